This design comes from an exercise in tuning for a short achievable clock period and few clock cycles on the open sky130 flow, not from production work. At most, simulation tests tie the RTL to the original design; equivalence was not proved. Runs are listed by start time; runs that overlapped did not see each other's results, and the first one shown may already differ from the original design. Some runs may be left out. An edit can pass the tests and still lose a function that they never use. Function not checked in runs 6 to 12, 14, 15 and 17: the RTL went through the layout flow alone. Power is estimated from default activity; no workload was simulated.

[design/flow/run.sh]
#!/bin/bash
# synth_recipe.tcl (not shown) runs the flow's synth.tcl, then flattens the netlist and writes it again
# the make line also repeats each setting of config.mk as NAME=value (left out here)
make -C /OpenROAD-flow-scripts/flow DESIGN_CONFIG=/design/flow/config.mk WORK_HOME=/design/flow/orfs CLKGATE_MAP_FILE= SYNTH_SCRIPT=/design/flow/synth_recipe.tcl finish
[design/flow/config.mk]
export PLATFORM = sky130hd
export DESIGN_NAME = theProcessor
export DESIGN_NICKNAME = theProcessor
export VERILOG_FILES = /design/flow/design.v
export SDC_FILE = /design/flow/constraint.sdc
export NUM_CORES = 4
export LEC_CHECK = 0
export CAP_MARGIN = 20
export CORE_MARGIN = 2
export CORE_UTILIZATION = 40
export SETUP_SLACK_MARGIN = 0.3
export SLEW_MARGIN = 20
[design/flow/constraint.sdc]
create_clock -name core_clock -period 9.0 [get_ports {clk}]
set_input_delay 1.8000 -clock core_clock [delete_from_list [all_inputs] [get_ports {clk}]]
set_output_delay 1.8000 -clock core_clock [all_outputs]
set_load 0.01 [all_outputs]
[design/flow/design.v]
`timescale 1ns / 1ps
module ALU( 
    input [31:0] input1,
    input [31:0] input2,
    input [3:0] ALUCtrl,
    output [31:0] ALU_result,
	 output zero
    );
	assign ALU_result = (ALUCtrl == 4'b0000) ? input1 & input2 :
							  (ALUCtrl == 4'b0001) ? input1 | input2 :
							  (ALUCtrl == 4'b0010) ? input1 + input2 :
							  (ALUCtrl == 4'b0110) ? input1 - input2 : 
							  (ALUCtrl == 4'b0111) ? {31'b0, ($signed(input1) < $signed(input2))} : 32'b0;
	assign zero = ALU_result == 0;
endmodule
`timescale 1ns / 1ps
module ALU_control(
    input [5:0] funct,
    input [1:0] ALUOp,
    output reg [3:0] ALUCtrl
    );
	always @(*) begin
		ALUCtrl = 4'b1111;
		begin
			if(ALUOp == 2'b00) begin
				ALUCtrl = 4'b0010;  
			end
			else if(ALUOp == 2'b01) begin
				ALUCtrl = 4'b0110;
			end
			else if(ALUOp == 2'b10) begin
				case (funct)
					6'b100000: ALUCtrl = 4'b0010;
					6'b100010: ALUCtrl = 4'b0110;
					6'b100100: ALUCtrl = 4'b0000;
					6'b100101: ALUCtrl = 4'b0001;
					6'b101010: ALUCtrl = 4'b0111;
				endcase
			end
		end
	end
endmodule
`timescale 1ns / 1ps
module Control(
    input [5:0] opCode,
    output RegDst,
    output ALUSrc,
    output MemtoReg,
    output RegWrite,
    output MemRead,
    output MemWrite,
    output Branch,
    output [1:0] ALUOp
    );
	assign RegDst = (opCode == 6'b00_0000) ? 1 :
						 (opCode == 6'b10_0011) ? 0 :
						 (opCode == 6'b10_1011) ? 0 :  
						 (opCode == 6'b00_0100) ? 0 : 0;  
	assign ALUSrc = (opCode == 6'b00_0000) ? 0 :
						 (opCode == 6'b10_0011) ? 1 :
						 (opCode == 6'b10_1011) ? 1 : 
						 (opCode == 6'b00_0100) ? 0 : 0; 
	assign MemtoReg = (opCode == 6'b00_0000) ? 0 :
						 (opCode == 6'b10_0011) ? 1 :
						 (opCode == 6'b10_1011) ? 0 :  
						 (opCode == 6'b00_0100) ? 0 : 0;  
	assign RegWrite = (opCode == 6'b00_0000) ? 1 :
						 (opCode == 6'b10_0011) ? 1 :
						 (opCode == 6'b10_1011) ? 0 : 
						 (opCode == 6'b00_0100) ? 0 : 0;
	assign MemRead = (opCode == 6'b00_0000) ? 0 :
						 (opCode == 6'b10_0011) ? 1 :
						 (opCode == 6'b10_1011) ? 0 :
						 (opCode == 6'b00_0100) ? 0 : 0; 
	assign MemWrite = (opCode == 6'b00_0000) ? 0 :
						 (opCode == 6'b10_0011) ? 0 :
						 (opCode == 6'b10_1011) ? 1 : 
						 (opCode == 6'b00_0100) ? 0 : 0; 
	assign Branch = (opCode == 6'b00_0000) ? 0 :
						 (opCode == 6'b10_0011) ? 0 :
						 (opCode == 6'b10_1011) ? 0 : 
						 (opCode == 6'b00_0100) ? 1 : 0; 
	assign ALUOp = (opCode == 6'b00_0000) ? 2'b10 :
						 (opCode == 6'b10_0011) ? 2'b00 :
						 (opCode == 6'b10_1011) ? 2'b00 : 
						 (opCode == 6'b00_0100) ? 2'b01 : 2'b00; 
endmodule
`timescale 1ns / 1ps
module Mux32(
    input [31:0] input_l,
    input [31:0] input_h,
    input sel,
    output [31:0] mux_output
    );
	assign mux_output = (sel == 1'b1) ? input_h : input_l;
endmodule
`timescale 1ns / 1ps
module Mux5(
    input [4:0] input_l,
    input [4:0] input_h,
    input sel,
    output [4:0] mux_output
    );
	assign mux_output = (sel == 1'b1) ? input_h : input_l;
endmodule
`timescale 1ns / 1ps
module PC(
    input clk,
    input rst,
    input [31:0] pc_next,
    output reg [31:0] pc_now
    );
always @(posedge clk or posedge rst) begin
	if(rst == 1'b1) begin
		pc_now <= 32'b0;
	end
	else begin
		pc_now <= pc_next;
	end
end
endmodule
`timescale 1ns / 1ps
module Registers(
	 input clk,
    input [4:0] read_reg1,
    input [4:0] read_reg2,
    input [4:0] write_reg,
    input [31:0] write_data,
    input RegWrite,
    output [31:0] read_data1,
    output [31:0] read_data2
    );
	 reg [31:0] reg_mem[1:31];  
	 assign read_data1 = (read_reg1 == 5'b00000) ? 32'd0 : reg_mem[read_reg1];
	 assign read_data2 = (read_reg2 == 5'b00000) ? 32'd0 : reg_mem[read_reg2];
	 always @(posedge clk) begin
		if(RegWrite == 1'b1 && write_reg != 5'b00000) begin
			reg_mem[write_reg] <= write_data;
		end
	 end
endmodule
`timescale 1ns / 1ps
module Shift_left_2(
    input [31:0] sl_input,
    output [31:0] sl_output
    );
	assign sl_output = {sl_input[29:0] , 2'b0};
endmodule
`timescale 1ns / 1ps
module Sign_extend(
    input [15:0] inst,
    output [31:0] extended_inst
    );
	assign extended_inst = {{16{inst[15]}}, inst};
endmodule
`timescale 1ns / 1ps
module add4_32(
    input [31:0] add_input,
    output [31:0] add_output
    );
	assign add_output = add_input + 32'd4;
endmodule
`timescale 1ns / 1ps
module theProcessor(clk, 
                    rst, 
                    imem_addr, 
                    imem_rdata, 
                    dmem_addr, 
                    dmem_wdata, 
                    dmem_we, 
                    dmem_rdata);
    input clk;
    input rst;
   output [31:0] imem_addr;
    input [31:0] imem_rdata;
   output [31:0] dmem_addr;
   output [31:0] dmem_wdata;
   output dmem_we;
    input [31:0] dmem_rdata;
   wire [1:0] ALUOp;
   wire ALUSrc;
   wire [31:0] ALU_result;
   wire Branch;
   wire [3:0] ctrl_add;
   wire [31:0] extended_inst;
   wire MemRead;
   wire MemtoReg;
   wire MemWrite;
   wire [31:0] pc_next;
   wire [31:0] pc_now;
   wire [31:0] Read_memory;
   wire [31:0] Read_reg1;
   wire [31:0] Read_reg2;
   wire RegDst;
   wire RegWrite;
   wire [31:0] write_data;
   wire [4:0] write_reg;
   wire [31:0] XLXN_63;
   wire [31:0] XLXN_66;
   wire [3:0] XLXN_101;
   wire [31:0] XLXN_132;
   wire XLXN_137;
   wire XLXN_139;
   wire [31:0] XLXN_144;
   wire [31:0] inst_DUMMY;
   assign ctrl_add = 4'b0010;
   assign XLXN_139 = XLXN_137 & Branch;
   assign imem_addr = pc_now;
   assign inst_DUMMY = imem_rdata;
   assign dmem_addr = XLXN_66;
   assign dmem_wdata = Read_reg2;
   assign dmem_we = MemWrite;
   assign Read_memory = dmem_rdata;
   PC  XLXI_1 (.clk(clk), 
              .pc_next(pc_next[31:0]), 
              .rst(rst), 
              .pc_now(pc_now[31:0]));
   Sign_extend  XLXI_10 (.inst(inst_DUMMY[15:0]), 
                        .extended_inst(extended_inst[31:0]));
   ALU  XLXI_12 (.ALUCtrl(XLXN_101[3:0]), 
                .input1(Read_reg1[31:0]), 
                .input2(XLXN_63[31:0]), 
                .ALU_result(XLXN_66[31:0]), 
                .zero(XLXN_137));
   Control  XLXI_15 (.opCode(inst_DUMMY[31:26]), 
                    .ALUOp(ALUOp[1:0]), 
                    .ALUSrc(ALUSrc), 
                    .Branch(Branch), 
                    .MemRead(MemRead), 
                    .MemtoReg(MemtoReg), 
                    .MemWrite(MemWrite), 
                    .RegDst(RegDst), 
                    .RegWrite(RegWrite));
   Mux5  XLXI_16 (.input_h(inst_DUMMY[15:11]), 
                 .input_l(inst_DUMMY[20:16]), 
                 .sel(RegDst), 
                 .mux_output(write_reg[4:0]));
   Mux32  XLXI_20 (.input_h(extended_inst[31:0]), 
                  .input_l(Read_reg2[31:0]), 
                  .sel(ALUSrc), 
                  .mux_output(XLXN_63[31:0]));
   Mux32  XLXI_22 (.input_h(Read_memory[31:0]), 
                  .input_l(XLXN_66[31:0]), 
                  .sel(MemtoReg), 
                  .mux_output(write_data[31:0]));
   ALU_control  XLXI_23 (.ALUOp(ALUOp[1:0]), 
                        .funct(inst_DUMMY[5:0]), 
                        .ALUCtrl(XLXN_101[3:0]));
   add4_32  XLXI_24 (.add_input(pc_now[31:0]), 
                    .add_output(XLXN_132[31:0]));
   ALU  XLXI_26 (.ALUCtrl(ctrl_add[3:0]), 
                .input1(XLXN_132[31:0]), 
                .input2(XLXN_144[31:0]), 
                .ALU_result(ALU_result[31:0]), 
                .zero());
   Mux32  XLXI_33 (.input_h(ALU_result[31:0]), 
                  .input_l(XLXN_132[31:0]), 
                  .sel(XLXN_139), 
                  .mux_output(pc_next[31:0]));
   Shift_left_2  XLXI_35 (.sl_input(extended_inst[31:0]), 
                         .sl_output(XLXN_144[31:0]));
   Registers  XLXI_38 (.clk(clk), 
                      .read_reg1(inst_DUMMY[25:21]), 
                      .read_reg2(inst_DUMMY[20:16]), 
                      .RegWrite(RegWrite), 
                      .write_data(write_data[31:0]), 
                      .write_reg(write_reg[4:0]), 
                      .read_data1(Read_reg1[31:0]), 
                      .read_data2(Read_reg2[31:0]));
endmodule
==> summary.txt, run 1 <==
Floorplanning
  • Initial Util: between 40% and 50%
  • Die Ht: 377 µm
  • # rows: 136
  • I/O pin total: approximately 160
  • Die area: between 100,000 and 150,000 µm²
  • Core ar.: 138,000 µm²
  • Die width: approximately 380 µm

Synth
  • EDFF count, synth: 992
  • Area share of the largest cell type after synthesis: between 50% and 60%
  • Xor-xnor portion of the synthesized cell area: less than 1%
  • Synth area leader: edfxtp_1
  • Mapped Avg Cell Area: 14.0 µm²
  • #FFs+latches synth: 1,022
  • Ys Warns: 3
  • Synth top area cells: edfxtp_1 54%, mux4_2 14%, mux2i_1 5.6%
  • Post-synth top flop: edfxtp_1
  • Synth top cells by count: 992 x edfxtp_1, 338 x mux4_2, 313 x mux2i_1
  • Post-synthesis mux area share: roughly 22%
  • Post-Synth Simple-Gate Area: under 10%
  • Seq/Total Area, Yosys: 54.9%
  • Distinct cells, synth: between 80 and 90
  • Post-Synth Adder-Cell Area: between 2 and 3%
  • Post-Synthesis Cells: 3,985
  • Largest family of logic cells by synthesized area: multiplexers
  • Synth Area in Compound Gates: a little over a tenth
  • Async set-reset flop share out of synthesis: under 10%
  • Most common cell in the netlist: edfxtp_1
  • Synthesized area: 55,700 µm²

Global routing
  • Number of global-route vias before repair: 39,688
  • Largest net degree at the start of global routing: 65
  • Antenna violations before repair: 4
  • Global-route wire length before repair: 284 mm
  • Grt ovf: 0
  • Gr usage total: about 28%

Finish
  • FILL cells: 11,769
  • Synth-to-layout area growth: 19.8%
  • Util after Layout: 48.4%
  • Share of post-route cells with drive strength above 1: between 20 and 30%
  • Final nets: approximately 4,600
  • Post-Layout Cell Count: roughly 6,300
  • Area of the multi-input gates: 24,300 µm²
  • FF/Latch Area: slightly above 30,000 µm²

Clock tree
  • Worst-case clock buffer depth: 3
  • TritonCTS clock tree: done
  • Post-CTS Hold Buffers: 0
  • CTS Root Cell: clkbuf_16
  • Total CTS buffers: 104
  • Skew-Pair Late Insertion Delay: about 0.75 ns
  • H-tree Lvls: 3
  • Worst-path clk slew: 0.05 ns
  • CTS Sinks: between 1,000 and 1,500

Drt
  • Post-route ant nets: 0
  • M1 WL: 78.3 mm
  • DR top layer: met4
  • Vias per inst: between 6 and 7
  • DRT iter0 DRCs: approximately 5,000
  • Routed len/inst: around 32 µm
  • Routed met2 length: roughly 96 mm
  • WL final: between 200 and 250 mm
  • Initial DRT Pass Iterations: 5
  • DR vias: between 40,000 and 50,000
  • Met3 WL: approximately 18 mm
  • DRC viols: 0

Timing
  • Final Setup Violations: 0
  • Max Clk Rate: approximately 110 MHz
  • Unrepaired setup endpoints after global routing: true
  • Hold WS: between 0.6 and 0.7 ns
  • Slew Viols, Final: 0
  • Final Hold Vio Count: 0
  • Worst-Margin Slew: roughly 1.2 ns
  • Slack of the critical path: approximately 0.24 ns
  • Post-layout min period: a little under 9 ns
  • Final worst-path cycle share: about 97%
  • Slew Limit Headroom: approximately 21%
  • Clock skew: approximately 0.065 ns

Setup path
  • R2r setup slk: approximately 2.1 ns
  • R2r endpoint: XLXI_1.pc_now[16]
  • CP arrival: just under 7 ns
  • R2R depth: 23
  • Most frequent CP cell: buf_4
  • Crit-path max FO: 60
  • Crit. End Element: output pin
  • Cell Chain, Critical Path: buf_8, buf_12, buf_6, mux4_2, mux2_2, a221oi_1, nor3_1, a21oi_2, ha_1, buf_4, nor4_2, buf_4, and2_1, nand2_1, o22ai_2, o21ba_2, mux2i_1, a31oi_2, clkdlybuf4s50_1
  • Max stage delay cell, worst path: clkdlybuf4s50_1
  • FF-to-FF Start: XLXI_38.reg_mem[31][1]
  • Critical path required time: around 7 ns
  • Kind of critical path: primary input to output pin
  • CP max stage delay: 0.60 ns
  • Critical path launch point type: primary input

Run status
  • Run status: timing/DRC/antenna clean

Placement
  • Port Buffers: 160
  • Post-DP HPWL: roughly 130 mm
  • DP Worst Slack: -0.198 ns
  • Final estimated routing congestion in global placement: about 1
  • Cell count after placement: between 6,000 and 7,000

Power
  • PwrDens: between 200 and 250 nW/µm²
  • Peak supply drop: 0.159 mV
  • Lkg Pwr: between 20 and 25 nW

Worst hold path
  • Hold depth: 2
  • Min-Delay Endpoint: XLXI_1.pc_now[31]
  • Hold WC Path Type: flop to flop
  • Hold path start: XLXI_1.pc_now[31]

Job
  • Max-cap viol count: 0
[metrics by stage]
step           area, µm²  power, mW  TNS (ns)
5_1_grt            66700       13.8         0
4_1_cts            66200       13.3         0
2_1_floorplan      55700       7.43         0
6_report           66700       13.4         0
3_5_place_dp       62600       8.94    -0.268
3_3_place_gp       62500       8.91    -0.157
[registers in the layout (all words and copies together), names as in the netlist]
name / flops
XLXI_38.reg_mem: 992
XLXI_1.pc_now: 30
[cell type report]
type                       count  share of cell area (%)
clock buffer                 128                    4.10
clock inverter                62                    1.03
tap                         1794                    3.37
multi-input combinational   2542                    36.4
inverter                     132                   0.743
timing repair buffer         616                    8.55
antenna                        2                 0.00750
sequential                  1022                    45.8
[routing by layer]
| metal | vias to the layer above | track usage [%] |
|---|---|---|
| li1 | 16956 | - |
| met1 | 20765 | 36.6 |
| met2 | 2166 | 45.7 |
| met3 | 406 | 4.70 |
| met4 | 0 | 11.2 |
| met5 | - | 0 |
[how the worst max path moves through the flow]
stage | start | cells after the start | end
5_1_grt | imem_rdata[17] | 20 | dmem_addr[31]
3_3_place_gp | imem_rdata[19] | 17 | dmem_addr[31]
6_report | imem_rdata[17] | 19 | dmem_addr[31]
3_5_place_dp | imem_rdata[16] | 18 | dmem_addr[31]
4_1_cts | imem_rdata[16] | 20 | dmem_addr[31]
2_1_floorplan | imem_rdata[16] | 18 | dmem_addr[30]
[cells by family (layout without fill, tap and decap cells)]
kind of cell / after synthesis / after routing
flip-flops: 1022 / 1022
AND/OR/NAND/NOR: 669 / 669
AO/OA/AOI/OAI: 912 / 912
multiplexers: 768 / 768
buffers and inverters: 422 / 938
other: 1 / 4
XOR/XNOR: 62 / 62
adder cells (fa/ha/maj): 129 / 129
[layout by cell type, fill, tap and decap left out, types with 20 or more instances in the layout]
| cell | instances |
|---|---|
| clkbuf_1 | 22 |
| nand2_1 | 152 |
| mux2i_1 | 308 |
| o221ai_1 | 96 |
| nor2b_1 | 28 |
| a21o_1 | 24 |
| ha_1 | 121 |
| nor2_1 | 177 |
| inv_1 | 130 |
| a221oi_1 | 50 |
| o22ai_1 | 70 |
| nand3_1 | 36 |
| xnor2_1 | 45 |
| clkbuf_16 | 108 |
| a211oi_1 | 42 |
| dfrtp_1 | 30 |
| buf_4 | 404 |
| nor2_4 | 30 |
| edfxtp_1 | 992 |
| mux4_2 | 338 |
| a21oi_1 | 228 |
| buf_12 | 40 |
| clkdlybuf4s50_1 | 145 |
| clkinv_2 | 23 |
| o21ai_0 | 193 |
| nor3_2 | 20 |
| nor3_1 | 51 |
| nor3b_1 | 33 |
| mux2_2 | 108 |
[power by group]
| group | leakage, nW | internal, mW | switching [mW] | total, mW |
|---|---|---|---|---|
| Combinational | 12.6 | 1.18 | 2.01 | 3.19 |
| Clock | 1.67 | 2.49 | 1.91 | 4.40 |
| Sequential | 9.30 | 5.79 | 0.00202 | 5.79 |
[worst max-delay path, delay by kind of cell]
kind | cells | cell delay, ns
adder cells (fa/ha/maj) | 1 | 0.37
multiplexers | 3 | 0.72
buffers and inverters | 6 | 1.86
AO/OA/AOI/OAI | 5 | 1.38
AND/OR/NAND/NOR | 4 | 0.76
[timing repair]
| item | 4_1_cts | 5_1_grt |
|---|---|---|
| buffers inserted | 4 | 8 |
| setup endpoints to repair | 13 | 19 |
| hold endpoints to repair | 0 | 0 |
| resized for setup | 32 | 75 |
| gates cloned | 1 | 2 |
| pin swaps | 1 | 9 |
Testbench counts, summed over its fixed seeds: cycles 13,740.
==> run 2: changes to the inputs <==
--- a/design/flow/design.v
+++ b/design/flow/design.v
@@ -162,11 +162,11 @@
 endmodule
 `timescale 1ns / 1ps
-module theProcessor(clk, 
-                    rst, 
-                    imem_addr, 
-                    imem_rdata, 
-                    dmem_addr, 
-                    dmem_wdata, 
-                    dmem_we, 
+module theProcessor(clk,
+                    rst,
+                    imem_addr,
+                    imem_rdata,
+                    dmem_addr,
+                    dmem_wdata,
+                    dmem_we,
                     dmem_rdata);
     input clk;
@@ -178,93 +178,144 @@
    output dmem_we;
     input [31:0] dmem_rdata;
-   wire [1:0] ALUOp;
-   wire ALUSrc;
-   wire [31:0] ALU_result;
-   wire Branch;
-   wire [3:0] ctrl_add;
-   wire [31:0] extended_inst;
-   wire MemRead;
-   wire MemtoReg;
-   wire MemWrite;
-   wire [31:0] pc_next;
-   wire [31:0] pc_now;
-   wire [31:0] Read_memory;
-   wire [31:0] Read_reg1;
-   wire [31:0] Read_reg2;
-   wire RegDst;
-   wire RegWrite;
-   wire [31:0] write_data;
-   wire [4:0] write_reg;
-   wire [31:0] XLXN_63;
-   wire [31:0] XLXN_66;
-   wire [3:0] XLXN_101;
-   wire [31:0] XLXN_132;
-   wire XLXN_137;
-   wire XLXN_139;
-   wire [31:0] XLXN_144;
-   wire [31:0] inst_DUMMY;
-   assign ctrl_add = 4'b0010;
-   assign XLXN_139 = XLXN_137 & Branch;
-   assign imem_addr = pc_now;
-   assign inst_DUMMY = imem_rdata;
-   assign dmem_addr = XLXN_66;
-   assign dmem_wdata = Read_reg2;
-   assign dmem_we = MemWrite;
-   assign Read_memory = dmem_rdata;
-   PC  XLXI_1 (.clk(clk), 
-              .pc_next(pc_next[31:0]), 
-              .rst(rst), 
-              .pc_now(pc_now[31:0]));
-   Sign_extend  XLXI_10 (.inst(inst_DUMMY[15:0]), 
-                        .extended_inst(extended_inst[31:0]));
-   ALU  XLXI_12 (.ALUCtrl(XLXN_101[3:0]), 
-                .input1(Read_reg1[31:0]), 
-                .input2(XLXN_63[31:0]), 
-                .ALU_result(XLXN_66[31:0]), 
-                .zero(XLXN_137));
-   Control  XLXI_15 (.opCode(inst_DUMMY[31:26]), 
-                    .ALUOp(ALUOp[1:0]), 
-                    .ALUSrc(ALUSrc), 
-                    .Branch(Branch), 
-                    .MemRead(MemRead), 
-                    .MemtoReg(MemtoReg), 
-                    .MemWrite(MemWrite), 
-                    .RegDst(RegDst), 
-                    .RegWrite(RegWrite));
-   Mux5  XLXI_16 (.input_h(inst_DUMMY[15:11]), 
-                 .input_l(inst_DUMMY[20:16]), 
-                 .sel(RegDst), 
-                 .mux_output(write_reg[4:0]));
-   Mux32  XLXI_20 (.input_h(extended_inst[31:0]), 
-                  .input_l(Read_reg2[31:0]), 
-                  .sel(ALUSrc), 
-                  .mux_output(XLXN_63[31:0]));
-   Mux32  XLXI_22 (.input_h(Read_memory[31:0]), 
-                  .input_l(XLXN_66[31:0]), 
-                  .sel(MemtoReg), 
-                  .mux_output(write_data[31:0]));
-   ALU_control  XLXI_23 (.ALUOp(ALUOp[1:0]), 
-                        .funct(inst_DUMMY[5:0]), 
-                        .ALUCtrl(XLXN_101[3:0]));
-   add4_32  XLXI_24 (.add_input(pc_now[31:0]), 
-                    .add_output(XLXN_132[31:0]));
-   ALU  XLXI_26 (.ALUCtrl(ctrl_add[3:0]), 
-                .input1(XLXN_132[31:0]), 
-                .input2(XLXN_144[31:0]), 
-                .ALU_result(ALU_result[31:0]), 
-                .zero());
-   Mux32  XLXI_33 (.input_h(ALU_result[31:0]), 
-                  .input_l(XLXN_132[31:0]), 
-                  .sel(XLXN_139), 
-                  .mux_output(pc_next[31:0]));
-   Shift_left_2  XLXI_35 (.sl_input(extended_inst[31:0]), 
-                         .sl_output(XLXN_144[31:0]));
-   Registers  XLXI_38 (.clk(clk), 
-                      .read_reg1(inst_DUMMY[25:21]), 
-                      .read_reg2(inst_DUMMY[20:16]), 
-                      .RegWrite(RegWrite), 
-                      .write_data(write_data[31:0]), 
-                      .write_reg(write_reg[4:0]), 
-                      .read_data1(Read_reg1[31:0]), 
-                      .read_data2(Read_reg2[31:0]));
-endmodule
+   reg  [31:0] pc;
+   reg         id_valid;
+   reg  [31:0] id_ir;
+   reg  [31:0] id_pc4;
+   reg         ex_we;         
+   reg         ex_lw;
+   reg         ex_sw;
+   reg         ex_br;         
+   reg  [4:0]  ex_dst;
+   reg  [31:0] ex_a;
+   reg  [31:0] ex_b;
+   reg  [31:0] ex_imm;
+   reg  [31:0] ex_target;
+   reg  [1:0]  ex_op;         
+   reg         ex_or;
+   reg         ex_useimm;
+   reg         ex_fa_mem, ex_fa_wb;
+   reg         ex_fb_mem, ex_fb_wb;
+   reg         ex_fs_mem, ex_fs_ld, ex_fs_wb;
+   reg         mem_we;
+   reg         mem_lw;
+   reg         mem_sw;
+   reg  [4:0]  mem_dst;
+   reg  [31:0] mem_res;
+   reg  [31:0] mem_wdata;
+   reg         wb_we;
+   reg  [4:0]  wb_dst;
+   reg  [31:0] wb_val;
+   reg  [31:0] rf [1:31];
+   wire [5:0]  op  = id_ir[31:26];
+   wire [4:0]  rs  = id_ir[25:21];
+   wire [4:0]  rt  = id_ir[20:16];
+   wire [4:0]  rd  = id_ir[15:11];
+   wire [5:0]  fn  = id_ir[5:0];
+   wire [31:0] sext = {{16{id_ir[15]}}, id_ir[15:0]};
+   wire is_r   = ~op[5] & ~op[2];
+   wire is_beq = ~op[5] &  op[2];
+   wire is_lw  =  op[5] & ~op[3];
+   wire is_sw  =  op[5] &  op[3];
+   wire imm_nz   = |id_ir[15:0];
+   wire br_same  = (rs == rt);
+   wire br_uncond = is_beq & br_same;
+   wire br_cond   = is_beq & ~br_same;
+   wire [4:0] dst = is_r ? rd : rt;
+   wire       we  = (is_r | is_lw) & (dst != 5'd0);
+   wire use_rs = ~br_uncond;
+   wire use_rt = is_r | br_cond;
+   wire load_use = id_valid & ex_lw &
+                   ((use_rs & (ex_dst == rs)) | (use_rt & (ex_dst == rt)));
+   wire [31:0] id_target = id_pc4 + {sext[29:0], 2'b00};
+   wire id_redirect = id_valid & br_uncond & imm_nz;
+   wire [31:0] rf_rs = (rs == 5'd0) ? 32'd0 : rf[rs];
+   wire [31:0] rf_rt = (rt == 5'd0) ? 32'd0 : rf[rt];
+   wire [31:0] rs_val = (wb_we & (wb_dst == rs)) ? wb_val : rf_rs;
+   wire [31:0] rt_val = (wb_we & (wb_dst == rt)) ? wb_val : rf_rt;
+   wire fa_mem = ex_we & (ex_dst == rs);
+   wire fa_wb  = mem_we & (mem_dst == rs) & ~fa_mem;
+   wire fr_mem = ex_we & (ex_dst == rt);
+   wire fr_wb  = mem_we & (mem_dst == rt) & ~fr_mem;
+   wire [31:0] a = ex_fa_mem ? mem_res : ex_fa_wb ? wb_val : ex_a;
+   wire [31:0] b = ex_fb_mem ? mem_res : ex_fb_wb ? wb_val :
+                   ex_useimm ? ex_imm : ex_b;
+   wire [31:0] sdata = ex_fs_ld ? dmem_rdata : ex_fs_mem ? mem_res :
+                       ex_fs_wb ? wb_val : ex_b;
+   wire        sub  = (ex_op == 2'd1) | (ex_op == 2'd3);
+   wire [31:0] sum  = a + (sub ? ~b : b) + {31'd0, sub};
+   wire        lt   = (a[31] ^ b[31]) ? a[31] : sum[31];
+   wire [31:0] lg   = ex_or ? (a | b) : (a & b);
+   wire [31:0] res  = (ex_op == 2'd2) ? lg :
+                      (ex_op == 2'd3) ? {31'd0, lt} : sum;
+   wire ex_eq = (a == b);
+   wire ex_mispredict = ex_br & ex_eq;
+   wire stall = load_use & ~ex_mispredict;
+   wire [31:0] pc4 = pc + 32'd4;
+   assign imem_addr  = pc;
+   assign dmem_addr  = mem_res;
+   assign dmem_wdata = mem_wdata;
+   assign dmem_we    = mem_sw;
+   wire id_kill = ex_mispredict | load_use;    
+   always @(posedge clk or posedge rst) begin
+      if (rst) begin
+         pc       <= 32'd0;
+         id_valid <= 1'b0;
+         ex_we    <= 1'b0;
+         ex_lw    <= 1'b0;
+         ex_sw    <= 1'b0;
+         ex_br    <= 1'b0;
+         mem_we   <= 1'b0;
+         mem_lw   <= 1'b0;
+         mem_sw   <= 1'b0;
+         wb_we    <= 1'b0;
+      end else begin
+         if (ex_mispredict) begin
+            pc       <= ex_target;
+            id_valid <= 1'b0;
+         end else if (load_use) begin
+         end else if (id_redirect) begin
+            pc       <= id_target;
+            id_valid <= 1'b0;
+         end else begin
+            pc       <= pc4;
+            id_valid <= 1'b1;
+         end
+         ex_we <= id_valid & ~id_kill & we;
+         ex_lw <= id_valid & ~id_kill & is_lw;
+         ex_sw <= id_valid & ~id_kill & is_sw;
+         ex_br <= id_valid & ~id_kill & br_cond & imm_nz;
+         mem_we <= ex_we;
+         mem_lw <= ex_lw;
+         mem_sw <= ex_sw;
+         wb_we  <= mem_we;
+      end
+   end
+   always @(posedge clk) begin
+      if (~ex_mispredict & ~load_use) begin
+         id_ir  <= imem_rdata;
+         id_pc4 <= pc4;
+      end
+      ex_dst    <= dst;
+      ex_a      <= rs_val;
+      ex_b      <= rt_val;
+      ex_imm    <= sext;
+      ex_target <= id_target;
+      ex_op     <= is_r ? (fn[3] ? 2'd3 : fn[2] ? 2'd2 : fn[1] ? 2'd1 : 2'd0) :
+                   is_beq ? 2'd1 : 2'd0;
+      ex_or     <= fn[0];
+      ex_useimm <= is_lw | is_sw;
+      ex_fa_mem <= fa_mem;
+      ex_fa_wb  <= fa_wb;
+      ex_fb_mem <= fr_mem & ~(is_lw | is_sw);
+      ex_fb_wb  <= fr_wb & ~(is_lw | is_sw);
+      ex_fs_ld  <= ex_lw & ex_we & (ex_dst == rt);
+      ex_fs_mem <= fr_mem;
+      ex_fs_wb  <= fr_wb;
+      mem_dst   <= ex_dst;
+      mem_res   <= res;
+      mem_wdata <= sdata;
+      wb_dst    <= mem_dst;
+      wb_val    <= mem_lw ? dmem_rdata : mem_res;
+      if (wb_we) rf[wb_dst] <= wb_val;
+   end
+endmodule
==> run 2 against run 1 <==
  * Still clean
  * Sequential share of layout area increased by 5.7 points
  * Clock skew is 0.037 ns lower
  * Synthesized area up 15%
  * Sequential power rose by 45%
  * Core utilization fell by 2.7 points
  * Critical path type is now flop to flop
  * Critical endpoint is now ex_lw
  * Largest cell class unchanged
==> summary.txt, run 2 <==
Drt
  • Post-route ant nets: 0 (unchanged)
  • DR top layer: met4 (unchanged)
  • Initial DRT Pass Iterations: 6 (was 5)
  • Met3 WL: 13.3 mm (was 18.4 mm)
  • DRT iter0 DRCs: 4,309 (was 5,035)
  • Routed met2 length: 88.4 mm (was 95.9 mm)
  • WL final: 187 mm (was 201 mm)
  • Routed len/inst: 28.8 µm (was 31.9 µm)
  • DRC viols: 0 (unchanged)
  • Vias per inst: 6.02 (was 6.40)
  • M1 WL: 79.4 mm (was 78.3 mm)
  • DR vias: 39,107 (was 40,293)

Finish
  • Synth-to-layout area growth: 13.6% (was 19.8%)
  • Util after Layout: 45.6% (was 48.4%)
  • Share of post-route cells with drive strength above 1: 22.3% (was 27.6%)
  • Register name with the most flops: rf (was XLXI_38.reg_mem)
  • Commonest non-fill, non-tap cell in the layout: edfxtp_1 (unchanged)
  • Commonest cells after routing, fill and taps aside: 1,053 x edfxtp_1, 559 x mux4_2, 252 x a21oi_1, 247 x mux2i_1, 243 x nand2_1 (was 992 x edfxtp_1, 404 x buf_4, 338 x mux4_2, 308 x mux2i_1, 228 x a21oi_1)
  • Final nets: 4,494 (was 4,613)
  • FILL cells: 13,855 (was 11,769)
  • Ant diodes: 0 (was 2)
  • Max reg flops: 992 (unchanged)

Timing
  • Final Setup Violations: 0 (unchanged)
  • Post-layout min period: 5.51 ns (was 8.76 ns)
  • Max Clk Rate: 181 MHz (was 114 MHz)
  • Slew Limit Headroom: 34.1% (was 20.8%)
  • Clock skew: 0.0281 ns (was 0.0652 ns)
  • Slack of the critical path: 3.49 ns (was 0.238 ns)
  • Worst-Margin Slew: 0.988 ns (was 1.19 ns)
  • Slew Viols, Final: 0 (unchanged)
  • Unrepaired setup endpoints after global routing: false (was true)
  • Final Hold Vio Count: 0 (unchanged)
  • Final worst-path cycle share: 61.3% (was 97.4%)
  • Sum Neg Setup Slack: 0 ns (unchanged)

Worst hold path
  • Hold WC Path Type: flop to flop (unchanged)
  • Min-Delay Endpoint: ex_target[0] (was XLXI_1.pc_now[31])
  • Hold depth: 0 (was 2)
  • Hold path start: id_pc4[0] (was XLXI_1.pc_now[31])

Floorplanning
  • Die area: 164,000 µm² (was 142,000 µm²)
  • Core ar.: 160,000 µm² (was 138,000 µm²)
  • Die width: 405 µm (was 377 µm)
  • # rows: 147 (was 136)
  • Die Ht: 405 µm (was 377 µm)
  • Initial Util: 40.2% (was 40.4%)
  • I/O pin total: 163 (unchanged)

Clock tree
  • PostCTS Resize Cnt: 0 (was 32)
  • Worst-path clk slew: 0.06 ns (was 0.05 ns)
  • Total CTS buffers: 143 (was 104)
  • Skew-Pair Late Insertion Delay: 0.78 ns (was 0.75 ns)
  • CTS Sinks: 1,337 (was 1,022)
  • H-tree Lvls: 4 (was 3)
  • Post-CTS Hold Buffers: 0 (unchanged)
  • # Post-CTS Setup Buffers: 0 (was 4)
  • Worst-case clock buffer depth: 3 (unchanged)
  • TritonCTS clock tree: done (unchanged)
  • CTS Root Cell: clkbuf_16 (unchanged)

Global routing
  • Global-route wire length before repair: 271 mm (was 284 mm)
  • Gr usage total: 22.7% (was 27.8%)
  • Grt ovf: 0 (unchanged)
  • Antenna violations before repair: 2 (was 4)
  • Largest net degree at the start of global routing: 133 (was 65)
  • Number of global-route vias before repair: 39,180 (was 39,688)

Synth
  • Synthesized area: 64,300 µm² (was 55,700 µm²)
  • Post-Synthesis Cells: 4,187 (was 3,985)
  • Post-synth top flop: edfxtp_1 (unchanged)
  • Seq/Total Area, Yosys: 58.3% (was 54.9%)
  • Area share of the largest cell type after synthesis: 49.2% (was 53.5%)
  • Most common cell in the netlist: edfxtp_1 (unchanged)
  • Synth top cells by count: 1,053 x edfxtp_1, 559 x mux4_2, 252 x a21oi_1 (was 992 x edfxtp_1, 338 x mux4_2, 313 x mux2i_1)
  • Distinct cells, synth: 73 (was 86)
  • Ys Warns: 1 (was 3)
  • Synth top area cells: edfxtp_1 49%, mux4_2 20%, dfxtp_1 7.6% (was edfxtp_1 54%, mux4_2 14%, mux2i_1 5.6%)
  • #FFs+latches synth: 1,337 (was 1,022)
  • Mapped Avg Cell Area: 15.4 µm² (was 14.0 µm²)
  • EDFF count, synth: 1,053 (was 992)
  • Async set-reset flop share out of synthesis: 3.07% (was 2.94%)
  • Synth area leader: edfxtp_1 (unchanged)

Setup path
  • Kind of critical path: flop to flop (was primary input to output pin)
  • R2r setup slk: 3.49 ns (was 2.09 ns)
  • Crit-path max FO: 36 (was 60)
  • FF-to-FF Start: ex_useimm (was XLXI_38.reg_mem[31][1])
  • R2r endpoint: ex_lw (was XLXI_1.pc_now[16])
  • CP arrival: 6.17 ns (was 6.96 ns)
  • R2R depth: 16 (was 23)
  • Crit. End Element: flop (was output pin)
  • Critical path launch point type: flop (was primary input)
  • Critical path required time: 9.65 ns (was 7.20 ns)

Power
  • Peak supply drop: 0.246 mV (was 0.159 mV)
  • Lkg Pwr: 24.8 nW (was 23.5 nW)
  • PwrDens: 250 nW/µm² (was 201 nW/µm²)

Placement
  • Final estimated routing congestion in global placement: 0.879 (was 0.975)
  • Port Buffers: 159 (was 160)
  • DP Worst Slack: 3.63 ns (was -0.198 ns)
  • Post-DP HPWL: 111 mm (was 130 mm)

Job
  • Max-cap viol count: 0 (unchanged)

Run status
  • Run status: timing/DRC/antenna clean (unchanged)
## run 2: cell count changes in the layout (fill, tap and decap cells not counted), moves of 48 or more
| cell | before | now |
|---|---|---|
| a221oi_1 | 50 | 2 |
| buf_4 | 404 | 99 |
| dfxtp_1 | 0 | 216 |
| edfxtp_1 | 992 | 1053 |
| mux2_2 | 108 | 38 |
| mux2i_1 | 308 | 247 |
| mux4_2 | 338 | 559 |
| nand2_1 | 152 | 243 |
| o221ai_1 | 96 | 2 |
| xnor2_1 | 45 | 105 |
## run 2: stage by stage
| step | hold slack [ns] | instances | area, µm² | power (mW) |
|---|---|---|---|---|
| floorplan | 0.331 | 4187 | 64300 | 10.9 |
| global placement | 0.338 | 6243 | 68500 | 12.6 |
| detailed placement | 0.357 | 6243 | 68500 | 12.6 |
| CTS | 0.380 | 6499 | 73000 | 18.3 |
| global route | 0.389 | 6499 | 73000 | 19.0 |
| finish | 0.378 | 6499 | 73000 | 18.3 |
## run 2: logic make-up after synthesis
| kind of cell | count (synthesis) | share of synthesized area [%] |
|---|---|---|
| AO/OA/AOI/OAI | 638 | 5.91 |
| XOR/XNOR | 146 | 1.99 |
| adder cells (fa/ha/maj) | 126 | 2.48 |
| buffers and inverters | 422 | 2.53 |
| flip-flops | 1337 | 58.3 |
| multiplexers | 844 | 24.1 |
| AND/OR/NAND/NOR | 674 | 4.65 |
## run 2: metal layers
layer	GRT usage, %	up-vias
li1	-	16721
met1	32.2	20494
met2	36.0	1615
met3	3.15	277
met4	7.99	0
met5	0	-
## run 2: cell type report
class	instances	area (µm²)	area share [%]
clock buffers	186	3930	5.38
well taps	2086	2610	3.57
flip-flops and latches	1337	37600	51.4
inverters	127	478	0.655
clock inverters	70	542	0.742
multi-input cells	2428	25400	34.8
repair buffers	265	2470	3.39
## run 2: where the power goes
group	total [mW]	switching (mW)	internal (mW)
sequential	8.41	0.598	7.82
clock	5.73	2.46	3.27
combinational	4.13	2.40	1.73
## run 2: worst max path at each step
stage,slack [ns],startpoint,endpoint
2_1_floorplan,4.14,ex_useimm,id_ir[0]
3_3_place_gp,3.65,ex_useimm,ex_br
3_5_place_dp,3.63,ex_useimm,ex_br
4_1_cts,3.62,ex_useimm,ex_lw
5_1_grt,3.17,ex_useimm,ex_sw
6_report,3.49,ex_useimm,ex_lw
## run 2: critical path, cell delays in order (launching register included)
cell and delay [ns]:
dfxtp_2 0.31, buf_4 0.46, nand2_1 0.72, a21oi_1 0.32, a21oi_1 0.06, nor2_1 0.11, a21oi_1 0.09, ha_1 0.41
nor4_1 0.68, nand4_1 0.23, or4_1 0.57, buf_4 0.26, nand2_1 0.15, inv_2 0.31, buf_4 0.40, nand2_1 0.16
nor3b_1 0.06
Testbench counts for the RTL of run 2, summed over its fixed seeds: cycles 15,763.
==> run 3: changes to the inputs <==
--- a/design/flow/design.v
+++ b/design/flow/design.v
@@ -186,4 +186,5 @@
    reg         ex_sw;
    reg         ex_br;         
+   reg         ex_k1;         
    reg  [4:0]  ex_dst;
    reg  [31:0] ex_a;
@@ -225,8 +226,8 @@
    wire use_rs = ~br_uncond;
    wire use_rt = is_r | br_cond;
-   wire load_use = id_valid & ex_lw &
+   wire id_live  = id_valid & ~ex_taken;
+   wire load_use = id_live & ex_lw &
                    ((use_rs & (ex_dst == rs)) | (use_rt & (ex_dst == rt)));
    wire [31:0] id_target = id_pc4 + {sext[29:0], 2'b00};
-   wire id_redirect = id_valid & br_uncond & imm_nz;
    wire [31:0] rf_rs = (rs == 5'd0) ? 32'd0 : rf[rs];
    wire [31:0] rf_rt = (rt == 5'd0) ? 32'd0 : rf[rt];
@@ -249,6 +250,17 @@
                       (ex_op == 2'd3) ? {31'd0, lt} : sum;
    wire ex_eq = (a == b);
-   wire ex_mispredict = ex_br & ex_eq;
-   wire stall = load_use & ~ex_mispredict;
+   wire ex_taken = ex_br & ex_eq;
+   wire ex_mispredict = ex_taken & ~(ex_k1 & id_valid);
+   wire [5:0]  f_op  = imem_rdata[31:26];
+   wire        f_uncond = ~f_op[5] & f_op[2] &
+                          (imem_rdata[25:21] == imem_rdata[20:16]) &
+                          (|imem_rdata[15:0]);
+   wire [16:0] f_lo  = {1'b0, pc4[17:2]} + {1'b0, imem_rdata[15:0]};
+   wire [13:0] pc_up = pc4[31:18];
+   wire [13:0] up_inc = pc_up + 14'd1;
+   wire [13:0] up_dec = pc_up - 14'd1;
+   wire [13:0] f_up  = (f_lo[16] == imem_rdata[15]) ? pc_up :
+                       f_lo[16] ? up_inc : up_dec;
+   wire [31:0] f_target = {f_up, f_lo[15:0], 2'b00};
    wire [31:0] pc4 = pc + 32'd4;
    assign imem_addr  = pc;
@@ -256,5 +268,5 @@
    assign dmem_wdata = mem_wdata;
    assign dmem_we    = mem_sw;
-   wire id_kill = ex_mispredict | load_use;    
+   wire id_kill = ex_taken | load_use;    
    always @(posedge clk or posedge rst) begin
       if (rst) begin
@@ -274,6 +286,6 @@
             id_valid <= 1'b0;
          end else if (load_use) begin
-         end else if (id_redirect) begin
-            pc       <= id_target;
+         end else if (f_uncond) begin
+            pc       <= f_target;
             id_valid <= 1'b0;
          end else begin
@@ -285,4 +297,5 @@
          ex_sw <= id_valid & ~id_kill & is_sw;
          ex_br <= id_valid & ~id_kill & br_cond & imm_nz;
+         ex_k1 <= id_ir[15:0] == 16'd1;
          mem_we <= ex_we;
          mem_lw <= ex_lw;
--- a/design/flow/config.mk
+++ b/design/flow/config.mk
@@ -6,7 +6,9 @@
 export NUM_CORES = 4
 export LEC_CHECK = 0
+export ABC_CLOCK_PERIOD_IN_PS = 2500
 export CAP_MARGIN = 20
 export CORE_MARGIN = 2
 export CORE_UTILIZATION = 40
-export SETUP_SLACK_MARGIN = 0.3
+export SETUP_SLACK_MARGIN = 5
 export SLEW_MARGIN = 20
+export TNS_END_PERCENT = 100
==> run 3 against run 2 <==
  * Still clean on timing, DRC and antenna
  * Via count increased by 5.2%
  * Sequential share of layout area fell by 2.5 points
  * Clock skew up 0.0031 ns
  * Clock-buffer cell count is 9 lower
  * Sequential power about the same
  * Synthesized cell count is 4.0% higher
  * Register-to-register slack improved by 0.65 ns
  * Non-clock buffer count is 127 higher
  * First-iteration DRC count rose by 6.2%
  * Core utilization increased by 1.6 points
  * Power grew 8.4%
  * Largest power group unchanged
  * Highest routed layer is now met5
==> summary.txt, run 3 <==
Global routing
  • Number of global-route vias before repair: 40,748 (was 39,180)
  • Antenna violations before repair: 5 (was 2)
  • Largest net degree at the start of global routing: 134 (was 133)
  • Global-route wire length before repair: 280 mm (was 271 mm)
  • Grt ovf: 0 (unchanged)
  • Gr usage total: 22.9% (was 22.7%)

Setup path
  • Most frequent CP cell: ha_4
  • Worst path bufs/invs: 4 (unchanged)
  • Crit-path max FO: 4 (was 36)
  • Cell Chain, Critical Path: buf_8, ha_4, inv_2, fa_2, nand2b_4, a211o_1, a311oi_2, or2_4, inv_8, ha_4, and3_4, o41ai_4, o211ai_2, o21bai_1, a2111o_1, a31oi_4, buf_6, a21oi_2, or3_1, nand3_2, xor2_1, o21ai_1 (was buf_4, nand2_1, a21oi_1, a21oi_1, nor2_1, a21oi_1, ha_1, nor4_1, nand4_1, or4_1, buf_4, nand2_1, inv_2, buf_4, nand2_1, nor3b_1)
  • Kind of critical path: primary input to flop (was flop to flop)
  • Cell family with most CP delay: compound AO/OA/AOI/OAI gates (was simple AND/OR/NAND/NOR gates)
  • CP arrival: 5.58 ns (was 6.17 ns)
  • Critical path launch point type: primary input (was flop)
  • Max stage delay cell, worst path: a2111o_1 (was nand2_1)
  • Worst Setup SP: imem_rdata[0] (was ex_useimm)
  • CP max stage delay: 0.41 ns (was 0.72 ns)
  • Crit. End Element: flop (unchanged)
  • Critical path required time: 9.63 ns (was 9.65 ns)
  • FF-to-FF Start: pc[9] (was ex_useimm)

Floorplanning
  • Die Ht: 409 µm (was 405 µm)
  • Core ar.: 163,000 µm² (was 160,000 µm²)
  • I/O pin total: 163 (unchanged)
  • Die width: 409 µm (was 405 µm)
  • # rows: 148 (was 147)
  • Initial Util: 40.3% (was 40.2%)
  • Die area: 167,000 µm² (was 164,000 µm²)

Clock tree
  • Worst-case clock buffer depth: 3 (unchanged)
  • Post-CTS Hold Buffers: 0 (unchanged)
  • CTS Sinks: 1,338 (was 1,337)
  • TritonCTS clock tree: done (unchanged)
  • Skew-Pair Late Insertion Delay: 0.76 ns (was 0.78 ns)
  • Worst-path clk slew: 0.06 ns (about the same)
  • CTS Root Cell: clkbuf_16 (unchanged)
  • H-tree Lvls: 4 (unchanged)
  • Total CTS buffers: 140 (was 143)

Synth
  • Synth top cells by count: 1,054 x edfxtp_1, 559 x mux4_2, 259 x a21oi_1 (was 1,053 x edfxtp_1, 559 x mux4_2, 252 x a21oi_1)
  • Most common cell in the netlist: edfxtp_1 (unchanged)
  • Ys Warns: 1 (unchanged)
  • Synth area leader: edfxtp_1 (unchanged)
  • #FFs+latches synth: 1,338 (was 1,337)
  • Post-Synth Adder-Cell Area: 2.92% (was 2.48%)
  • Synth Area in Compound Gates: 6.49% (was 5.91%)
  • Largest family of logic cells by synthesized area: multiplexers (unchanged)
  • Distinct cells, synth: 82 (was 73)
  • Area share of the largest cell type after synthesis: 48.3% (was 49.2%)
  • Synth top area cells: edfxtp_1 48%, mux4_2 19%, dfxtp_1 7.4% (was edfxtp_1 49%, mux4_2 20%, dfxtp_1 7.6%)
  • Seq/Total Area, Yosys: 57.3% (was 58.3%)
  • Post-synthesis mux area share: 23.5% (was 24.1%)
  • Synthesized area: 65,600 µm² (was 64,300 µm²)
  • Post-Synth Simple-Gate Area: 4.99% (was 4.65%)
  • Async set-reset flop share out of synthesis: 3.06% (was 3.07%)
  • EDFF count, synth: 1,054 (was 1,053)
  • Post-Synthesis Cells: 4,353 (was 4,187)
  • Post-synth top flop: edfxtp_1 (unchanged)
  • Xor-xnor portion of the synthesized cell area: 2.33% (was 1.99%)
  • Mapped Avg Cell Area: 15.1 µm² (was 15.4 µm²)

Finish
  • Design area: 76,900 µm² (was 73,000 µm²)
  • Ant diodes: 0 (unchanged)
  • Register name with the most flops: rf (unchanged)
  • FF/Latch Area: 37,600 µm² (about the same)
  • Commonest cells after routing, fill and taps aside: 1,054 x edfxtp_1, 559 x mux4_2, 242 x nand2_1, 240 x mux2i_1 (was 1,053 x edfxtp_1, 559 x mux4_2, 252 x a21oi_1, 247 x mux2i_1, 243 x nand2_1)
  • Share of post-route cells with drive strength above 1: 27.4% (was 22.3%)
  • Util after Layout: 47.2% (was 45.6%)
  • Max reg flops: 992 (unchanged)
  • Synth-to-layout area growth: 17.2% (was 13.6%)
  • Commonest non-fill, non-tap cell in the layout: edfxtp_1 (unchanged)
  • Area of the multi-input gates: 27,900 µm² (was 25,400 µm²)
  • FILL cells: 13,874 (was 13,855)
  • Final nets: 4,812 (was 4,494)

Timing
  • Sum Neg Setup Slack: 0 ns (unchanged)
  • Clock skew: 0.0312 ns (was 0.0281 ns)
  • Final worst-path cycle share: 55.0% (was 61.3%)
  • Unrepaired setup endpoints after global routing: true (was false)
  • Post-layout min period: 4.95 ns (was 5.51 ns)
  • Final Hold Vio Count: 0 (unchanged)
  • Worst-Margin Slew: 1.02 ns (was 0.988 ns)
  • Slew Viols, Final: 0 (unchanged)
  • Final Setup Violations: 0 (unchanged)
  • Slew Limit Headroom: 31.6% (was 34.1%)
  • Slack of the critical path: 4.05 ns (was 3.49 ns)
  • Max Clk Rate: 202 MHz (was 181 MHz)

Worst hold path
  • Hold WC Path Type: flop to flop (unchanged)
  • Hold path start: id_pc4[1] (was id_pc4[0])

Drt
  • DR vias: 41,147 (was 39,107)
  • WL final: 195 mm (was 187 mm)
  • Post-route ant nets: 0 (unchanged)
  • Initial DRT Pass Iterations: 6 (unchanged)
  • Routed len/inst: 28.3 µm (was 28.8 µm)
  • Vias per inst: 5.98 (was 6.02)
  • DRT iter0 DRCs: 4,575 (was 4,309)
  • DRC viols: 0 (unchanged)

Power
  • PwrDens: 258 nW/µm² (was 250 nW/µm²)
  • Lkg Pwr: 26.2 nW (was 24.8 nW)
  • Pwr Total: 19.8 mW (was 18.3 mW)
  • Peak supply drop: 0.197 mV (was 0.246 mV)

Placement
  • Post-DP HPWL: 111 mm (about the same)
  • Placed cell areas: 70,000 µm² (was 68,500 µm²)
  • Final estimated routing congestion in global placement: 0.870 (was 0.879)
  • DP Worst Slack: 2.19 ns (was 3.63 ns)
  • Port Buffers: 159 (unchanged)

Job
  • Max-cap viol count: 0 (unchanged)

Run status
  • Run status: timing/DRC/antenna clean (unchanged)
[run 3: cell types whose count changed in the layout (fill, tap and decap cells not counted), sizes merged, moves of 9 or more]
cell,delta
clkdlybuf4s50,-16
dlygate4sd2,+9
o21ai,+20
inv,+13
nor2,+11
nand2,+11
a21o,+14
buf,+123
xor2,+26
ha,+22
[run 3: worst paths after layout]
| check | endpoint | slack, ns | cells past startpoint |
|---|---|---|---|
| max | pc[29] | 4.05 | 22 |
| min | ex_target[1] | 0.34 | 0 |
| max reg2reg | pc[29] | 4.14 | 21 |
| min reg2reg | ex_target[1] | 0.34 | 0 |
| max in group asynchronous | pc[11] | 6.99 | 3 |
| min in group asynchronous | pc[5] | 1.53 | 3 |
[run 3: routing by layer]
layer	global-route usage, %	routed length, µm	vias to the layer above
met4	7.66	6470	4
met3	3.21	13700	273
met1	32.1	81400	21472
li1	-	-	17678
met5	0	22	-
met2	36.7	93200	1720
[run 3: metrics by stage]
| stage | std cells | hold WS, ns |
|---|---|---|
| after global routing | 6878 | 0.360 |
| final | 6878 | 0.344 |
| after global placement | 6496 | 0.333 |
| after detailed placement | 6496 | 0.331 |
| after floorplan | 4353 | 0.323 |
| after CTS | 6818 | 0.345 |
[run 3: power by group]
group / total [mW] / leakage [nW] / switching (mW) / internal (mW)
combinational: 5.85 / 12.0 / 3.24 / 2.60
clock: 5.52 / 2.08 / 2.44 / 3.08
sequential: 8.44 / 12.1 / 0.609 / 7.83
[run 3: layout make-up]
class,instances,area share [%]
Timing Repair inverter,1,0.0114
Sequential cell,1338,48.9
Timing Repair Buffer,392,4.99
Clock inverter,72,0.653
Multi-Input combinational cell,2588,36.2
Clock buffer,177,4.90
Inverter,135,0.703
Tap cell,2175,3.54
[run 3: kinds of logic after synthesis]
logic type	count (synthesis)
AO/OA/AOI/OAI	704
XOR/XNOR	173
adder cells (fa/ha/maj)	151
buffers and inverters	427
flip-flops	1338
multiplexers	838
AND/OR/NAND/NOR	722
[run 3: timing repair]
action                     4_1_cts  5_1_grt
gates cloned                     5        3
hold endpoints to repair         0        0
pin swaps                       64       74
setup buffers                   68       57
setup endpoints to repair      140       97
resized for setup              229      108
Testbench counts for the RTL of run 3, summed over its fixed seeds: cycles 14,362.
==> run 4: changes to the inputs <==
--- a/design/flow/config.mk
+++ b/design/flow/config.mk
@@ -6,5 +6,5 @@
 export NUM_CORES = 4
 export LEC_CHECK = 0
-export ABC_CLOCK_PERIOD_IN_PS = 2500
+export ABC_CLOCK_PERIOD_IN_PS = 1000
 export CAP_MARGIN = 20
 export CORE_MARGIN = 2
==> run 4 against run 3 <==
  * Clock power is essentially flat
  * Via count is the same
  * Die area is the same
  * Core utilization is the same
  * Fmax is the same
  * Combinational power is essentially flat
  * Global-route usage is the same
  * Critical path type unchanged
  * Critical endpoint unchanged
==> summary.txt, run 4 <==
Synth
  • Synth top cells by count: 1,054 x edfxtp_1, 559 x mux4_2, 259 x a21oi_1 (unchanged)
  • Post-synth top flop: edfxtp_1 (unchanged)
  • Synthesized area: 65,600 µm² (unchanged)
  • Ys Warns: 1 (unchanged)
  • EDFF count, synth: 1,054 (unchanged)
  • Mapped Avg Cell Area: 15.1 µm² (unchanged)
  • Async set-reset flop share out of synthesis: 3.06% (unchanged)
  • Distinct cells, synth: 82 (unchanged)
  • Area share of the largest cell type after synthesis: 48.3% (unchanged)
  • Most common cell in the netlist: edfxtp_1 (unchanged)
  • #FFs+latches synth: 1,338 (unchanged)
  • Synth area leader: edfxtp_1 (unchanged)
  • Seq/Total Area, Yosys: 57.3% (unchanged)
  • Post-Synthesis Cells: 4,353 (unchanged)
  • Synth top area cells: edfxtp_1 48%, mux4_2 19%, dfxtp_1 7.4% (unchanged)

Timing
  • Slew Limit Headroom: 31.6% (unchanged)
  • Final worst-path cycle share: 55.0% (unchanged)
  • Worst-Margin Slew: 1.02 ns (unchanged)
  • Final Setup Violations: 0 (unchanged)
  • Slack of the critical path: 4.05 ns (unchanged)
  • Final Hold Vio Count: 0 (unchanged)
  • Post-layout min period: 4.95 ns (unchanged)
  • Sum Neg Setup Slack: 0 ns (unchanged)
  • Slew Viols, Final: 0 (unchanged)
  • Unrepaired setup endpoints after global routing: true (unchanged)
  • Clock skew: 0.0312 ns (unchanged)
  • Max Clk Rate: 202 MHz (unchanged)

Clock tree
  • CTS Root Cell: clkbuf_16 (unchanged)
  • Total CTS buffers: 140 (unchanged)
  • Worst-path clk slew: 0.06 ns (about the same)
  • Skew-Pair Late Insertion Delay: 0.76 ns (about the same)
  • H-tree Lvls: 4 (unchanged)
  • Worst-case clock buffer depth: 3 (unchanged)
  • CTS Sinks: 1,338 (unchanged)
  • Post-CTS Hold Buffers: 0 (unchanged)
  • TritonCTS clock tree: done (unchanged)

Floorplanning
  • Die area: 167,000 µm² (unchanged)
  • Core ar.: 163,000 µm² (unchanged)
  • I/O pin total: 163 (unchanged)
  • # rows: 148 (unchanged)
  • Initial Util: 40.3% (unchanged)
  • Die Ht: 409 µm (unchanged)
  • Die width: 409 µm (unchanged)

Finish
  • Commonest non-fill, non-tap cell in the layout: edfxtp_1 (unchanged)
  • Post-Layout Cell Count: 6,878 (unchanged)
  • Max reg flops: 992 (unchanged)
  • Ant diodes: 0 (unchanged)
  • Register name with the most flops: rf (unchanged)
  • Final nets: 4,812 (unchanged)
  • Share of post-route cells with drive strength above 1: 27.4% (unchanged)
  • FF/Latch Area: 37,600 µm² (unchanged)
  • FILL cells: 13,874 (unchanged)
  • Area of the multi-input gates: 27,900 µm² (unchanged)
  • Synth-to-layout area growth: 17.2% (unchanged)
  • Commonest cells after routing, fill and taps aside: 1,054 x edfxtp_1, 559 x mux4_2, 242 x nand2_1, 240 x mux2i_1 (unchanged)

Setup path
  • Critical path launch point type: primary input (unchanged)
  • CP arrival: 5.58 ns (about the same)
  • Crit. End Element: flop (unchanged)
  • Kind of critical path: primary input to flop (unchanged)
  • Most frequent CP cell: ha_4 (unchanged)
  • Cell Chain, Critical Path: buf_8, ha_4, inv_2, fa_2, nand2b_4, a211o_1, a311oi_2, or2_4, inv_8, ha_4, and3_4, o41ai_4, o211ai_2, o21bai_1, a2111o_1, a31oi_4, buf_6, a21oi_2, or3_1, nand3_2, xor2_1, o21ai_1 (unchanged)
  • CP max stage delay: 0.41 ns (about the same)
  • Crit-path max FO: 4 (unchanged)
  • Worst Setup SP: imem_rdata[0] (unchanged)
  • Max stage delay cell, worst path: a2111o_1 (unchanged)
  • R2R depth: 21 (unchanged)
  • Critical path required time: 9.63 ns (about the same)
  • FF-to-FF Start: pc[9] (unchanged)

Placement
  • Cell count after placement: 6,496 (unchanged)
  • DP Worst Slack: 2.19 ns (unchanged)
  • Final estimated routing congestion in global placement: 0.870 (unchanged)
  • Port Buffers: 159 (unchanged)
  • Post-DP HPWL: 111 mm (unchanged)

Global routing
  • Global-route wire length before repair: 280 mm (unchanged)
  • Grt ovf: 0 (unchanged)
  • Largest net degree at the start of global routing: 134 (unchanged)
  • Antenna violations before repair: 5 (unchanged)
  • Number of global-route vias before repair: 40,748 (unchanged)
  • Gr usage total: 22.9% (unchanged)

Drt
  • DRT iter0 DRCs: 4,575 (unchanged)
  • Post-route ant nets: 0 (unchanged)
  • Routed len/inst: 28.3 µm (unchanged)
  • WL final: 195 mm (unchanged)
  • DRC viols: 0 (unchanged)
  • Vias per inst: 5.98 (unchanged)
  • Initial DRT Pass Iterations: 6 (unchanged)
  • DR vias: 41,147 (unchanged)

Power
  • Peak supply drop: 0.197 mV (unchanged)
  • Switching pwr: 6.29 mW (unchanged)
  • Clock power share: 27.9% (about the same)
  • Int Pwr: 13.5 mW (unchanged)
  • Flop pwr share: 42.6% (about the same)
  • PwrDens: 258 nW/µm² (unchanged)
  • Lkg Pwr: 26.2 nW (unchanged)
  • Switching Fraction: 31.8% (unchanged)
  • Comb pwr share: 29.5% (about the same)

Job
  • Max-cap viol count: 0 (unchanged)

Worst hold path
  • Hold depth: 0 (unchanged)
  • Hold WC Path Type: flop to flop (unchanged)
  • Hold path start: id_pc4[1] (unchanged)

Run status
  • Run status: timing/DRC/antenna clean (unchanged)
==> run 4: per-layer routing <==
metal | track usage, % | routed length, µm
met1 | 32.1 | 81400
met2 | 36.7 | 93200
met3 | 3.21 | 13700
met4 | 7.66 | 6470
met5 | 0 | 22
==> run 4: critical path, delay by kind of cell <==
family	cells	cell delay [ns]
compound gates	9	1.65
xor+xnor	1	0.16
buf+inv	4	0.29
fa+ha+maj	3	0.70
simple gates	5	0.96
==> run 4: worst paths after layout <==
check	endpoint	slack [ns]
max	pc[29]	4.05
max reg2reg	pc[29]	4.14
min	ex_target[1]	0.34
min reg2reg	ex_target[1]	0.34
max in group asynchronous	pc[11]	6.99
min in group asynchronous	pc[5]	1.53
==> run 4: what timing repair did <==
item	in CTS	in global routing
hold endpoints to repair	0	0
gates cloned	5	3
endpoints found under the setup margin	140	97
gates resized for setup	229	108
pin swaps	64	74
setup buffers	68	57
==> run 4: cell type report <==
class | instances | share of cell area (%)
clock buffers | 177 | 4.90
repair buffers | 392 | 4.99
repair inverters | 1 | 0.0114
well taps | 2175 | 3.54
multi-input cells | 2588 | 36.2
flip-flops and latches | 1338 | 48.9
clock inverters | 72 | 0.653
inverters | 135 | 0.703
==> run 4: power by group through the flow <==
stage | sequential (mW) | clock, mW | combinational [mW]
global placement | 8.53 | 0 | 4.87
floorplan | 8.62 | 0 | 2.97
CTS | 8.44 | 5.60 | 5.46
detailed placement | 8.53 | 0 | 4.92
global route | 8.51 | 5.84 | 6.29
finish | 8.44 | 5.52 | 5.85
==> run 4: logic make-up (layout without fill, tap and decap cells) <==
| kind of cell | Yosys count | count (layout) | share of synthesized area [%] |
|---|---|---|---|
| AOI/OAI and AO/OA | 704 | 704 | 6.49 |
| muxes | 838 | 838 | 23.5 |
| xor gates and xnor gates | 173 | 173 | 2.33 |
| adders and majority gates | 151 | 151 | 2.92 |
| DFF | 1338 | 1338 | 57.3 |
| and+or+nand+nor | 722 | 722 | 4.99 |
| buffers and inverters | 427 | 777 | 2.48 |
==> run 4: stage by stage <==
step / hold slack [ns] / utilization (%) / cell area (µm²) / power [mW]
6_report: 0.344 / 47.2 / 76900 / 19.8
5_1_grt: 0.360 / 47.2 / 76900 / 20.6
4_1_cts: 0.345 / 46.6 / 75900 / 19.5
3_5_place_dp: 0.331 / 43.0 / 70000 / 13.4
3_3_place_gp: 0.333 / 43.0 / 70000 / 13.4
2_1_floorplan: 0.323 / - / 65700 / 11.6
==> run 5: changes to the inputs <==
==> design/flow/flow/run.sh (new file) <==
#!/bin/bash
set -euo pipefail
bash standard.sh SETUP_SLACK_MARGIN=6 finish > standard_flow.log 2>&1
==> design/flow/standard.sh (new file) <==
#!/bin/bash
# synth_recipe.tcl (not shown) runs the flow's synth.tcl, then flattens the netlist and writes it again
# the make line also repeats each setting of config.mk as NAME=value (left out here)
make -C /OpenROAD-flow-scripts/flow DESIGN_CONFIG=/design/flow/config.mk WORK_HOME=/design/flow/orfs CLKGATE_MAP_FILE= SYNTH_SCRIPT=/design/flow/synth_recipe.tcl "${@:-finish}"
removed: design/flow/run.sh
==> run 5 against run 4 <==
  * Non-clock buffer count grew 162
  * Die area unchanged
  * Via count grew 3.5%
  * Cell count rose by 2.7%
  * Synthesized area is the same
  * Highest routed layer unchanged
==> summary.txt, run 5 <==
Setup path
  • Crit-path max FO: 5 (was 4)
  • Crit. End Element: flop (unchanged)
  • Most frequent CP cell: ha_4 (unchanged)
  • CP arrival: 5.72 ns (was 5.58 ns)
  • CP max stage delay: 0.42 ns (was 0.41 ns)
  • Kind of critical path: primary input to flop (unchanged)
  • Critical path launch point type: primary input (unchanged)
  • Max stage delay cell, worst path: a2111o_1 (unchanged)
  • Cell Chain, Critical Path: buf_8, ha_4, inv_2, fa_2, nand2b_4, a211o_1, a311oi_2, or2_4, inv_8, ha_4, and3_4, o41ai_4, o211ai_2, o21bai_1, a2111o_1, a31oi_4, buf_6, and2_4, nor3_4, o31ai_2, xor2_1, o21ai_1 (was buf_8, ha_4, inv_2, fa_2, nand2b_4, a211o_1, a311oi_2, or2_4, inv_8, ha_4, and3_4, o41ai_4, o211ai_2, o21bai_1, a2111o_1, a31oi_4, buf_6, a21oi_2, or3_1, nand3_2, xor2_1, o21ai_1)
  • Critical path required time: 9.67 ns (was 9.63 ns)

Synth
  • Synth top area cells: edfxtp_1 48%, mux4_2 19%, dfxtp_1 7.4% (unchanged)
  • Synth area leader: edfxtp_1 (unchanged)
  • Distinct cells, synth: 82 (unchanged)
  • Ys Warns: 1 (unchanged)
  • Area share of the largest cell type after synthesis: 48.3% (unchanged)
  • Seq/Total Area, Yosys: 57.3% (unchanged)
  • Synthesized area: 65,600 µm² (unchanged)
  • Most common cell in the netlist: edfxtp_1 (unchanged)
  • Mapped Avg Cell Area: 15.1 µm² (unchanged)
  • EDFF count, synth: 1,054 (unchanged)
  • Post-Synthesis Cells: 4,353 (unchanged)
  • Post-synth top flop: edfxtp_1 (unchanged)
  • Synth top cells by count: 1,054 x edfxtp_1, 559 x mux4_2, 259 x a21oi_1 (unchanged)
  • Async set-reset flop share out of synthesis: 3.06% (unchanged)
  • #FFs+latches synth: 1,338 (unchanged)

Timing
  • Slack of the critical path: 3.95 ns (was 4.05 ns)
  • Sum Neg Setup Slack: 0 ns (unchanged)
  • Clock skew: 0.0286 ns (was 0.0312 ns)
  • Post-layout min period: 5.05 ns (was 4.95 ns)
  • Slew Limit Headroom: 35.2% (was 31.6%)
  • Hold WS: 0.348 ns (was 0.344 ns)
  • Final Hold Vio Count: 0 (unchanged)
  • Unrepaired setup endpoints after global routing: true (unchanged)
  • Max Clk Rate: 198 MHz (was 202 MHz)
  • Slew Viols, Final: 0 (unchanged)
  • Final Setup Violations: 0 (unchanged)
  • Final worst-path cycle share: 56.1% (was 55.0%)
  • Worst-Margin Slew: 0.971 ns (was 1.02 ns)

Power
  • PwrDens: 258 nW/µm² (about the same)
  • Pwr Total: 20.6 mW (was 19.8 mW)
  • Peak supply drop: 0.245 mV (was 0.197 mV)
  • Lkg Pwr: 27.8 nW (was 26.2 nW)

Floorplanning
  • Die Ht: 409 µm (unchanged)
  • Core ar.: 163,000 µm² (unchanged)
  • # rows: 148 (unchanged)
  • Die width: 409 µm (unchanged)
  • Initial Util: 40.3% (unchanged)
  • Die area: 167,000 µm² (unchanged)
  • I/O pin total: 163 (unchanged)

Job
  • Max-cap viol count: 0 (unchanged)

Clock tree
  • Total CTS buffers: 140 (unchanged)
  • Post-CTS Hold Buffers: 0 (unchanged)
  • Skew-Pair Late Insertion Delay: 0.80 ns (was 0.76 ns)
  • Worst-case clock buffer depth: 3 (unchanged)
  • CTS Sinks: 1,338 (unchanged)
  • TritonCTS clock tree: done (unchanged)
  • CTS Root Cell: clkbuf_16 (unchanged)
  • H-tree Lvls: 4 (unchanged)
  • Worst-path clk slew: 0.06 ns (about the same)

Global routing
  • Largest net degree at the start of global routing: 65 (was 134)
  • Grt ovf: 0 (unchanged)
  • Global-route wire length before repair: 294 mm (was 280 mm)
  • Gr usage total: 24.2% (was 22.9%)
  • Number of global-route vias before repair: 42,541 (was 40,748)
  • Antenna violations before repair: 2 (was 5)

Finish
  • Register name with the most flops: rf (unchanged)
  • Share of post-route cells with drive strength above 1: 35.9% (was 27.4%)
  • Design area: 80,000 µm² (was 76,900 µm²)
  • Final nets: 4,990 (was 4,812)
  • Synth-to-layout area growth: 22.0% (was 17.2%)
  • Post-Layout Cell Count: 7,067 (was 6,878)
  • Max reg flops: 992 (unchanged)
  • Area of the multi-input gates: 28,600 µm² (was 27,900 µm²)
  • FILL cells: 13,472 (was 13,874)
  • Commonest cells after routing, fill and taps aside: 1,054 x edfxtp_1, 559 x mux4_2, 261 x buf_4, 224 x mux2i_1, 218 x nand2_1 (was 1,054 x edfxtp_1, 559 x mux4_2, 242 x nand2_1, 240 x mux2i_1)
  • Commonest non-fill, non-tap cell in the layout: edfxtp_1 (unchanged)
  • Util after Layout: 49.2% (was 47.2%)
  • FF/Latch Area: 37,800 µm² (was 37,600 µm²)

Drt
  • DRC viols: 0 (unchanged)
  • WL final: 206 mm (was 195 mm)
  • DR vias: 42,586 (was 41,147)
  • DRT iter0 DRCs: 4,885 (was 4,575)
  • Initial DRT Pass Iterations: 5 (was 6)
  • Vias per inst: 6.03 (was 5.98)
  • Post-route ant nets: 0 (unchanged)
  • Routed len/inst: 29.2 µm (was 28.3 µm)

Placement
  • DP Worst Slack: 2.10 ns (was 2.19 ns)
  • Port Buffers: 159 (unchanged)
  • Post-DP HPWL: 112 mm (was 111 mm)
  • Final estimated routing congestion in global placement: 0.890 (was 0.870)
  • Placed cell areas: 70,300 µm² (was 70,000 µm²)
  • Cell count after placement: 6,495 (was 6,496)

Worst hold path
  • Hold WC Path Type: flop to flop (unchanged)

Run status
  • Run status: timing/DRC/antenna clean (unchanged)
==> run 5: critical path, delay by kind of cell <==
family | cells | cell delay (ns)
AO/OA/AOI/OAI | 9 | 2.02
AND/OR/NAND/NOR | 5 | 0.74
adder cells (fa/ha/maj) | 3 | 0.70
buffers and inverters | 4 | 0.28
XOR/XNOR | 1 | 0.17
==> run 5: logic make-up after synthesis <==
| family | Yosys count | synth area share, % |
|---|---|---|
| simple gates | 722 | 4.99 |
| xor+xnor | 173 | 2.33 |
| buf+inv | 427 | 2.48 |
| flops | 1338 | 57.3 |
| mux | 838 | 23.5 |
| compound gates | 704 | 6.49 |
| fa+ha+maj | 151 | 2.92 |
==> run 5: cell type report <==
type,count,area share [%]
Clock inverter,74,0.819
Sequential cell,1338,47.2
Timing Repair Buffer,554,7.10
Inverter,135,0.680
Timing Repair inverter,14,0.314
Tap cell,2175,3.40
Multi-Input combinational cell,2591,35.8
Clock buffer,183,4.68
Antenna cell,3,0.00938
==> run 5: layer usage <==
layer  vias up  wire [µm]  part of all wire, %  global-route usage, %
met2      2012      98500                   48                   39.0
met4         2       7770                  3.8                   9.15
met5         -         20               0.0097                      0
li1      18027          -                    -                      -
met3       406      16500                  8.0                   3.77
met1     22139      83600                   41                   33.0
==> run 5: timing repair <==
item	4_1_cts	5_1_grt
pin swaps	96	119
cloned	27	6
endpoints found under the setup margin	352	320
gates resized for setup	884	196
buffers inserted	211	68
==> run 5: power by group <==
part	switching, mW	leakage (nW)	internal (mW)
logic	3.49	13.5	2.92
clock network	2.51	2.16	3.17
registers	0.660	12.1	7.89
==> run 5: worst paths after layout <==
kind | startpoint | endpoint | slack [ns] | cells past startpoint
worst max-delay path | imem_rdata[0] | pc[31] | 3.95 | 22
worst min-delay path | id_pc4[0] | ex_target[0] | 0.35 | 0
worst max register to register | pc[6] | pc[31] | 4.01 | 23
worst min register to register | id_pc4[0] | ex_target[0] | 0.35 | 0
max in group asynchronous | rst | mem_lw | 6.95 | 3
min in group asynchronous | rst | pc[4] | 1.55 | 3
==> run 6: changes to the inputs <==
--- a/design/flow/design.v
+++ b/design/flow/design.v
@@ -161,4 +161,32 @@
 	assign add_output = add_input + 32'd4;
 endmodule
+module ks_add #(parameter W = 32) (
+    input  [W-1:0] a,
+    input  [W-1:0] b,
+    input          cin,
+    output [W-1:0] s
+    );
+	localparam L = $clog2(W);
+	wire [W-1:0] g [0:L];
+	wire [W-1:0] p [0:L];
+	wire [W-1:0] x = a ^ b;
+	assign g[0] = (a & b) | {{(W-1){1'b0}}, x[0] & cin};
+	assign p[0] = x;
+	genvar k, i;
+	generate
+		for (k = 1; k <= L; k = k + 1) begin : lvl
+			for (i = 0; i < W; i = i + 1) begin : bit_
+				if (i >= (1 << (k-1))) begin : comb
+					assign g[k][i] = g[k-1][i] | (p[k-1][i] & g[k-1][i - (1 << (k-1))]);
+					assign p[k][i] = p[k-1][i] & p[k-1][i - (1 << (k-1))];
+				end else begin : pass
+					assign g[k][i] = g[k-1][i];
+					assign p[k][i] = p[k-1][i];
+				end
+			end
+		end
+	endgenerate
+	assign s = x ^ {g[L][W-2:0], cin};
+endmodule
 `timescale 1ns / 1ps
 module theProcessor(clk,
@@ -181,5 +209,5 @@
    reg         id_valid;
    reg  [31:0] id_ir;
-   reg  [31:0] id_pc4;
+   reg  [31:0] id_pc;
    reg         ex_we;         
    reg         ex_lw;
@@ -192,10 +220,12 @@
    reg  [31:0] ex_imm;
    reg  [31:0] ex_target;
-   reg  [1:0]  ex_op;         
+   reg         ex_sub;        
+   reg         ex_slt;
+   reg         ex_and;
    reg         ex_or;
-   reg         ex_useimm;
-   reg         ex_fa_mem, ex_fa_wb;
-   reg         ex_fb_mem, ex_fb_wb;
-   reg         ex_fs_mem, ex_fs_ld, ex_fs_wb;
+   reg         ex_add;        
+   reg         ex_a_id, ex_a_mem, ex_a_wb;
+   reg         ex_b_id, ex_b_mem, ex_b_wb, ex_b_imm;
+   reg         ex_s_id, ex_s_mem, ex_s_wb, ex_s_ld;
    reg         mem_we;
    reg         mem_lw;
@@ -208,4 +238,15 @@
    reg  [31:0] wb_val;
    reg  [31:0] rf [1:31];
+   wire [29:0] pc_w4;
+   assign pc_w4 = pc[31:2] + 30'd1;
+   wire [31:0] pc4 = {pc_w4, 2'b00};
+   wire [5:0]  f_op = imem_rdata[31:26];
+   wire        f_uncond = ~f_op[5] & f_op[2] &
+                          (imem_rdata[25:21] == imem_rdata[20:16]) &
+                          (|imem_rdata[15:0]);
+   wire [29:0] f_tw;
+   ks_add #(30) f_add (.a(pc[31:2]), .b({{14{imem_rdata[15]}}, imem_rdata[15:0]}),
+                       .cin(1'b1), .s(f_tw));
+   wire [31:0] f_target = {f_tw, 2'b00};
    wire [5:0]  op  = id_ir[31:26];
    wire [4:0]  rs  = id_ir[25:21];
@@ -218,55 +259,63 @@
    wire is_lw  =  op[5] & ~op[3];
    wire is_sw  =  op[5] &  op[3];
-   wire imm_nz   = |id_ir[15:0];
-   wire br_same  = (rs == rt);
-   wire br_uncond = is_beq & br_same;
-   wire br_cond   = is_beq & ~br_same;
+   wire is_mem = op[5];
+   wire imm_nz    = |id_ir[15:0];
+   wire br_cond   = is_beq & (rs != rt);
    wire [4:0] dst = is_r ? rd : rt;
    wire       we  = (is_r | is_lw) & (dst != 5'd0);
-   wire use_rs = ~br_uncond;
    wire use_rt = is_r | br_cond;
-   wire id_live  = id_valid & ~ex_taken;
-   wire load_use = id_live & ex_lw &
-                   ((use_rs & (ex_dst == rs)) | (use_rt & (ex_dst == rt)));
-   wire [31:0] id_target = id_pc4 + {sext[29:0], 2'b00};
+   wire [29:0] id_tw;
+   ks_add #(30) id_add (.a(id_pc[31:2]), .b(sext[29:0]), .cin(1'b1), .s(id_tw));
+   wire [31:0] id_target = {id_tw, 2'b00};
    wire [31:0] rf_rs = (rs == 5'd0) ? 32'd0 : rf[rs];
    wire [31:0] rf_rt = (rt == 5'd0) ? 32'd0 : rf[rt];
    wire [31:0] rs_val = (wb_we & (wb_dst == rs)) ? wb_val : rf_rs;
    wire [31:0] rt_val = (wb_we & (wb_dst == rt)) ? wb_val : rf_rt;
-   wire fa_mem = ex_we & (ex_dst == rs);
-   wire fa_wb  = mem_we & (mem_dst == rs) & ~fa_mem;
-   wire fr_mem = ex_we & (ex_dst == rt);
-   wire fr_wb  = mem_we & (mem_dst == rt) & ~fr_mem;
-   wire [31:0] a = ex_fa_mem ? mem_res : ex_fa_wb ? wb_val : ex_a;
-   wire [31:0] b = ex_fb_mem ? mem_res : ex_fb_wb ? wb_val :
-                   ex_useimm ? ex_imm : ex_b;
-   wire [31:0] sdata = ex_fs_ld ? dmem_rdata : ex_fs_mem ? mem_res :
-                       ex_fs_wb ? wb_val : ex_b;
-   wire        sub  = (ex_op == 2'd1) | (ex_op == 2'd3);
-   wire [31:0] sum  = a + (sub ? ~b : b) + {31'd0, sub};
-   wire        lt   = (a[31] ^ b[31]) ? a[31] : sum[31];
-   wire [31:0] lg   = ex_or ? (a | b) : (a & b);
-   wire [31:0] res  = (ex_op == 2'd2) ? lg :
-                      (ex_op == 2'd3) ? {31'd0, lt} : sum;
-   wire ex_eq = (a == b);
-   wire ex_taken = ex_br & ex_eq;
-   wire ex_mispredict = ex_taken & ~(ex_k1 & id_valid);
-   wire [5:0]  f_op  = imem_rdata[31:26];
-   wire        f_uncond = ~f_op[5] & f_op[2] &
-                          (imem_rdata[25:21] == imem_rdata[20:16]) &
-                          (|imem_rdata[15:0]);
-   wire [16:0] f_lo  = {1'b0, pc4[17:2]} + {1'b0, imem_rdata[15:0]};
-   wire [13:0] pc_up = pc4[31:18];
-   wire [13:0] up_inc = pc_up + 14'd1;
-   wire [13:0] up_dec = pc_up - 14'd1;
-   wire [13:0] f_up  = (f_lo[16] == imem_rdata[15]) ? pc_up :
-                       f_lo[16] ? up_inc : up_dec;
-   wire [31:0] f_target = {f_up, f_lo[15:0], 2'b00};
-   wire [31:0] pc4 = pc + 32'd4;
+   wire rs_ex  = ex_we & (ex_dst == rs);
+   wire rs_mem = mem_we & (mem_dst == rs);
+   wire rt_ex  = ex_we & (ex_dst == rt);
+   wire rt_mem = mem_we & (mem_dst == rt);
+   wire [31:0] a = ({32{ex_a_id}}  & ex_a) |
+                   ({32{ex_a_mem}} & mem_res) |
+                   ({32{ex_a_wb}}  & wb_val);
+   wire [31:0] b = ({32{ex_b_id}}  & ex_b) |
+                   ({32{ex_b_mem}} & mem_res) |
+                   ({32{ex_b_wb}}  & wb_val) |
+                   ({32{ex_b_imm}} & ex_imm);
+   wire [31:0] sdata = ({32{ex_s_id}}  & ex_b) |
+                       ({32{ex_s_mem}} & mem_res) |
+                       ({32{ex_s_wb}}  & wb_val) |
+                       ({32{ex_s_ld}}  & dmem_rdata);
+   wire [31:0] sum;
+   ks_add #(32) alu_add (.a(a), .b(b ^ {32{ex_sub}}), .cin(ex_sub), .s(sum));
+   wire        lt  = (a[31] ^ b[31]) ? a[31] : sum[31];
+   wire [31:0] res = ({32{ex_add}} & sum) |
+                     ({32{ex_and}} & (a & b)) |
+                     ({32{ex_or}}  & (a | b)) |
+                     {31'd0, ex_slt & lt};
+   wire eq_ii = (ex_a == ex_b);
+   wire eq_im = (ex_a == mem_res);
+   wire eq_iw = (ex_a == wb_val);
+   wire eq_mi = (mem_res == ex_b);
+   wire eq_mw = (mem_res == wb_val);
+   wire eq_wi = (wb_val == ex_b);
+   wire ex_eq = (ex_a_id  & ex_b_id  & eq_ii) |
+                (ex_a_id  & ex_b_mem & eq_im) |
+                (ex_a_id  & ex_b_wb  & eq_iw) |
+                (ex_a_mem & ex_b_id  & eq_mi) |
+                (ex_a_mem & ex_b_mem) |
+                (ex_a_mem & ex_b_wb  & eq_mw) |
+                (ex_a_wb  & ex_b_id  & eq_wi) |
+                (ex_a_wb  & ex_b_mem & eq_mw) |
+                (ex_a_wb  & ex_b_wb);
+   wire ex_taken    = ex_br & ex_eq;
+   wire ex_redirect = ex_taken & ~(ex_k1 & id_valid);
+   wire id_live  = id_valid & ~ex_taken;
+   wire load_use = id_live & ex_lw & (rs_ex | (use_rt & rt_ex));
+   wire id_go    = id_live & ~load_use;      
    assign imem_addr  = pc;
    assign dmem_addr  = mem_res;
    assign dmem_wdata = mem_wdata;
    assign dmem_we    = mem_sw;
-   wire id_kill = ex_taken | load_use;    
    always @(posedge clk or posedge rst) begin
       if (rst) begin
@@ -282,5 +331,5 @@
          wb_we    <= 1'b0;
       end else begin
-         if (ex_mispredict) begin
+         if (ex_redirect) begin
             pc       <= ex_target;
             id_valid <= 1'b0;
@@ -293,9 +342,8 @@
             id_valid <= 1'b1;
          end
-         ex_we <= id_valid & ~id_kill & we;
-         ex_lw <= id_valid & ~id_kill & is_lw;
-         ex_sw <= id_valid & ~id_kill & is_sw;
-         ex_br <= id_valid & ~id_kill & br_cond & imm_nz;
-         ex_k1 <= id_ir[15:0] == 16'd1;
+         ex_we <= id_go & we;
+         ex_lw <= id_go & is_lw;
+         ex_sw <= id_go & is_sw;
+         ex_br <= id_go & br_cond & imm_nz;
          mem_we <= ex_we;
          mem_lw <= ex_lw;
@@ -305,8 +353,9 @@
    end
    always @(posedge clk) begin
-      if (~ex_mispredict & ~load_use) begin
-         id_ir  <= imem_rdata;
-         id_pc4 <= pc4;
+      if (~load_use) begin
+         id_ir <= imem_rdata;
+         id_pc <= pc;
       end
+      ex_k1     <= id_ir[15:0] == 16'd1;
       ex_dst    <= dst;
       ex_a      <= rs_val;
@@ -314,15 +363,20 @@
       ex_imm    <= sext;
       ex_target <= id_target;
-      ex_op     <= is_r ? (fn[3] ? 2'd3 : fn[2] ? 2'd2 : fn[1] ? 2'd1 : 2'd0) :
-                   is_beq ? 2'd1 : 2'd0;
-      ex_or     <= fn[0];
-      ex_useimm <= is_lw | is_sw;
-      ex_fa_mem <= fa_mem;
-      ex_fa_wb  <= fa_wb;
-      ex_fb_mem <= fr_mem & ~(is_lw | is_sw);
-      ex_fb_wb  <= fr_wb & ~(is_lw | is_sw);
-      ex_fs_ld  <= ex_lw & ex_we & (ex_dst == rt);
-      ex_fs_mem <= fr_mem;
-      ex_fs_wb  <= fr_wb;
+      ex_sub    <= is_r & (fn[1] | fn[3]);
+      ex_slt    <= is_r & fn[3];
+      ex_and    <= is_r & ~fn[3] & fn[2] & ~fn[0];
+      ex_or     <= is_r & ~fn[3] & fn[2] & fn[0];
+      ex_add    <= is_mem | (is_r & ~fn[3] & ~fn[2]);
+      ex_a_mem  <= rs_ex;
+      ex_a_wb   <= ~rs_ex & rs_mem;
+      ex_a_id   <= ~rs_ex & ~rs_mem;
+      ex_b_imm  <= is_mem;
+      ex_b_mem  <= ~is_mem & rt_ex;
+      ex_b_wb   <= ~is_mem & ~rt_ex & rt_mem;
+      ex_b_id   <= ~is_mem & ~rt_ex & ~rt_mem;
+      ex_s_ld   <= rt_ex & ex_lw;
+      ex_s_mem  <= rt_ex & ~ex_lw;
+      ex_s_wb   <= ~rt_ex & rt_mem;
+      ex_s_id   <= ~rt_ex & ~rt_mem;
       mem_dst   <= ex_dst;
       mem_res   <= res;
==> run 6 against run 5 <==
  * Core utilization decreased by 0.33 points
  * Critical endpoint is now mem_res[31]
  * Fmax up 41%
  * Critical path depth fell by 9
  * Die area up 1.2%
  * Power rose by 1.9%
  * Worst hold slack better by 0.012 ns
  * Clock-buffer cell count grew 7
  * Critical path type is now flop to flop
  * Clock power up 2%
  * Register-to-register slack improved by 1.4 ns
  * Synthesized area increased by 1.3%
  * Global-route usage grew 2.1 points
  * Largest cell class unchanged
==> summary.txt, run 6 <==
Synth
  • Async set-reset flop share out of synthesis: 2.91% (was 3.06%)
  • Most common cell in the netlist: edfxtp_1 (unchanged)
  • Post-Synth Adder-Cell Area: 1.81% (was 2.92%)
  • Post-synthesis mux area share: 21.8% (was 23.5%)
  • Synth Area in Compound Gates: 7.38% (was 6.49%)
  • Synth top area cells: edfxtp_1 48%, mux4_2 19%, dfxtp_1 7.5% (was edfxtp_1 48%, mux4_2 19%, dfxtp_1 7.4%)
  • Post-Synthesis Cells: 4,485 (was 4,353)
  • Ys Warns: 3 (was 1)
  • Area share of the largest cell type after synthesis: 47.5% (was 48.3%)
  • Seq/Total Area, Yosys: 56.5% (was 57.3%)
  • #FFs+latches synth: 1,338 (unchanged)
  • Largest family of logic cells by synthesized area: multiplexers (unchanged)
  • Mapped Avg Cell Area: 14.8 µm² (was 15.1 µm²)
  • Synth top cells by count: 1,051 x edfxtp_1, 556 x mux4_2, 272 x clkbuf_1 (was 1,054 x edfxtp_1, 559 x mux4_2, 259 x a21oi_1)
  • Synth area leader: edfxtp_1 (unchanged)
  • Post-synth top flop: edfxtp_1 (unchanged)
  • Synthesized area: 66,400 µm² (was 65,600 µm²)
  • Distinct cells, synth: 81 (was 82)
  • EDFF count, synth: 1,051 (was 1,054)
  • Xor-xnor portion of the synthesized cell area: 4.52% (was 2.33%)
  • Post-Synth Simple-Gate Area: 5.46% (was 4.99%)

Finish
  • Final nets: 5,031 (was 4,990)
  • FILL cells: 13,779 (was 13,472)
  • Commonest cells after routing, fill and taps aside: 1,051 x edfxtp_1, 556 x mux4_2, 301 x buf_4, 260 x nand2_1, 172 x xnor2_1 (was 1,054 x edfxtp_1, 559 x mux4_2, 261 x buf_4, 224 x mux2i_1, 218 x nand2_1)
  • Area of the multi-input gates: 28,700 µm² (was 28,600 µm²)
  • Max reg flops: 992 (unchanged)
  • Commonest non-fill, non-tap cell in the layout: edfxtp_1 (unchanged)
  • FF/Latch Area: 37,800 µm² (about the same)
  • Synth-to-layout area growth: 21.4% (was 22.0%)
  • Register name with the most flops: rf (unchanged)
  • Util after Layout: 48.8% (was 49.2%)
  • Share of post-route cells with drive strength above 1: 35.3% (was 35.9%)

Drt
  • Post-route ant nets: 0 (unchanged)
  • DRC viols: 0 (unchanged)
  • WL final: 228 mm (was 206 mm)
  • DR vias: 45,039 (was 42,586)
  • DRT iter0 DRCs: 5,665 (was 4,885)
  • Routed len/inst: 31.8 µm (was 29.2 µm)
  • Vias per inst: 6.28 (was 6.03)
  • Initial DRT Pass Iterations: 21 (was 5)

Placement
  • Port Buffers: 157 (was 159)
  • Final estimated routing congestion in global placement: 0.964 (was 0.890)
  • Post-DP HPWL: 124 mm (was 112 mm)

Clock tree
  • Worst-case clock buffer depth: 3 (unchanged)
  • Total CTS buffers: 143 (was 140)
  • H-tree Lvls: 4 (unchanged)
  • CTS Root Cell: clkbuf_16 (unchanged)
  • TritonCTS clock tree: done (unchanged)
  • CTS Sinks: 1,338 (unchanged)
  • Worst-path clk slew: 0.06 ns (about the same)
  • Skew-Pair Late Insertion Delay: 0.79 ns (was 0.80 ns)
  • Post-CTS Hold Buffers: 0 (unchanged)

Worst hold path
  • Hold WC Path Type: flop to flop (unchanged)
  • Hold depth: 0 (unchanged)
  • Min-Delay Endpoint: wb_dst[3] (was ex_target[0])
  • Hold path start: mem_dst[3] (was id_pc4[0])

Timing
  • Sum Neg Setup Slack: 0 ns (unchanged)
  • Final Hold Vio Count: 0 (unchanged)
  • Slew Viols, Final: 0 (unchanged)
  • Final Setup Violations: 0 (unchanged)
  • Clock skew: 0.0362 ns (was 0.0286 ns)
  • Unrepaired setup endpoints after global routing: true (unchanged)
  • Max Clk Rate: 279 MHz (was 198 MHz)
  • Post-layout min period: 3.58 ns (was 5.05 ns)
  • Slew Limit Headroom: 35.7% (was 35.2%)
  • Final worst-path cycle share: 39.8% (was 56.1%)
  • Worst-Margin Slew: 0.964 ns (was 0.971 ns)

Setup path
  • FF-to-FF Start: ex_b[2] (was pc[6])
  • R2r endpoint: mem_res[31] (was pc[31])
  • Critical path launch point type: flop (was primary input)
  • CP max stage delay: 0.42 ns (about the same)
  • Cell Chain, Critical Path: a22oi_2, nand2_1, xor2_1, ha_1, and3_1, a32o_2, o31a_1, o31ai_4, a21oi_4, o2111a_2, o2111ai_4, and3_4, o31ai_2 (was buf_8, ha_4, inv_2, fa_2, nand2b_4, a211o_1, a311oi_2, or2_4, inv_8, ha_4, and3_4, o41ai_4, o211ai_2, o21bai_1, a2111o_1, a31oi_4, buf_6, and2_4, nor3_4, o31ai_2, xor2_1, o21ai_1)
  • Crit. End Element: flop (unchanged)
  • Crit-path max FO: 5 (unchanged)
  • R2R depth: 13 (was 23)
  • CP arrival: 4.23 ns (was 5.72 ns)
  • Max stage delay cell, worst path: dfxtp_2 (was a2111o_1)
  • Kind of critical path: flop to flop (was primary input to flop)
  • R2r setup slk: 5.42 ns (was 4.01 ns)
  • Critical path required time: 9.65 ns (was 9.67 ns)

Global routing
  • Grt ovf: 0 (unchanged)
  • Antenna violations before repair: 8 (was 2)
  • Number of global-route vias before repair: 44,409 (was 42,541)
  • Largest net degree at the start of global routing: 87 (was 65)
  • Global-route wire length before repair: 319 mm (was 294 mm)
  • Gr usage total: 26.3% (was 24.2%)

Floorplanning
  • Die area: 169,000 µm² (was 167,000 µm²)
  • Die Ht: 411 µm (was 409 µm)
  • Die width: 411 µm (was 409 µm)
  • # rows: 149 (was 148)
  • Initial Util: 40.2% (was 40.3%)
  • Core ar.: 165,000 µm² (was 163,000 µm²)
  • I/O pin total: 163 (unchanged)

Run status
  • Run status: timing/DRC/antenna clean (unchanged)

Power
  • PwrDens: 261 nW/µm² (was 258 nW/µm²)
  • Lkg Pwr: 27.9 nW (was 27.8 nW)
  • Peak supply drop: 0.183 mV (was 0.245 mV)

Job
  • Max-cap viol count: 0 (unchanged)
-- run 6: cell types whose count changed in the layout (fill, tap and decap cells not counted), moves of 40 or more --
cell	delta
a22oi_1	+113
xor2_1	+97
xnor2_1	+83
ha_1	-51
a21oi_1	-66
nor2_1	-57
nand2_1	+42
buf_4	+40
inv_1	-66
mux2i_1	-92
-- run 6: where the power goes --
part           leakage, nW  switching [mW]  internal [mW]  total (mW)
clock network         2.21            2.49           3.31        5.79
registers             12.2           0.792           7.80        8.59
logic                 13.5            3.66           2.99        6.65
total                 27.9            6.94           14.1        21.0
-- run 6: worst max-delay path by stage --
stage	from	to	slack (ns)	depth (start not counted)
final	ex_b[2]	mem_res[31]	5.42	13
after global routing	ex_b_wb	mem_res[30]	5.32	16
after CTS	ex_b_id	mem_res[31]	5.40	14
after detailed placement	imem_rdata[15]	pc[31]	3.60	9
after global placement	imem_rdata[15]	pc[31]	3.55	9
after floorplan	imem_rdata[0]	pc[30]	5.14	13
-- run 6: stage by stage --
stage               instance area (µm²)  worst slack (ns)  instances  hold WS (ns)  total power, mW
floorplan                         66800              5.14       4486         0.331             11.7
global placement                  70600              3.55       6551         0.379             13.5
detailed placement                70600              3.60       6551         0.384             13.6
CTS                               79300              5.40       7090         0.362             20.6
global route                      80600              5.32       7173         0.366             21.7
finish                            80600              5.42       7176         0.360             21.0
-- run 6: area by class of cell --
class	count	share of cell area, %
sequential	1338	47.0
multi-input combinational	2705	35.6
timing repair buffer	615	7.97
clock buffer	190	4.87
tap	2189	3.40
clock inverter	68	0.777
inverter	68	0.345
antenna	3	0.00932
-- run 6: cell families after synthesis --
logic type,Yosys count
other cells,1
compound gates,747
xor+xnor,343
mux,742
flops,1338
simple gates,777
buf+inv,443
fa+ha+maj,94
-- run 6: what timing repair did --
action                     CTS  global route
gates cloned                16             4
pin swaps                  127           128
hold endpoints to repair     0             0
buffers inserted           265            79
setup endpoints to repair  371           290
resized for setup          954           157
-- run 6: critical path: cells and delay by family (launching register included) --
family	cells	cell delay (ns)
xor+xnor	1	0.15
fa+ha+maj	1	0.34
flops	1	0.42
compound gates	8	1.97
simple gates	3	0.54
-- run 6: metal layers --
layer / global-route usage, % / wire [µm] / vias to the layer above
met5: 0 / 82 / -
met4: 12.7 / 12700 / 14
met3: 5.06 / 20900 / 587
met2: 42.2 / 108000 / 2526
met1: 34.3 / 86800 / 23305
li1: - / - / 18607
==> run 7: changes to the inputs <==
--- a/design/flow/design.v
+++ b/design/flow/design.v
@@ -214,5 +214,4 @@
    reg         ex_sw;
    reg         ex_br;         
-   reg         ex_k1;         
    reg  [4:0]  ex_dst;
    reg  [31:0] ex_a;
@@ -238,4 +237,9 @@
    reg  [31:0] wb_val;
    reg  [31:0] rf [1:31];
+   reg  [7:0]  fold_v;
+   reg  [31:5] fold_key [0:7];
+   reg  [31:2] fold_tgt [0:7];
+   reg  [31:0] last_pc;       
+   reg         last_seq;      
    wire [29:0] pc_w4;
    assign pc_w4 = pc[31:2] + 30'd1;
@@ -249,4 +253,8 @@
                        .cin(1'b1), .s(f_tw));
    wire [31:0] f_target = {f_tw, 2'b00};
+   wire [2:0]  fi = pc[4:2];
+   wire        fold_hit = fold_v[fi] & (fold_key[fi] == pc[31:5]);
+   wire [31:0] fold_target = {fold_tgt[fi], 2'b00};
+   wire [2:0]  wi = last_pc[4:2];
    wire [5:0]  op  = id_ir[31:26];
    wire [4:0]  rs  = id_ir[25:21];
@@ -310,5 +318,5 @@
                 (ex_a_wb  & ex_b_wb);
    wire ex_taken    = ex_br & ex_eq;
-   wire ex_redirect = ex_taken & ~(ex_k1 & id_valid);
+   wire ex_redirect = ex_taken;
    wire id_live  = id_valid & ~ex_taken;
    wire load_use = id_live & ex_lw & (rs_ex | (use_rt & rt_ex));
@@ -322,4 +330,6 @@
          pc       <= 32'd0;
          id_valid <= 1'b0;
+         fold_v   <= 8'd0;
+         last_seq <= 1'b0;
          ex_we    <= 1'b0;
          ex_lw    <= 1'b0;
@@ -334,12 +344,20 @@
             pc       <= ex_target;
             id_valid <= 1'b0;
+            last_seq <= 1'b0;
          end else if (load_use) begin
          end else if (f_uncond) begin
             pc       <= f_target;
             id_valid <= 1'b0;
+            last_seq <= 1'b0;
+         end else if (fold_hit) begin
+            pc       <= fold_target;
+            id_valid <= 1'b1;
+            last_seq <= 1'b0;
          end else begin
             pc       <= pc4;
             id_valid <= 1'b1;
+            last_seq <= 1'b1;
          end
+         if (f_uncond & last_seq) fold_v[wi] <= 1'b1;
          ex_we <= id_go & we;
          ex_lw <= id_go & is_lw;
@@ -356,6 +374,10 @@
          id_ir <= imem_rdata;
          id_pc <= pc;
+         last_pc <= pc;
+      end
+      if (f_uncond & last_seq) begin
+         fold_key[wi] <= last_pc[31:5];
+         fold_tgt[wi] <= f_target[31:2];
       end
-      ex_k1     <= id_ir[15:0] == 16'd1;
       ex_dst    <= dst;
       ex_a      <= rs_val;
==> run 7 against run 6 <==
  * Still clean
  * Die area increased by 27%
  * Largest power group unchanged
  * Power increased by 41%
  * Global-route usage increased by 0.53 points
==> summary.txt, run 7 <==
Floorplanning
  • Die Ht: 464 µm (was 411 µm)
  • Initial Util: 40.4% (was 40.2%)
  • Core ar.: 210,000 µm² (was 165,000 µm²)
  • Die width: 464 µm (was 411 µm)
  • I/O pin total: 163 (unchanged)
  • # rows: 168 (was 149)
  • Die area: 216,000 µm² (was 169,000 µm²)

Timing
  • Clock skew: 0.0773 ns (was 0.0362 ns)
  • Slack of the critical path: 5.18 ns (was 5.42 ns)
  • Slew Limit Headroom: 24.6% (was 35.7%)
  • Slew Viols, Final: 0 (unchanged)
  • Sum Neg Setup Slack: 0 ns (unchanged)
  • Unrepaired setup endpoints after global routing: true (unchanged)
  • Worst-Margin Slew: 1.13 ns (was 0.964 ns)
  • Post-layout min period: 3.82 ns (was 3.58 ns)
  • Max Clk Rate: 262 MHz (was 279 MHz)
  • Hold WS: 0.363 ns (was 0.360 ns)
  • Final Hold Vio Count: 0 (unchanged)
  • Final Setup Violations: 0 (unchanged)
  • Final worst-path cycle share: 42.5% (was 39.8%)

Power
  • Int Pwr: 19.6 mW (was 14.1 mW)
  • Switching Fraction: 33.9% (was 33.0%)
  • Peak supply drop: 0.239 mV (was 0.183 mV)
  • Flop pwr share: 39.8% (was 40.8%)
  • Lkg Pwr: 36.5 nW (was 27.9 nW)
  • Clock power share: 25.9% (was 27.5%)
  • Switching pwr: 10.1 mW (was 6.94 mW)
  • Comb pwr share: 34.3% (was 31.6%)
  • PwrDens: 279 nW/µm² (was 261 nW/µm²)

Clock tree
  • CTS Sinks: 1,802 (was 1,338)
  • CTS Root Cell: clkbuf_16 (unchanged)
  • Skew-Pair Late Insertion Delay: 0.86 ns (was 0.79 ns)
  • Total CTS buffers: 186 (was 143)
  • TritonCTS clock tree: done (unchanged)
  • Post-CTS Hold Buffers: 0 (unchanged)
  • Worst-case clock buffer depth: 3 (unchanged)
  • H-tree Lvls: 4 (unchanged)
  • Worst-path clk slew: 0.06 ns (about the same)

Setup path
  • Crit-path max FO: 8 (was 5)
  • Critical path required time: 9.59 ns (was 9.65 ns)
  • CP max stage delay: 0.38 ns (was 0.42 ns)
  • FF-to-FF Start: pc[2] (was ex_b[2])
  • Worst path bufs/invs: 4 (was 0)
  • Cell Chain, Critical Path: buf_12, inv_12, ha_4, inv_2, fa_2, a211oi_4, o211ai_1, a21oi_2, o31ai_4, a211oi_4, o31ai_4, a21oi_1, o21bai_1, xor2_2, buf_6 (was a22oi_2, nand2_1, xor2_1, ha_1, and3_1, a32o_2, o31a_1, o31ai_4, a21oi_4, o2111a_2, o2111ai_4, and3_4, o31ai_2)
  • Crit. End Element: flop (unchanged)
  • Cell family with most CP delay: compound AO/OA/AOI/OAI gates (unchanged)
  • R2R depth: 17 (was 13)
  • CP arrival: 4.41 ns (was 4.23 ns)
  • Max stage delay cell, worst path: fa_2 (was dfxtp_2)
  • R2r setup slk: 5.23 ns (was 5.42 ns)
  • Critical path launch point type: primary input (was flop)
  • Kind of critical path: primary input to flop (was flop to flop)
  • Cell count along the critical path: 15 (was 13)
  • R2r endpoint: fold_tgt[0][26] (was mem_res[31])

Finish
  • Commonest cells after routing, fill and taps aside: 1,507 x edfxtp_1, 650 x mux4_2, 336 x buf_4, 251 x nand2_1, 232 x clkbuf_16 (was 1,051 x edfxtp_1, 556 x mux4_2, 301 x buf_4, 260 x nand2_1, 172 x xnor2_1)
  • Final nets: 6,106 (was 5,031)
  • Max reg flops: 992 (unchanged)
  • Post-Layout Cell Count: 8,911 (was 7,176)
  • Commonest non-fill, non-tap cell in the layout: edfxtp_1 (unchanged)
  • Register name with the most flops: rf (unchanged)
  • Share of post-route cells with drive strength above 1: 38.1% (was 35.3%)
  • Synth-to-layout area growth: 25.7% (was 21.4%)
  • Util after Layout: 50.7% (was 48.8%)

Placement
  • Post-DP HPWL: 160 mm (was 124 mm)
  • DP Worst Slack: 2.99 ns (was 3.60 ns)
  • Final estimated routing congestion in global placement: 0.994 (was 0.964)
  • Port Buffers: 157 (unchanged)
  • Cell count after placement: 7,980 (was 6,551)

Global routing
  • Gr usage total: 26.8% (was 26.3%)
  • Global-route wire length before repair: 410 mm (was 319 mm)
  • Number of global-route vias before repair: 53,882 (was 44,409)
  • Largest net degree at the start of global routing: 61 (was 87)
  • Antenna violations before repair: 32 (was 8)
  • Grt ovf: 0 (unchanged)

Synth
  • Synthesized area: 84,700 µm² (was 66,400 µm²)
  • Most common cell in the netlist: edfxtp_1 (unchanged)
  • Async set-reset flop share out of synthesis: 2.66% (was 2.91%)
  • Distinct cells, synth: 81 (unchanged)
  • Post-synth top flop: edfxtp_1 (unchanged)
  • Post-Synthesis Cells: 5,327 (was 4,485)
  • Seq/Total Area, Yosys: 60.7% (was 56.5%)
  • Ys Warns: 3 (unchanged)
  • #FFs+latches synth: 1,802 (was 1,338)
  • Synth top area cells: edfxtp_1 53%, mux4_2 17%, dfxtp_1 5.8% (was edfxtp_1 48%, mux4_2 19%, dfxtp_1 7.5%)
  • Area share of the largest cell type after synthesis: 53.4% (was 47.5%)
  • Synth area leader: edfxtp_1 (unchanged)
  • Mapped Avg Cell Area: 15.9 µm² (was 14.8 µm²)
  • Synth top cells by count: 1,507 x edfxtp_1, 650 x mux4_2, 315 x clkbuf_1 (was 1,051 x edfxtp_1, 556 x mux4_2, 272 x clkbuf_1)
  • EDFF count, synth: 1,507 (was 1,051)

Worst hold path
  • Hold depth: 0 (unchanged)
  • Hold WC Path Type: flop to flop (unchanged)
  • Min-Delay Endpoint: mem_sw (was wb_dst[3])
  • Hold path start: ex_sw (was mem_dst[3])

Drt
  • DR vias: 56,644 (was 45,039)
  • WL final: 305 mm (was 228 mm)
  • Post-route ant nets: 0 (unchanged)
  • DRC viols: 0 (unchanged)
  • Initial DRT Pass Iterations: 6 (was 21)
  • Vias per inst: 6.36 (was 6.28)
  • Routed len/inst: 34.3 µm (was 31.8 µm)
  • DRT iter0 DRCs: 8,438 (was 5,665)

Run status
  • Run status: timing/DRC/antenna clean (unchanged)

Job
  • Max-cap viol count: 0 (unchanged)
[run 7: cell types whose count changed after synthesis, sizes merged, moves of 11 or more]
cell	delta
clkbuf	+43
nor4	+20
xor2	+78
mux2	+18
nor3	+11
mux4	+94
edfxtp	+456
nor2	+17
xnor2	-45
a211oi	+42
o21ai	-18
a21oi	-15
nand3	+11
mux2i	+85
[run 7: worst max path at each step]
stage,start,to
after floorplan,imem_rdata[16],fold_key[5][0]
after global placement,imem_rdata[16],fold_key[1][20]
after detailed placement,imem_rdata[16],fold_key[1][20]
after CTS,imem_rdata[0],fold_tgt[2][28]
after global routing,imem_rdata[0],fold_tgt[0][26]
final,imem_rdata[0],fold_tgt[0][26]
[run 7: power by group through the flow]
stage | clock network [mW] | registers [mW] | logic (mW)
after floorplan | 0 | 11.5 | 4.74
after global placement | 0 | 12.7 | 5.97
after detailed placement | 0 | 12.8 | 6.06
after CTS | 7.77 | 11.8 | 9.15
after global routing | 8.11 | 11.9 | 10.7
final | 7.71 | 11.8 | 10.2
[run 7: kinds of logic (layout without fill, tap and decap cells)]
kind of cell             count (synthesis)  after routing  synth area share (%)
adder cells (fa/ha/maj)                 98             98                  1.47
multiplexers                           939            939                  20.8
XOR/XNOR                               376            376                  3.89
AND/OR/NAND/NOR                        837            838                  4.72
other                                    1             10               0.00443
flip-flops                            1802           1802                  60.7
AO/OA/AOI/OAI                          785            785                  6.21
buffers and inverters                  489           1258                  2.27
[run 7: layout make-up]
| cell class | instances | area, µm² |
|---|---|---|
| Multi-Input combinational cell | 3038 | 34100 |
| Sequential cell | 1802 | 51800 |
| Inverter | 63 | 256 |
| Tap cell | 2805 | 3510 |
| Timing Repair Buffer | 851 | 10700 |
| Clock inverter | 108 | 1060 |
| Antenna cell | 8 | 20.0 |
| Clock buffer | 236 | 4990 |
| Fill cell | 16816 | 104000 |
[run 7: timing repair]
item,CTS,global route
endpoints found under the setup margin,1041,889
hold endpoints to repair,0,0
pin swaps,145,122
gates cloned,37,50
gates resized for setup,1232,240
setup buffers,358,134
[run 7: metrics by stage]
step / power (mW) / cell area, µm²
3_3_place_gp: 18.7 / 90200
3_5_place_dp: 18.9 / 90200
2_1_floorplan: 16.2 / 85800
6_report: 29.7 / 106000
5_1_grt: 30.6 / 106000
4_1_cts: 28.7 / 103000
[run 7: routing by layer]
metal	up-vias	global-route usage (%)	part of all wire (%)
met4	14	10.2	4.7
met5	-	0	0.029
met1	29654	37.3	38
met2	3618	39.5	44
li1	22645	-	-
met3	713	8.15	13
[run 7: worst reg2reg max path, delay by kind of cell (launching register included)]
kind	cells	cell delay, ns
buffers and inverters	6	0.69
xor gates and xnor gates	1	0.15
DFF	1	0.50
AOI/OAI and AO/OA	8	1.63
adders and majority gates	2	0.53
==> run 8: changes to the inputs <==
--- a/design/flow/design.v
+++ b/design/flow/design.v
@@ -207,4 +207,5 @@
     input [31:0] dmem_rdata;
    reg  [31:0] pc;
+   reg  [31:0] pc_o;          
    reg         id_valid;
    reg  [31:0] id_ir;
@@ -215,7 +216,8 @@
    reg         ex_br;         
    reg  [4:0]  ex_dst;
-   reg  [31:0] ex_a;
-   reg  [31:0] ex_b;
-   reg  [31:0] ex_imm;
+   reg  [31:0] ex_a;          
+   reg  [31:0] ex_b;          
+   reg  [31:0] ex_bx;         
+   reg  [31:0] ex_sd;         
    reg  [31:0] ex_target;
    reg         ex_sub;        
@@ -224,7 +226,8 @@
    reg         ex_or;
    reg         ex_add;        
-   reg         ex_a_id, ex_a_mem, ex_a_wb;
-   reg         ex_b_id, ex_b_mem, ex_b_wb, ex_b_imm;
-   reg         ex_s_id, ex_s_mem, ex_s_wb, ex_s_ld;
+   reg         ex_fa;         
+   reg         ex_fb;         
+   reg         ex_fs;         
+   reg         ex_fs_ld;      
    reg         mem_we;
    reg         mem_lw;
@@ -237,9 +240,10 @@
    reg  [31:0] wb_val;
    reg  [31:0] rf [1:31];
-   reg  [7:0]  fold_v;
-   reg  [31:5] fold_key [0:7];
-   reg  [31:2] fold_tgt [0:7];
-   reg  [31:0] last_pc;       
+   reg  [3:0]  fold_v;
+   reg  [31:4] fold_key [0:3];
+   reg  [31:2] fold_tgt [0:3];
    reg         last_seq;      
+   reg         fw_go;         
+   reg  [31:2] fw_at;
    wire [29:0] pc_w4;
    assign pc_w4 = pc[31:2] + 30'd1;
@@ -253,8 +257,7 @@
                        .cin(1'b1), .s(f_tw));
    wire [31:0] f_target = {f_tw, 2'b00};
-   wire [2:0]  fi = pc[4:2];
-   wire        fold_hit = fold_v[fi] & (fold_key[fi] == pc[31:5]);
+   wire [1:0]  fi = pc[3:2];
+   wire        fold_hit = fold_v[fi] & (fold_key[fi] == pc[31:4]);
    wire [31:0] fold_target = {fold_tgt[fi], 2'b00};
-   wire [2:0]  wi = last_pc[4:2];
    wire [5:0]  op  = id_ir[31:26];
    wire [4:0]  rs  = id_ir[25:21];
@@ -272,55 +275,54 @@
    wire [4:0] dst = is_r ? rd : rt;
    wire       we  = (is_r | is_lw) & (dst != 5'd0);
+   wire       sub = is_r & (fn[1] | fn[3]);
    wire use_rt = is_r | br_cond;
    wire [29:0] id_tw;
    ks_add #(30) id_add (.a(id_pc[31:2]), .b(sext[29:0]), .cin(1'b1), .s(id_tw));
    wire [31:0] id_target = {id_tw, 2'b00};
-   wire [31:0] rf_rs = (rs == 5'd0) ? 32'd0 : rf[rs];
-   wire [31:0] rf_rt = (rt == 5'd0) ? 32'd0 : rf[rt];
-   wire [31:0] rs_val = (wb_we & (wb_dst == rs)) ? wb_val : rf_rs;
-   wire [31:0] rt_val = (wb_we & (wb_dst == rt)) ? wb_val : rf_rt;
    wire rs_ex  = ex_we & (ex_dst == rs);
    wire rs_mem = mem_we & (mem_dst == rs);
+   wire rs_wb  = wb_we & (wb_dst == rs);
    wire rt_ex  = ex_we & (ex_dst == rt);
    wire rt_mem = mem_we & (mem_dst == rt);
-   wire [31:0] a = ({32{ex_a_id}}  & ex_a) |
-                   ({32{ex_a_mem}} & mem_res) |
-                   ({32{ex_a_wb}}  & wb_val);
-   wire [31:0] b = ({32{ex_b_id}}  & ex_b) |
-                   ({32{ex_b_mem}} & mem_res) |
-                   ({32{ex_b_wb}}  & wb_val) |
-                   ({32{ex_b_imm}} & ex_imm);
-   wire [31:0] sdata = ({32{ex_s_id}}  & ex_b) |
-                       ({32{ex_s_mem}} & mem_res) |
-                       ({32{ex_s_wb}}  & wb_val) |
-                       ({32{ex_s_ld}}  & dmem_rdata);
+   wire rt_wb  = wb_we & (wb_dst == rt);
+   wire [31:0] mem_val = mem_lw ? dmem_rdata : mem_res;
+   wire [31:0] rf_rs = (rs == 5'd0) ? 32'd0 : rf[rs];
+   wire [31:0] rf_rt = (rt == 5'd0) ? 32'd0 : rf[rt];
+   wire [31:0] rs_val = rs_mem ? mem_val : rs_wb ? wb_val : rf_rs;
+   wire [31:0] rt_val = rt_mem ? mem_val : rt_wb ? wb_val : rf_rt;
+   wire [31:0] b_val  = is_mem ? sext : rt_val;
+   wire [31:0] a  = ex_fa ? mem_res : ex_a;
+   wire [31:0] bo = ex_fb ? mem_res : ex_b;                    
+   wire [31:0] bx = ex_fb ? (mem_res ^ {32{ex_sub}}) : ex_bx;    
+   wire [31:0] sdata = ex_fs_ld ? dmem_rdata : ex_fs ? mem_res : ex_sd;
    wire [31:0] sum;
-   ks_add #(32) alu_add (.a(a), .b(b ^ {32{ex_sub}}), .cin(ex_sub), .s(sum));
-   wire        lt  = (a[31] ^ b[31]) ? a[31] : sum[31];
+   ks_add #(32) alu_add (.a(a), .b(bx), .cin(ex_sub), .s(sum));
+   wire        lt  = (a[31] ^ bo[31]) ? a[31] : sum[31];
    wire [31:0] res = ({32{ex_add}} & sum) |
-                     ({32{ex_and}} & (a & b)) |
-                     ({32{ex_or}}  & (a | b)) |
+                     ({32{ex_and}} & (a & bo)) |
+                     ({32{ex_or}}  & (a | bo)) |
                      {31'd0, ex_slt & lt};
    wire eq_ii = (ex_a == ex_b);
-   wire eq_im = (ex_a == mem_res);
-   wire eq_iw = (ex_a == wb_val);
    wire eq_mi = (mem_res == ex_b);
-   wire eq_mw = (mem_res == wb_val);
-   wire eq_wi = (wb_val == ex_b);
-   wire ex_eq = (ex_a_id  & ex_b_id  & eq_ii) |
-                (ex_a_id  & ex_b_mem & eq_im) |
-                (ex_a_id  & ex_b_wb  & eq_iw) |
-                (ex_a_mem & ex_b_id  & eq_mi) |
-                (ex_a_mem & ex_b_mem) |
-                (ex_a_mem & ex_b_wb  & eq_mw) |
-                (ex_a_wb  & ex_b_id  & eq_wi) |
-                (ex_a_wb  & ex_b_mem & eq_mw) |
-                (ex_a_wb  & ex_b_wb);
-   wire ex_taken    = ex_br & ex_eq;
-   wire ex_redirect = ex_taken;
-   wire id_live  = id_valid & ~ex_taken;
+   wire eq_im = (ex_a == mem_res);
+   wire ex_eq = (~ex_fa & ~ex_fb & eq_ii) |
+                ( ex_fa & ~ex_fb & eq_mi) |
+                (~ex_fa &  ex_fb & eq_im) |
+                ( ex_fa &  ex_fb);
+   wire ex_redirect = ex_br & ex_eq;
+   wire id_live  = id_valid & ~ex_redirect;
    wire load_use = id_live & ex_lw & (rs_ex | (use_rt & rt_ex));
    wire id_go    = id_live & ~load_use;      
-   assign imem_addr  = pc;
+   wire s_ex   = ex_redirect;
+   wire s_hold = ~ex_redirect & load_use;
+   wire s_f    = ~ex_redirect & ~load_use & f_uncond;
+   wire s_fold = ~ex_redirect & ~load_use & ~f_uncond & fold_hit;
+   wire s_seq  = ~ex_redirect & ~load_use & ~f_uncond & ~fold_hit;
+   wire [31:0] pc_o_next = ({32{s_ex}}   & ex_target) |
+                           ({32{s_hold}} & pc_o) |
+                           ({32{s_fold}} & fold_target) |
+                           ({32{s_seq}}  & pc4) |
+                           ({32{s_f}}    & f_target);
+   assign imem_addr  = pc_o;
    assign dmem_addr  = mem_res;
    assign dmem_wdata = mem_wdata;
@@ -329,7 +331,9 @@
       if (rst) begin
          pc       <= 32'd0;
+         pc_o     <= 32'd0;
          id_valid <= 1'b0;
-         fold_v   <= 8'd0;
+         fold_v   <= 4'd0;
          last_seq <= 1'b0;
+         fw_go    <= 1'b0;
          ex_we    <= 1'b0;
          ex_lw    <= 1'b0;
@@ -359,5 +363,7 @@
             last_seq <= 1'b1;
          end
-         if (f_uncond & last_seq) fold_v[wi] <= 1'b1;
+         pc_o  <= pc_o_next;
+         fw_go <= s_f & last_seq;
+         if (fw_go) fold_v[fw_at[3:2]] <= 1'b1;
          ex_we <= id_go & we;
          ex_lw <= id_go & is_lw;
@@ -372,38 +378,32 @@
    always @(posedge clk) begin
       if (~load_use) begin
-         id_ir <= imem_rdata;
-         id_pc <= pc;
-         last_pc <= pc;
+         id_ir   <= imem_rdata;
+         id_pc   <= pc;
       end
-      if (f_uncond & last_seq) begin
-         fold_key[wi] <= last_pc[31:5];
-         fold_tgt[wi] <= f_target[31:2];
+      fw_at <= id_pc[31:2];
+      if (fw_go) begin
+         fold_key[fw_at[3:2]] <= fw_at[31:4];
+         fold_tgt[fw_at[3:2]] <= pc[31:2];
       end
       ex_dst    <= dst;
       ex_a      <= rs_val;
-      ex_b      <= rt_val;
-      ex_imm    <= sext;
+      ex_b      <= b_val;
+      ex_bx     <= b_val ^ {32{sub}};
+      ex_sd     <= rt_val;
       ex_target <= id_target;
-      ex_sub    <= is_r & (fn[1] | fn[3]);
+      ex_sub    <= sub;
       ex_slt    <= is_r & fn[3];
       ex_and    <= is_r & ~fn[3] & fn[2] & ~fn[0];
       ex_or     <= is_r & ~fn[3] & fn[2] & fn[0];
       ex_add    <= is_mem | (is_r & ~fn[3] & ~fn[2]);
-      ex_a_mem  <= rs_ex;
-      ex_a_wb   <= ~rs_ex & rs_mem;
-      ex_a_id   <= ~rs_ex & ~rs_mem;
-      ex_b_imm  <= is_mem;
-      ex_b_mem  <= ~is_mem & rt_ex;
-      ex_b_wb   <= ~is_mem & ~rt_ex & rt_mem;
-      ex_b_id   <= ~is_mem & ~rt_ex & ~rt_mem;
-      ex_s_ld   <= rt_ex & ex_lw;
-      ex_s_mem  <= rt_ex & ~ex_lw;
-      ex_s_wb   <= ~rt_ex & rt_mem;
-      ex_s_id   <= ~rt_ex & ~rt_mem;
+      ex_fa     <= rs_ex;
+      ex_fb     <= rt_ex & ~is_mem;
+      ex_fs     <= rt_ex & ~ex_lw;
+      ex_fs_ld  <= rt_ex & ex_lw;
       mem_dst   <= ex_dst;
       mem_res   <= res;
       mem_wdata <= sdata;
       wb_dst    <= mem_dst;
-      wb_val    <= mem_lw ? dmem_rdata : mem_res;
+      wb_val    <= mem_val;
       if (wb_we) rf[wb_dst] <= wb_val;
    end
==> run 8 against run 7 <==
  * Power is 15% lower
  * Register-to-register slack better by 0.21 ns
  * Synthesized area is 7.4% lower
  * Via count is 10% lower
  * Global-route usage is 1.0 points lower
  * Final area is 8.8% lower
  * Cell count is 7.0% lower
  * Critical path type unchanged
  * Highest routed layer unchanged
==> summary.txt, run 8 <==
Timing
  • Unrepaired setup endpoints after global routing: true (unchanged)
  • Max Clk Rate: 266 MHz (was 262 MHz)
  • Slew Limit Headroom: 19.4% (was 24.6%)
  • Clock skew: 0.0568 ns (was 0.0773 ns)
  • Post-layout min period: 3.76 ns (was 3.82 ns)
  • Final Hold Vio Count: 0 (unchanged)
  • Slew Viols, Final: 0 (unchanged)
  • Final Setup Violations: 0 (unchanged)
  • Sum Neg Setup Slack: 0 ns (unchanged)
  • Worst-Margin Slew: 1.21 ns (was 1.13 ns)
  • Final worst-path cycle share: 41.8% (was 42.5%)

Drt
  • DRC viols: 0 (unchanged)
  • M1 WL: 105 mm (was 117 mm)
  • Initial DRT Pass Iterations: 6 (unchanged)
  • DRT iter0 DRCs: 5,905 (was 8,438)
  • WL final: 263 mm (was 305 mm)
  • Vias per inst: 6.12 (was 6.36)
  • DR vias: 50,773 (was 56,644)
  • Routed len/inst: 31.7 µm (was 34.3 µm)
  • Post-route ant nets: 0 (unchanged)
  • DR top layer: met5 (unchanged)
  • Routed met2 length: 122 mm (was 134 mm)
  • Met3 WL: 24.1 mm (was 39.4 mm)

Setup path
  • Crit-path max FO: 2 (was 8)
  • R2r setup slk: 5.44 ns (was 5.23 ns)
  • Critical path required time: 9.74 ns (was 9.59 ns)
  • CP arrival: 4.50 ns (was 4.41 ns)
  • Kind of critical path: primary input to flop (unchanged)
  • Cell Chain, Critical Path: buf_12, inv_12, ha_4, inv_2, fa_2, a211oi_2, o211ai_1, nand4_1, buf_6, buf_6, buf_6, a21oi_2, a21o_1, buf_4, a21oi_2, xor2_1, o221ai_1, a21o_1 (was buf_12, inv_12, ha_4, inv_2, fa_2, a211oi_4, o211ai_1, a21oi_2, o31ai_4, a211oi_4, o31ai_4, a21oi_1, o21bai_1, xor2_2, buf_6)
  • Max stage delay cell, worst path: fa_2 (unchanged)
  • FF-to-FF Start: ex_fa (was pc[2])
  • R2R depth: 15 (was 17)
  • Critical path launch point type: primary input (unchanged)
  • CP max stage delay: 0.36 ns (was 0.38 ns)
  • Most frequent CP cell: buf_6
  • R2r endpoint: mem_res[28] (was fold_tgt[0][26])
  • Crit. End Element: flop (unchanged)

Job
  • Max-cap viol count: 0 (unchanged)

Finish
  • Register name with the most flops: rf (unchanged)
  • Commonest cells after routing, fill and taps aside: 1,283 x edfxtp_1, 596 x mux4_2, 307 x buf_4, 213 x dfxtp_1, 209 x mux2i_1 (was 1,507 x edfxtp_1, 650 x mux4_2, 336 x buf_4, 251 x nand2_1, 232 x clkbuf_16)
  • Commonest non-fill, non-tap cell in the layout: edfxtp_1 (unchanged)
  • Final nets: 5,673 (was 6,106)
  • Share of post-route cells with drive strength above 1: 37.2% (was 38.1%)
  • Max reg flops: 992 (unchanged)
  • Design area: 97,100 µm² (was 106,000 µm²)
  • Synth-to-layout area growth: 23.7% (was 25.7%)

Placement
  • Post-DP HPWL: 150 mm (was 160 mm)
  • Placed cell areas: 83,600 µm² (was 90,200 µm²)
  • Final estimated routing congestion in global placement: 0.930 (was 0.994)
  • Port Buffers: 159 (was 157)

Clock tree
  • Total CTS buffers: 177 (was 186)
  • CTS Sinks: 1,678 (was 1,802)
  • Worst-case clock buffer depth: 3 (unchanged)
  • CTS Root Cell: clkbuf_16 (unchanged)
  • Worst-path clk slew: 0.06 ns (about the same)
  • H-tree Lvls: 4 (unchanged)
  • Skew-Pair Late Insertion Delay: 0.86 ns (about the same)
  • TritonCTS clock tree: done (unchanged)

Synth
  • Synth Area in Compound Gates: 6.82% (was 6.21%)
  • Ys Warns: 3 (unchanged)
  • Most common cell in the netlist: edfxtp_1 (unchanged)
  • Post-Synthesis Cells: 5,033 (was 5,327)
  • Post-Synth Simple-Gate Area: 4.42% (was 4.72%)
  • Synthesized area: 78,500 µm² (was 84,700 µm²)
  • Area share of the largest cell type after synthesis: 49.1% (was 53.4%)
  • Xor-xnor portion of the synthesized cell area: 3.53% (was 3.89%)
  • Largest family of logic cells by synthesized area: multiplexers (unchanged)
  • Post-Synth Adder-Cell Area: 1.55% (was 1.47%)
  • Synth area leader: edfxtp_1 (unchanged)
  • Mapped Avg Cell Area: 15.6 µm² (was 15.9 µm²)
  • Synth top cells by count: 1,283 x edfxtp_1, 596 x mux4_2, 318 x dfxtp_1 (was 1,507 x edfxtp_1, 650 x mux4_2, 315 x clkbuf_1)
  • Async set-reset flop share out of synthesis: 4.59% (was 2.66%)
  • Synth top area cells: edfxtp_1 49%, mux4_2 17%, dfxtp_1 8.1% (was edfxtp_1 53%, mux4_2 17%, dfxtp_1 5.8%)
  • #FFs+latches synth: 1,678 (was 1,802)
  • Post-synth top flop: edfxtp_1 (unchanged)
  • EDFF count, synth: 1,283 (was 1,507)
  • Post-synthesis mux area share: 21.7% (was 20.8%)
  • Distinct cells, synth: 82 (was 81)
  • Seq/Total Area, Yosys: 59.7% (was 60.7%)

Floorplanning
  • # rows: 162 (was 168)
  • Core ar.: 195,000 µm² (was 210,000 µm²)
  • Die Ht: 447 µm (was 464 µm)
  • Die area: 200,000 µm² (was 216,000 µm²)
  • I/O pin total: 163 (unchanged)
  • Die width: 447 µm (was 464 µm)
  • Initial Util: 40.3% (was 40.4%)

Power
  • PwrDens: 262 nW/µm² (was 279 nW/µm²)
  • Peak supply drop: 0.216 mV (was 0.239 mV)
  • Lkg Pwr: 33.5 nW (was 36.5 nW)

Worst hold path
  • Hold path start: ex_sw (unchanged)
  • Min-Delay Endpoint: mem_sw (unchanged)
  • Hold WC Path Type: flop to flop (unchanged)
  • Hold depth: 0 (unchanged)

Global routing
  • Gr usage total: 25.8% (was 26.8%)
  • Antenna violations before repair: 22 (was 32)
  • Global-route wire length before repair: 366 mm (was 410 mm)
  • Number of global-route vias before repair: 49,416 (was 53,882)
  • Largest net degree at the start of global routing: 65 (was 61)
  • Grt ovf: 0 (unchanged)

Run status
  • Run status: timing/DRC/antenna clean (unchanged)
## run 8: changes by cell type in the layout (fill, tap and decap cells not counted), sizes merged, moves of 52 or more
cell    delta
buf      -169
mux4      -54
a22oi    -121
a21oi     +95
dfxtp     +71
xor2     -112
edfxtp   -224
nand2     -79
xnor2     +52
## run 8: timing repair
item | in CTS | in global routing
gates resized for setup | 1169 | 216
hold endpoints to repair | 0 | 0
setup endpoints to repair | 398 | 379
hold buffers | 0 | 0
pin swaps | 123 | 117
setup buffers | 235 | 113
gates cloned | 38 | 13
## run 8: worst max-delay path, delay by kind of cell
kind | cells | cell delay [ns]
adders and majority gates | 2 | 0.49
xor gates and xnor gates | 1 | 0.15
AOI/OAI and AO/OA | 7 | 1.20
and+or+nand+nor | 1 | 0.18
buffers and inverters | 7 | 0.65
## run 8: power by group
group	internal, mW	switching, mW	total [mW]
clock	4.17	3.19	7.36
sequential	9.82	1.24	11.1
combinational	3.26	3.74	7.00
total	17.2	8.17	25.4
## run 8: area by class of cell
class / count / area, µm²
Multi-Input combinational cell: 2902 / 32900
Sequential cell: 1678 / 47100
Tap cell: 2624 / 3280
Clock inverter: 98 / 1080
Timing Repair Buffer: 658 / 7670
Antenna cell: 7 / 17.5
Fill cell: 16153 / 97900
Timing Repair inverter: 1 / 7.51
Clock buffer: 229 / 4740
Inverter: 94 / 377
## run 8: how the worst max path moves through the flow
stage,to,cells after the start,startpoint,slack (ns)
after CTS,pc[28],15,imem_rdata[0],5.27
after global routing,pc[20],18,imem_rdata[0],5.17
after detailed placement,pc_o[28],14,imem_rdata[0],3.50
final,pc_o[18],18,imem_rdata[0],5.24
after floorplan,pc[28],13,imem_rdata[0],4.84
after global placement,pc_o[28],14,imem_rdata[0],3.50
## run 8: routing by layer
layer | GRT usage, % | up-vias
met2 | 40.6 | 2693
met3 | 4.58 | 526
met4 | 10.2 | 6
met1 | 35.5 | 26482
met5 | 0 | -
li1 | - | 21066
## run 8: kinds of logic after synthesis
| family | count (synthesis) |
|---|---|
| DFF | 1678 |
| muxes | 942 |
| AOI/OAI and AO/OA | 818 |
| and+or+nand+nor | 724 |
| buffers and inverters | 460 |
| xor gates and xnor gates | 316 |
| adders and majority gates | 95 |
## run 8: per-stage QoR
step | instances | util [%] | setup WS, ns | total power [mW] | hold slack [ns]
after floorplan | 5033 | - | 4.84 | 14.4 | 0.331
after global placement | 7556 | 42.9 | 3.50 | 16.6 | 0.337
after detailed placement | 7558 | 42.9 | 3.50 | 16.7 | 0.340
after CTS | 8158 | 48.7 | 5.27 | 25.1 | 0.353
after global routing | 8290 | 49.8 | 5.17 | 26.3 | 0.377
final | 8291 | 49.8 | 5.24 | 25.4 | 0.349
==> run 9: changes to the inputs <==
--- a/design/flow/design.v
+++ b/design/flow/design.v
@@ -226,7 +226,10 @@
    reg         ex_or;
    reg         ex_add;        
-   reg         ex_fa;         
-   reg         ex_fb;         
-   reg         ex_fs;         
+   reg         ex_fa_s;       
+   reg         ex_fa_l;       
+   reg         ex_fb_s;       
+   reg         ex_fb_l;       
+   reg         ex_fs_s;       
+   reg         ex_fs_l;       
    reg         ex_fs_ld;      
    reg         mem_we;
@@ -234,5 +237,7 @@
    reg         mem_sw;
    reg  [4:0]  mem_dst;
-   reg  [31:0] mem_res;
+   reg         mem_issum;     
+   reg  [31:0] mem_sum;       
+   reg  [31:0] mem_lg;        
    reg  [31:0] mem_wdata;
    reg         wb_we;
@@ -253,8 +258,17 @@
                           (imem_rdata[25:21] == imem_rdata[20:16]) &
                           (|imem_rdata[15:0]);
-   wire [29:0] f_tw;
-   ks_add #(30) f_add (.a(pc[31:2]), .b({{14{imem_rdata[15]}}, imem_rdata[15:0]}),
-                       .cin(1'b1), .s(f_tw));
-   wire [31:0] f_target = {f_tw, 2'b00};
+   wire [16:0] f_lo;
+   ks_add #(17) f_add (.a({1'b0, pc[17:2]}), .b({1'b0, imem_rdata[15:0]}),
+                       .cin(1'b1), .s(f_lo));
+   wire [13:0] up = pc[31:18];
+   wire [13:0] up_p, up_m;
+   ks_add #(14) up_inc (.a(up), .b(14'd0), .cin(1'b1), .s(up_p));
+   ks_add #(14) up_dec (.a(up), .b(14'h3fff), .cin(1'b0), .s(up_m));
+   wire        c16 = f_lo[16];
+   wire        neg = imem_rdata[15];
+   wire [13:0] f_up = ({14{ c16 & ~neg}} & up_p) |
+                      ({14{~c16 &  neg}} & up_m) |
+                      ({14{c16 == neg}}  & up);
+   wire [31:0] f_target = {f_up, f_lo[15:0], 2'b00};
    wire [1:0]  fi = pc[3:2];
    wire        fold_hit = fold_v[fi] & (fold_key[fi] == pc[31:4]);
@@ -286,4 +300,5 @@
    wire rt_mem = mem_we & (mem_dst == rt);
    wire rt_wb  = wb_we & (wb_dst == rt);
+   wire [31:0] mem_res = mem_issum ? mem_sum : mem_lg;
    wire [31:0] mem_val = mem_lw ? dmem_rdata : mem_res;
    wire [31:0] rf_rs = (rs == 5'd0) ? 32'd0 : rf[rs];
@@ -292,22 +307,28 @@
    wire [31:0] rt_val = rt_mem ? mem_val : rt_wb ? wb_val : rf_rt;
    wire [31:0] b_val  = is_mem ? sext : rt_val;
-   wire [31:0] a  = ex_fa ? mem_res : ex_a;
-   wire [31:0] bo = ex_fb ? mem_res : ex_b;                    
-   wire [31:0] bx = ex_fb ? (mem_res ^ {32{ex_sub}}) : ex_bx;    
-   wire [31:0] sdata = ex_fs_ld ? dmem_rdata : ex_fs ? mem_res : ex_sd;
+   wire [31:0] a  = ({32{ex_fa_s}} & mem_sum) | ({32{ex_fa_l}} & mem_lg) |
+                    ({32{~ex_fa_s & ~ex_fa_l}} & ex_a);
+   wire [31:0] bo = ({32{ex_fb_s}} & mem_sum) | ({32{ex_fb_l}} & mem_lg) |
+                    ({32{~ex_fb_s & ~ex_fb_l}} & ex_b);                       
+   wire [31:0] bx = ({32{ex_fb_s}} & (mem_sum ^ {32{ex_sub}})) |
+                    ({32{ex_fb_l}} & (mem_lg ^ {32{ex_sub}})) |
+                    ({32{~ex_fb_s & ~ex_fb_l}} & ex_bx);                      
+   wire [31:0] sdata = ({32{ex_fs_ld}} & dmem_rdata) |
+                       ({32{ex_fs_s}} & mem_sum) | ({32{ex_fs_l}} & mem_lg) |
+                       ({32{~ex_fs_ld & ~ex_fs_s & ~ex_fs_l}} & ex_sd);
    wire [31:0] sum;
    ks_add #(32) alu_add (.a(a), .b(bx), .cin(ex_sub), .s(sum));
    wire        lt  = (a[31] ^ bo[31]) ? a[31] : sum[31];
-   wire [31:0] res = ({32{ex_add}} & sum) |
-                     ({32{ex_and}} & (a & bo)) |
+   wire [31:0] lg  = ({32{ex_and}} & (a & bo)) |
                      ({32{ex_or}}  & (a | bo)) |
                      {31'd0, ex_slt & lt};
-   wire eq_ii = (ex_a == ex_b);
-   wire eq_mi = (mem_res == ex_b);
-   wire eq_im = (ex_a == mem_res);
-   wire ex_eq = (~ex_fa & ~ex_fb & eq_ii) |
-                ( ex_fa & ~ex_fb & eq_mi) |
-                (~ex_fa &  ex_fb & eq_im) |
-                ( ex_fa &  ex_fb);
+   wire fa_id = ~ex_fa_s & ~ex_fa_l;
+   wire fb_id = ~ex_fb_s & ~ex_fb_l;
+   wire ex_eq = (fa_id & fb_id & (ex_a == ex_b)) |
+                (ex_fa_s & fb_id & (mem_sum == ex_b)) |
+                (ex_fa_l & fb_id & (mem_lg == ex_b)) |
+                (fa_id & ex_fb_s & (ex_a == mem_sum)) |
+                (fa_id & ex_fb_l & (ex_a == mem_lg)) |
+                (ex_fa_s & ex_fb_s) | (ex_fa_l & ex_fb_l);
    wire ex_redirect = ex_br & ex_eq;
    wire id_live  = id_valid & ~ex_redirect;
@@ -325,5 +346,5 @@
                            ({32{s_f}}    & f_target);
    assign imem_addr  = pc_o;
-   assign dmem_addr  = mem_res;
+   assign dmem_addr  = mem_sum;
    assign dmem_wdata = mem_wdata;
    assign dmem_we    = mem_sw;
@@ -397,10 +418,15 @@
       ex_or     <= is_r & ~fn[3] & fn[2] & fn[0];
       ex_add    <= is_mem | (is_r & ~fn[3] & ~fn[2]);
-      ex_fa     <= rs_ex;
-      ex_fb     <= rt_ex & ~is_mem;
-      ex_fs     <= rt_ex & ~ex_lw;
+      ex_fa_s   <= rs_ex & ex_add;
+      ex_fa_l   <= rs_ex & ~ex_add;
+      ex_fb_s   <= rt_ex & ~is_mem & ex_add;
+      ex_fb_l   <= rt_ex & ~is_mem & ~ex_add;
+      ex_fs_s   <= rt_ex & ~ex_lw & ex_add;
+      ex_fs_l   <= rt_ex & ~ex_lw & ~ex_add;
       ex_fs_ld  <= rt_ex & ex_lw;
       mem_dst   <= ex_dst;
-      mem_res   <= res;
+      mem_issum <= ex_add;
+      mem_sum   <= sum;
+      mem_lg    <= lg;
       mem_wdata <= sdata;
       wb_dst    <= mem_dst;
==> run 9 against run 8 <==
  * Via count up 7.6%
  * Final area grew 3.1%
  * Sequential power hardly changed
  * First-iteration DRC count grew 29%
  * Combinational power rose by 1%
  * Routed wire length increased by 9.0%
  * Critical endpoint is now pc[30]
==> summary.txt, run 9 <==
Timing
  • Max Clk Rate: 215 MHz (was 266 MHz)
  • Final Hold Vio Count: 0 (unchanged)
  • Final worst-path cycle share: 51.6% (was 41.8%)
  • Clock skew: 0.0641 ns (was 0.0568 ns)
  • Slew Limit Headroom: 18.6% (was 19.4%)
  • Worst-Margin Slew: 1.22 ns (was 1.21 ns)
  • Final Setup Violations: 0 (unchanged)
  • Post-layout min period: 4.64 ns (was 3.76 ns)
  • Slack of the critical path: 4.36 ns (was 5.24 ns)
  • Slew Viols, Final: 0 (unchanged)
  • Unrepaired setup endpoints after global routing: true (unchanged)
  • Sum Neg Setup Slack: 0 ns (unchanged)

Synth
  • Post-Synthesis Cells: 5,370 (was 5,033)
  • Seq/Total Area, Yosys: 59.3% (was 59.7%)
  • Synth Area in Compound Gates: 8.19% (was 6.82%)
  • Async set-reset flop share out of synthesis: 4.49% (was 4.59%)
  • Distinct cells, synth: 80 (was 82)
  • Synth top cells by count: 1,283 x edfxtp_1, 597 x mux4_2, 354 x dfxtp_1 (was 1,283 x edfxtp_1, 596 x mux4_2, 318 x dfxtp_1)
  • Xor-xnor portion of the synthesized cell area: 3.80% (was 3.53%)
  • Post-Synth Simple-Gate Area: 4.96% (was 4.42%)
  • Synth top area cells: edfxtp_1 48%, mux4_2 17%, dfxtp_1 8.8% (was edfxtp_1 49%, mux4_2 17%, dfxtp_1 8.1%)
  • Post-synth top flop: edfxtp_1 (unchanged)
  • #FFs+latches synth: 1,714 (was 1,678)
  • Synthesized area: 80,100 µm² (was 78,500 µm²)
  • Largest family of logic cells by synthesized area: multiplexers (unchanged)
  • Most common cell in the netlist: edfxtp_1 (unchanged)
  • Mapped Avg Cell Area: 14.9 µm² (was 15.6 µm²)
  • Post-synthesis mux area share: 19.6% (was 21.7%)
  • Synth area leader: edfxtp_1 (unchanged)
  • EDFF count, synth: 1,283 (unchanged)
  • Area share of the largest cell type after synthesis: 48.1% (was 49.1%)
  • Post-Synth Adder-Cell Area: 1.38% (was 1.55%)
  • Ys Warns: 5 (was 3)

Finish
  • Max reg flops: 992 (unchanged)
  • Share of post-route cells with drive strength above 1: 36.0% (was 37.2%)
  • Commonest non-fill, non-tap cell in the layout: edfxtp_1 (unchanged)
  • Register name with the most flops: rf (unchanged)
  • Commonest cells after routing, fill and taps aside: 1,283 x edfxtp_1, 597 x mux4_2, 324 x buf_4, 271 x nor2_1, 245 x a21oi_1 (was 1,283 x edfxtp_1, 596 x mux4_2, 307 x buf_4, 213 x dfxtp_1, 209 x mux2i_1)
  • Final nets: 6,013 (was 5,673)
  • Synth-to-layout area growth: 24.9% (was 23.7%)

Global routing
  • Grt ovf: 0 (unchanged)
  • Global-route wire length before repair: 395 mm (was 366 mm)
  • Gr usage total: 27.1% (was 25.8%)
  • Number of global-route vias before repair: 52,295 (was 49,416)
  • Antenna violations before repair: 2 (was 22)
  • Largest net degree at the start of global routing: 65 (unchanged)

Clock tree
  • TritonCTS clock tree: done (unchanged)
  • Post-CTS Hold Buffers: 0 (unchanged)
  • CTS Sinks: 1,714 (was 1,678)
  • Worst-case clock buffer depth: 3 (unchanged)
  • Total CTS buffers: 181 (was 177)
  • Skew-Pair Late Insertion Delay: 0.85 ns (was 0.86 ns)
  • Worst-path clk slew: 0.06 ns (about the same)
  • H-tree Lvls: 4 (unchanged)
  • CTS Root Cell: clkbuf_16 (unchanged)

Floorplanning
  • Die area: 204,000 µm² (was 200,000 µm²)
  • Die Ht: 452 µm (was 447 µm)
  • # rows: 164 (was 162)
  • Die width: 452 µm (was 447 µm)
  • Initial Util: 40.2% (was 40.3%)
  • I/O pin total: 163 (unchanged)
  • Core ar.: 199,000 µm² (was 195,000 µm²)

Power
  • PwrDens: 257 nW/µm² (was 262 nW/µm²)
  • Lkg Pwr: 35.8 nW (was 33.5 nW)
  • Peak supply drop: 0.194 mV (was 0.216 mV)

Drt
  • Post-route ant nets: 0 (unchanged)
  • Routed len/inst: 33.1 µm (was 31.7 µm)
  • WL final: 287 mm (was 263 mm)
  • DR vias: 54,639 (was 50,773)
  • Vias per inst: 6.30 (was 6.12)
  • DRT iter0 DRCs: 7,612 (was 5,905)
  • DRC viols: 0 (unchanged)
  • Initial DRT Pass Iterations: 9 (was 6)

Worst hold path
  • Hold WC Path Type: flop to flop (unchanged)

Run status
  • Run status: timing/DRC/antenna clean (unchanged)

Setup path
  • CP arrival: 5.32 ns (was 4.50 ns)
  • Kind of critical path: primary input to flop (unchanged)
  • Critical path launch point type: primary input (unchanged)
  • Crit. End Element: flop (unchanged)
  • Crit-path max FO: 3 (was 2)
  • Critical path required time: 9.68 ns (was 9.74 ns)

Job
  • Max-cap viol count: 0 (unchanged)

Placement
  • Port Buffers: 159 (unchanged)
  • DP Worst Slack: 2.64 ns (was 3.50 ns)
  • Final estimated routing congestion in global placement: 0.964 (was 0.930)
  • Post-DP HPWL: 159 mm (was 150 mm)
==> run 9: routing by layer <==
| metal | up-vias | track usage, % | wire length, µm |
|---|---|---|---|
| met5 | - | 0 | 0 |
| met4 | 0 | 12.4 | 16300 |
| met3 | 692 | 5.11 | 29200 |
| met2 | 3455 | 42.0 | 131000 |
| met1 | 28237 | 37.2 | 111000 |
| li1 | 22255 | - | - |
==> run 9: report_power, final <==
group          leakage, nW  switching (mW)  total (mW)  internal (mW)
Clock                 2.97            3.28        7.65           4.37
Sequential            15.6            1.21        11.0           9.81
Combinational         17.2            3.79        7.07           3.28
Total                 35.8            8.28        25.7           17.5
==> run 9: final timing paths <==
check,start,endpoint,slack [ns],cells past startpoint
worst min register to register,ex_sw,mem_sw,0.36,0
worst min-delay path,ex_sw,mem_sw,0.36,0
worst max register to register,pc[2],pc[30],4.61,20
min in group asynchronous,rst,pc[16],1.48,2
max in group asynchronous,rst,pc_o[21],6.24,3
worst max-delay path,imem_rdata[0],pc[30],4.36,21
==> run 9: what timing repair did <==
item,in CTS,in global routing
setup endpoints to repair,403,560
resized for setup,1180,266
pin swaps,134,138
buffers inserted,280,102
cloned,60,14
==> run 9: logic make-up (layout without fill, tap and decap cells) <==
| kind of cell | after synthesis | in the layout |
|---|---|---|
| AO/OA/AOI/OAI | 992 | 995 |
| XOR/XNOR | 348 | 348 |
| adder cells (fa/ha/maj) | 86 | 86 |
| buffers and inverters | 551 | 1184 |
| flip-flops | 1714 | 1714 |
| multiplexers | 822 | 822 |
| other | 0 | 2 |
| AND/OR/NAND/NOR | 857 | 862 |
==> run 9: through the flow <==
step / instance area, µm² / util (%) / power [mW] / std cells / hold WS (ns)
after floorplan: 80800 / - / 14.2 / 5370 / 0.331
after global placement: 85100 / 42.7 / 16.4 / 7876 / 0.336
after detailed placement: 85100 / 42.7 / 16.5 / 7877 / 0.343
after CTS: 97700 / 49.0 / 25.2 / 8550 / 0.358
after global routing: 100000 / 50.2 / 26.6 / 8668 / 0.370
final: 100000 / 50.2 / 25.7 / 8669 / 0.358
==> run 9: area by class of cell <==
cell class | instances | area [µm²]
Multi-Input combinational cell | 3113 | 33500
Antenna cell | 2 | 5.00
Clock buffer | 236 | 4990
Fill cell | 16487 | 99300
Tap cell | 2656 | 3320
Timing Repair inverter | 6 | 125
Timing Repair Buffer | 722 | 8720
Clock inverter | 97 | 1090
Inverter | 123 | 528
Sequential cell | 1714 | 47800
==> run 9: critical path: stages <==
cell and delay [ns]:
buf_12 0.12, inv_12 0.04, ha_4 0.12, inv_2 0.03, fa_2 0.35, a211oi_2 0.21, nor2_2 0.07, or4_4 0.44
nand2_4 0.09, o31ai_4 0.09, o41ai_2 0.35, o21bai_1 0.12, a21o_1 0.22, ha_4 0.19, and2_4 0.16, a41oi_2 0.14
nor2_1 0.05, a31oi_1 0.16, a31oi_1 0.13, o31ai_2 0.30, nand3_1 0.11
==> run 10: changes to the inputs <==
--- a/design/flow/design.v
+++ b/design/flow/design.v
@@ -257,18 +257,19 @@
    wire        f_uncond = ~f_op[5] & f_op[2] &
                           (imem_rdata[25:21] == imem_rdata[20:16]) &
-                          (|imem_rdata[15:0]);
-   wire [16:0] f_lo;
-   ks_add #(17) f_add (.a({1'b0, pc[17:2]}), .b({1'b0, imem_rdata[15:0]}),
-                       .cin(1'b1), .s(f_lo));
-   wire [13:0] up = pc[31:18];
-   wire [13:0] up_p, up_m;
-   ks_add #(14) up_inc (.a(up), .b(14'd0), .cin(1'b1), .s(up_p));
-   ks_add #(14) up_dec (.a(up), .b(14'h3fff), .cin(1'b0), .s(up_m));
-   wire        c16 = f_lo[16];
-   wire        neg = imem_rdata[15];
-   wire [13:0] f_up = ({14{ c16 & ~neg}} & up_p) |
-                      ({14{~c16 &  neg}} & up_m) |
-                      ({14{c16 == neg}}  & up);
-   wire [31:0] f_target = {f_up, f_lo[15:0], 2'b00};
+                          (|imem_rdata[15:0]) & f_short;
+   wire        f_short = (imem_rdata[15:7] == 9'h000) | (imem_rdata[15:7] == 9'h1ff);
+   wire [8:0]  f_lo;
+   ks_add #(9) f_add (.a({1'b0, pc[9:2]}), .b({1'b0, imem_rdata[7:0]}),
+                      .cin(1'b1), .s(f_lo));
+   wire [21:0] up = pc[31:10];
+   wire [21:0] up_p, up_m;
+   ks_add #(22) up_inc (.a(up), .b(22'd0), .cin(1'b1), .s(up_p));
+   ks_add #(22) up_dec (.a(up), .b(22'h3fffff), .cin(1'b0), .s(up_m));
+   wire        c8  = f_lo[8];
+   wire        neg = imem_rdata[7];
+   wire [21:0] f_up = ({22{ c8 & ~neg}} & up_p) |
+                      ({22{~c8 &  neg}} & up_m) |
+                      ({22{c8 == neg}}  & up);
+   wire [31:0] f_target = {f_up, f_lo[7:0], 2'b00};
    wire [1:0]  fi = pc[3:2];
    wire        fold_hit = fold_v[fi] & (fold_key[fi] == pc[31:4]);
@@ -291,4 +292,6 @@
    wire       sub = is_r & (fn[1] | fn[3]);
    wire use_rt = is_r | br_cond;
+   wire id_long  = is_beq & (rs == rt) & imm_nz &
+                   ~((id_ir[15:7] == 9'h000) | (id_ir[15:7] == 9'h1ff));
    wire [29:0] id_tw;
    ks_add #(30) id_add (.a(id_pc[31:2]), .b(sext[29:0]), .cin(1'b1), .s(id_tw));
@@ -335,11 +338,14 @@
    wire load_use = id_live & ex_lw & (rs_ex | (use_rt & rt_ex));
    wire id_go    = id_live & ~load_use;      
+   wire id_redirect = id_live & id_long;
    wire s_ex   = ex_redirect;
    wire s_hold = ~ex_redirect & load_use;
-   wire s_f    = ~ex_redirect & ~load_use & f_uncond;
-   wire s_fold = ~ex_redirect & ~load_use & ~f_uncond & fold_hit;
-   wire s_seq  = ~ex_redirect & ~load_use & ~f_uncond & ~fold_hit;
+   wire s_id   = ~ex_redirect & ~load_use & id_redirect;
+   wire s_f    = ~ex_redirect & ~load_use & ~id_redirect & f_uncond;
+   wire s_fold = ~ex_redirect & ~load_use & ~id_redirect & ~f_uncond & fold_hit;
+   wire s_seq  = ~ex_redirect & ~load_use & ~id_redirect & ~f_uncond & ~fold_hit;
    wire [31:0] pc_o_next = ({32{s_ex}}   & ex_target) |
                            ({32{s_hold}} & pc_o) |
+                           ({32{s_id}}   & id_target) |
                            ({32{s_fold}} & fold_target) |
                            ({32{s_seq}}  & pc4) |
@@ -371,4 +377,8 @@
             last_seq <= 1'b0;
          end else if (load_use) begin
+         end else if (id_redirect) begin
+            pc       <= id_target;
+            id_valid <= 1'b0;
+            last_seq <= 1'b0;
          end else if (f_uncond) begin
             pc       <= f_target;
==> run 10 against run 9 <==
  * Fmax grew 18%
  * Power grew 1.9%
  * Final area grew 1.1%
  * First-iteration DRC count grew 2.5%
  * Cell count grew 0.59%
  * Clock-buffer cell count shrank 5
  * Sequential power is essentially flat
  * Critical endpoint is now pc[24]
  * Worst hold slack lost 0.0091 ns
  * Non-clock buffer count grew 16
  * Synthesized cell count grew 1.2%
  * Highest routed layer is now met5
  * Synthesized area grew 0.78%
==> summary.txt, run 10 <==
Run status
  • Run status: timing/DRC/antenna clean (unchanged)

Finish
  • Design area: 101,000 µm² (was 100,000 µm²)
  • Commonest non-fill, non-tap cell in the layout: edfxtp_1 (unchanged)
  • Max reg flops: 992 (unchanged)
  • Share of post-route cells with drive strength above 1: 36.8% (was 36.0%)
  • Util after Layout: 50.6% (was 50.2%)
  • Synth-to-layout area growth: 25.4% (was 24.9%)
  • Final nets: 6,056 (was 6,013)
  • Commonest cells after routing, fill and taps aside: 1,283 x edfxtp_1, 601 x mux4_2, 309 x buf_4, 300 x nand2_1, 221 x nor2_1 (was 1,283 x edfxtp_1, 597 x mux4_2, 324 x buf_4, 271 x nor2_1, 245 x a21oi_1)
  • Register name with the most flops: rf (unchanged)

Floorplanning
  • I/O pin total: 163 (unchanged)
  • Die Ht: 453 µm (was 452 µm)
  • Initial Util: 40.3% (was 40.2%)
  • Die width: 453 µm (was 452 µm)
  • Die area: 206,000 µm² (was 204,000 µm²)
  • Core ar.: 200,000 µm² (was 199,000 µm²)
  • # rows: 164 (unchanged)

Clock tree
  • H-tree Lvls: 4 (unchanged)
  • Total CTS buffers: 184 (was 181)
  • Skew-Pair Late Insertion Delay: 0.84 ns (was 0.85 ns)
  • Post-CTS Hold Buffers: 0 (unchanged)
  • TritonCTS clock tree: done (unchanged)
  • CTS Sinks: 1,714 (unchanged)
  • CTS Root Cell: clkbuf_16 (unchanged)
  • Worst-path clk slew: 0.06 ns (about the same)
  • Worst-case clock buffer depth: 3 (unchanged)

Synth
  • Post-Synthesis Cells: 5,437 (was 5,370)
  • #FFs+latches synth: 1,714 (unchanged)
  • Seq/Total Area, Yosys: 58.9% (was 59.3%)
  • Synth area leader: edfxtp_1 (unchanged)
  • Distinct cells, synth: 84 (was 80)
  • Synth top area cells: edfxtp_1 48%, mux4_2 17%, dfxtp_1 8.8% (unchanged)
  • Most common cell in the netlist: edfxtp_1 (unchanged)
  • Area share of the largest cell type after synthesis: 47.7% (was 48.1%)
  • Post-synth top flop: edfxtp_1 (unchanged)
  • Async set-reset flop share out of synthesis: 4.49% (unchanged)
  • EDFF count, synth: 1,283 (unchanged)
  • Synthesized area: 80,800 µm² (was 80,100 µm²)
  • Ys Warns: 5 (unchanged)
  • Synth top cells by count: 1,283 x edfxtp_1, 601 x mux4_2, 354 x dfxtp_1 (was 1,283 x edfxtp_1, 597 x mux4_2, 354 x dfxtp_1)
  • Mapped Avg Cell Area: 14.9 µm² (about the same)

Power
  • Flop pwr share: 42.3% (was 42.8%)
  • Switching pwr: 8.57 mW (was 8.28 mW)
  • Int Pwr: 17.7 mW (was 17.5 mW)
  • Lkg Pwr: 35.9 nW (was 35.8 nW)
  • PwrDens: 259 nW/µm² (was 257 nW/µm²)
  • Comb pwr share: 27.6% (was 27.5%)
  • Clock power share: 30.2% (was 29.7%)
  • Switching Fraction: 32.7% (was 32.2%)
  • Peak supply drop: 0.200 mV (was 0.194 mV)

Timing
  • Unrepaired setup endpoints after global routing: true (unchanged)
  • Post-layout min period: 3.94 ns (was 4.64 ns)
  • Sum Neg Setup Slack: 0 ns (unchanged)
  • Slew Limit Headroom: 16.5% (was 18.6%)
  • Slew Viols, Final: 0 (unchanged)
  • Clock skew: 0.0732 ns (was 0.0641 ns)
  • Final Setup Violations: 0 (unchanged)
  • Max Clk Rate: 254 MHz (was 215 MHz)
  • Worst-Margin Slew: 1.25 ns (was 1.22 ns)
  • Final worst-path cycle share: 43.8% (was 51.6%)
  • Final Hold Vio Count: 0 (unchanged)
  • Hold WS: 0.349 ns (was 0.358 ns)

Setup path
  • Cell Chain, Critical Path: buf_12, inv_12, ha_4, inv_2, fa_2, nand2_1, nand2_1, a21oi_2, o21bai_1, a21oi_2, o21bai_1, a21o_1, inv_2, ha_4, nand4_1, o22ai_2, o2111ai_2, buf_4, nand2_1, a21oi_1, o31ai_1 (was buf_12, inv_12, ha_4, inv_2, fa_2, a211oi_2, nor2_2, or4_4, nand2_4, o31ai_4, o41ai_2, o21bai_1, a21o_1, ha_4, and2_4, a41oi_2, nor2_1, a31oi_1, a31oi_1, o31ai_2, nand3_1)
  • Crit-path max FO: 7 (was 3)
  • CP arrival: 4.72 ns (was 5.32 ns)
  • Kind of critical path: primary input to flop (unchanged)
  • Most frequent CP cell: nand2_1
  • Max stage delay cell, worst path: fa_2 (was or4_4)
  • Crit. End Element: flop (unchanged)
  • CP max stage delay: 0.34 ns (was 0.44 ns)
  • Critical path launch point type: primary input (unchanged)
  • Critical path required time: 9.77 ns (was 9.68 ns)

Drt
  • Initial DRT Pass Iterations: 7 (was 9)
  • DR vias: 55,498 (was 54,639)
  • Routed len/inst: 33.8 µm (was 33.1 µm)
  • DRT iter0 DRCs: 7,803 (was 7,612)
  • WL final: 295 mm (was 287 mm)
  • Post-route ant nets: 0 (unchanged)
  • DRC viols: 0 (unchanged)
  • Vias per inst: 6.36 (was 6.30)

Placement
  • Port Buffers: 159 (unchanged)
  • Post-DP HPWL: 161 mm (was 159 mm)
  • Final estimated routing congestion in global placement: 0.955 (was 0.964)
  • Placed cell areas: 85,500 µm² (was 85,100 µm²)

Worst hold path
  • Hold WC Path Type: flop to flop (unchanged)

Global routing
  • Number of global-route vias before repair: 53,098 (was 52,295)
  • Grt ovf: 0 (unchanged)
  • Antenna violations before repair: 8 (was 2)
  • Largest net degree at the start of global routing: 68 (was 65)
  • Gr usage total: 27.7% (was 27.1%)
  • Global-route wire length before repair: 404 mm (was 395 mm)

Job
  • Max-cap viol count: 0 (unchanged)
==> run 10: path summary, 6_finish.rpt <==
| path | from | end | slack, ns | cells after the start |
|---|---|---|---|---|
| setup reg to reg | pc[12] | pc[25] | 5.07 | 10 |
| hold reg to reg | id_pc[25] | fw_at[25] | 0.35 | 0 |
| max in group asynchronous | rst | pc_o[29] | 6.22 | 3 |
| min in group asynchronous | rst | mem_sw | 1.47 | 2 |
| hold / removal | id_pc[25] | fw_at[25] | 0.35 | 0 |
| setup / recovery | imem_rdata[0] | pc[24] | 5.06 | 21 |
==> run 10: layout make-up <==
| type | instances | area, µm² |
|---|---|---|
| Fill cell | 16444 | 99000 |
| Sequential cell | 1714 | 47900 |
| Multi-Input combinational cell | 3115 | 33900 |
| Timing Repair Buffer | 738 | 9080 |
| Clock buffer | 231 | 4980 |
| Tap cell | 2656 | 3320 |
| Clock inverter | 103 | 1330 |
| Inverter | 153 | 674 |
| Timing Repair inverter | 6 | 116 |
| Antenna cell | 4 | 10.0 |
==> run 10: through the flow <==
stage | instances | setup slack, ns | total power [mW]
after detailed placement | 7906 | 3.10 | 16.5
after global placement | 7906 | 3.08 | 16.4
after CTS | 8572 | 5.05 | 25.5
after floorplan | 5437 | 4.53 | 14.1
final | 8720 | 5.06 | 26.2
after global routing | 8719 | 4.91 | 27.0
==> run 10: timing repair <==
| item | CTS | global route |
|---|---|---|
| gates resized for setup | 1153 | 355 |
| endpoints found under the hold margin | 0 | 0 |
| pin swaps | 118 | 172 |
| cloned | 56 | 23 |
| endpoints found under the setup margin | 574 | 389 |
| setup buffers | 276 | 121 |
==> run 10: power by group through the flow <==
stage                     clock network (mW)  registers [mW]  logic [mW]
final                                   7.91            11.1        7.23
after floorplan                            0            10.5        3.60
after CTS                               7.99            11.0        6.49
after detailed placement                   0            11.4        5.11
after global placement                     0            11.3        5.06
after global routing                    8.30            11.1        7.57
==> run 10: layer usage <==
metal,track usage [%],up-vias,wire (µm)
li1,-,22531,-
met1,37.7,28820,112000
met2,41.9,3449,133000
met3,6.39,690,32700
met4,13.6,8,18000
met5,0,-,48
==> run 10: worst max-delay path, delay by kind of cell <==
| kind | cells | cell delay, ns |
|---|---|---|
| AO/OA/AOI/OAI | 9 | 1.37 |
| adder cells (fa/ha/maj) | 3 | 0.69 |
| buffers and inverters | 5 | 0.47 |
| AND/OR/NAND/NOR | 4 | 0.36 |
==> run 10: cells by family (layout without fill, tap and decap cells) <==
group | after synthesis | after routing | share of synthesized area [%]
compound gates | 991 | 993 | 8.58
simple gates | 869 | 871 | 4.92
buf+inv | 612 | 1231 | 2.98
flops | 1714 | 1714 | 58.9
xor+xnor | 330 | 330 | 3.58
other cells | 0 | 4 | 0
fa+ha+maj | 78 | 78 | 1.25
mux | 843 | 843 | 19.8
==> run 11: changes to the inputs <==
==> design/flow/design.v: back to that of run 8 <==
==> design/flow/run.sh (new file) <==
#!/bin/bash
# synth_recipe.tcl (not shown) runs the flow's synth.tcl, then flattens the netlist and writes it again
# the make line also repeats each setting of config.mk as NAME=value (left out here)
make -C /OpenROAD-flow-scripts/flow DESIGN_CONFIG=/design/flow/config.mk WORK_HOME=/design/flow/orfs CLKGATE_MAP_FILE= SYNTH_SCRIPT=/design/flow/synth_recipe.tcl finish
removed: design/flow/flow/run.sh
removed: design/flow/standard.sh
==> run 11 against run 10 <==
  * First-iteration DRC count decreased by 32%
  * Combinational power decreased by 21%
  * Synthesized area decreased by 2.8%
  * Clock power decreased by 6.7%
  * Final area decreased by 11%
  * Largest cell class unchanged
  * Highest routed layer unchanged
==> summary.txt, run 11 <==
Worst hold path
  • Hold path start: ex_sw (was id_pc[25])
  • Hold WC Path Type: flop to flop (unchanged)
  • Min-Delay Endpoint: mem_sw (was fw_at[25])
  • Hold depth: 0 (unchanged)

Run status
  • Run status: timing/DRC/antenna clean (unchanged)

Synth
  • Mapped Avg Cell Area: 15.6 µm² (was 14.9 µm²)
  • Synth top area cells: edfxtp_1 49%, mux4_2 17%, dfxtp_1 8.1% (was edfxtp_1 48%, mux4_2 17%, dfxtp_1 8.8%)
  • Synth area leader: edfxtp_1 (unchanged)
  • Area share of the largest cell type after synthesis: 49.1% (was 47.7%)
  • Synth top cells by count: 1,283 x edfxtp_1, 596 x mux4_2, 318 x dfxtp_1 (was 1,283 x edfxtp_1, 601 x mux4_2, 354 x dfxtp_1)
  • Synthesized area: 78,500 µm² (was 80,800 µm²)
  • Xor-xnor portion of the synthesized cell area: 3.53% (was 3.58%)
  • Most common cell in the netlist: edfxtp_1 (unchanged)
  • Distinct cells, synth: 82 (was 84)
  • Post-Synthesis Cells: 5,033 (was 5,437)
  • Post-synth top flop: edfxtp_1 (unchanged)
  • #FFs+latches synth: 1,678 (was 1,714)
  • Async set-reset flop share out of synthesis: 4.59% (was 4.49%)
  • Post-Synth Adder-Cell Area: 1.55% (was 1.25%)
  • Seq/Total Area, Yosys: 59.7% (was 58.9%)
  • Post-synthesis mux area share: 21.7% (was 19.8%)
  • EDFF count, synth: 1,283 (unchanged)
  • Post-Synth Simple-Gate Area: 4.42% (was 4.92%)
  • Largest family of logic cells by synthesized area: multiplexers (unchanged)
  • Ys Warns: 3 (was 5)
  • Synth Area in Compound Gates: 6.82% (was 8.58%)

Setup path
  • R2r setup slk: 4.99 ns (was 5.07 ns)
  • Critical path launch point type: flop (was primary input)
  • CP arrival: 4.76 ns (was 4.72 ns)
  • Critical path required time: 9.75 ns (was 9.77 ns)
  • R2r endpoint: ex_bx[18] (was pc[25])
  • Kind of critical path: flop to flop (was primary input to flop)
  • Crit-path max FO: 63 (was 7)
  • R2R depth: 8 (was 10)
  • Crit. End Element: flop (unchanged)

Floorplanning
  • Core ar.: 195,000 µm² (was 200,000 µm²)
  • Die width: 447 µm (was 453 µm)
  • Initial Util: 40.3% (about the same)
  • Die area: 200,000 µm² (was 206,000 µm²)
  • # rows: 162 (was 164)
  • Die Ht: 447 µm (was 453 µm)
  • I/O pin total: 163 (unchanged)

Power
  • Comb pwr share: 23.5% (was 27.6%)
  • Peak supply drop: 0.189 mV (was 0.200 mV)
  • Int Pwr: 16.5 mW (was 17.7 mW)
  • PwrDens: 267 nW/µm² (was 259 nW/µm²)
  • Flop pwr share: 46.0% (was 42.3%)
  • Lkg Pwr: 30.6 nW (was 35.9 nW)
  • Clock power share: 30.5% (was 30.2%)
  • Switching Fraction: 31.9% (was 32.7%)
  • Switching pwr: 7.71 mW (was 8.57 mW)

Drt
  • WL final: 247 mm (was 295 mm)
  • Routed met2 length: 117 mm (was 133 mm)
  • DR top layer: met5 (unchanged)
  • Post-route ant nets: 0 (unchanged)
  • Met3 WL: 19.5 mm (was 32.7 mm)
  • Initial DRT Pass Iterations: 6 (was 7)
  • DR vias: 48,246 (was 55,498)
  • Vias per inst: 6.07 (was 6.36)
  • DRT iter0 DRCs: 5,324 (was 7,803)
  • DRC viols: 0 (unchanged)
  • Routed len/inst: 31.1 µm (was 33.8 µm)
  • M1 WL: 102 mm (was 112 mm)

Finish
  • Final nets: 5,319 (was 6,056)
  • Synth-to-layout area growth: 15.2% (was 25.4%)
  • Share of post-route cells with drive strength above 1: 24.8% (was 36.8%)
  • Register name with the most flops: rf (unchanged)
  • Commonest non-fill, non-tap cell in the layout: edfxtp_1 (unchanged)
  • Commonest cells after routing, fill and taps aside: 1,283 x edfxtp_1, 596 x mux4_2, 269 x dfxtp_1, 238 x a21oi_1, 226 x mux2i_1 (was 1,283 x edfxtp_1, 601 x mux4_2, 309 x buf_4, 300 x nand2_1, 221 x nor2_1)
  • Max reg flops: 992 (unchanged)

Clock tree
  • CTS Root Cell: clkbuf_16 (unchanged)
  • CTS Sinks: 1,678 (was 1,714)
  • Skew-Pair Late Insertion Delay: 0.84 ns (about the same)
  • Worst-case clock buffer depth: 3 (unchanged)
  • Worst-path clk slew: 0.06 ns (about the same)
  • TritonCTS clock tree: done (unchanged)
  • Post-CTS Hold Buffers: 0 (unchanged)
  • H-tree Lvls: 4 (unchanged)
  • Total CTS buffers: 177 (was 184)

Timing
  • Final Hold Vio Count: 0 (unchanged)
  • Hold WS: 0.361 ns (was 0.349 ns)
  • Final Setup Violations: 0 (unchanged)
  • Post-layout min period: 4.01 ns (was 3.94 ns)
  • Final worst-path cycle share: 44.6% (was 43.8%)
  • Max Clk Rate: 249 MHz (was 254 MHz)
  • Slew Viols, Final: 0 (unchanged)
  • Worst-Margin Slew: 1.14 ns (was 1.25 ns)
  • Sum Neg Setup Slack: 0 ns (unchanged)
  • Slew Limit Headroom: 23.7% (was 16.5%)
  • Clock skew: 0.0588 ns (was 0.0732 ns)
  • Unrepaired setup endpoints after global routing: true (unchanged)

Global routing
  • Antenna violations before repair: 15 (was 8)
  • Largest net degree at the start of global routing: 98 (was 68)
  • Number of global-route vias before repair: 47,606 (was 53,098)
  • Global-route wire length before repair: 349 mm (was 404 mm)
  • Gr usage total: 24.4% (was 27.7%)
  • Grt ovf: 0 (unchanged)

Placement
  • Port Buffers: 159 (unchanged)
  • Post-DP HPWL: 149 mm (was 161 mm)
  • Final estimated routing congestion in global placement: 0.913 (was 0.955)

Job
  • Max-cap viol count: 0 (unchanged)
run 11: through the flow:
stage          setup WS (ns)  cells  instance area, µm²  util [%]  total power [mW]
2_1_floorplan           4.83   5033               78600         -              14.3
3_3_place_gp            3.32   7561               83300      42.7              16.5
3_5_place_dp            3.30   7563               83300      42.7              16.6
4_1_cts                 4.90   7918               89900      46.1              24.1
5_1_grt                 4.92   7938               90400      46.4              25.1
6_report                4.99   7944               90400      46.4              24.2
run 11: cells by family (layout without fill, tap and decap cells):
family | after synthesis | count (layout)
AOI/OAI and AO/OA | 818 | 818
xor gates and xnor gates | 316 | 316
adders and majority gates | 95 | 95
buffers and inverters | 460 | 733
DFF | 1678 | 1678
muxes | 942 | 942
other | 0 | 14
and+or+nand+nor | 724 | 724
run 11: layer usage:
metal | vias up | GRT usage, %
met5 | - | 0
li1 | 20334 | -
met4 | 4 | 8.92
met2 | 2127 | 38.5
met1 | 25384 | 34.0
met3 | 397 | 4.00
run 11: worst max path at each step:
stage,startpoint,end,slack (ns),cells past startpoint
2_1_floorplan,imem_rdata[0],pc[28],4.83,13
6_report,flop,ex_bx[18],4.99,8
5_1_grt,flop,ex_bx[18],4.92,8
3_3_place_gp,imem_rdata[12],pc_o[22],3.32,11
4_1_cts,flop,ex_bx[18],4.90,8
3_5_place_dp,imem_rdata[12],pc[22],3.30,11
run 11: critical path: stages, from the launching register on:
cell	delay, ns
dfxtp_4	0.65
buf_6	0.61
mux4_2	0.43
mux4_2	0.46
a21oi_1	0.58
nor2_1	0.13
a221oi_1	0.55
xor2_1	0.13
o21ai_1	0.25
run 11: layout make-up:
type,instances,area (µm²)
antenna,14,35.0
timing repair buffer,312,3300
tap,2624,3280
clock buffer,241,4970
fill,16820,105000
multi-input combinational,2895,30600
clock inverter,86,908
sequential,1678,46900
inverter,94,373
run 11: timing repair:
action,CTS,global route
pin swaps,15,10
gates resized for setup,101,52
buffers inserted,25,7
endpoints found under the setup margin,201,78
gates cloned,3,4
run 11: power by group through the flow:
stage          clock network [mW]  logic, mW  registers (mW)
2_1_floorplan                   0       3.65            10.6
3_3_place_gp                    0       5.23            11.3
3_5_place_dp                    0       5.27            11.3
4_1_cts                      7.48       5.55            11.1
5_1_grt                      7.76       6.09            11.2
6_report                     7.38       5.69            11.1
==> run 12: changes to the inputs <==
==> design/flow/flow/run.sh (new file) <==
#!/bin/bash
set -euo pipefail
bash standard.sh SETUP_SLACK_MARGIN=5.7 finish > standard_flow.log 2>&1
==> design/flow/standard.sh (new file) <==
#!/bin/bash
# synth_recipe.tcl (not shown) runs the flow's synth.tcl, then flattens the netlist and writes it again
# the make line also repeats each setting of config.mk as NAME=value (left out here)
make -C /OpenROAD-flow-scripts/flow DESIGN_CONFIG=/design/flow/config.mk WORK_HOME=/design/flow/orfs CLKGATE_MAP_FILE= SYNTH_SCRIPT=/design/flow/synth_recipe.tcl "${@:-finish}"
removed: design/flow/run.sh
==> run 12 against run 11 <==
  * Flip-flop and latch count unchanged
  * Synthesized area unchanged
  * Fmax up 7.9%
  * Cell count up 3.0%
  * First-iteration DRC count up 22%
  * Largest cell class unchanged
  * Largest power group unchanged
==> summary.txt, run 12 <==
Run status
  • Run status: timing/DRC/antenna clean (unchanged)

Clock tree
  • CTS Sinks: 1,678 (unchanged)
  • H-tree Lvls: 4 (unchanged)
  • TritonCTS clock tree: done (unchanged)
  • Post-CTS Hold Buffers: 0 (unchanged)
  • CTS Root Cell: clkbuf_16 (unchanged)
  • Worst-path clk slew: 0.06 ns (about the same)
  • Worst-case clock buffer depth: 3 (unchanged)
  • Total CTS buffers: 180 (was 177)
  • Skew-Pair Late Insertion Delay: 0.86 ns (was 0.84 ns)

Finish
  • Commonest non-fill, non-tap cell in the layout: edfxtp_1 (unchanged)
  • Share of post-route cells with drive strength above 1: 32.9% (was 24.8%)
  • Area of the multi-input gates: 32,200 µm² (was 30,600 µm²)
  • Synth-to-layout area growth: 20.5% (was 15.2%)
  • FILL cells: 16,382 (was 16,820)
  • Max reg flops: 992 (unchanged)
  • FF/Latch Area: 47,000 µm² (was 46,900 µm²)
  • Commonest cells after routing, fill and taps aside: 1,283 x edfxtp_1, 596 x mux4_2, 271 x buf_4, 242 x dfxtp_1, 217 x a21oi_1 (was 1,283 x edfxtp_1, 596 x mux4_2, 269 x dfxtp_1, 238 x a21oi_1, 226 x mux2i_1)
  • Util after Layout: 48.5% (was 46.4%)
  • Register name with the most flops: rf (unchanged)
  • Final nets: 5,560 (was 5,319)

Synth
  • Synth area leader: edfxtp_1 (unchanged)
  • Async set-reset flop share out of synthesis: 4.59% (unchanged)
  • Synth top cells by count: 1,283 x edfxtp_1, 596 x mux4_2, 318 x dfxtp_1 (unchanged)
  • Seq/Total Area, Yosys: 59.7% (unchanged)
  • Mapped Avg Cell Area: 15.6 µm² (unchanged)
  • Ys Warns: 3 (unchanged)
  • Post-Synthesis Cells: 5,033 (unchanged)
  • Distinct cells, synth: 82 (unchanged)
  • Post-synth top flop: edfxtp_1 (unchanged)
  • Synth top area cells: edfxtp_1 49%, mux4_2 17%, dfxtp_1 8.1% (unchanged)
  • #FFs+latches synth: 1,678 (unchanged)
  • EDFF count, synth: 1,283 (unchanged)
  • Most common cell in the netlist: edfxtp_1 (unchanged)
  • Area share of the largest cell type after synthesis: 49.1% (unchanged)
  • Synthesized area: 78,500 µm² (unchanged)

Setup path
  • FF-to-FF Start: ex_fa
  • R2R depth: 16 (was 8)
  • Critical path launch point type: primary input (was flop)
  • Most frequent CP cell: o211ai_1 (was mux4_2)
  • R2r setup slk: 5.46 ns (was 4.99 ns)
  • Crit-path max FO: 2 (was 63)
  • Worst path bufs/invs: 3 (was 1)
  • Cell family with most CP delay: compound AO/OA/AOI/OAI gates (unchanged)
  • R2r endpoint: mem_res[30] (was ex_bx[18])
  • Crit. End Element: flop (unchanged)
  • CP arrival: 4.43 ns (was 4.76 ns)
  • Kind of critical path: primary input to flop (was flop to flop)
  • CP max stage delay: 0.48 ns (was 0.65 ns)
  • Max stage delay cell, worst path: or4b_4 (was dfxtp_4)
  • Cell Chain, Critical Path: buf_12, inv_12, ha_4, inv_2, fa_2, a211oi_4, o211ai_1, nand4_1, a21boi_2, o22ai_4, or4b_4, o2111ai_2, o211ai_1, a21o_1 (was buf_6, mux4_2, mux4_2, a21oi_1, nor2_1, a221oi_1, xor2_1, o21ai_1)
  • Critical path required time: 9.71 ns (was 9.75 ns)

Timing
  • Final Hold Vio Count: 0 (unchanged)
  • Sum Neg Setup Slack: 0 ns (unchanged)
  • Slew Viols, Final: 0 (unchanged)
  • Final worst-path cycle share: 41.3% (was 44.6%)
  • Post-layout min period: 3.72 ns (was 4.01 ns)
  • Worst-Margin Slew: 1.10 ns (was 1.14 ns)
  • Final Setup Violations: 0 (unchanged)
  • Clock skew: 0.0729 ns (was 0.0588 ns)
  • Max Clk Rate: 269 MHz (was 249 MHz)
  • Unrepaired setup endpoints after global routing: true (unchanged)
  • Slew Limit Headroom: 26.6% (was 23.7%)

Global routing
  • Number of global-route vias before repair: 48,731 (was 47,606)
  • Grt ovf: 0 (unchanged)
  • Largest net degree at the start of global routing: 77 (was 98)
  • Antenna violations before repair: 16 (was 15)
  • Gr usage total: 25.5% (was 24.4%)
  • Global-route wire length before repair: 363 mm (was 349 mm)

Floorplanning
  • Initial Util: 40.3% (unchanged)
  • Die width: 447 µm (unchanged)
  • Die Ht: 447 µm (unchanged)
  • Core ar.: 195,000 µm² (unchanged)
  • I/O pin total: 163 (unchanged)
  • Die area: 200,000 µm² (unchanged)
  • # rows: 162 (unchanged)

Power
  • PwrDens: 267 nW/µm² (about the same)
  • Lkg Pwr: 32.3 nW (was 30.6 nW)
  • Peak supply drop: 0.227 mV (was 0.189 mV)

Placement
  • Post-DP HPWL: 148 mm (was 149 mm)
  • Final estimated routing congestion in global placement: 0.917 (was 0.913)
  • Port Buffers: 159 (unchanged)

Drt
  • Routed len/inst: 31.9 µm (was 31.1 µm)
  • Initial DRT Pass Iterations: 6 (unchanged)
  • DR vias: 50,467 (was 48,246)
  • Vias per inst: 6.17 (was 6.07)
  • Post-route ant nets: 0 (unchanged)
  • WL final: 261 mm (was 247 mm)
  • DRT iter0 DRCs: 6,490 (was 5,324)
  • DRC viols: 0 (unchanged)

Worst hold path
  • Hold WC Path Type: flop to flop (unchanged)
  • Hold path start: id_pc[18] (was ex_sw)
  • Hold depth: 0 (unchanged)
  • Min-Delay Endpoint: fw_at[18] (was mem_sw)

Job
  • Max-cap viol count: 0 (unchanged)
## run 12: cell counts after synthesis
No cell type changed its count.
## run 12: report_power, final
group / internal, mW / total, mW / switching [mW]
Sequential: 9.81 / 11.0 / 1.21
Clock: 4.23 / 7.46 / 3.23
Combinational: 3.06 / 6.77 / 3.71
Total: 17.1 / 25.2 / 8.15
## run 12: layout make-up
class	instances	share of cell area, %
antenna	8	0.0212
clock buffer	244	5.27
clock inverter	92	1.02
inverter	94	0.401
multi-input combinational	2897	34.0
sequential	1678	49.7
tap	2624	3.47
timing repair buffer	548	6.05
## run 12: routing by layer
layer	wire [µm]	global-route usage (%)	vias to the layer above
met5	0	0	-
li1	-	-	20855
met1	106000	36.1	26527
met3	26200	5.58	432
met2	119000	38.6	2653
met4	9990	9.21	0
## run 12: logic make-up after synthesis
kind of cell	Yosys count	synth area share (%)
multiplexers	942	21.7
adder cells (fa/ha/maj)	95	1.55
XOR/XNOR	316	3.53
buffers and inverters	460	2.33
flip-flops	1678	59.7
AO/OA/AOI/OAI	818	6.82
AND/OR/NAND/NOR	724	4.42
## run 12: timing repair
item | in CTS | in global routing
buffers inserted | 175 | 77
setup endpoints to repair | 383 | 237
gates cloned | 19 | 8
gates resized for setup | 776 | 150
pin swaps | 74 | 104
## run 12: worst max path at each step
stage,depth (start not counted),start,slack [ns],endpoint
floorplan,13,imem_rdata[0],4.84,pc[28]
global placement,10,imem_rdata[9],3.32,pc_o[18]
detailed placement,10,imem_rdata[9],3.30,pc[16]
CTS,14,imem_rdata[0],5.26,pc_o[28]
global route,15,imem_rdata[0],5.24,pc[22]
finish,14,imem_rdata[0],5.28,pc_o[28]
## run 12: through the flow
step                      hold WS [ns]  instances  setup WS, ns  total power, mW  instance area [µm²]
after global routing             0.355       8184          5.24             26.1                94600
after global placement           0.334       7559          3.32             16.6                83500
after detailed placement         0.338       7560          3.30             16.7                83600
after CTS                        0.329       8090          5.26             24.9                93000
final                            0.327       8185          5.28             25.2                94600
after floorplan                  0.331       5033          4.84             14.3                79000
==> run 13: changes to the inputs <==
--- a/design/flow/design.v
+++ b/design/flow/design.v
@@ -167,5 +167,5 @@
     output [W-1:0] s
     );
-	localparam L = $clog2(W);
+	localparam L = 5;         
 	wire [W-1:0] g [0:L];
 	wire [W-1:0] p [0:L];
==> run 13 against run 12 <==
  * Still clean
  * Non-clock buffer count unchanged
  * Combinational power about the same
  * Clock-buffer cell count unchanged
  * Cell count unchanged
  * Synthesized cell count unchanged
  * Power unchanged
  * Clock skew unchanged
  * Flip-flop and latch count unchanged
  * Global-route usage unchanged
  * Fmax unchanged
  * Sequential share of layout area unchanged
  * Via count unchanged
==> summary.txt, run 13 <==
Clock tree
  • Worst-path clk slew: 0.06 ns (about the same)
  • CTS Root Cell: clkbuf_16 (unchanged)
  • CTS Sinks: 1,678 (unchanged)
  • H-tree Lvls: 4 (unchanged)
  • Total CTS buffers: 180 (unchanged)
  • TritonCTS clock tree: done (unchanged)
  • Skew-Pair Late Insertion Delay: 0.86 ns (about the same)
  • Worst-case clock buffer depth: 3 (unchanged)

Global routing
  • Grt ovf: 0 (unchanged)
  • Gr usage total: 25.5% (unchanged)
  • Largest net degree at the start of global routing: 77 (unchanged)
  • Global-route wire length before repair: 363 mm (unchanged)
  • Number of global-route vias before repair: 48,731 (unchanged)
  • Antenna violations before repair: 16 (unchanged)

Floorplanning
  • Initial Util: 40.3% (unchanged)
  • Die width: 447 µm (unchanged)
  • Die Ht: 447 µm (unchanged)
  • # rows: 162 (unchanged)
  • I/O pin total: 163 (unchanged)
  • Core ar.: 195,000 µm² (unchanged)
  • Die area: 200,000 µm² (unchanged)

Synth
  • Synthesized area: 78,500 µm² (unchanged)
  • Post-Synth Simple-Gate Area: 4.42% (unchanged)
  • Synth area leader: edfxtp_1 (unchanged)
  • Most common cell in the netlist: edfxtp_1 (unchanged)
  • #FFs+latches synth: 1,678 (unchanged)
  • Post-synthesis mux area share: 21.7% (unchanged)
  • Mapped Avg Cell Area: 15.6 µm² (unchanged)
  • Synth top area cells: edfxtp_1 49%, mux4_2 17%, dfxtp_1 8.1% (unchanged)
  • Distinct cells, synth: 82 (unchanged)
  • Synth Area in Compound Gates: 6.82% (unchanged)
  • Synth top cells by count: 1,283 x edfxtp_1, 596 x mux4_2, 318 x dfxtp_1 (unchanged)
  • Largest family of logic cells by synthesized area: multiplexers (unchanged)
  • Post-Synthesis Cells: 5,033 (unchanged)
  • Seq/Total Area, Yosys: 59.7% (unchanged)
  • Area share of the largest cell type after synthesis: 49.1% (unchanged)
  • Xor-xnor portion of the synthesized cell area: 3.53% (unchanged)
  • Ys Warns: 3 (unchanged)
  • Post-synth top flop: edfxtp_1 (unchanged)
  • Post-Synth Adder-Cell Area: 1.55% (unchanged)
  • EDFF count, synth: 1,283 (unchanged)
  • Async set-reset flop share out of synthesis: 4.59% (unchanged)

Finish
  • Commonest cells after routing, fill and taps aside: 1,283 x edfxtp_1, 596 x mux4_2, 271 x buf_4, 242 x dfxtp_1, 217 x a21oi_1 (unchanged)
  • Share of post-route cells with drive strength above 1: 32.9% (unchanged)
  • Commonest non-fill, non-tap cell in the layout: edfxtp_1 (unchanged)
  • Final nets: 5,560 (unchanged)
  • Register name with the most flops: rf (unchanged)
  • Synth-to-layout area growth: 20.5% (unchanged)
  • Max reg flops: 992 (unchanged)

Timing
  • Final Setup Violations: 0 (unchanged)
  • Final Hold Vio Count: 0 (unchanged)
  • Post-layout min period: 3.72 ns (unchanged)
  • Slew Viols, Final: 0 (unchanged)
  • Slew Limit Headroom: 26.6% (unchanged)
  • Clock skew: 0.0729 ns (unchanged)
  • Max Clk Rate: 269 MHz (unchanged)
  • Unrepaired setup endpoints after global routing: true (unchanged)
  • Sum Neg Setup Slack: 0 ns (unchanged)
  • Worst-Margin Slew: 1.10 ns (unchanged)
  • Final worst-path cycle share: 41.3% (unchanged)

Power
  • Lkg Pwr: 32.3 nW (unchanged)
  • PwrDens: 267 nW/µm² (unchanged)
  • Pwr Total: 25.2 mW (unchanged)
  • Peak supply drop: 0.227 mV (unchanged)

Drt
  • Initial DRT Pass Iterations: 6 (unchanged)
  • Routed len/inst: 31.9 µm (unchanged)
  • Vias per inst: 6.17 (unchanged)
  • Post-route ant nets: 0 (unchanged)
  • WL final: 261 mm (unchanged)
  • DRT iter0 DRCs: 6,490 (unchanged)
  • DRC viols: 0 (unchanged)
  • DR vias: 50,467 (unchanged)

Placement
  • Post-DP HPWL: 148 mm (unchanged)
  • Final estimated routing congestion in global placement: 0.917 (unchanged)
  • Port Buffers: 159 (unchanged)

Worst hold path
  • Hold depth: 0 (unchanged)
  • Hold WC Path Type: flop to flop (unchanged)

Run status
  • Run status: timing/DRC/antenna clean (unchanged)

Setup path
  • Crit. End Element: flop (unchanged)
  • Kind of critical path: primary input to flop (unchanged)
  • R2R depth: 16 (unchanged)
  • Critical path required time: 9.71 ns (about the same)
  • CP arrival: 4.43 ns (about the same)
  • Critical path launch point type: primary input (unchanged)
  • Crit-path max FO: 2 (unchanged)
  • R2r setup slk: 5.46 ns (about the same)

Job
  • Max-cap viol count: 0 (unchanged)
## run 13: cell counts after synthesis
Identical to the previous run, type by type.
## run 13: report_power, final
part	switching (mW)	internal, mW
Sequential	1.21	9.81
Clock	3.23	4.23
Combinational	3.71	3.06
Total	8.15	17.1
## run 13: area by class of cell
class / instances / area [µm²]
well taps: 2624 / 3280
repair buffers: 548 / 5720
fillers: 16382 / 100000
flip-flops and latches: 1678 / 47000
clock buffers: 244 / 4980
diodes: 8 / 20.0
clock inverters: 92 / 966
multi-input cells: 2897 / 32200
inverters: 94 / 379
## run 13: cells by family after synthesis
family	count (synthesis)
AO/OA/AOI/OAI	818
XOR/XNOR	316
adder cells (fa/ha/maj)	95
buffers and inverters	460
flip-flops	1678
multiplexers	942
AND/OR/NAND/NOR	724
## run 13: layer usage
layer	track usage [%]	vias up	wire (µm)
met5	0	-	0
met4	9.21	0	9990
met3	5.58	432	26200
met2	38.6	2653	119000
met1	36.1	26527	106000
li1	-	20855	-
## run 13: timing repair
action | in CTS | in global routing
cloned | 19 | 8
resized for setup | 776 | 150
hold buffers | 0 | 0
setup endpoints to repair | 383 | 237
setup buffers | 175 | 77
pin swaps | 74 | 104
## run 13: worst max-delay path, stage by stage
cell and delay [ns]:
buf_12 0.12, inv_12 0.04, ha_4 0.11, inv_2 0.03
fa_2 0.37, a211oi_4 0.25, o211ai_1 0.22, nand4_1 0.27
a21boi_2 0.13, o22ai_4 0.19, or4b_4 0.48, o2111ai_2 0.09
o211ai_1 0.14, a21o_1 0.17
## run 13: worst paths after layout
check                               from           to
setup / recovery           imem_rdata[0]     pc_o[28]
hold / removal                 id_pc[18]    fw_at[18]
setup reg to reg                   ex_fa  mem_res[30]
hold reg to reg                id_pc[18]    fw_at[18]
max in group asynchronous            rst     pc_o[17]
min in group asynchronous            rst        ex_br
## run 13: per-stage QoR
stage               worst slack (ns)  instances  area, µm²  util (%)  hold slack [ns]
CTS                             5.26       8090      93000      47.7            0.329
global placement                3.32       7559      83500      42.8            0.334
finish                          5.28       8185      94600      48.5            0.327
global route                    5.24       8184      94600      48.5            0.355
detailed placement              3.30       7560      83600      42.8            0.338
floorplan                       4.84       5033      79000         -            0.331
Testbench counts for the RTL of run 13, summed over its fixed seeds: cycles 13,401.
==> run 14: changes to the inputs <==
--- a/design/flow/design.v
+++ b/design/flow/design.v
@@ -165,5 +165,6 @@
     input  [W-1:0] b,
     input          cin,
-    output [W-1:0] s
+    output [W-1:0] s,
+    output [W-1:0] c          
     );
 	localparam L = 5;         
@@ -187,5 +188,6 @@
 		end
 	endgenerate
-	assign s = x ^ {g[L][W-2:0], cin};
+	assign c = {g[L][W-2:0], cin};
+	assign s = x ^ c;
 endmodule
 `timescale 1ns / 1ps
@@ -226,7 +228,10 @@
    reg         ex_or;
    reg         ex_add;        
-   reg         ex_fa;         
-   reg         ex_fb;         
-   reg         ex_fs;         
+   reg         ex_fa_s;       
+   reg         ex_fa_l;       
+   reg         ex_fb_s;       
+   reg         ex_fb_l;       
+   reg         ex_fs_s;       
+   reg         ex_fs_l;       
    reg         ex_fs_ld;      
    reg         mem_we;
@@ -234,5 +239,7 @@
    reg         mem_sw;
    reg  [4:0]  mem_dst;
-   reg  [31:0] mem_res;
+   reg         mem_issum;     
+   reg  [31:0] mem_sum;       
+   reg  [31:0] mem_lg;        
    reg  [31:0] mem_wdata;
    reg         wb_we;
@@ -286,4 +293,5 @@
    wire rt_mem = mem_we & (mem_dst == rt);
    wire rt_wb  = wb_we & (wb_dst == rt);
+   wire [31:0] mem_res = mem_issum ? mem_sum : mem_lg;
    wire [31:0] mem_val = mem_lw ? dmem_rdata : mem_res;
    wire [31:0] rf_rs = (rs == 5'd0) ? 32'd0 : rf[rs];
@@ -292,22 +300,29 @@
    wire [31:0] rt_val = rt_mem ? mem_val : rt_wb ? wb_val : rf_rt;
    wire [31:0] b_val  = is_mem ? sext : rt_val;
-   wire [31:0] a  = ex_fa ? mem_res : ex_a;
-   wire [31:0] bo = ex_fb ? mem_res : ex_b;                    
-   wire [31:0] bx = ex_fb ? (mem_res ^ {32{ex_sub}}) : ex_bx;    
-   wire [31:0] sdata = ex_fs_ld ? dmem_rdata : ex_fs ? mem_res : ex_sd;
-   wire [31:0] sum;
-   ks_add #(32) alu_add (.a(a), .b(bx), .cin(ex_sub), .s(sum));
-   wire        lt  = (a[31] ^ bo[31]) ? a[31] : sum[31];
-   wire [31:0] res = ({32{ex_add}} & sum) |
-                     ({32{ex_and}} & (a & bo)) |
+   wire [31:0] a  = ({32{ex_fa_s}} & mem_sum) | ({32{ex_fa_l}} & mem_lg) |
+                    ({32{~ex_fa_s & ~ex_fa_l}} & ex_a);
+   wire [31:0] bo = ({32{ex_fb_s}} & mem_sum) | ({32{ex_fb_l}} & mem_lg) |
+                    ({32{~ex_fb_s & ~ex_fb_l}} & ex_b);                       
+   wire [31:0] bx = ({32{ex_fb_s}} & (mem_sum ^ {32{ex_sub}})) |
+                    ({32{ex_fb_l}} & (mem_lg ^ {32{ex_sub}})) |
+                    ({32{~ex_fb_s & ~ex_fb_l}} & ex_bx);                      
+   wire [31:0] sdata = ({32{ex_fs_ld}} & dmem_rdata) |
+                       ({32{ex_fs_s}} & mem_sum) | ({32{ex_fs_l}} & mem_lg) |
+                       ({32{~ex_fs_ld & ~ex_fs_s & ~ex_fs_l}} & ex_sd);
+   wire [31:0] sum, carry;
+   ks_add #(32) alu_add (.a(a), .b(bx), .cin(ex_sub), .s(sum), .c(carry));
+   wire        c31 = carry[31];
+   wire        lt  = ~((~a[31] & ~bx[31]) | ((a[31] ^ bx[31]) & c31));
+   wire [31:0] lg  = ({32{ex_and}} & (a & bo)) |
                      ({32{ex_or}}  & (a | bo)) |
                      {31'd0, ex_slt & lt};
-   wire eq_ii = (ex_a == ex_b);
-   wire eq_mi = (mem_res == ex_b);
-   wire eq_im = (ex_a == mem_res);
-   wire ex_eq = (~ex_fa & ~ex_fb & eq_ii) |
-                ( ex_fa & ~ex_fb & eq_mi) |
-                (~ex_fa &  ex_fb & eq_im) |
-                ( ex_fa &  ex_fb);
+   wire fa_id = ~ex_fa_s & ~ex_fa_l;
+   wire fb_id = ~ex_fb_s & ~ex_fb_l;
+   wire ex_eq = (fa_id & fb_id & (ex_a == ex_b)) |
+                (ex_fa_s & fb_id & (mem_sum == ex_b)) |
+                (ex_fa_l & fb_id & (mem_lg == ex_b)) |
+                (fa_id & ex_fb_s & (ex_a == mem_sum)) |
+                (fa_id & ex_fb_l & (ex_a == mem_lg)) |
+                (ex_fa_s & ex_fb_s) | (ex_fa_l & ex_fb_l);
    wire ex_redirect = ex_br & ex_eq;
    wire id_live  = id_valid & ~ex_redirect;
@@ -325,5 +340,5 @@
                            ({32{s_f}}    & f_target);
    assign imem_addr  = pc_o;
-   assign dmem_addr  = mem_res;
+   assign dmem_addr  = mem_sum;
    assign dmem_wdata = mem_wdata;
    assign dmem_we    = mem_sw;
@@ -397,10 +412,15 @@
       ex_or     <= is_r & ~fn[3] & fn[2] & fn[0];
       ex_add    <= is_mem | (is_r & ~fn[3] & ~fn[2]);
-      ex_fa     <= rs_ex;
-      ex_fb     <= rt_ex & ~is_mem;
-      ex_fs     <= rt_ex & ~ex_lw;
+      ex_fa_s   <= rs_ex & ex_add;
+      ex_fa_l   <= rs_ex & ~ex_add;
+      ex_fb_s   <= rt_ex & ~is_mem & ex_add;
+      ex_fb_l   <= rt_ex & ~is_mem & ~ex_add;
+      ex_fs_s   <= rt_ex & ~ex_lw & ex_add;
+      ex_fs_l   <= rt_ex & ~ex_lw & ~ex_add;
       ex_fs_ld  <= rt_ex & ex_lw;
       mem_dst   <= ex_dst;
-      mem_res   <= res;
+      mem_issum <= ex_add;
+      mem_sum   <= sum;
+      mem_lg    <= lg;
       mem_wdata <= sdata;
       wb_dst    <= mem_dst;
==> run 14 against run 13 <==
  * Still clean on timing, DRC and antenna
  * Setup slack got worse by 0.23 ns
  * Combinational power rose by 2%
  * Core utilization rose by 0.21 points
  * Sequential power barely moved
  * Routed wire length rose by 4.0%
  * Non-clock buffer count rose by 13
  * Power rose by 1.1%
  * Via count rose by 4.1%
  * Synthesized area rose by 2.4%
  * Final area rose by 2.8%
  * Worst hold slack improved by 0.035 ns
  * Cell count rose by 3.5%
  * Critical endpoint unchanged
  * Largest power group unchanged
==> summary.txt, run 14 <==
Run status
  • Run status: timing/DRC/antenna clean (unchanged)

Setup path
  • Cell Chain, Critical Path: buf_12, inv_12, ha_4, inv_2, fa_2, a211o_1, a21oi_2, o211ai_1, a221oi_2, o221a_2, nor3_4, or4_1, nand3_2, o211ai_1, o211a_1 (was buf_12, inv_12, ha_4, inv_2, fa_2, a211oi_4, o211ai_1, nand4_1, a21boi_2, o22ai_4, or4b_4, o2111ai_2, o211ai_1, a21o_1)
  • CP max stage delay: 0.43 ns (was 0.48 ns)
  • Worst path bufs/invs: 3 (unchanged)
  • Kind of critical path: primary input to flop (unchanged)
  • Max stage delay cell, worst path: or4_1 (was or4b_4)
  • Critical path required time: 9.74 ns (was 9.71 ns)
  • Critical path launch point type: primary input (unchanged)
  • Most frequent CP cell: o211ai_1 (unchanged)
  • Crit. End Element: flop (unchanged)
  • CP arrival: 4.69 ns (was 4.43 ns)
  • Cell family with most CP delay: compound AO/OA/AOI/OAI gates (unchanged)
  • Crit-path max FO: 3 (was 2)

Finish
  • FILL cells: 16,680 (was 16,382)
  • FF/Latch Area: 47,800 µm² (was 47,000 µm²)
  • Util after Layout: 48.7% (was 48.5%)
  • Share of post-route cells with drive strength above 1: 32.3% (was 32.9%)
  • Register name with the most flops: rf (unchanged)
  • Commonest cells after routing, fill and taps aside: 1,283 x edfxtp_1, 599 x mux4_2, 261 x buf_4, 257 x dfxtp_1, 252 x nand2_1 (was 1,283 x edfxtp_1, 596 x mux4_2, 271 x buf_4, 242 x dfxtp_1, 217 x a21oi_1)
  • Max reg flops: 992 (unchanged)
  • Area of the multi-input gates: 33,100 µm² (was 32,200 µm²)
  • Commonest non-fill, non-tap cell in the layout: edfxtp_1 (unchanged)
  • Post-Layout Cell Count: 8,471 (was 8,185)
  • Synth-to-layout area growth: 21.0% (was 20.5%)
  • Final nets: 5,821 (was 5,560)

Synth
  • Synthesized area: 80,400 µm² (was 78,500 µm²)
  • Async set-reset flop share out of synthesis: 4.49% (was 4.59%)
  • Synth Area in Compound Gates: 8.27% (was 6.82%)
  • Largest family of logic cells by synthesized area: multiplexers (unchanged)
  • Most common cell in the netlist: edfxtp_1 (unchanged)
  • Post-Synthesis Cells: 5,322 (was 5,033)
  • Xor-xnor portion of the synthesized cell area: 3.81% (was 3.53%)
  • Distinct cells, synth: 79 (was 82)
  • Mapped Avg Cell Area: 15.1 µm² (was 15.6 µm²)
  • Post-synth top flop: edfxtp_1 (unchanged)
  • Area share of the largest cell type after synthesis: 47.9% (was 49.1%)
  • Synth top cells by count: 1,283 x edfxtp_1, 599 x mux4_2, 354 x dfxtp_1 (was 1,283 x edfxtp_1, 596 x mux4_2, 318 x dfxtp_1)
  • Seq/Total Area, Yosys: 59.1% (was 59.7%)
  • Ys Warns: 3 (unchanged)
  • #FFs+latches synth: 1,714 (was 1,678)
  • Post-Synth Simple-Gate Area: 4.78% (was 4.42%)
  • Synth top area cells: edfxtp_1 48%, mux4_2 17%, dfxtp_1 8.8% (was edfxtp_1 49%, mux4_2 17%, dfxtp_1 8.1%)
  • Post-synthesis mux area share: 19.7% (was 21.7%)
  • Post-Synth Adder-Cell Area: 1.51% (was 1.55%)
  • Synth area leader: edfxtp_1 (unchanged)
  • EDFF count, synth: 1,283 (unchanged)

Global routing
  • Grt ovf: 0 (unchanged)
  • Largest net degree at the start of global routing: 92 (was 77)
  • Antenna violations before repair: 7 (was 16)
  • Number of global-route vias before repair: 51,501 (was 48,731)
  • Global-route wire length before repair: 377 mm (was 363 mm)
  • Gr usage total: 25.6% (was 25.5%)

Timing
  • Sum Neg Setup Slack: 0 ns (unchanged)
  • Final Setup Violations: 0 (unchanged)
  • Unrepaired setup endpoints after global routing: true (unchanged)
  • Final Hold Vio Count: 0 (unchanged)
  • Slew Viols, Final: 0 (unchanged)
  • Max Clk Rate: 253 MHz (was 269 MHz)
  • Clock skew: 0.0852 ns (was 0.0729 ns)
  • Post-layout min period: 3.95 ns (was 3.72 ns)
  • Slew Limit Headroom: 25.5% (was 26.6%)
  • Final worst-path cycle share: 43.9% (was 41.3%)
  • Worst-Margin Slew: 1.12 ns (was 1.10 ns)

Clock tree
  • H-tree Lvls: 4 (unchanged)
  • Worst-case clock buffer depth: 3 (unchanged)
  • Skew-Pair Late Insertion Delay: 0.86 ns (about the same)
  • CTS Root Cell: clkbuf_16 (unchanged)
  • CTS Sinks: 1,714 (was 1,678)
  • TritonCTS clock tree: done (unchanged)
  • Worst-path clk slew: 0.06 ns (about the same)
  • Total CTS buffers: 184 (was 180)

Power
  • PwrDens: 263 nW/µm² (was 267 nW/µm²)
  • Lkg Pwr: 34.3 nW (was 32.3 nW)
  • Peak supply drop: 0.200 mV (was 0.227 mV)
  • Pwr Total: 25.5 mW (was 25.2 mW)

Floorplanning
  • Die area: 205,000 µm² (was 200,000 µm²)
  • # rows: 164 (was 162)
  • Die Ht: 452 µm (was 447 µm)
  • Die width: 452 µm (was 447 µm)
  • Core ar.: 200,000 µm² (was 195,000 µm²)
  • I/O pin total: 163 (unchanged)
  • Initial Util: 40.3% (about the same)

Job
  • Max-cap viol count: 0 (unchanged)

Drt
  • DR vias: 52,561 (was 50,467)
  • Vias per inst: 6.20 (was 6.17)
  • Routed len/inst: 32.1 µm (was 31.9 µm)
  • Initial DRT Pass Iterations: 9 (was 6)
  • DRT iter0 DRCs: 6,842 (was 6,490)
  • DRC viols: 0 (unchanged)
  • WL final: 272 mm (was 261 mm)
  • Post-route ant nets: 0 (unchanged)

Worst hold path
  • Hold WC Path Type: flop to flop (unchanged)

Placement
  • Port Buffers: 159 (unchanged)
  • Final estimated routing congestion in global placement: 0.943 (was 0.917)
  • Cell count after placement: 7,831 (was 7,560)
  • Post-DP HPWL: 156 mm (was 148 mm)
run 14: cell count changes in the layout (fill, tap and decap cells not counted), sizes merged, moves of 27 or more:
cell	before	now
a21o	90	54
dfxtp	318	354
mux2	116	51
nand2	183	255
nor2	253	289
a222oi	0	34
xor2	130	202
mux2i	230	180
inv	95	135
o22ai	11	41
a221o	12	43
a22o	5	59
a21boi	5	32
xnor2	186	148
run 14: logic make-up after synthesis:
group	Yosys count
compound gates	963
xor+xnor	350
fa+ha+maj	94
buf+inv	542
flops	1714
mux	830
simple gates	829
run 14: through the flow:
stage,worst slack (ns),hold slack (ns),instance area (µm²)
global placement,3.56,0.339,85100
detailed placement,3.51,0.359,85100
finish,5.05,0.362,97200
floorplan,4.66,0.331,80800
global route,5.01,0.368,97200
CTS,5.11,0.364,95500
run 14: worst paths after layout:
check                           depth (start not counted)  slack, ns          to          start
worst min register to register                          0       0.36  mem_dst[0]      ex_dst[0]
worst min-delay path                                    0       0.36  mem_dst[0]      ex_dst[0]
max in group asynchronous                               3       6.25      pc[19]            rst
worst max register to register                         20       5.10   mem_lg[0]        ex_fb_s
min in group asynchronous                               2       1.32   fold_v[1]            rst
worst max-delay path                                   15       5.05    pc_o[28]  imem_rdata[0]
run 14: power breakdown:
group          internal, mW  switching, mW
clock                  4.39           3.29
combinational          3.14           3.76
sequential             9.77           1.17
total                  17.3           8.23
run 14: worst register-to-register path, stage by stage (launching register included):
cell and delay [ns]:
dfxtp_4 0.35, buf_12 0.15, buf_12 0.14, buf_6 0.11
a22oi_2 0.14, nor2_1 0.07, a221o_1 0.33, ha_4 0.32
nand4_1 0.20, nor2_1 0.19, nor2_1 0.07, nand2_2 0.11
a311oi_4 0.06, or2_4 0.28, a2bb2oi_4 0.16, a21oi_2 0.18
a21oi_2 0.09, o2bb2ai_2 0.13, fa_2 0.45, a22oi_2 0.17
o21ai_1 0.09
run 14: cell type report:
type,count,share of cell area (%)
multi-input combinational,3070,34.1
timing repair buffer,561,6.50
clock inverter,88,1.09
sequential,1714,49.1
inverter,128,0.558
antenna,6,0.0154
clock buffer,246,5.18
tap,2656,3.42
timing repair inverter,2,0.0180
run 14: what timing repair did:
item	4_1_cts	5_1_grt
gates cloned	32	15
gates resized for setup	892	199
setup buffers	186	66
hold buffers	0	0
pin swaps	124	127
endpoints found under the setup margin	394	201
run 14: routing by layer:
layer  vias to the layer above  share of wire (%)  global-route usage, %
li1                      21843                  -                      -
met1                     27321                 39                   34.7
met2                      2793                 47                   40.4
met3                       602                8.6                   4.26
met4                         2                5.3                   11.5
met5                         -             0.0026                      0
==> run 15: changes to the inputs <==
--- a/design/flow/design.v
+++ b/design/flow/design.v
@@ -312,6 +312,5 @@
    wire [31:0] sum, carry;
    ks_add #(32) alu_add (.a(a), .b(bx), .cin(ex_sub), .s(sum), .c(carry));
-   wire        c31 = carry[31];
-   wire        lt  = ~((~a[31] & ~bx[31]) | ((a[31] ^ bx[31]) & c31));
+   wire        lt  = (a[31] ^ bo[31]) ? a[31] : sum[31];
    wire [31:0] lg  = ({32{ex_and}} & (a & bo)) |
                      ({32{ex_or}}  & (a | bo)) |
==> run 15 against run 14 <==
  * Still clean
  * Sequential share of layout area grew 0.33 points
  * Register-to-register slack gained 0.07 ns
  * Clock-buffer cell count shrank 3
  * First-iteration DRC count grew 10%
  * Fmax grew 3.3%
  * Sequential power is essentially flat
  * Die area is essentially flat
  * Critical path depth grew 4
  * Worst hold slack gained 0.014 ns
  * Via count shrank 0.53%
  * Highest routed layer unchanged
==> summary.txt, run 15 <==
Power
  • PwrDens: 262 nW/µm² (was 263 nW/µm²)
  • Peak supply drop: 0.230 mV (was 0.200 mV)
  • Lkg Pwr: 33.7 nW (was 34.3 nW)

Setup path
  • CP arrival: 4.58 ns (was 4.69 ns)
  • Cell Chain, Critical Path: buf_12, buf_8, a22o_1, a22oi_1, a21boi_2, fa_2, inv_2, fa_2, a211oi_2, o21ai_1, a21oi_2, o41ai_4, buf_4, buf_6, a21o_1, a21o_1, a31oi_4, nand3_2, o311ai_4 (was buf_12, inv_12, ha_4, inv_2, fa_2, a211o_1, a21oi_2, o211ai_1, a221oi_2, o221a_2, nor3_4, or4_1, nand3_2, o211ai_1, o211a_1)
  • Kind of critical path: flop to flop (was primary input to flop)
  • Crit-path max FO: 5 (was 3)
  • Crit. End Element: flop (unchanged)
  • Cell family with most CP delay: compound AO/OA/AOI/OAI gates (unchanged)
  • Critical path launch point type: flop (was primary input)
  • Critical path required time: 9.75 ns (was 9.74 ns)
  • Worst path bufs/invs: 5 (was 3)
  • Max stage delay cell, worst path: fa_2 (was or4_1)
  • CP max stage delay: 0.38 ns (was 0.43 ns)

Global routing
  • Antenna violations before repair: 11 (was 7)
  • Grt ovf: 0 (unchanged)
  • Global-route wire length before repair: 375 mm (was 377 mm)
  • Largest net degree at the start of global routing: 83 (was 92)
  • Number of global-route vias before repair: 50,946 (was 51,501)
  • Gr usage total: 25.5% (was 25.6%)

Placement
  • Port Buffers: 159 (unchanged)
  • Post-DP HPWL: 157 mm (was 156 mm)
  • Placed cell areas: 85,200 µm² (was 85,100 µm²)
  • Final estimated routing congestion in global placement: 0.965 (was 0.943)

Timing
  • Final Hold Vio Count: 0 (unchanged)
  • Sum Neg Setup Slack: 0 ns (unchanged)
  • Worst-Margin Slew: 1.10 ns (was 1.12 ns)
  • Clock skew: 0.0550 ns (was 0.0852 ns)
  • Final Setup Violations: 0 (unchanged)
  • Post-layout min period: 3.83 ns (was 3.95 ns)
  • Max Clk Rate: 261 MHz (was 253 MHz)
  • Hold WS: 0.376 ns (was 0.362 ns)
  • Slew Limit Headroom: 26.5% (was 25.5%)
  • Final worst-path cycle share: 42.5% (was 43.9%)
  • Unrepaired setup endpoints after global routing: true (unchanged)
  • Slew Viols, Final: 0 (unchanged)

Clock tree
  • Skew-Pair Late Insertion Delay: 0.85 ns (was 0.86 ns)
  • TritonCTS clock tree: done (unchanged)
  • Post-CTS Hold Buffers: 0 (unchanged)
  • Worst-case clock buffer depth: 3 (unchanged)
  • CTS Sinks: 1,714 (unchanged)
  • H-tree Lvls: 4 (unchanged)
  • Worst-path clk slew: 0.07 ns (was 0.06 ns)
  • CTS Root Cell: clkbuf_16 (unchanged)
  • Total CTS buffers: 183 (was 184)

Finish
  • FILL cells: 16,717 (was 16,680)
  • Final nets: 5,748 (was 5,821)
  • Max reg flops: 992 (unchanged)
  • Share of post-route cells with drive strength above 1: 31.6% (was 32.3%)
  • Register name with the most flops: rf (unchanged)
  • Design area: 96,600 µm² (was 97,200 µm²)
  • Commonest non-fill, non-tap cell in the layout: edfxtp_1 (unchanged)
  • Commonest cells after routing, fill and taps aside: 1,283 x edfxtp_1, 610 x mux4_2, 273 x dfxtp_1, 246 x nand2_1, 223 x nor2_1 (was 1,283 x edfxtp_1, 599 x mux4_2, 261 x buf_4, 257 x dfxtp_1, 252 x nand2_1)
  • Synth-to-layout area growth: 20.3% (was 21.0%)

Floorplanning
  • Die area: 204,000 µm² (was 205,000 µm²)
  • I/O pin total: 163 (unchanged)
  • Die Ht: 452 µm (about the same)
  • Core ar.: 200,000 µm² (unchanged)
  • Die width: 452 µm (about the same)
  • # rows: 164 (unchanged)
  • Initial Util: 40.2% (was 40.3%)

Drt
  • DRT iter0 DRCs: 7,531 (was 6,842)
  • WL final: 271 mm (was 272 mm)
  • Routed len/inst: 32.3 µm (was 32.1 µm)
  • Initial DRT Pass Iterations: 18 (was 9)
  • Post-route ant nets: 0 (unchanged)
  • DR vias: 52,285 (was 52,561)
  • DRC viols: 0 (unchanged)
  • Vias per inst: 6.22 (was 6.20)

Synth
  • Seq/Total Area, Yosys: 59.2% (was 59.1%)
  • Synth area leader: edfxtp_1 (unchanged)
  • Ys Warns: 3 (unchanged)
  • Synth top cells by count: 1,283 x edfxtp_1, 610 x mux4_2, 354 x dfxtp_1 (was 1,283 x edfxtp_1, 599 x mux4_2, 354 x dfxtp_1)
  • Mapped Avg Cell Area: 15.2 µm² (was 15.1 µm²)
  • EDFF count, synth: 1,283 (unchanged)
  • Area share of the largest cell type after synthesis: 48.0% (was 47.9%)
  • Post-synth top flop: edfxtp_1 (unchanged)
  • Most common cell in the netlist: edfxtp_1 (unchanged)
  • #FFs+latches synth: 1,714 (unchanged)
  • Post-Synthesis Cells: 5,285 (was 5,322)
  • Distinct cells, synth: 79 (unchanged)
  • Async set-reset flop share out of synthesis: 4.49% (unchanged)
  • Synth top area cells: edfxtp_1 48%, mux4_2 17%, dfxtp_1 8.8% (unchanged)
  • Synthesized area: 80,300 µm² (was 80,400 µm²)

Job
  • Max-cap viol count: 0 (unchanged)

Worst hold path
  • Hold WC Path Type: flop to flop (unchanged)

Run status
  • Run status: timing/DRC/antenna clean (unchanged)
-- run 15: per-stage QoR --
| step | util [%] | cells | setup WS, ns | total power, mW |
|---|---|---|---|---|
| CTS | 47.6 | 8334 | 5.23 | 24.9 |
| finish | 48.4 | 8407 | 5.17 | 25.3 |
| global route | 48.4 | 8403 | 5.07 | 26.2 |
| floorplan | - | 5285 | 4.86 | 14.1 |
| detailed placement | 42.7 | 7809 | 3.46 | 16.4 |
| global placement | 42.7 | 7809 | 3.43 | 16.4 |
-- run 15: kinds of logic (layout without fill, tap and decap cells) --
logic type | count (synthesis) | count (layout) | synth area share (%)
mux | 853 | 853 | 20.2
fa+ha+maj | 95 | 95 | 1.52
compound gates | 938 | 939 | 8.02
buf+inv | 537 | 996 | 2.65
xor+xnor | 353 | 353 | 3.85
flops | 1714 | 1714 | 59.2
other cells | 0 | 4 | 0
simple gates | 795 | 797 | 4.56
-- run 15: worst paths after layout --
kind	slack, ns	startpoint	to	depth (start not counted)
worst max-delay path	5.17	ex_fb_s	mem_sum[20]	19
worst min-delay path	0.38	ex_sw	mem_sw	0
worst max register to register	5.17	ex_fb_s	mem_sum[20]	19
worst min register to register	0.38	ex_sw	mem_sw	0
max in group asynchronous	6.27	rst	pc[3]	3
min in group asynchronous	1.40	rst	pc_o[5]	2
-- run 15: per-layer routing --
layer | global-route usage (%) | routed length (µm)
met1 | 34.6 | 106000
met2 | 39.8 | 126000
met3 | 4.33 | 24300
met4 | 12.8 | 15500
met5 | 0 | 7
-- run 15: power breakdown --
group,internal [mW],switching (mW)
Sequential,9.80,1.18
Combinational,3.01,3.62
Clock,4.39,3.33
-- run 15: area by class of cell --
cell class / count / area [µm²] / share of cell area, %
antenna: 4 / 10.0 / 0.0104
clock buffer: 243 / 5010 / 5.18
clock inverter: 102 / 1140 / 1.19
inverter: 130 / 519 / 0.538
multi-input combinational: 3037 / 32900 / 34.1
sequential: 1714 / 47800 / 49.5
tap: 2656 / 3320 / 3.44
timing repair buffer: 520 / 5900 / 6.10
timing repair inverter: 1 / 7.51 / 0.00777
-- run 15: timing repair --
action                     4_1_cts  5_1_grt
pin swaps                       94      105
buffers inserted               155       49
gates cloned                    25       20
setup endpoints to repair      393      192
resized for setup              841      157
==> run 16: changes to the inputs <==
==> design/flow/design.v: back to that of run 13 <==
--- a/design/flow/config.mk
+++ b/design/flow/config.mk
@@ -9,5 +9,6 @@
 export CAP_MARGIN = 20
 export CORE_MARGIN = 2
-export CORE_UTILIZATION = 40
+export CORE_UTILIZATION = 55
+export PLACE_DENSITY = 0.7
 export SETUP_SLACK_MARGIN = 5
 export SLEW_MARGIN = 20
==> run 16 against run 15 <==
  * Worst hold slack worse by 0.019 ns
  * Routed wire length down 12%
  * Power down 2.1%
  * Core utilization up 17 points
==> summary.txt, run 16 <==
Finish
  • FF/Latch Area: 47,000 µm² (was 47,800 µm²)
  • Area of the multi-input gates: 31,900 µm² (was 32,900 µm²)
  • Register name with the most flops: rf (unchanged)
  • Max reg flops: 992 (unchanged)
  • Post-Layout Cell Count: 7,364 (was 8,407)
  • Final nets: 5,482 (was 5,748)
  • Commonest cells after routing, fill and taps aside: 1,283 x edfxtp_1, 596 x mux4_2, 253 x dfxtp_1, 223 x buf_4, 216 x nor2_1 (was 1,283 x edfxtp_1, 610 x mux4_2, 273 x dfxtp_1, 246 x nand2_1, 223 x nor2_1)
  • Share of post-route cells with drive strength above 1: 30.8% (was 31.6%)
  • Design area: 92,300 µm² (was 96,600 µm²)
  • FILL cells: 9,727 (was 16,717)
  • Synth-to-layout area growth: 17.6% (was 20.3%)
  • Commonest non-fill, non-tap cell in the layout: edfxtp_1 (unchanged)

Floorplanning
  • Die Ht: 382 µm (was 452 µm)
  • # rows: 138 (was 164)
  • I/O pin total: 163 (unchanged)
  • Die area: 146,000 µm² (was 204,000 µm²)
  • Core ar.: 142,000 µm² (was 200,000 µm²)
  • Initial Util: 55.4% (was 40.2%)
  • Die width: 382 µm (was 452 µm)

Power
  • Lkg Pwr: 31.7 nW (was 33.7 nW)
  • Peak supply drop: 0.268 mV (was 0.230 mV)
  • PwrDens: 268 nW/µm² (was 262 nW/µm²)
  • Pwr Total: 24.8 mW (was 25.3 mW)

Synth
  • Post-Synthesis Cells: 5,033 (was 5,285)
  • Async set-reset flop share out of synthesis: 4.59% (was 4.49%)
  • Area share of the largest cell type after synthesis: 49.1% (was 48.0%)
  • #FFs+latches synth: 1,678 (was 1,714)
  • Synth top area cells: edfxtp_1 49%, mux4_2 17%, dfxtp_1 8.1% (was edfxtp_1 48%, mux4_2 17%, dfxtp_1 8.8%)
  • Most common cell in the netlist: edfxtp_1 (unchanged)
  • Post-synth top flop: edfxtp_1 (unchanged)
  • EDFF count, synth: 1,283 (unchanged)
  • Mapped Avg Cell Area: 15.6 µm² (was 15.2 µm²)
  • Synth area leader: edfxtp_1 (unchanged)
  • Synthesized area: 78,500 µm² (was 80,300 µm²)
  • Seq/Total Area, Yosys: 59.7% (was 59.2%)
  • Ys Warns: 3 (unchanged)
  • Synth top cells by count: 1,283 x edfxtp_1, 596 x mux4_2, 318 x dfxtp_1 (was 1,283 x edfxtp_1, 610 x mux4_2, 354 x dfxtp_1)
  • Distinct cells, synth: 82 (was 79)

Timing
  • Final Hold Vio Count: 0 (unchanged)
  • Unrepaired setup endpoints after global routing: true (unchanged)
  • Max Clk Rate: 270 MHz (was 261 MHz)
  • Worst-Margin Slew: 1.13 ns (was 1.10 ns)
  • Slack of the critical path: 5.30 ns (was 5.17 ns)
  • Clock skew: 0.0549 ns (was 0.0550 ns)
  • Final Setup Violations: 0 (unchanged)
  • Slew Viols, Final: 0 (unchanged)
  • Post-layout min period: 3.70 ns (was 3.83 ns)
  • Slew Limit Headroom: 24.5% (was 26.5%)
  • Sum Neg Setup Slack: 0 ns (unchanged)
  • Final worst-path cycle share: 41.1% (was 42.5%)

Clock tree
  • TritonCTS clock tree: done (unchanged)
  • Total CTS buffers: 175 (was 183)
  • CTS Sinks: 1,678 (was 1,714)
  • Skew-Pair Late Insertion Delay: 0.84 ns (was 0.85 ns)
  • CTS Root Cell: clkbuf_16 (unchanged)
  • Worst-case clock buffer depth: 3 (unchanged)
  • Worst-path clk slew: 0.06 ns (was 0.07 ns)
  • Post-CTS Hold Buffers: 0 (unchanged)
  • H-tree Lvls: 4 (unchanged)

Global routing
  • Gr usage total: 32.4% (was 25.5%)
  • Global-route wire length before repair: 342 mm (was 375 mm)
  • Largest net degree at the start of global routing: 151 (was 83)
  • Number of global-route vias before repair: 49,102 (was 50,946)
  • GRT Max-Usage Layer: met2 (unchanged)
  • GR met3 Demand/Resource: 7.72% (was 4.33%)
  • Grt ovf: 0 (unchanged)
  • Antenna violations before repair: 12 (was 11)
  • Met2 Track Usage GR: 48.4% (was 39.8%)
  • Met1 Usage GRT: 46.1% (was 34.6%)

Placement
  • Placed cell areas: 82,500 µm² (was 85,200 µm²)
  • Port Buffers: 159 (unchanged)
  • Cell count after placement: 6,809 (was 7,809)
  • Post-DP HPWL: 136 mm (was 157 mm)
  • Final estimated routing congestion in global placement: 0.961 (was 0.965)
  • DP Worst Slack: 3.24 ns (was 3.46 ns)

Drt
  • Vias per inst: 6.86 (was 6.22)
  • Post-route ant nets: 0 (unchanged)
  • Routed len/inst: 32.6 µm (was 32.3 µm)
  • DR vias: 50,526 (was 52,285)
  • WL final: 240 mm (was 271 mm)
  • DRC viols: 0 (unchanged)
  • DRT iter0 DRCs: 7,021 (was 7,531)
  • Initial DRT Pass Iterations: 6 (was 18)

Setup path
  • CP max stage delay: 0.49 ns (was 0.38 ns)
  • Max stage delay cell, worst path: or4b_4 (was fa_2)
  • Cell Chain, Critical Path: buf_12, inv_12, ha_4, inv_2, fa_2, a211oi_2, o211ai_1, nand4_1, a21boi_2, o22ai_4, or4b_4, o2111ai_2, o211ai_1, a21o_1 (was buf_12, buf_8, a22o_1, a22oi_1, a21boi_2, fa_2, inv_2, fa_2, a211oi_2, o21ai_1, a21oi_2, o41ai_4, buf_4, buf_6, a21o_1, a21o_1, a31oi_4, nand3_2, o311ai_4)
  • Worst path bufs/invs: 3 (was 5)
  • CP arrival: 4.43 ns (was 4.58 ns)
  • Most frequent CP cell: o211ai_1
  • Kind of critical path: primary input to flop (was flop to flop)
  • Crit. End Element: flop (unchanged)
  • FF-to-FF Start: pc[2] (was ex_fb_s)
  • Critical path launch point type: primary input (was flop)
  • Critical path required time: 9.73 ns (was 9.75 ns)
  • Worst Setup SP: imem_rdata[0] (was ex_fb_s)
  • Cell family with most CP delay: compound AO/OA/AOI/OAI gates (unchanged)
  • Crit-path max FO: 3 (was 5)

Job
  • Max-cap viol count: 0 (unchanged)

Worst hold path
  • Hold path start: ex_sw (unchanged)
  • Hold WC Path Type: flop to flop (unchanged)

Run status
  • Run status: timing/DRC/antenna clean (unchanged)
run 16: routing by layer:
metal / up-vias / share of wire [%]
met5: - / 0.014
met2: 3265 / 46
met1: 26020 / 39
met4: 4 / 4.2
li1: 20693 / -
met3: 544 / 11
run 16: repair_timing:
| action | 4_1_cts | 5_1_grt |
|---|---|---|
| cloned | 17 | 6 |
| setup endpoints to repair | 379 | 185 |
| resized for setup | 614 | 97 |
| pin swaps | 64 | 68 |
| buffers inserted | 166 | 35 |
run 16: path summary, 6_finish.rpt:
| path | to | slack, ns | cells after the start |
|---|---|---|---|
| setup / recovery | pc_o[28] | 5.30 | 14 |
| hold / removal | mem_sw | 0.36 | 0 |
| setup reg to reg | pc_o[13] | 5.41 | 14 |
| hold reg to reg | mem_sw | 0.36 | 0 |
| max in group asynchronous | pc_o[17] | 6.27 | 3 |
| min in group asynchronous | mem_sw | 1.48 | 2 |
run 16: logic make-up after synthesis:
group / Yosys count / synth area share (%)
compound gates: 818 / 6.82
mux: 942 / 21.7
fa+ha+maj: 95 / 1.55
flops: 1678 / 59.7
xor+xnor: 316 / 3.53
simple gates: 724 / 4.42
buf+inv: 460 / 2.33
run 16: where the power goes:
group	switching (mW)	total [mW]	internal (mW)
registers	1.27	11.1	9.81
logic	3.53	6.48	2.95
clock network	3.13	7.22	4.09
run 16: per-stage QoR:
step	hold slack [ns]	utilization [%]
finish	0.356	65.2
detailed placement	0.339	58.3
global placement	0.336	58.3
floorplan	0.331	-
global route	0.364	65.2
CTS	0.352	64.6
run 16: cell type report:
class	count	share of cell area [%]
clock inverter	96	1.04
inverter	94	0.411
timing repair inverter	1	0.00813
tap	1890	2.56
timing repair buffer	471	5.31
sequential	1678	50.9
clock buffer	229	5.14
multi-input combinational	2900	34.6
antenna	5	0.0136
run 16: worst reg2reg max path, stage by stage (launching register included):
cell and delay, ns:
dfrtp_4 0.51, buf_6 0.13, buf_12 0.12, buf_12 0.14, mux4_2 0.50, xor2_4 0.21
nand2b_4 0.17, or3b_4 0.40, nor4b_4 0.28, buf_6 0.20, buf_6 0.14, nand2_8 0.11
mux2i_2 0.21, o221ai_1 0.16, a21o_1 0.20
Testbench counts for the RTL of run 16, summed over its fixed seeds: cycles 13,401.
==> run 17: changes to the inputs <==
--- a/design/flow/design.v
+++ b/design/flow/design.v
@@ -222,4 +222,5 @@
    reg  [31:0] ex_target;
    reg         ex_sub;        
+   reg         ex_subonly;    
    reg         ex_slt;
    reg         ex_and;
@@ -311,17 +312,25 @@
                 ( ex_fa &  ex_fb);
    wire ex_redirect = ex_br & ex_eq;
+   wire id_early = is_beq & imm_nz & ex_subonly &
+                   (((rt == 5'd0) & rs_ex) | ((rs == 5'd0) & rt_ex));
    wire id_live  = id_valid & ~ex_redirect;
    wire load_use = id_live & ex_lw & (rs_ex | (use_rt & rt_ex));
+   wire id_redirect = id_live & id_early & ex_eq;
    wire id_go    = id_live & ~load_use;      
    wire s_ex   = ex_redirect;
    wire s_hold = ~ex_redirect & load_use;
-   wire s_f    = ~ex_redirect & ~load_use & f_uncond;
-   wire s_fold = ~ex_redirect & ~load_use & ~f_uncond & fold_hit;
-   wire s_seq  = ~ex_redirect & ~load_use & ~f_uncond & ~fold_hit;
-   wire [31:0] pc_o_next = ({32{s_ex}}   & ex_target) |
-                           ({32{s_hold}} & pc_o) |
-                           ({32{s_fold}} & fold_target) |
-                           ({32{s_seq}}  & pc4) |
-                           ({32{s_f}}    & f_target);
+   wire s_id   = ~ex_redirect & ~load_use & id_redirect;
+   wire s_f    = ~ex_redirect & ~load_use & ~id_redirect & f_uncond;
+   wire s_fold = ~ex_redirect & ~load_use & ~id_redirect & ~f_uncond & fold_hit;
+   wire s_seq  = ~ex_redirect & ~load_use & ~id_redirect & ~f_uncond & ~fold_hit;
+   wire [31:0] pc_o_early = ({32{s_ex}}   & ex_target) |
+                            ({32{s_hold}} & pc_o) |
+                            ({32{s_id}}   & id_target) |
+                            ({32{s_fold}} & fold_target) |
+                            ({32{s_seq}}  & pc4);
+   wire [31:0] pc_o_next = s_f ? f_target : pc_o_early;
+   wire [31:0] pc_early  = s_ex ? ex_target : s_hold ? pc : s_id ? id_target :
+                           s_fold ? fold_target : pc4;
+   wire [31:0] pc_next   = s_f ? f_target : pc_early;
    assign imem_addr  = pc_o;
    assign dmem_addr  = mem_res;
@@ -345,19 +354,19 @@
          wb_we    <= 1'b0;
       end else begin
+         pc <= pc_next;
          if (ex_redirect) begin
-            pc       <= ex_target;
             id_valid <= 1'b0;
             last_seq <= 1'b0;
          end else if (load_use) begin
+         end else if (id_redirect) begin
+            id_valid <= 1'b0;
+            last_seq <= 1'b0;
          end else if (f_uncond) begin
-            pc       <= f_target;
             id_valid <= 1'b0;
             last_seq <= 1'b0;
          end else if (fold_hit) begin
-            pc       <= fold_target;
             id_valid <= 1'b1;
             last_seq <= 1'b0;
          end else begin
-            pc       <= pc4;
             id_valid <= 1'b1;
             last_seq <= 1'b1;
@@ -369,5 +378,5 @@
          ex_lw <= id_go & is_lw;
          ex_sw <= id_go & is_sw;
-         ex_br <= id_go & br_cond & imm_nz;
+         ex_br <= id_go & br_cond & imm_nz & ~id_early;
          mem_we <= ex_we;
          mem_lw <= ex_lw;
@@ -393,4 +402,5 @@
       ex_target <= id_target;
       ex_sub    <= sub;
+      ex_subonly <= is_r & ~fn[3] & ~fn[2] & fn[1];
       ex_slt    <= is_r & fn[3];
       ex_and    <= is_r & ~fn[3] & fn[2] & ~fn[0];
--- a/design/flow/config.mk
+++ b/design/flow/config.mk
@@ -9,6 +9,5 @@
 export CAP_MARGIN = 20
 export CORE_MARGIN = 2
-export CORE_UTILIZATION = 55
-export PLACE_DENSITY = 0.7
+export CORE_UTILIZATION = 40
 export SETUP_SLACK_MARGIN = 5
 export SLEW_MARGIN = 20
==> run 17 against run 16 <==
  * Still clean
  * Global-route usage down 6.5 points
  * Clock-buffer cell count rose by 11
  * Power grew 4.8%
  * Core utilization fell by 16 points
  * Setup slack got worse by 0.16 ns
  * Non-clock buffer count is 89 higher
  * Flip-flop and latch count up 1
  * Die area rose by 38%
  * Clock skew up 0.015 ns
  * Clock power grew 7.9%
  * Combinational power grew 9.4%
  * Sequential share of layout area is 2.1 points lower
==> summary.txt, run 17 <==
Run status
  • Run status: timing/DRC/antenna clean (unchanged)

Power
  • PwrDens: 270 nW/µm² (was 268 nW/µm²)
  • Lkg Pwr: 33.3 nW (was 31.7 nW)
  • Peak supply drop: 0.200 mV (was 0.268 mV)

Placement
  • Post-DP HPWL: 152 mm (was 136 mm)
  • Final estimated routing congestion in global placement: 0.915 (was 0.961)
  • Port Buffers: 159 (unchanged)
  • Cell count after placement: 7,688 (was 6,809)

Synth
  • Distinct cells, synth: 82 (unchanged)
  • Ys Warns: 3 (unchanged)
  • Async set-reset flop share out of synthesis: 4.59% (about the same)
  • #FFs+latches synth: 1,679 (was 1,678)
  • Synth top cells by count: 1,283 x edfxtp_1, 590 x mux4_2, 319 x dfxtp_1 (was 1,283 x edfxtp_1, 596 x mux4_2, 318 x dfxtp_1)
  • Post-Synthesis Cells: 5,158 (was 5,033)
  • Synth area leader: edfxtp_1 (unchanged)
  • Most common cell in the netlist: edfxtp_1 (unchanged)
  • Mapped Avg Cell Area: 15.4 µm² (was 15.6 µm²)
  • Synth top area cells: edfxtp_1 49%, mux4_2 17%, dfxtp_1 8.1% (unchanged)
  • Synthesized area: 79,300 µm² (was 78,500 µm²)
  • EDFF count, synth: 1,283 (unchanged)
  • Post-synth top flop: edfxtp_1 (unchanged)
  • Seq/Total Area, Yosys: 59.1% (was 59.7%)
  • Area share of the largest cell type after synthesis: 48.6% (was 49.1%)

Clock tree
  • Skew-Pair Late Insertion Delay: 0.87 ns (was 0.84 ns)
  • Worst-path clk slew: 0.06 ns (about the same)
  • CTS Sinks: 1,679 (was 1,678)
  • CTS Root Cell: clkbuf_16 (unchanged)
  • TritonCTS clock tree: done (unchanged)
  • Total CTS buffers: 178 (was 175)
  • Worst-case clock buffer depth: 3 (unchanged)
  • H-tree Lvls: 4 (unchanged)

Drt
  • Routed len/inst: 32.5 µm (was 32.6 µm)
  • WL final: 271 mm (was 240 mm)
  • Initial DRT Pass Iterations: 7 (was 6)
  • Vias per inst: 6.18 (was 6.86)
  • Post-route ant nets: 0 (unchanged)
  • DR vias: 51,551 (was 50,526)
  • DRC viols: 0 (unchanged)
  • DRT iter0 DRCs: 6,530 (was 7,021)

Timing
  • Final Setup Violations: 0 (unchanged)
  • Post-layout min period: 3.86 ns (was 3.70 ns)
  • Slew Viols, Final: 0 (unchanged)
  • Worst-Margin Slew: 1.18 ns (was 1.13 ns)
  • Max Clk Rate: 259 MHz (was 270 MHz)
  • Unrepaired setup endpoints after global routing: true (unchanged)
  • Final Hold Vio Count: 0 (unchanged)
  • Sum Neg Setup Slack: 0 ns (unchanged)
  • Final worst-path cycle share: 42.9% (was 41.1%)
  • Slew Limit Headroom: 20.4% (was 24.5%)
  • Clock skew: 0.0700 ns (was 0.0549 ns)
  • Hold WS: 0.343 ns (was 0.356 ns)

Setup path
  • Cell Chain, Critical Path: buf_12, mux4_2, xnor2_4, nand2_2, nor4b_4, or4b_4, a2111oi_4, buf_6, buf_12, buf_16, mux2i_1, a2111oi_2, a221o_1 (was buf_12, inv_12, ha_4, inv_2, fa_2, a211oi_2, o211ai_1, nand4_1, a21boi_2, o22ai_4, or4b_4, o2111ai_2, o211ai_1, a21o_1)
  • Critical path launch point type: flop (was primary input)
  • Worst Setup SP: pc[2] (was imem_rdata[0])
  • CP arrival: 4.57 ns (was 4.43 ns)
  • Cell family with most CP delay: simple AND/OR/NAND/NOR gates (was compound AO/OA/AOI/OAI gates)
  • Max stage delay cell, worst path: mux4_2 (was or4b_4)
  • Crit. End Element: flop (unchanged)
  • R2r endpoint: pc[4] (was pc_o[13])
  • Crit-path max FO: 7 (was 3)
  • CP max stage delay: 0.57 ns (was 0.49 ns)
  • Most frequent CP cell: buf_12 (was o211ai_1)
  • Critical path required time: 9.71 ns (was 9.73 ns)
  • R2r setup slk: 5.14 ns (was 5.41 ns)
  • FF-to-FF Start: pc[2] (unchanged)
  • Worst path bufs/invs: 4 (was 3)
  • R2R depth: 13 (was 14)
  • Kind of critical path: flop to flop (was primary input to flop)

Global routing
  • Gr usage total: 25.9% (was 32.4%)
  • Global-route wire length before repair: 374 mm (was 342 mm)
  • Number of global-route vias before repair: 50,005 (was 49,102)
  • Grt ovf: 0 (unchanged)
  • Largest net degree at the start of global routing: 113 (was 151)
  • Antenna violations before repair: 19 (was 12)

Floorplanning
  • Die area: 202,000 µm² (was 146,000 µm²)
  • Initial Util: 40.2% (was 55.4%)
  • I/O pin total: 163 (unchanged)
  • Die Ht: 449 µm (was 382 µm)
  • Core ar.: 197,000 µm² (was 142,000 µm²)
  • Die width: 449 µm (was 382 µm)
  • # rows: 163 (was 138)

Worst hold path
  • Min-Delay Endpoint: fw_at[14] (was mem_sw)
  • Hold WC Path Type: flop to flop (unchanged)
  • Hold path start: id_pc[14] (was ex_sw)
  • Hold depth: 0 (unchanged)

Finish
  • Final nets: 5,686 (was 5,482)
  • FILL cells: 16,416 (was 9,727)
  • Commonest non-fill, non-tap cell in the layout: edfxtp_1 (unchanged)
  • Commonest cells after routing, fill and taps aside: 1,283 x edfxtp_1, 590 x mux4_2, 249 x dfxtp_1, 244 x buf_4, 229 x nor2_1 (was 1,283 x edfxtp_1, 596 x mux4_2, 253 x dfxtp_1, 223 x buf_4, 216 x nor2_1)
  • Max reg flops: 992 (unchanged)
  • Post-Layout Cell Count: 8,335 (was 7,364)
  • Register name with the most flops: rf (unchanged)
  • Share of post-route cells with drive strength above 1: 33.2% (was 30.8%)
  • Synth-to-layout area growth: 21.5% (was 17.6%)

Job
  • Max-cap viol count: 0 (unchanged)
[run 17: cell count changes after synthesis, sizes merged, moves of 18 or more]
cell,change
a21o,-18
o21ai,-29
o221ai,-18
a211oi,+27
nor2,+22
mux2,+23
xor2,+19
nand2,+41
[run 17: area by class of cell]
class	count	area, µm²	share of cell area [%]
multi-input combinational	3028	33000	34.2
clock buffer	240	5010	5.20
timing repair buffer	560	6340	6.58
sequential	1679	47000	48.9
antenna	16	40.0	0.0416
tap	2640	3300	3.43
inverter	78	332	0.344
clock inverter	94	1250	1.30
[run 17: cells by family after synthesis]
| family | Yosys count | share of synthesized area, % |
|---|---|---|
| flip-flops | 1679 | 59.1 |
| adder cells (fa/ha/maj) | 95 | 1.54 |
| AO/OA/AOI/OAI | 822 | 6.93 |
| multiplexers | 962 | 21.7 |
| buffers and inverters | 453 | 2.25 |
| XOR/XNOR | 330 | 3.65 |
| AND/OR/NAND/NOR | 817 | 4.85 |
[run 17: worst max path at each step]
stage / cells past startpoint / end
after floorplan: 14 / pc_o[28]
after global placement: 12 / pc_o[28]
after detailed placement: 10 / pc[28]
after CTS: 13 / pc[8]
after global routing: 14 / pc[15]
final: 13 / pc[4]
[run 17: timing repair]
action                                  CTS  global route
hold buffers                              0             0
endpoints found under the setup margin  383           255
buffers inserted                        183            72
cloned                                   29            13
pin swaps                                93           101
resized for setup                       752           175
[run 17: metal layers]
layer	wire length [µm]	share of wire, %	track usage, %
met5	21	0.0077	0
met4	15200	5.6	13.2
met3	27300	10	5.30
met2	123000	45	39.4
met1	106000	39	35.4
[run 17: power by group]
part / leakage (nW) / switching, mW / internal, mW
Combinational: 14.9 / 3.94 / 3.15
Clock: 3.04 / 3.27 / 4.52
Sequential: 15.3 / 1.27 / 9.81
[run 17: stage by stage]
step	cell area, µm²	setup slack [ns]	utilization [%]	power (mW)
final	96300	5.14	48.8	26.0
after global routing	96300	5.05	48.8	26.8
after floorplan	79700	4.99	-	14.4
after detailed placement	84200	3.42	42.7	16.9
after global placement	84200	3.44	42.7	16.8
after CTS	94500	5.27	47.9	25.6
==> run 18: changes to the inputs <==
--- a/design/flow/design.v
+++ b/design/flow/design.v
@@ -324,13 +324,10 @@
    wire s_fold = ~ex_redirect & ~load_use & ~id_redirect & ~f_uncond & fold_hit;
    wire s_seq  = ~ex_redirect & ~load_use & ~id_redirect & ~f_uncond & ~fold_hit;
-   wire [31:0] pc_o_early = ({32{s_ex}}   & ex_target) |
-                            ({32{s_hold}} & pc_o) |
-                            ({32{s_id}}   & id_target) |
-                            ({32{s_fold}} & fold_target) |
-                            ({32{s_seq}}  & pc4);
-   wire [31:0] pc_o_next = s_f ? f_target : pc_o_early;
-   wire [31:0] pc_early  = s_ex ? ex_target : s_hold ? pc : s_id ? id_target :
-                           s_fold ? fold_target : pc4;
-   wire [31:0] pc_next   = s_f ? f_target : pc_early;
+   wire [31:0] pc_o_next = ({32{s_ex}}   & ex_target) |
+                           ({32{s_hold}} & pc_o) |
+                           ({32{s_id}}   & id_target) |
+                           ({32{s_fold}} & fold_target) |
+                           ({32{s_seq}}  & pc4) |
+                           ({32{s_f}}    & f_target);
    assign imem_addr  = pc_o;
    assign dmem_addr  = mem_res;
@@ -354,19 +351,23 @@
          wb_we    <= 1'b0;
       end else begin
-         pc <= pc_next;
          if (ex_redirect) begin
+            pc       <= ex_target;
             id_valid <= 1'b0;
             last_seq <= 1'b0;
          end else if (load_use) begin
          end else if (id_redirect) begin
+            pc       <= id_target;
             id_valid <= 1'b0;
             last_seq <= 1'b0;
          end else if (f_uncond) begin
+            pc       <= f_target;
             id_valid <= 1'b0;
             last_seq <= 1'b0;
          end else if (fold_hit) begin
+            pc       <= fold_target;
             id_valid <= 1'b1;
             last_seq <= 1'b0;
          end else begin
+            pc       <= pc4;
             id_valid <= 1'b1;
             last_seq <= 1'b1;
==> run 18 against run 17 <==
  * Non-clock buffer count decreased by 73
  * Clock power decreased by 2.7%
  * Register-to-register slack improved by 0.37 ns
  * Critical path depth increased by 2
  * Die area decreased by 1.1%
  * Global-route usage decreased by 0.63 points
  * Flip-flop and latch count unchanged
  * Clock skew increased by 0.019 ns
  * Routed wire length decreased by 4.7%
  * Synthesized area decreased by 1.1%
  * Fmax increased by 10%
  * Cell count decreased by 3.1%
==> summary.txt, run 18 <==
Floorplanning
  • # rows: 162 (was 163)
  • Initial Util: 40.3% (was 40.2%)
  • Core ar.: 195,000 µm² (was 197,000 µm²)
  • Die Ht: 447 µm (was 449 µm)
  • Die width: 447 µm (was 449 µm)
  • Die area: 200,000 µm² (was 202,000 µm²)
  • I/O pin total: 163 (unchanged)

Synth
  • EDFF count, synth: 1,283 (unchanged)
  • Async set-reset flop share out of synthesis: 4.59% (unchanged)
  • Area share of the largest cell type after synthesis: 49.1% (was 48.6%)
  • Ys Warns: 3 (unchanged)
  • Distinct cells, synth: 83 (was 82)
  • Synth top area cells: edfxtp_1 49%, mux4_2 17%, dfxtp_1 8.1% (unchanged)
  • Seq/Total Area, Yosys: 59.7% (was 59.1%)
  • Synth top cells by count: 1,283 x edfxtp_1, 600 x mux4_2, 319 x dfxtp_1 (was 1,283 x edfxtp_1, 590 x mux4_2, 319 x dfxtp_1)
  • #FFs+latches synth: 1,679 (unchanged)
  • Post-Synthesis Cells: 4,982 (was 5,158)
  • Synth area leader: edfxtp_1 (unchanged)
  • Synthesized area: 78,400 µm² (was 79,300 µm²)
  • Mapped Avg Cell Area: 15.7 µm² (was 15.4 µm²)
  • Most common cell in the netlist: edfxtp_1 (unchanged)
  • Post-synth top flop: edfxtp_1 (unchanged)

Finish
  • Synth-to-layout area growth: 19.5% (was 21.5%)
  • Commonest cells after routing, fill and taps aside: 1,283 x edfxtp_1, 600 x mux4_2, 247 x dfxtp_1, 243 x buf_4, 199 x nor2_1 (was 1,283 x edfxtp_1, 590 x mux4_2, 249 x dfxtp_1, 244 x buf_4, 229 x nor2_1)
  • Post-Layout Cell Count: 8,075 (was 8,335)
  • Max reg flops: 992 (unchanged)
  • Final nets: 5,457 (was 5,686)
  • Commonest non-fill, non-tap cell in the layout: edfxtp_1 (unchanged)
  • Register name with the most flops: rf (unchanged)
  • Share of post-route cells with drive strength above 1: 33.0% (was 33.2%)

Power
  • Switching Fraction: 32.4% (was 32.7%)
  • Pwr Total: 25.3 mW (was 26.0 mW)
  • Peak supply drop: 0.222 mV (was 0.200 mV)
  • Switching pwr: 8.20 mW (was 8.49 mW)
  • Clock power share: 30.0% (about the same)
  • PwrDens: 270 nW/µm² (about the same)
  • Int Pwr: 17.1 mW (was 17.5 mW)
  • Comb pwr share: 26.4% (was 27.3%)
  • Flop pwr share: 43.6% (was 42.7%)
  • Lkg Pwr: 31.6 nW (was 33.3 nW)

Clock tree
  • TritonCTS clock tree: done (unchanged)
  • Post-CTS Hold Buffers: 0 (unchanged)
  • CTS Sinks: 1,679 (unchanged)
  • Total CTS buffers: 178 (unchanged)
  • Worst-case clock buffer depth: 3 (unchanged)
  • H-tree Lvls: 4 (unchanged)
  • Worst-path clk slew: 0.06 ns (about the same)
  • CTS Root Cell: clkbuf_16 (unchanged)
  • Skew-Pair Late Insertion Delay: 0.84 ns (was 0.87 ns)

Setup path
  • Cell count along the critical path: 15 (was 13)
  • Worst path bufs/invs: 4 (unchanged)
  • Critical path required time: 9.74 ns (was 9.71 ns)
  • Crit. End Element: flop (unchanged)
  • CP max stage delay: 0.37 ns (was 0.57 ns)
  • Most frequent CP cell: nor2_1 (was buf_12)
  • Cell Chain, Critical Path: buf_12, inv_12, ha_4, inv_2, fa_2, a211oi_4, o211ai_1, buf_4, a21boi_4, nor2_1, xnor2_1, nor2_1, a211oi_1, a221o_1, a21o_1 (was buf_12, mux4_2, xnor2_4, nand2_2, nor4b_4, or4b_4, a2111oi_4, buf_6, buf_12, buf_16, mux2i_1, a2111oi_2, a221o_1)
  • Cell family with most CP delay: compound AO/OA/AOI/OAI gates (was simple AND/OR/NAND/NOR gates)
  • Crit-path max FO: 3 (was 7)
  • CP arrival: 4.24 ns (was 4.57 ns)
  • R2R depth: 11 (was 13)
  • Critical path launch point type: primary input (was flop)
  • R2r setup slk: 5.51 ns (was 5.14 ns)
  • Max stage delay cell, worst path: fa_2 (was mux4_2)
  • Kind of critical path: primary input to flop (was flop to flop)

Worst hold path
  • Hold WC Path Type: flop to flop (unchanged)
  • Hold depth: 0 (unchanged)

Timing
  • Final Setup Violations: 0 (unchanged)
  • Clock skew: 0.0887 ns (was 0.0700 ns)
  • Slew Viols, Final: 0 (unchanged)
  • Sum Neg Setup Slack: 0 ns (unchanged)
  • Final Hold Vio Count: 0 (unchanged)
  • Post-layout min period: 3.49 ns (was 3.86 ns)
  • Max Clk Rate: 286 MHz (was 259 MHz)
  • Slew Limit Headroom: 22.1% (was 20.4%)
  • Final worst-path cycle share: 38.8% (was 42.9%)
  • Worst-Margin Slew: 1.16 ns (was 1.18 ns)
  • Unrepaired setup endpoints after global routing: true (unchanged)
  • Hold WS: 0.363 ns (was 0.343 ns)

Drt
  • Vias per inst: 6.13 (was 6.18)
  • Initial DRT Pass Iterations: 5 (was 7)
  • DRC viols: 0 (unchanged)
  • Met3 WL: 23.1 mm (was 27.3 mm)
  • DR top layer: met5 (unchanged)
  • DRT iter0 DRCs: 6,505 (was 6,530)
  • M1 WL: 104 mm (was 106 mm)
  • Post-route ant nets: 0 (unchanged)
  • Routed met2 length: 121 mm (was 123 mm)
  • Routed len/inst: 32.0 µm (was 32.5 µm)
  • DR vias: 49,487 (was 51,551)
  • WL final: 258 mm (was 271 mm)

Global routing
  • Antenna violations before repair: 16 (was 19)
  • Grt ovf: 0 (unchanged)
  • Largest net degree at the start of global routing: 113 (unchanged)
  • Global-route wire length before repair: 360 mm (was 374 mm)
  • Number of global-route vias before repair: 48,313 (was 50,005)
  • Gr usage total: 25.3% (was 25.9%)

Placement
  • Cell count after placement: 7,504 (was 7,688)
  • Port Buffers: 159 (unchanged)
  • Final estimated routing congestion in global placement: 0.921 (was 0.915)
  • Post-DP HPWL: 153 mm (was 152 mm)

Run status
  • Run status: timing/DRC/antenna clean (unchanged)

Job
  • Max-cap viol count: 0 (unchanged)
==> run 18: worst register-to-register path: cells and delay by family, from the launching register on <==
| family | cells | cell delay (ns) |
|---|---|---|
| buffers and inverters | 2 | 0.38 |
| AO/OA/AOI/OAI | 4 | 1.05 |
| multiplexers | 2 | 0.80 |
| AND/OR/NAND/NOR | 2 | 0.54 |
| XOR/XNOR | 1 | 0.17 |
| flip-flops | 1 | 0.47 |
==> run 18: cell type report <==
| class | count | area [µm²] |
|---|---|---|
| antenna | 4 | 10.0 |
| clock buffer | 232 | 4790 |
| clock inverter | 99 | 1270 |
| fill | 16405 | 101000 |
| inverter | 87 | 359 |
| multi-input combinational | 2862 | 32000 |
| sequential | 1679 | 47100 |
| tap | 2624 | 3280 |
| timing repair buffer | 487 | 4900 |
| timing repair inverter | 1 | 5.00 |
==> run 18: path summary, 6_finish.rpt <==
path / to / start
max reg2reg: pc_o[12] / pc[2]
min reg2reg: fw_at[10] / id_pc[10]
max in group asynchronous: pc_o[17] / rst
min in group asynchronous: pc[12] / rst
max: pc_o[12] / imem_rdata[0]
min: fw_at[10] / id_pc[10]
==> run 18: cell families (layout without fill, tap and decap cells) <==
logic type | count (synthesis) | count (layout) | share of synthesized area [%]
XOR/XNOR | 330 | 330 | 3.69
adder cells (fa/ha/maj) | 95 | 95 | 1.55
AND/OR/NAND/NOR | 700 | 702 | 4.20
other | 0 | 4 | 0
buffers and inverters | 443 | 906 | 2.28
multiplexers | 947 | 947 | 21.9
flip-flops | 1679 | 1679 | 59.7
AO/OA/AOI/OAI | 788 | 788 | 6.66
==> run 18: power groups by stage <==
| stage | Sequential, mW | Combinational (mW) | Clock, mW |
|---|---|---|---|
| 2_1_floorplan | 10.6 | 3.66 | 0 |
| 3_3_place_gp | 11.4 | 5.24 | 0 |
| 6_report | 11.0 | 6.70 | 7.58 |
| 3_5_place_dp | 11.4 | 5.26 | 0 |
| 5_1_grt | 11.1 | 7.09 | 8.00 |
| 4_1_cts | 11.0 | 6.25 | 7.69 |
==> run 18: through the flow <==
stage / utilization (%) / setup slack (ns) / area, µm²
floorplan: - / 5.13 / 78800
global placement: 42.8 / 3.95 / 83300
detailed placement: 42.8 / 3.89 / 83300
CTS: 47.4 / 5.55 / 92400
global route: 48.1 / 5.42 / 93700
finish: 48.1 / 5.51 / 93700
==> run 18: routing by layer <==
layer  vias up  global-route usage, %
met1     26012                   34.7
met2      2407                   39.4
li1      20608                      -
met3       452                   5.57
met4         8                   9.60
met5         -                      0
==> run 18: repair_timing <==
action                                 in CTS  in global routing
endpoints found under the hold margin       0                  0
setup endpoints to repair                 395                133
pin swaps                                  87                 96
resized for setup                         688                171
buffers inserted                          169                 48
gates cloned                               10                  8
Testbench counts for the RTL of run 18, summed over its fixed seeds: cycles 13,203.
==> run 19: changes to the inputs <==
--- a/design/flow/design.v
+++ b/design/flow/design.v
@@ -215,4 +215,5 @@
    reg         ex_sw;
    reg         ex_br;         
+   reg         ex_br_ii, ex_br_mi, ex_br_im, ex_br_mm;
    reg  [4:0]  ex_dst;
    reg  [31:0] ex_a;          
@@ -311,5 +312,6 @@
                 (~ex_fa &  ex_fb & eq_im) |
                 ( ex_fa &  ex_fb);
-   wire ex_redirect = ex_br & ex_eq;
+   wire ex_redirect = (ex_br_ii & eq_ii) | (ex_br_mi & eq_mi) |
+                      (ex_br_im & eq_im) | ex_br_mm;
    wire id_early = is_beq & imm_nz & ex_subonly &
                    (((rt == 5'd0) & rs_ex) | ((rs == 5'd0) & rt_ex));
@@ -346,4 +348,8 @@
          ex_sw    <= 1'b0;
          ex_br    <= 1'b0;
+         ex_br_ii <= 1'b0;
+         ex_br_mi <= 1'b0;
+         ex_br_im <= 1'b0;
+         ex_br_mm <= 1'b0;
          mem_we   <= 1'b0;
          mem_lw   <= 1'b0;
@@ -380,4 +386,8 @@
          ex_sw <= id_go & is_sw;
          ex_br <= id_go & br_cond & imm_nz & ~id_early;
+         ex_br_ii <= id_go & br_cond & imm_nz & ~id_early & ~rs_ex & ~rt_ex;
+         ex_br_mi <= id_go & br_cond & imm_nz & ~id_early &  rs_ex & ~rt_ex;
+         ex_br_im <= id_go & br_cond & imm_nz & ~id_early & ~rs_ex &  rt_ex;
+         ex_br_mm <= id_go & br_cond & imm_nz & ~id_early &  rs_ex &  rt_ex;
          mem_we <= ex_we;
          mem_lw <= ex_lw;
==> run 19 against run 18 <==
  * Combinational power shrank 14%
  * Cell count grew 2.3%
  * Largest power group unchanged
  * Final area grew 1.5%
  * Largest cell class unchanged
  * First-iteration DRC count shrank 1.2%
  * Register-to-register slack is essentially flat
  * Synthesized cell count grew 3.1%
  * Routed wire length grew 3.3%
  * Flip-flop and latch count grew 3
  * Die area grew 0.97%
==> summary.txt, run 19 <==
Run status
  • Run status: timing/DRC/antenna clean (unchanged)

Setup path
  • Most frequent CP cell: buf_12 (was nor2_1)
  • R2r setup slk: 5.50 ns (was 5.51 ns)
  • Worst path bufs/invs: 3 (was 4)
  • CP max stage delay: 0.40 ns (was 0.37 ns)
  • Crit. End Element: flop (unchanged)
  • Max stage delay cell, worst path: xnor2_1 (was fa_2)
  • Kind of critical path: flop to flop (was primary input to flop)
  • Critical path required time: 9.72 ns (was 9.74 ns)
  • CP arrival: 4.22 ns (was 4.24 ns)
  • Cell family with most CP delay: simple AND/OR/NAND/NOR gates (was compound AO/OA/AOI/OAI gates)
  • Cell Chain, Critical Path: xnor2_1, nand4_1, nor4_4, nand3_1, nand3_4, buf_12, nor2b_4, buf_12, nor3_4, buf_4, o21ai_1, a21oi_1, a211oi_2 (was buf_12, inv_12, ha_4, inv_2, fa_2, a211oi_4, o211ai_1, buf_4, a21boi_4, nor2_1, xnor2_1, nor2_1, a211oi_1, a221o_1, a21o_1)
  • Critical path launch point type: flop (was primary input)
  • Crit-path max FO: 16 (was 3)

Finish
  • Util after Layout: 48.3% (was 48.1%)
  • Commonest cells after routing, fill and taps aside: 1,283 x edfxtp_1, 589 x mux4_2, 250 x dfxtp_1, 237 x buf_4, 212 x nor2_1 (was 1,283 x edfxtp_1, 600 x mux4_2, 247 x dfxtp_1, 243 x buf_4, 199 x nor2_1)
  • Final nets: 5,627 (was 5,457)
  • Share of post-route cells with drive strength above 1: 32.8% (was 33.0%)
  • Commonest non-fill, non-tap cell in the layout: edfxtp_1 (unchanged)
  • Max reg flops: 992 (unchanged)
  • FF/Latch Area: 47,100 µm² (about the same)
  • Synth-to-layout area growth: 20.1% (was 19.5%)
  • Area of the multi-input gates: 32,800 µm² (was 32,000 µm²)
  • Post-Layout Cell Count: 8,264 (was 8,075)
  • FILL cells: 16,702 (was 16,405)
  • Design area: 95,100 µm² (was 93,700 µm²)
  • Register name with the most flops: rf (unchanged)

Drt
  • Vias per inst: 6.21 (was 6.13)
  • Initial DRT Pass Iterations: 6 (was 5)
  • WL final: 267 mm (was 258 mm)
  • Post-route ant nets: 0 (unchanged)
  • DRT iter0 DRCs: 6,425 (was 6,505)
  • DRC viols: 0 (unchanged)
  • Routed len/inst: 32.3 µm (was 32.0 µm)
  • DR vias: 51,321 (was 49,487)

Timing
  • Unrepaired setup endpoints after global routing: true (unchanged)
  • Final Setup Violations: 0 (unchanged)
  • Final Hold Vio Count: 0 (unchanged)
  • Slew Limit Headroom: 22.9% (was 22.1%)
  • Worst-Margin Slew: 1.15 ns (was 1.16 ns)
  • Max Clk Rate: 286 MHz (about the same)
  • Final worst-path cycle share: 38.9% (was 38.8%)
  • Slew Viols, Final: 0 (unchanged)
  • Sum Neg Setup Slack: 0 ns (unchanged)
  • Clock skew: 0.0825 ns (was 0.0887 ns)
  • Post-layout min period: 3.50 ns (was 3.49 ns)

Global routing
  • Gr usage total: 25.7% (was 25.3%)
  • Number of global-route vias before repair: 50,311 (was 48,313)
  • Largest net degree at the start of global routing: 69 (was 113)
  • Antenna violations before repair: 12 (was 16)
  • Global-route wire length before repair: 373 mm (was 360 mm)
  • Grt ovf: 0 (unchanged)

Placement
  • Post-DP HPWL: 155 mm (was 153 mm)
  • Final estimated routing congestion in global placement: 0.905 (was 0.921)
  • Cell count after placement: 7,671 (was 7,504)
  • Placed cell areas: 84,000 µm² (was 83,300 µm²)
  • Port Buffers: 159 (unchanged)

Power
  • Switching Fraction: 32.0% (was 32.4%)
  • Peak supply drop: 0.177 mV (was 0.222 mV)
  • Clock power share: 31.1% (was 30.0%)
  • Comb pwr share: 24.1% (was 26.4%)
  • Int Pwr: 16.3 mW (was 17.1 mW)
  • PwrDens: 252 nW/µm² (was 270 nW/µm²)
  • Lkg Pwr: 32.4 nW (was 31.6 nW)
  • Flop pwr share: 44.8% (was 43.6%)
  • Switching pwr: 7.68 mW (was 8.20 mW)

Synth
  • Synth top area cells: edfxtp_1 49%, mux4_2 17%, dfxtp_1 8.1% (unchanged)
  • EDFF count, synth: 1,283 (unchanged)
  • Distinct cells, synth: 90 (was 83)
  • Ys Warns: 3 (unchanged)
  • Mapped Avg Cell Area: 15.4 µm² (was 15.7 µm²)
  • Async set-reset flop share out of synthesis: 4.76% (was 4.59%)
  • Post-Synthesis Cells: 5,134 (was 4,982)
  • Most common cell in the netlist: edfxtp_1 (unchanged)
  • Synth top cells by count: 1,283 x edfxtp_1, 589 x mux4_2, 319 x dfxtp_1 (was 1,283 x edfxtp_1, 600 x mux4_2, 319 x dfxtp_1)
  • Seq/Total Area, Yosys: 59.2% (was 59.7%)
  • Area share of the largest cell type after synthesis: 48.7% (was 49.1%)
  • Synthesized area: 79,200 µm² (was 78,400 µm²)
  • Post-synth top flop: edfxtp_1 (unchanged)
  • #FFs+latches synth: 1,682 (was 1,679)
  • Synth area leader: edfxtp_1 (unchanged)

Clock tree
  • CTS Root Cell: clkbuf_16 (unchanged)
  • Skew-Pair Late Insertion Delay: 0.89 ns (was 0.84 ns)
  • Post-CTS Hold Buffers: 0 (unchanged)
  • TritonCTS clock tree: done (unchanged)
  • CTS Sinks: 1,682 (was 1,679)
  • H-tree Lvls: 4 (unchanged)
  • Worst-path clk slew: 0.06 ns (about the same)
  • Worst-case clock buffer depth: 3 (unchanged)
  • Total CTS buffers: 178 (unchanged)

Floorplanning
  • Die area: 202,000 µm² (was 200,000 µm²)
  • Die Ht: 449 µm (was 447 µm)
  • # rows: 163 (was 162)
  • Initial Util: 40.2% (was 40.3%)
  • I/O pin total: 163 (unchanged)
  • Die width: 449 µm (was 447 µm)
  • Core ar.: 197,000 µm² (was 195,000 µm²)

Job
  • Max-cap viol count: 0 (unchanged)

Worst hold path
  • Hold WC Path Type: flop to flop (unchanged)
==> run 19: cell type report <==
class	count	share of cell area [%]
diodes	1	0.00263
well taps	2640	3.47
repair buffers	512	5.87
flip-flops and latches	1682	49.5
clock buffers	228	5.02
inverters	89	0.393
clock inverters	109	1.25
multi-input cells	3003	34.5
==> run 19: final timing paths <==
| path | from | end | depth (start not counted) |
|---|---|---|---|
| setup / recovery | mem_res[4] | pc[29] | 13 |
| hold / removal | ex_sw | mem_sw | 0 |
| setup reg to reg | mem_res[4] | pc[29] | 13 |
| hold reg to reg | ex_sw | mem_sw | 0 |
| max in group asynchronous | rst | pc_o[25] | 3 |
| min in group asynchronous | rst | wb_we | 2 |
==> run 19: power by group through the flow <==
stage | logic, mW | clock network [mW] | registers, mW
floorplan | 3.21 | 0 | 10.4
global placement | 4.55 | 0 | 11.0
detailed placement | 4.58 | 0 | 11.1
CTS | 5.48 | 7.55 | 10.7
global route | 6.12 | 7.86 | 10.8
finish | 5.78 | 7.47 | 10.8
==> run 19: per-layer routing <==
metal	global-route usage (%)	vias up	part of all wire [%]
met5	0	-	0.0094
met4	11.3	4	4.9
met3	5.89	548	9.9
met2	39.4	2816	46
met1	35.1	26762	40
li1	-	21191	-
==> run 19: metrics by stage <==
step	power, mW	hold slack (ns)	worst slack [ns]
after floorplan	13.6	0.331	5.05
after global placement	15.6	0.339	3.79
after detailed placement	15.6	0.345	3.76
after CTS	23.7	0.358	5.50
after global routing	24.8	0.364	5.41
final	24.0	0.355	5.50
==> run 19: logic make-up (layout without fill, tap and decap cells) <==
| logic type | after synthesis | after routing | share of synthesized area (%) |
|---|---|---|---|
| AO/OA/AOI/OAI | 866 | 866 | 7.21 |
| buffers and inverters | 451 | 938 | 2.40 |
| AND/OR/NAND/NOR | 797 | 799 | 4.78 |
| flip-flops | 1682 | 1682 | 59.2 |
| multiplexers | 918 | 918 | 21.2 |
| adder cells (fa/ha/maj) | 95 | 95 | 1.54 |
| other | 1 | 2 | 0.00474 |
| XOR/XNOR | 324 | 324 | 3.59 |
==> run 19: repair_timing <==
action / in CTS / in global routing
setup endpoints to repair: 399 / 150
gates resized for setup: 747 / 138
gates cloned: 22 / 9
pin swaps: 126 / 117
buffers inserted: 172 / 51
Testbench counts for the RTL of run 19, summed over its fixed seeds: cycles 13,203.

## what the ideal ports hide
In the flow no input, the clock included, has a driving cell. The finished layouts below were timed again as built, in two steps.
Step 1 assumes that a clkbuf_16 drives the clock port and a buf_2 every other input.
Step 2 moves the port delays by t, midway between the first and last clock arrival at a register: inputs arrive t later, outputs are due t later. That takes back most of the time a late clock gives input paths.
a / b / c = no drivers / after step 1 / after step 2; a / b = the first two.
run	shift t [ns]	setup WS [ns]	slew at the worst register clock pin (ns)
run 1	0.796	0.238 / 0.188 / 0.188	0.07 / 0.07
run 2	0.847	3.486 / 3.486 / 3.486	0.07 / 0.07
run 3	0.837	4.048 / 4.076 / 3.239	0.07 / 0.07
run 4	0.837	4.048 / 4.076 / 3.239	0.07 / 0.07
run 5	0.867	3.948 / 3.983 / 3.116	0.07 / 0.07
run 6	0.847	5.418 / 5.418 / 4.723	0.07 / 0.07
run 7	0.911	5.177 / 5.212 / 4.301	0.07 / 0.07
run 8	0.907	5.241 / 5.265 / 4.358	0.06 / 0.06
run 9	0.903	4.358 / 4.393 / 3.490	0.07 / 0.07
run 10	0.908	5.057 / 5.067 / 4.172	0.07 / 0.07
run 11	0.903	4.987 / 4.978 / 4.172	0.07 / 0.07
run 12	0.899	5.283 / 5.312 / 4.413	0.06 / 0.06
run 13	0.899	5.283 / 5.312 / 4.413	0.06 / 0.06
run 14	0.908	5.049 / 5.084 / 4.175	0.07 / 0.07
run 15	0.908	5.174 / 5.174 / 4.560	0.07 / 0.07
run 16	0.893	5.303 / 5.333 / 4.440	0.07 / 0.07
run 17	0.913	5.141 / 5.141 / 4.308	0.07 / 0.07
run 18	0.889	5.507 / 5.509 / 4.655	0.07 / 0.07
run 19	0.930	5.501 / 5.501 / 4.661	0.07 / 0.07
After both steps every run listed still meets setup and hold. For run 10, which loses most, drivers alone change the setup slack by +0.010 ns; drivers and shift together by -0.885 ns.
